From an optimization exercise on the open Yosys and OpenROAD flow, aimed at small area; shortcuts taken in it are not production practice. RTL that was checked went through simulation tests only; none was proved equivalent to the original. Order is by start time. A run may have started before the one above it ended, and the first run may already hold edits. The series may have gaps, and a smaller design here may also do less where the tests do not look. For run 15, only the layout was checked, not whether the RTL still works.

File: design/flow/config.mk
export PLATFORM = sky130hd
export DESIGN_NAME = top_module
export DESIGN_NICKNAME = top_module
export VERILOG_FILES = /design/flow/design.v
export SDC_FILE = /design/flow/constraint.sdc
export NUM_CORES = 4
export LEC_CHECK = 0
export CAP_MARGIN = 20
export CORE_MARGIN = 2
export CORE_UTILIZATION = 40
export SLEW_MARGIN = 20
File: design/flow/constraint.sdc
create_clock -name core_clock -period 44.0 [get_ports {CLOCK}]
set_input_delay 8.8000 -clock core_clock [delete_from_list [all_inputs] [get_ports {CLOCK}]]
set_output_delay 8.8000 -clock core_clock [all_outputs]
set_load 0.01 [all_outputs]
File: design/flow/design.v
`timescale 1ns / 1ps
module half_clock(
    input CLOCK,
    input reset,
    output reg HALF_CLOCK,
    output HALF_RISE
    );
    reg [2:0] COUNT;
    always @ (posedge CLOCK) begin
        if (reset) begin
            COUNT <= 3'b000;
            HALF_CLOCK <= 1'b0;
        end else begin
            COUNT <= COUNT + 1;
            HALF_CLOCK <= (COUNT == 3'b000) ? ~HALF_CLOCK : HALF_CLOCK;
        end
    end
    assign HALF_RISE = (COUNT == 3'b000) & ~HALF_CLOCK;
endmodule
`timescale 1ns / 1ps
module DAC_clock(
    input CLOCK,
    input reset,
    output reg DAC_CLOCK
    );
    reg [31:0] COUNT;
    reg [31:0] MAX_COUNT;
    always @ (posedge CLOCK) begin
        if (reset) begin
            COUNT <= 0;
            MAX_COUNT <= 0;
            DAC_CLOCK <= 1'b0;
        end else begin
            MAX_COUNT <= 1000;
            DAC_CLOCK <= (COUNT == MAX_COUNT/2) ? ~DAC_CLOCK : DAC_CLOCK;
            COUNT <= (COUNT == MAX_COUNT/2) ? 0 : (COUNT + 1);
        end
    end
endmodule
`timescale 1ns / 1ps
module clock_2s(
    input CLOCK,
    input reset,
    output reg show_freq
    );
    reg [31:0] COUNT;
    reg [31:0] MAX_COUNT;
    always @ (posedge CLOCK) begin
        if (reset) begin
            COUNT <= 0;
            MAX_COUNT <= 0;
            show_freq <= 1'b0;
        end else begin
            MAX_COUNT <= 200000;
            show_freq <= (COUNT == MAX_COUNT/2) ? ~show_freq : show_freq;
            COUNT <= (COUNT == MAX_COUNT/2) ? 0 : (COUNT + 1);
        end
    end
endmodule
`timescale 1ns / 1ps
module start_clock(
    input CLOCK,reset,
    input [11:0] Freq_Req,
    input [7:0] step,
    output reg START_CLOCK,
    output START_RISE
    );
    reg [31:0] COUNT;
    reg [31:0] MAX_COUNT;
    wire [11:0] Freq_Div = (Freq_Req == 12'd0) ? 12'd1 : Freq_Req;
    wire wrap = (COUNT >= MAX_COUNT/2);
    always@(posedge CLOCK) begin
        if(reset) begin
            START_CLOCK <= 0;
            MAX_COUNT <= 0;
            COUNT <= 0;
        end else begin
            MAX_COUNT <= (100000000*step) / (Freq_Div *8192);
            START_CLOCK <= wrap ? ~START_CLOCK : START_CLOCK;
            COUNT <= wrap ? 0 : (COUNT + 1);
        end
    end
    assign START_RISE = wrap & ~START_CLOCK;
endmodule
`timescale 1ns / 1ps
module DA2RefComp(
    input CLOCK,
    input CLK_EN,
    input RST,
    output D1,
    output D2,
    output CLK_OUT,
    output reg nSYNC,
    input [11:0] DATA1,
    input [11:0] DATA2,
    input START,
    output reg DONE
    );
    localparam [3:0] control = 4'b0000;
    localparam [1:0] Idle = 2'd0, ShiftOut = 2'd1, SyncData = 2'd2;
    reg [1:0] current_state;
    reg [1:0] next_state;
    reg [15:0] temp1;
    reg [15:0] temp2;
    reg [27:0] clk_counter;
    reg [3:0] shiftCounter;
    reg enShiftCounter;
    reg enParalelLoad;
    wire clk_div = clk_counter[0];
    wire div_rise = CLK_EN & ~clk_counter[0];
    always @(posedge CLOCK) begin
        if (RST)
            clk_counter <= 28'd0;
        else if (CLK_EN)
            clk_counter <= clk_counter + 1'b1;
    end
    assign CLK_OUT = clk_counter[0];
    always @(posedge CLOCK) begin
        if (RST) begin
            shiftCounter <= 4'd0;
            temp1 <= 16'd0;
            temp2 <= 16'd0;
        end else if (div_rise) begin
            if (enParalelLoad) begin
                shiftCounter <= 4'd0;
                temp1 <= {control, DATA1};
                temp2 <= {control, DATA2};
            end else if (enShiftCounter) begin
                temp1 <= {temp1[14:0], temp1[15]};
                temp2 <= {temp2[14:0], temp2[15]};
                shiftCounter <= shiftCounter + 1'b1;
            end
        end
    end
    assign D1 = temp1[15];
    assign D2 = temp2[15];
    always @(posedge CLOCK) begin
        if (RST)
            current_state <= Idle;
        else if (div_rise)
            current_state <= next_state;
    end
    always @(*) begin
        if (current_state == Idle) begin
            enShiftCounter = 1'b0;
            DONE = 1'b1;
            nSYNC = 1'b1;
            enParalelLoad = 1'b1;
        end else if (current_state == ShiftOut) begin
            enShiftCounter = 1'b1;
            DONE = 1'b0;
            nSYNC = 1'b0;
            enParalelLoad = 1'b0;
        end else begin
            enShiftCounter = 1'b0;
            DONE = 1'b0;
            nSYNC = 1'b1;
            enParalelLoad = 1'b0;
        end
    end
    always @(*) begin
        next_state = current_state;
        case (current_state)
            Idle:     if (START == 1'b1) next_state = ShiftOut;
            ShiftOut: if (shiftCounter == 4'hF) next_state = SyncData;
            SyncData: if (START == 1'b0) next_state = Idle;
            default:  next_state = Idle;
        endcase
    end
endmodule
`timescale 1ns / 1ps
module my_DAC(
    input CLOCK,
    input RESET,
    input [11:0] Freq,Amp,
    input set_sqr,set_tri,set_sine,
    output [3:0] JA,
    output LED
    );
    reg [11:0] DATA_A;
    reg [10:0] COUNT;
    localparam [7:0] step = 32;
    reg [31:0] new_data_a;
    wire START_CLOCK, START_RISE;
    wire HALF_CLOCK, HALF_RISE;
    wire DAC_CLOCK;
    reg [11:0] SINE_LUT [0:255];
    initial $readmemh("sine.hex",SINE_LUT);
    half_clock c2(CLOCK, RESET, HALF_CLOCK, HALF_RISE);
    DAC_clock c3(CLOCK, RESET, DAC_CLOCK);
    start_clock c4(CLOCK,RESET,Freq,step,START_CLOCK,START_RISE);
    always @ (posedge CLOCK) begin
        if (RESET)
            new_data_a <= 0;
        else if (HALF_RISE)
            new_data_a <= (DATA_A * Amp) / 3300;
    end
    always @ (posedge CLOCK) begin
        if (RESET) begin
            DATA_A <= 12'b0;
            COUNT <= 11'b0;
        end else if (START_RISE) begin
            if(set_tri == 1) begin   
                if (COUNT == 1'b0)
                begin
                    if (DATA_A >= (12'hFFF-step))
                    begin
                        COUNT <= 1'b1;
                        DATA_A <= DATA_A - step;
                    end
                    else
                        DATA_A <= DATA_A + step;
                end
                else
                begin
                    if(DATA_A < step)  
                    begin
                        COUNT <= 1'b0;
                        DATA_A <= DATA_A + step;
                    end
                    else
                        DATA_A <= DATA_A - step;
                end
            end else if(set_sqr == 1) begin   
                DATA_A <= (COUNT <= (4096/step)) ? 0: 12'hFFF;
                COUNT <= (COUNT == (8192/step)) ? 0 : (COUNT + 1);
            end else if(set_sine == 1) begin   
                DATA_A <= SINE_LUT[COUNT[7:0]];
                COUNT <= (COUNT >= ((8192/step)-1)) ? 0 : (COUNT + 1);
            end
        end
    end
    DA2RefComp MY_BASIC_DAC(
        .CLOCK(CLOCK),
        .CLK_EN(HALF_RISE),
        .RST(RESET),
        .D1(JA[1]),
        .D2(JA[2]),
        .CLK_OUT(JA[3]),
        .nSYNC(JA[0]),
        .DATA1(new_data_a[11:0]),
        .DATA2(12'b0),
        .START(DAC_CLOCK),
        .DONE(LED)
        );
endmodule
`timescale 1ns / 1ps
module sevenseg(
 input clock, reset,
 input [3:0] in0, in1, in2, in3,   
 output reg [6:0] sseg_temp,  
 output [3:0] an    
 );
localparam N = 18;
reg [N-1:0]count;  
always @ (posedge clock)
 begin
  if (reset)
   count <= 0;
  else
   count <= count + 1;
 end
reg [3:0]sseg;  
reg [3:0]an_temp;  
always @ (*)
 begin
  case(count[N-1:N-2])  
   2'b00 :   
    begin
     sseg = in0;
     an_temp = 4'b1110;
    end
   2'b01:   
    begin
     sseg = in1;
     an_temp = 4'b1101;
    end
   2'b10:   
    begin
     sseg = in2;
     an_temp = 4'b1011;
    end
   2'b11:   
    begin
     sseg = in3;
     an_temp = 4'b0111;
    end
  endcase
 end
assign an = an_temp;
always @ (*)
 begin
  case(sseg)
   4'd0 : sseg_temp = 7'b1000000;  
   4'd1 : sseg_temp = 7'b1111001;  
   4'd2 : sseg_temp = 7'b0100100;  
   4'd3 : sseg_temp = 7'b0110000;  
   4'd4 : sseg_temp = 7'b0011001;  
   4'd5 : sseg_temp = 7'b0010010;  
   4'd6 : sseg_temp = 7'b0000010;  
   4'd7 : sseg_temp = 7'b1111000;  
   4'd8 : sseg_temp = 7'b0000000;  
   4'd9 : sseg_temp = 7'b0010000;  
   default : sseg_temp = 7'b0111111;  
  endcase
 end
endmodule
`timescale 1ns / 1ps
module mouse(
	input wire CLOCK,
	input wire reset,
	input wire clk,  
	input wire data,  
	output reg [1:0] d
);
reg [7:0] data_curr;
reg [3:0] b;
reg [1:0] c1;
reg flag;
reg clk_s1, clk_s2, data_s1;
wire clk_fall = clk_s2 & ~clk_s1;
wire flag_rise = clk_fall & (b == 4'd10) & ~flag;
always @(posedge CLOCK)
begin
	if (reset) begin
		clk_s1 <= 1'b1;
		clk_s2 <= 1'b1;
		data_s1 <= 1'b1;
	end else begin
		clk_s1 <= clk;
		clk_s2 <= clk_s1;
		data_s1 <= data;
	end
end
always @(posedge CLOCK)  
begin
if (reset) begin
	b <= 4'd0;
	flag <= 1'b0;
	data_curr <= 8'hf0;
end else if (clk_fall) begin
case(b)
	1:;  
	2:data_curr[0]<=data_s1;
	3:data_curr[1]<=data_s1;
	4:data_curr[2]<=data_s1;
	5:data_curr[3]<=data_s1;
	6:data_curr[4]<=data_s1;
	7:data_curr[5]<=data_s1;
	8:data_curr[6]<=data_s1;
	9:data_curr[7]<=data_s1;
	10:flag<=1'b1;  
	11:flag<=1'b0;  
	default:;
endcase
 if(b<=10)
	b <= b+1;
 else if(b==11)
	b <= 1;
end
end
always @(posedge CLOCK)  
begin
if (reset) begin
	c1 <= 2'd0;
	d <= 2'd0;
end else if (flag_rise) begin
	if(c1 == 2)
		c1 <= 0;
	else
		c1 <= c1+1;
	if(c1 == 0)
		if(data_curr[1] == 1)
			if(d == 2)
				d <= 0;
			else
				d <= d+1;
end
end
endmodule
`timescale 1ns / 1ps
module top_module(
	input CLOCK,
	input reset,
	input PS2Clk,  
	input PS2Data,  
	input [15:1] SW,
	input PB1,PB2,
	output [6:0] seg,  
	output [3:0] an,    
	output [3:0] JA,
	output LED
    );
	reg [11:0] Freq,Amp;
	reg [11:0] Freq1,Amp1;
	reg [3:0] d0,d1,d2,d3;
	wire show_freq;
	wire slow_clock, slow_rise;
	wire [1:0] sel;
	reg set_sqr,set_tri,set_sine;
sevenseg seg7(CLOCK,reset,d0,d1,d2,d3,seg,an);
clock_2s clock_2second(CLOCK,reset,show_freq);
my_DAC dac(CLOCK,reset,Freq,Amp,set_sqr,set_tri,set_sine,JA,LED);
half_clock hc(CLOCK,reset,slow_clock,slow_rise);
mouse mouse1(CLOCK,reset,PS2Clk,PS2Data,sel);
	always@(sel,SW[15:13])
	begin
		set_sqr = 0;
		set_tri = 0;
		set_sine = 0;
		if(SW[15] == 1) begin
			if(sel == 0) begin
				set_sqr = 1;
				set_tri = 0;
				set_sine = 0;
			end else if(sel == 1) begin
				set_sqr = 0;
				set_tri = 1;
				set_sine = 0;
			end else if(sel == 2) begin
				set_sqr = 0;
				set_tri = 0;
				set_sine = 1;
			end
		end else begin
			if(SW[14:13] == 0) begin
				set_sqr = 1;
				set_tri = 0;
				set_sine = 0;
			end else if(SW[14:13] == 1) begin
				set_sqr = 1;
				set_tri = 0;
				set_sine = 0;
			end else if(SW[14:13] == 2) begin
				set_sqr = 0;
				set_tri = 1;
				set_sine = 0;
			end else if(SW[14:13] == 3) begin
				set_sqr = 0;
				set_tri = 0;
				set_sine = 1;
			end
		end
	end
	always@(posedge CLOCK)
        begin
            if(reset) begin
                Freq <= 1;
                Amp <= 1;
            end else begin
                if(PB1 == 1) begin
                    Freq <= SW[12:1];
                end else if(PB2 == 1) begin
                    Amp <= SW[12:1];
                end
            end
        end
	always@(posedge CLOCK)
	begin
		if (reset) begin
			d0 = 4'd0;
			d1 = 4'd0;
			d2 = 4'd0;
			d3 = 4'd0;
		end else if (slow_rise) begin
			Freq1 = Freq;
			Amp1 = Amp;
			if(show_freq == 1) begin
				d3 = Freq1 / 1000;
				Freq1 = Freq1 - d3*1000;
				d2 = Freq1 / 100;
				Freq1 = Freq1 - d2*100;
				d1 = Freq1 / 10;
				Freq1 = Freq1 - d1*10;
				d0 = Freq1;
			end else begin
				d3 = Amp1 / 1000;
				Amp1 = Amp1 - d3*1000;
				d2 = Amp1 / 100;
				Amp1 = Amp1 - d2*100;
				d1 = Amp1 / 10;
				Amp1 = Amp1 - d1*10;
				d0 = Amp1;
			end
		end
	end
endmodule
File: design/flow/sine.hex
800
832
864
896
8c8
8fa
92c
95e
98f
9c0
9f1
a22
a52
a82
ab1
ae0
b0f
b3d
b6b
b98
bc5
bf1
c1c
c47
c71
c9a
cc3
ceb
d12
d39
d5f
d83
da7
dca
ded
e0e
e2e
e4e
e6c
e8a
ea6
ec1
edc
ef5
f0d
f24
f3a
f4f
f63
f76
f87
f98
fa7
fb5
fc2
fcd
fd8
fe1
fe9
ff0
ff5
ff9
ffd
ffe
fff
ffe
ffd
ff9
ff5
ff0
fe9
fe1
fd8
fcd
fc2
fb5
fa7
f98
f87
f76
f63
f4f
f3a
f24
f0d
ef5
edc
ec1
ea6
e8a
e6c
e4e
e2e
e0e
ded
dca
da7
d83
d5f
d39
d12
ceb
cc3
c9a
c71
c47
c1c
bf1
bc5
b98
b6b
b3d
b0f
ae0
ab1
a82
a52
a22
9f1
9c0
98f
95e
92c
8fa
8c8
896
864
832
800
7cd
79b
769
737
705
6d3
6a1
670
63f
60e
5dd
5ad
57d
54e
51f
4f0
4c2
494
467
43a
40e
3e3
3b8
38e
365
33c
314
2ed
2c6
2a0
27c
258
235
212
1f1
1d1
1b1
193
175
159
13e
123
10a
f2
db
c5
b0
9c
89
78
67
58
4a
3d
32
27
1e
16
f
a
6
2
1
0
1
2
6
a
f
16
1e
27
32
3d
4a
58
67
78
89
9c
b0
c5
db
f2
10a
123
13e
159
175
193
1b1
1d1
1f1
212
235
258
27c
2a0
2c6
2ed
314
33c
365
38e
3b8
3e3
40e
43a
467
494
4c2
4f0
51f
54e
57d
5ad
5dd
60e
63f
670
6a1
6d3
705
737
769
79b
7cd
File: design/flow/run.sh
#!/bin/bash
# synth_recipe.tcl (not shown) runs the flow's synth.tcl, then flattens the netlist and writes it again
# the make line also repeats each setting of config.mk as NAME=value (left out here)
make -C /OpenROAD-flow-scripts/flow DESIGN_CONFIG=/design/flow/config.mk WORK_HOME=/design/flow/orfs CLKGATE_MAP_FILE= SYNTH_SCRIPT=/design/flow/synth_recipe.tcl finish
==> reports/results.txt, run 1 <==
yosys synthesis warning count = 9
Syn Inst Count = 4,974
Placement Cell Area = 37,500 sq um
critical path class = reg2reg
vias in the first global route = 32,800
Worst Setup SP = Freq[11]
TNS Setup = 0 ps
GR Util All Layers = 0.204
CTS sink cnt = 283
Worst Hold Launch = seg7.count[0]
first-pass GRT wire length = 165 mm
share of layout cells above drive strength 1 = 0.0452
final worst-path cycle share = 0.904
slowest stage delay, CP = 570 ps
Synth top area share = 0.156
Max-cap violations = 0
clk buf depth = 3
R2R Setup Slk = 4240 ps
Final Hold Vio Count = 0
largest net degree at the start of global routing = 69
CTS Hold Bufs = 0
fin area = 38,500 sq um
Worst EP required = 44,450 ps
Clock Latency Late Sink = 580 ps
H-tree depth = 1
area leader, netlist = dfxtp_1
Top cell by count, worst path = a21o_1
RSZ-0062 raised after global routing = false
TritonRoute pass-1 iters = 6
Slew HR = 0.277
die height = 305 um
Initial DRC Count = 2,949
top cells by count, synth = nand2_1 (605), nor2_1 (493), a21oi_1 (370)
Area Growth Syn to Fin = 6.18%
library cells used by synthesis = 116
endpoints failing setup = 0
Most used DFF post-synth = dfxtp_1
crit path max-delay cell type = nor4_2
final WL = 97.9 mm
Worst Hold Class = reg2reg
hold_ws = 442 ps
# fillers = 9,318
Async SR Flop Fraction = 0
Core Rows = 110
total die area = 93,100 sq um
vias post-DR = 34,900
r2r worst-path depth = 210
gr ovfl total = 0
Worst setup EP type = flip-flop
I/O Buffers = 36
Initial Utilization = 0.404
status = complete, no violations
Post-synth EDFFs = 0
Routed Antenna Nets = 0
CP Capture Point = dac.c4.MAX_COUNT[1]
Final GP Congestion = 0.950
Pins Over Slew Limit = 0
Remaining DRCs = 0
Worst Setup Start Kind = flip-flop
Area contributors post-synth = dfxtp_1 (16%), ha_1 (12%), nand2_1 (6.3%)
skew final = 12.3 ps
WL per Instance = 16.2 um
cts bufs inserted = 30
crit path time final = 39,760 ps
post-synthesis sequential area ratio = 0.156
Clock Tree Root = clkbuf_16
Mean Syn Cell Area = 7.29 sq um
f_max = 25.2 MHz
R2R Path Start = Freq[11]
Die X = 305 um
Critical Path Fanout Max = 25
post-synth net total = 5,451
routed vias/inst = 5.77
worst path arrival time = 40,210 ps
io pins = 37
area of the core = 89,900 sq um
top-count cell post-synth = nand2_1
DP HPWL = 71.9 mm
CTS clk-pin slew, worst paths = 70 ps
CTS tree = yes
Syn Std Cell Area = 36,300 sq um
initial antenna violation count = 2
R2R Path End = dac.c4.MAX_COUNT[1]
layout net count = 5,323
final cell utilization of the core = 0.429
Worst Max-Slew Pin Slew = 1080 ps
synthesized flop and latch total = 283
[worst min path at each step]
| stage | to | slack (ps) | depth (start not counted) |
|---|---|---|---|
| 6_report | seg7.count[0] | 440 | 1 |
| 5_1_grt | seg7.count[0] | 460 | 1 |
| 4_1_cts | seg7.count[0] | 440 | 1 |
| 3_5_place_dp | seg7.count[0] | 430 | 1 |
| 3_3_place_gp | seg7.count[0] | 430 | 1 |
| 2_1_floorplan | seg7.count[0] | 410 | 1 |
[cell type report]
class / instances / area, sq um / share of cell area
diodes: 2 / 5.00 / 0.000130
clock buffers: 42 / 856 / 0.0222
clock inverters: 12 / 151 / 0.00393
inverters: 300 / 1130 / 0.0293
multi-input cells: 4163 / 28600 / 0.743
flip-flops and latches: 283 / 5670 / 0.147
well taps: 1176 / 1470 / 0.0382
repair buffers: 68 / 602 / 0.0156
[kinds of logic after synthesis]
kind of cell,count (synthesis),synth area share
and+or+nand+nor,1845,0.238
DFF,283,0.156
buffers and inverters,528,0.0559
adders and majority gates,481,0.187
AOI/OAI and AO/OA,1420,0.257
muxes,86,0.0257
xor gates and xnor gates,330,0.0799
other,1,0.000103
[per-stage QoR]
stage / cells / setup WS [ps]
after floorplan: 4974 / 5490
after global placement: 5990 / 2950
after detailed placement: 5990 / 2340
after CTS: 6044 / 2200
after global routing: 6046 / 179
final: 6046 / 4240
[worst max-delay path: cells and delay by family, from the launching register on]
family / cells / cell delay [ps]
xor gates and xnor gates: 1 / 220
adders and majority gates: 18 / 5530
muxes: 4 / 1430
and+or+nand+nor: 75 / 11410
buffers and inverters: 6 / 1350
DFF: 1 / 460
AOI/OAI and AO/OA: 106 / 19210
[what timing repair did]
action | in CTS | in global routing
resized for setup | 0 | 12
setup endpoints to repair | 0 | 2
setup buffers | 0 | 0
[registers in the layout, summed over array words and instances, names as in the netlist, 16 cells and up, named ones only]
| name | flops |
|---|---|
| dac.MY_BASIC_DAC.temp2 | 16 |
| dac.c4.MAX_COUNT | 19 |
| dac.MY_BASIC_DAC.temp1 | 16 |
| clock_2second.COUNT | 32 |
| dac.c4.COUNT | 32 |
| seg7.count | 18 |
| dac.c3.COUNT | 32 |
[cells in the final DEF (no fill, tap or decap), types with 17 or more instances in the layout]
cell | synthesis | layout
nor2b_1 | 56 | 56
o21ai_0 | 304 | 304
ha_1 | 346 | 346
a21o_1 | 118 | 118
and2_1 | 87 | 87
nor3_1 | 118 | 117
or2_2 | 27 | 27
xnor2_1 | 181 | 181
a21oi_1 | 370 | 369
clkdlybuf4s50_1 | 0 | 35
buf_4 | 7 | 32
xor2_1 | 148 | 148
and3_1 | 52 | 50
nand2b_1 | 75 | 74
inv_1 | 296 | 295
fa_1 | 110 | 110
o211ai_1 | 42 | 42
nor4_1 | 35 | 33
mux2_2 | 27 | 27
o22ai_1 | 38 | 38
nand3_1 | 134 | 134
nand2_1 | 605 | 605
clkbuf_16 | 0 | 30
nor2_1 | 493 | 489
or3_1 | 47 | 46
dfxtp_1 | 283 | 283
a211oi_1 | 56 | 56
a31oi_1 | 59 | 59
o31ai_1 | 61 | 61
mux2i_1 | 55 | 55
nand4_1 | 46 | 46
o21a_1 | 80 | 80
a311oi_1 | 19 | 19
a211o_1 | 17 | 17
maj3_1 | 24 | 24
[layer usage]
| layer | track usage | routed length [um] | vias to the layer above |
|---|---|---|---|
| met5 | 0 | 0 | - |
| met2 | 0.337 | 43600 | 921 |
| met1 | 0.286 | 46600 | 16300 |
| met4 | 0.0479 | 2390 | 0 |
| met3 | 0.0226 | 5250 | 196 |
| li1 | - | - | 17500 |
Power of run 1 is not shown: default switching activity piles up to over one toggle a cycle in this logic, so the estimate is an artifact.
==> run 2: changes to the inputs <==
==> design/flow/design.v (replaced) <==
`timescale 1ns / 1ps
module top_module(
	input CLOCK,
	input reset,
	input PS2Clk,
	input PS2Data,
	input [15:1] SW,
	input PB1,PB2,
	output [6:0] seg,
	output [3:0] an,
	output [3:0] JA,
	output LED
    );
    reg [17:0] cnt;
    always @(posedge CLOCK)
        if (reset) cnt <= 18'd0;
        else       cnt <= cnt + 1'b1;
    wire hr       = (cnt[3:0] == 4'd0);    
    wire div_rise = hr & ~cnt[4];           
    wire cap      = hr &  cnt[4];           
    assign JA[3]  = ~(cnt[4] ^ hr);         
    reg [11:0] Freq, Amp;
    always @(posedge CLOCK)
        if (reset) begin
            Freq <= 12'd1;
            Amp  <= 12'd1;
        end else if (PB1)
            Freq <= SW[12:1];
        else if (PB2)
            Amp <= SW[12:1];
    reg [16:0] c2;
    reg show_freq;
    always @(posedge CLOCK)
        if (reset) begin
            c2 <= 17'd100000;
            show_freq <= 1'b0;
        end else if (c2 == 17'd100000) begin
            c2 <= 17'd0;
            show_freq <= ~show_freq;
        end else
            c2 <= c2 + 1'b1;
    reg [8:0] c3;
    reg dac_start;
    always @(posedge CLOCK)
        if (reset) begin
            c3 <= 9'd500;
            dac_start <= 1'b0;
        end else if (c3 == 9'd500) begin
            c3 <= 9'd0;
            dac_start <= ~dac_start;
        end else
            c3 <= c3 + 1'b1;
    reg [17:0] sc_cnt;
    reg sc_w, sc_clk;
    wire [11:0] Fd = (Freq == 12'd0) ? 12'd1 : Freq;
    wire [17:0] T = 18'd195312 / Fd;
    wire [17:0] sc_next = sc_w ? 18'd0 : sc_cnt + 1'b1;
    always @(posedge CLOCK) begin
        sc_cnt <= sc_next;
        if (reset) begin
            sc_w <= 1'b1;
            sc_clk <= 1'b0;
        end else begin
            sc_w <= (sc_next >= T);
            if (sc_w) sc_clk <= ~sc_clk;
        end
    end
    wire start_rise = sc_w & ~sc_clk;
    wire [1:0] msel;
    reg set_sqr, set_tri, set_sine;
    always @(*) begin
        set_sqr = 1'b0; set_tri = 1'b0; set_sine = 1'b0;
        if (SW[15]) begin
            set_sqr  = (msel == 2'd0);
            set_tri  = (msel == 2'd1);
            set_sine = (msel == 2'd2);
        end else begin
            set_sqr  = ~SW[14];
            set_tri  = SW[14] & ~SW[13];
            set_sine = SW[14] &  SW[13];
        end
    end
    reg [8:0] wc;
    reg [11:0] data_a;
    wire [6:0] sj = wc[6:0];
    wire [6:0] sidx = sj[6] ? (7'd0 - sj) : sj;
    reg [10:0] qv;
    always @(*) begin
        case (sidx)
            7'd0: qv = 11'h000;
            7'd1: qv = 11'h032;
            7'd2: qv = 11'h064;
            7'd3: qv = 11'h096;
            7'd4: qv = 11'h0c8;
            7'd5: qv = 11'h0fa;
            7'd6: qv = 11'h12c;
            7'd7: qv = 11'h15e;
            7'd8: qv = 11'h18f;
            7'd9: qv = 11'h1c0;
            7'd10: qv = 11'h1f1;
            7'd11: qv = 11'h222;
            7'd12: qv = 11'h252;
            7'd13: qv = 11'h282;
            7'd14: qv = 11'h2b1;
            7'd15: qv = 11'h2e0;
            7'd16: qv = 11'h30f;
            7'd17: qv = 11'h33d;
            7'd18: qv = 11'h36b;
            7'd19: qv = 11'h398;
            7'd20: qv = 11'h3c5;
            7'd21: qv = 11'h3f1;
            7'd22: qv = 11'h41c;
            7'd23: qv = 11'h447;
            7'd24: qv = 11'h471;
            7'd25: qv = 11'h49a;
            7'd26: qv = 11'h4c3;
            7'd27: qv = 11'h4eb;
            7'd28: qv = 11'h512;
            7'd29: qv = 11'h539;
            7'd30: qv = 11'h55f;
            7'd31: qv = 11'h583;
            7'd32: qv = 11'h5a7;
            7'd33: qv = 11'h5ca;
            7'd34: qv = 11'h5ed;
            7'd35: qv = 11'h60e;
            7'd36: qv = 11'h62e;
            7'd37: qv = 11'h64e;
            7'd38: qv = 11'h66c;
            7'd39: qv = 11'h68a;
            7'd40: qv = 11'h6a6;
            7'd41: qv = 11'h6c1;
            7'd42: qv = 11'h6dc;
            7'd43: qv = 11'h6f5;
            7'd44: qv = 11'h70d;
            7'd45: qv = 11'h724;
            7'd46: qv = 11'h73a;
            7'd47: qv = 11'h74f;
            7'd48: qv = 11'h763;
            7'd49: qv = 11'h776;
            7'd50: qv = 11'h787;
            7'd51: qv = 11'h798;
            7'd52: qv = 11'h7a7;
            7'd53: qv = 11'h7b5;
            7'd54: qv = 11'h7c2;
            7'd55: qv = 11'h7cd;
            7'd56: qv = 11'h7d8;
            7'd57: qv = 11'h7e1;
            7'd58: qv = 11'h7e9;
            7'd59: qv = 11'h7f0;
            7'd60: qv = 11'h7f5;
            7'd61: qv = 11'h7f9;
            7'd62: qv = 11'h7fd;
            7'd63: qv = 11'h7fe;
            7'd64: qv = 11'h7ff;
            default: qv = 11'h7ff;
        endcase
    end
    wire [11:0] sine_val = ~wc[7] ? {1'b1, qv} :
                           (sj == 7'd0) ? 12'h800 : {1'b0, ~qv};
    always @(posedge CLOCK)
        if (reset) begin
            data_a <= 12'd0;
            wc <= 9'd0;
        end else if (start_rise) begin
            if (set_tri) begin
                if (wc == 9'd0) begin
                    if (data_a >= 12'd4063) begin
                        wc <= 9'd1;
                        data_a[11:5] <= data_a[11:5] - 1'b1;
                    end else
                        data_a[11:5] <= data_a[11:5] + 1'b1;
                end else begin
                    if (data_a < 12'd32) begin
                        wc <= 9'd0;
                        data_a[11:5] <= data_a[11:5] + 1'b1;
                    end else
                        data_a[11:5] <= data_a[11:5] - 1'b1;
                end
            end else if (set_sqr) begin
                data_a <= (wc <= 9'd128) ? 12'h000 : 12'hFFF;
                wc <= (wc == 9'd256) ? 9'd0 : wc + 1'b1;
            end else if (set_sine) begin
                data_a <= sine_val;
                wc <= (wc >= 9'd255) ? 9'd0 : wc + 1'b1;
            end
        end
    reg busy, shifting;       
    reg [3:0] k;              
    reg [11:0] Dm;
    reg [11:0] H;
    reg [12:0] L;
    wire mul_step = ~busy & cnt[4] & (cnt[3:0] != 4'd0) & (cnt[3:0] <= 4'd13);
    wire div_step = shifting & div_rise & (k >= 4'd2) & (k != 4'd15);
    wire [12:0] msum = {1'b0, H} + (L[0] ? {1'b0, Dm} : 13'd0);
    wire [12:0] dx = {H, L[12]};
    wire dq = (dx >= 13'd3300);
    wire [12:0] dr = dq ? dx - 13'd3300 : dx;
    always @(posedge CLOCK) begin
        if (cap & ~busy) begin
            Dm <= data_a;
            H <= 12'd0;
            L <= {1'b0, Amp};
        end else if (mul_step) begin
            H <= msum[12:1];
            L <= {msum[0], L[12:1]};
        end else if (div_step) begin
            H <= dr[11:0];
            L <= {L[11:0], dq};
        end
    end
    always @(posedge CLOCK)
        if (reset) begin
            busy <= 1'b0;
            shifting <= 1'b0;
            k <= 4'd0;
        end else if (div_rise) begin
            if (~busy) begin
                if (dac_start) begin
                    busy <= 1'b1;
                    shifting <= 1'b1;
                end
            end else if (shifting) begin
                k <= k + 1'b1;
                if (k == 4'd15) shifting <= 1'b0;
            end else if (~dac_start)
                busy <= 1'b0;
        end
    assign JA[0] = ~shifting;
    assign JA[1] = shifting & (k[3] | k[2]) & L[0];
    assign JA[2] = 1'b0;
    assign LED = ~busy;
    reg ps_c1, ps_c2, ps_d;
    reg [3:0] b;
    reg dbit;
    reg [1:0] c1, ms;
    wire clk_fall = ps_c2 & ~ps_c1;
    always @(posedge CLOCK) begin
        ps_d <= PS2Data;
        if (reset) begin
            ps_c1 <= 1'b1;
            ps_c2 <= 1'b1;
        end else begin
            ps_c1 <= PS2Clk;
            ps_c2 <= ps_c1;
        end
    end
    always @(posedge CLOCK)
        if (reset) begin
            b <= 4'd0;
            dbit <= 1'b0;
        end else if (clk_fall) begin
            if (b == 4'd3) dbit <= ps_d;
            if (b <= 4'd10) b <= b + 1'b1;
            else if (b == 4'd11) b <= 4'd1;
        end
    wire flag_rise = clk_fall & (b == 4'd10);
    always @(posedge CLOCK)
        if (reset) begin
            c1 <= 2'd0;
            ms <= 2'd0;
        end else if (flag_rise) begin
            c1 <= (c1 == 2'd2) ? 2'd0 : c1 + 1'b1;
            if (c1 == 2'd0 && dbit)
                ms <= (ms == 2'd2) ? 2'd0 : ms + 1'b1;
        end
    assign msel = ms;
    reg [11:0] X;
    always @(posedge CLOCK)
        if (reset) X <= 12'd0;
        else if (hr) X <= show_freq ? Freq : Amp;
    reg [15:0] bcd;
    integer i;
    always @(*) begin
        bcd = 16'd0;
        for (i = 11; i >= 0; i = i - 1) begin
            if (bcd[3:0]   >= 4'd5) bcd[3:0]   = bcd[3:0]   + 4'd3;
            if (bcd[7:4]   >= 4'd5) bcd[7:4]   = bcd[7:4]   + 4'd3;
            if (bcd[11:8]  >= 4'd5) bcd[11:8]  = bcd[11:8]  + 4'd3;
            bcd = {bcd[14:0], X[i]};
        end
    end
    reg [3:0] dig;
    reg [3:0] an_r;
    always @(*) begin
        case (cnt[17:16])
            2'd0: begin dig = bcd[3:0];   an_r = 4'b1110; end
            2'd1: begin dig = bcd[7:4];   an_r = 4'b1101; end
            2'd2: begin dig = bcd[11:8];  an_r = 4'b1011; end
            default: begin dig = bcd[15:12]; an_r = 4'b0111; end
        endcase
    end
    assign an = an_r;
    reg [6:0] seg_r;
    always @(*) begin
        case (dig)
            4'd0 : seg_r = 7'b1000000;
            4'd1 : seg_r = 7'b1111001;
            4'd2 : seg_r = 7'b0100100;
            4'd3 : seg_r = 7'b0110000;
            4'd4 : seg_r = 7'b0011001;
            4'd5 : seg_r = 7'b0010010;
            4'd6 : seg_r = 7'b0000010;
            4'd7 : seg_r = 7'b1111000;
            4'd8 : seg_r = 7'b0000000;
            4'd9 : seg_r = 7'b0010000;
            default : seg_r = 7'b0111111;
        endcase
    end
    assign seg = seg_r;
endmodule
removed: design/flow/sine.hex
==> run 2 against run 1 <==
Compared with the run above:
- clock skew about the same
- design area down 42%
- global-route usage up 1.0 points
- sequential share of layout area up 2.3 points
- synthesized cell count down 45%
- area after synthesis down 43%
- worst hold slack better by 9.1 ps
- worst setup slack better by 2700 ps
- register-to-register slack better by 2700 ps
==> reports/results.txt, run 2 <==
Area Growth Syn to Fin = 7.44%
worst slack, placed = 7650 ps (+5300 ps)
Slew HR = 0.261 (-0.0157)
met2 WL post-DR = 26.9 mm (-38%)
Clock Tree Root = clkbuf_16
GR Util All Layers = 0.215 (+0.0104)
Initial Utilization = 0.405 (+0.00185)
hold_ws = 451 ps (+9.08 ps)
layout net count = 2,963 (-44%)
TritonRoute pass-1 iters = 6 (unchanged)
# fillers = 5,153 (-45%)
share of layout cells above drive strength 1 = 0.0676 (+0.0225)
WL per Instance = 17.3 um (+7.0%)
total die area = 53,900 sq um (-42%)
io pins = 37 (unchanged)
Top cell by count, worst path = ha_1
clk buf depth = 2 (-1)
worst path arrival time = 37,420 ps (-2790 ps)
CTS Hold Bufs = 0 (unchanged)
yosys synthesis warning count = 1 (-8)
final worst-path cycle share = 0.843 (-0.0606)
top sig layer = met4
f_max = 27.0 MHz (+7.2%)
status = complete, no violations
CTS tree = yes
placed cells = 3,367 (-44%)
critical path class = reg2reg
post-cts resize count = 0 (unchanged)
Async SR Flop Fraction = 0 (unchanged)
met1 wire length = 28.1 mm (-40%)
Largest regs = cnt: 18 flops, sc_cnt: 18 flops, c2: 17 flops
Pins Over Slew Limit = 0 (unchanged)
CTS clk-pin slew, worst paths = 70 ps (about the same)
Finished Layout Cells = 3,400 (-44%)
routed vias/inst = 5.85 (+1.3%)
endpoints failing setup = 0 (unchanged)
Setup Fix Bufs, Post-CTS = 0 (unchanged)
Most used DFF post-synth = dfxtp_1
n_diodes = 0 (-2)
Final GP Congestion = 0.937 (-1.4%)
largest net degree at the start of global routing = 51 (-26%)
I/O Buffers = 35 (-2.8%)
area of the core = 51,400 sq um (-43%)
RSZ-0062 raised after global routing = false
area leader, netlist = dfxtp_1
post-synth net total = 2,990 (-45%)
Worst Setup Start Kind = flip-flop
die height = 232 um (-24%)
slowest stage delay, CP = 740 ps (+170 ps)
vias in the first global route = 18,800 (-43%)
Die X = 232 um (-24%)
Remaining DRCs = 0 (unchanged)
cts bufs inserted = 17 (-43%)
Syn Std Cell Area = 20,800 sq um (-43%)
initial antenna violation count = 0 (-2)
CTS sink cnt = 178 (-37%)
final WL = 58.9 mm (-40%)
library cells used by synthesis = 103 (-11%)
Area contributors post-synth = dfxtp_1 (15%), ha_1 (14%), nor2_1 (5.3%)
metal3 WL = 2.76 mm (-48%)
gr ovfl total = 0 (unchanged)
skew final = 12.6 ps (+0.220 ps)
Worst Hold Class = reg2reg
Worst EP required = 44,330 ps (-120 ps)
Final WS setup = 6910 ps (+2670 ps)
Max-cap violations = 0 (unchanged)
Critical Path Fanout Max = 20 (-20%)
Core Rows = 83 (-25%)
Post-synth EDFFs = 24 (+24)
post-synthesis sequential area ratio = 0.182 (+0.0263)
top cells by count, synth = nor2_1 (297), nand2_1 (236), ha_1 (234)
top-count cell post-synth = nor2_1
Worst setup EP type = flip-flop
vias post-DR = 19,900 (-43%)
Synth top area share = 0.148 (-0.00827)
Clock Latency Late Sink = 430 ps (-150 ps)
Initial DRC Count = 1,526 (-48%)
synthesized flop and latch total = 178 (-37%)
Syn Inst Count = 2,734 (-45%)
H-tree depth = 4 (+3)
crit path max-delay cell type = dfxtp_1
most common cell after layout, fill and taps aside = nor2_1
first-pass GRT wire length = 96.0 mm (-42%)
DP HPWL = 44.6 mm (-38%)
Final Hold Vio Count = 0 (unchanged)
Mean Syn Cell Area = 7.62 sq um (+4.5%)
most frequent cells in the layout = nor2_1 (297), nand2_1 (236), ha_1 (234), a21oi_1 (177), dfxtp_1 (154)
Worst Max-Slew Pin Slew = 1100 ps (+19.4 ps)
crit path time final = 37,090 ps (-2670 ps)
Routed Antenna Nets = 0 (unchanged)
TNS Setup = 0 ps (unchanged)
==> run 2: cell count changes after synthesis, sizes merged, moves of 56 or more <==
cell	before	now
nand2	606	237
nor2	497	299
a21oi	376	179
inv	296	132
o21ai	324	165
dfxtp	283	154
clkbuf	193	77
ha	346	234
fa	110	1
xnor2	182	95
nor3	122	59
xor2	148	86
a21o	118	57
and2	88	32
==> run 2: path summary, 6_finish.rpt <==
check | from | slack [ps] | end | cells past startpoint
min | data_a[1] | 450 | Dm[1] | 0
max reg2reg | Freq[1] | 6910 | sc_w | 146
min reg2reg | data_a[1] | 450 | Dm[1] | 0
max | Freq[1] | 6910 | sc_w | 146
==> run 2: area by class of cell <==
cell class / instances / area (sq um) / share of cell area
multi-input combinational: 2313 / 16100 / 0.719
sequential: 178 / 3800 / 0.170
tap: 680 / 851 / 0.0380
timing repair buffer: 62 / 568 / 0.0254
inverter: 135 / 507 / 0.0226
clock buffer: 19 / 433 / 0.0193
clock inverter: 13 / 130 / 0.00581
==> run 2: cells by family after synthesis <==
logic type,Yosys count,synth area share
simple gates,987,0.232
compound gates,758,0.243
buf+inv,243,0.0462
fa+ha+maj,235,0.141
xor+xnor,181,0.0761
flops,178,0.182
mux,151,0.0786
other cells,1,0.000180
==> run 2: per-stage QoR <==
step / instance area (sq um) / utilization
detailed placement: 21800 / 0.424
finish: 22400 / 0.436
global placement: 21800 / 0.424
floorplan: 20800 / -
global route: 22400 / 0.436
CTS: 22400 / 0.435
==> run 2: layer usage <==
layer,GRT usage,up-vias
met4,0.0497,0
met2,0.359,548
li1,-,9922
met3,0.0232,77
met5,0,-
met1,0.295,9344
==> run 2: critical path, delay by kind of cell (launching register included) <==
family                     cells  cell delay, ps
muxes                         12            4160
DFF                            1             740
AOI/OAI and AO/OA             75           16830
buffers and inverters         11            2930
and+or+nand+nor               30            6030
adders and majority gates     18            6210
Power of run 2 is left out for the same reason.
==> run 3: changes to the inputs <==
==> design/flow/flow/run.sh (new file) <==
#!/bin/bash
# Own layout flow: the standard synthesis (registers and their names
# unchanged), then the combinational logic between the registers
# re-optimised for area by ABC, then the standard layout from floorplan
# to finish.  Each tool writes its full output to a log of its own here.
set -euo pipefail
W=$(pwd)
F=$W/flow
R=$W/orfs/results/${FLOW_PLATFORM:-sky130hd}/top_module/base
export REOPT_LIB=$FLOW_HOME/platforms/sky130hd/lib/sky130_fd_sc_hd__tt_025C_1v80.lib
export REOPT_DIR=$W/reopt
mkdir -p "$REOPT_DIR"

# 1. standard synthesis only
bash standard.sh "$R/1_2_yosys.v" > "$W/flow_synth.log" 2>&1
cp "$R/1_2_yosys.v" "$REOPT_DIR/std.v"

# 2. combinational re-optimisation
grep -o -- "-dont_use [A-Za-z0-9_]*" "$W/orfs/logs/${FLOW_PLATFORM:-sky130hd}/top_module/base/1_2_yosys.log" \
    | sort -u | tr '\n' ' ' > "$REOPT_DIR/dont_use.txt" || true
yosys -q -p "read_liberty -ignore_miss_func $REOPT_LIB; write_verilog -noattr $REOPT_DIR/cells_all.v" \
    > "$W/flow_cells.log" 2>&1
python3 "$F/comb_cells.py" "$REOPT_DIR/cells_all.v" "$REOPT_DIR/cells_comb.v" > "$W/flow_comb_cells.log" 2>&1
export REOPT_IN=$REOPT_DIR/std.v
export REOPT_OUT=$REOPT_DIR/reopt.v
export REOPT_SCRIPT=$F/area.abc
yosys -c "$F/reopt.tcl" > "$W/flow_reopt.log" 2>&1
cp "$REOPT_OUT" "$R/1_2_yosys.v"

# 3. standard layout from the re-optimised netlist
bash standard.sh > "$W/flow_layout.log" 2>&1
==> design/flow/flow/area.abc (new file) <==
strash
&get -n
&fraig -x
&put
dc2
dc2
strash
&get -n
&deepsyn -T 60
&put
strash
&get -n
&dch -f
&nf -R 1000
&put
==> design/flow/flow/comb_cells.py (new file) <==
#!/usr/bin/env python3
# Keeps the combinational cells of the liberty dump (argv[1]) as a techmap
# file (argv[2]): every module without a register, minus tie/fill/tap/etc.
import re, sys
src = open(sys.argv[1]).read()
mods = re.split(r'(?=^module )', src, flags=re.M)
skip = re.compile(r'module sky130_fd_sc_hd__(df|edf|sdf|dl|sdl|lpflow|probe|tap|fill|decap|diode|conb|macro)')
keep = [m for m in mods if m.startswith('module') and not skip.match(m) and 'reg ' not in m]
open(sys.argv[2], 'w').write(''.join(keep))
print(len(keep), 'combinational cells')
==> design/flow/flow/reopt.tcl (new file) <==
# Re-optimise the combinational logic of the standard netlist for area.
# Registers (and every other non-combinational cell) stay as they are.
yosys -import
set lib $::env(REOPT_LIB)
set du [string trim [read [open $::env(REOPT_DIR)/dont_use.txt]]]
read_liberty -lib $lib
read_verilog $::env(REOPT_IN)
hierarchy -check -top top_module
tee -o $::env(REOPT_DIR)/stat_before.txt stat -liberty $lib
techmap -map $::env(REOPT_DIR)/cells_comb.v
techmap
opt -purge
eval abc -script $::env(REOPT_SCRIPT) -liberty $lib $du
opt_clean -purge
hilomap -singleton -hicell sky130_fd_sc_hd__conb_1 HI -locell sky130_fd_sc_hd__conb_1 LO
insbuf -buf sky130_fd_sc_hd__buf_4 A X
splitnets
opt_clean -purge
check -assert
tee -o $::env(REOPT_DIR)/stat_after.txt stat -liberty $lib
write_verilog -noattr -nohex -nodec $::env(REOPT_OUT)
==> design/flow/standard.sh (new file) <==
#!/bin/bash
# synth_recipe.tcl (not shown) runs the flow's synth.tcl, then flattens the netlist and writes it again
# the make line also repeats each setting of config.mk as NAME=value (left out here)
make -C /OpenROAD-flow-scripts/flow DESIGN_CONFIG=/design/flow/config.mk WORK_HOME=/design/flow/orfs CLKGATE_MAP_FILE= SYNTH_SCRIPT=/design/flow/synth_recipe.tcl "${@:-finish}"
removed: design/flow/run.sh
==> run 3 against run 2 <==
Compared with the run above:
- routed wire length fell by 43%
- final cell count shrank 32%
- maximum frequency is essentially flat
- non-clock buffer count did not move
- worst setup slack better by 15 ps
- critical path type unchanged
==> reports/results.txt, run 3 <==
Routed Antenna Nets = 0 (unchanged)
Critical Path Fanout Max = 17 (-15%)
Worst path top cell family by delay = simple AND/OR/NAND/NOR gates
vias post-DR = 13,000 (-35%)
Clock Latency Late Sink = 440 ps (about the same)
most common cell after layout, fill and taps aside = nor2_1
vias in the first global route = 11,700 (-37%)
first-pass GRT wire length = 57.2 mm (-40%)
Worst Hold Class = reg2reg
Mean Syn Cell Area = 7.08 sq um (-7.1%)
share of layout cells above drive strength 1 = 0.0311 (-0.0366)
post-cts resize count = 0 (unchanged)
endpoints failing setup = 0 (unchanged)
Largest regs = cnt: 18 flops, sc_cnt: 18 flops, c2: 17 flops
yosys synthesis warning count = 1 (unchanged)
cts bufs inserted = 17 (unchanged)
Worst setup EP type = flip-flop
most frequent cells in the layout = nor2_1 (255), nand2_1 (219), a21oi_1 (209), dfxtp_1 (154), o21ai_0 (139)
Worst EP required = 44,330 ps (about the same)
Remaining DRCs = 0 (unchanged)
post-synth net total = 1,843 (-38%)
Buf+Inv Stages, Crit Path = 18 (+7)
Core Rows = 65 (-22%)
clk buf depth = 2 (unchanged)
TNS Setup = 0 ps (unchanged)
Initial Utilization = 0.408 (+0.00234)
Worst Max-Slew Pin Slew = 1060 ps (-41.4 ps)
total die area = 33,700 sq um (-38%)
GR Util All Layers = 0.204 (-0.0110)
I/O Buffers = 35 (unchanged)
f_max = 27.0 MHz (about the same)
n_diodes = 0 (unchanged)
die height = 184 um (-21%)
Final Hold Vio Count = 0 (unchanged)
DP HPWL = 24.7 mm (-45%)
Syn Std Cell Area = 12,900 sq um (-38%)
critical path class = reg2reg
initial antenna violation count = 0 (unchanged)
routed vias/inst = 5.63 (-3.7%)
CTS Hold Bufs = 0 (unchanged)
final worst-path cycle share = 0.843 (about the same)
Final GP Congestion = 0.871 (-7.0%)
RSZ-0062 raised after global routing = false
TritonRoute pass-1 iters = 8 (+2)
Max-cap violations = 0 (unchanged)
Slew HR = 0.286 (+0.0252)
crit path max-delay cell type = dfxtp_1
sequential cell area = 3800 sq um (unchanged)
Worst Setup Start Kind = flip-flop
area of the core = 31,600 sq um (-38%)
status = complete, no violations
largest net degree at the start of global routing = 43 (-16%)
skew final = 11.3 ps (-1.24 ps)
layout net count = 1,909 (-36%)
WL per Instance = 14.7 um (-15%)
Area Growth Syn to Fin = 12.0%
# fillers = 3,135 (-39%)
Die X = 184 um (-21%)
Initial DRC Count = 1,024 (-33%)
Setup Fix Bufs, Post-CTS = 0 (unchanged)
gr ovfl total = 0 (unchanged)
Top cell by count, worst path = nor2_1
worst path arrival time = 37,400 ps (-20 ps)
area of the multi-input gates = 8700 sq um (-46%)
final WL = 33.8 mm (-43%)
Syn Inst Count = 1,822 (-33%)
CTS clk-pin slew, worst paths = 70 ps (about the same)
H-tree depth = 4 (unchanged)
crit path time final = 37,070 ps (-15.2 ps)
Pins Over Slew Limit = 0 (unchanged)
CTS sink cnt = 178 (unchanged)
CTS tree = yes
io pins = 37 (unchanged)
Clock Tree Root = clkbuf_16
slowest stage delay, CP = 780 ps (+40 ps)
==> run 3: final cells by class <==
cell class	count	area share
Sequential cell	178	0.263
Tap cell	402	0.0348
Multi-Input combinational cell	1551	0.602
Timing Repair Buffer	62	0.0393
Clock buffer	20	0.0324
Clock inverter	11	0.00788
Inverter	78	0.0203
==> run 3: per-stage QoR <==
stage,std cells,hold slack (ps),utilization,setup WS [ps],area (sq um)
3_5_place_dp,2270,441,0.437,7540,13800
2_1_floorplan,1822,417,-,10980,12900
6_report,2302,453,0.457,6930,14400
5_1_grt,2302,457,0.457,1640,14400
3_3_place_gp,2270,435,0.437,8560,13800
4_1_cts,2301,456,0.456,7370,14400
==> run 3: path summary, 6_finish.rpt <==
path	start	end	slack, ps	cells past startpoint
setup reg to reg	Freq[9]	sc_w	6930	227
hold / removal	ps_c1	ps_c2	450	1
hold reg to reg	ps_c1	ps_c2	450	1
setup / recovery	Freq[9]	sc_w	6930	227
==> run 3: layer usage <==
layer | vias up | GRT usage | routed length (um)
met5 | - | 0 | 0
met4 | 0 | 0.0474 | 350
met3 | 36 | 0.0275 | 1540
met2 | 310 | 0.336 | 15100
met1 | 5944 | 0.283 | 16800
li1 | 6678 | - | -
==> run 3: worst reg2reg max path: cells and delay by family (launching register included) <==
family / cells / cell delay, ps
buffers and inverters: 18 / 3160
adders and majority gates: 5 / 1540
muxes: 1 / 390
AOI/OAI and AO/OA: 74 / 13260
xor gates and xnor gates: 6 / 1130
DFF: 1 / 780
and+or+nand+nor: 123 / 16760
Power of run 3 is not shown: the default activity estimate is doubtful for this run.
==> run 4: changes to the inputs <==
--- a/design/flow/design.v
+++ b/design/flow/design.v
@@ -34,9 +34,9 @@
         if (reset) begin
-            c2 <= 17'd100000;
+            c2 <= 17'h15728;
             show_freq <= 1'b0;
-        end else if (c2 == 17'd100000) begin
-            c2 <= 17'd0;
+        end else if (c2 == 17'h15728) begin
+            c2 <= 17'h1ffff;
             show_freq <= ~show_freq;
         end else
-            c2 <= c2 + 1'b1;
+            c2 <= {c2[15:0], c2[16] ^ c2[13]};
     reg [8:0] c3;
@@ -45,9 +45,9 @@
         if (reset) begin
-            c3 <= 9'd500;
+            c3 <= 9'h1bc;
             dac_start <= 1'b0;
-        end else if (c3 == 9'd500) begin
-            c3 <= 9'd0;
+        end else if (c3 == 9'h1bc) begin
+            c3 <= 9'h1ff;
             dac_start <= ~dac_start;
         end else
-            c3 <= c3 + 1'b1;
+            c3 <= {c3[7:0], c3[8] ^ c3[4]};
     reg [17:0] sc_cnt;
@@ -159,2 +159,14 @@
                            (sj == 7'd0) ? 12'h800 : {1'b0, ~qv};
+    wire inwin = cnt[4] & (cnt[3:0] <= 4'd12);
+    wire [1:0] mode_now = set_tri ? 2'd1 : set_sqr ? 2'd2 : set_sine ? 2'd3 : 2'd0;
+    reg pend;
+    reg [1:0] pmode;
+    always @(posedge CLOCK) begin
+        if (start_rise & inwin) pmode <= mode_now;
+        if (reset) pend <= 1'b0;
+        else if (start_rise & inwin) pend <= 1'b1;
+        else if (~inwin) pend <= 1'b0;
+    end
+    wire upd = (start_rise | pend) & ~inwin;
+    wire [1:0] mode = pend ? pmode : mode_now;
     always @(posedge CLOCK)
@@ -163,4 +175,4 @@
             wc <= 9'd0;
-        end else if (start_rise) begin
-            if (set_tri) begin
+        end else if (upd) begin
+            if (mode == 2'd1) begin
                 if (wc == 9'd0) begin
@@ -178,6 +190,6 @@
                 end
-            end else if (set_sqr) begin
+            end else if (mode == 2'd2) begin
                 data_a <= (wc <= 9'd128) ? 12'h000 : 12'hFFF;
                 wc <= (wc == 9'd256) ? 9'd0 : wc + 1'b1;
-            end else if (set_sine) begin
+            end else if (mode == 2'd3) begin
                 data_a <= sine_val;
@@ -188,3 +200,2 @@
     reg [3:0] k;              
-    reg [11:0] Dm;
     reg [11:0] H;
@@ -193,3 +204,3 @@
     wire div_step = shifting & div_rise & (k >= 4'd2) & (k != 4'd15);
-    wire [12:0] msum = {1'b0, H} + (L[0] ? {1'b0, Dm} : 13'd0);
+    wire [12:0] msum = {1'b0, H} + (L[0] ? {1'b0, data_a} : 13'd0);
     wire [12:0] dx = {H, L[12]};
@@ -199,3 +210,2 @@
         if (cap & ~busy) begin
-            Dm <= data_a;
             H <= 12'd0;
==> run 4 against run 3 <==
Compared with the run above:
- area after synthesis shrank 2.6%
- first-iteration DRC count shrank 16%
- clock-buffer cell count shrank 2
- register-to-register slack lost 1700 ps
- routed wire length shrank 2.3%
- die area shrank 2.5%
- non-clock buffer count is the same
- maximum frequency shrank 4.5%
- worst setup slack lost 1700 ps
- final cell count shrank 3.4%
- critical path type unchanged
- highest routed layer unchanged
==> reports/results.txt, run 4 <==
critical path class = reg2reg
CTS tree = yes
total die area = 32,800 sq um (-2.5%)
Setup Fix Bufs, Post-CTS = 0 (unchanged)
Worst Setup Start Kind = flip-flop
WL per Instance = 14.8 um (+1.1%)
Die X = 181 um (-1.3%)
Area Growth Syn to Fin = 12.6%
Worst Hold Depth = 1 (unchanged)
Routed Antenna Nets = 0 (unchanged)
Top cell by count, worst path = nor2_1
Syn Std Cell Area = 12,600 sq um (-2.6%)
Remaining DRCs = 0 (unchanged)
vias in the first global route = 11,400 (-2.8%)
crit path time final = 38,810 ps (+1740 ps)
R2R Path End = sc_w
n_diodes = 0 (unchanged)
hold_ws = 435 ps (-17.8 ps)
share of layout cells above drive strength 1 = 0.0372 (+0.00615)
Mean Syn Cell Area = 7.18 sq um (+1.5%)
DP HPWL = 24.1 mm (-2.5%)
worst path arrival time = 39,120 ps (+1720 ps)
Worst Hold Launch = c2[2]
final WL = 33.0 mm (-2.3%)
most frequent cells in the layout = nor2_1 (237), nand2_1 (201), dfxtp_1 (155), a21oi_1 (151), o21ai_0 (106)
RSZ-0062 raised after global routing = false
worst slack, placed = 3790 ps (-3750 ps)
Slew HR = 0.410 (+0.124)
Critical Path Fanout Max = 15 (-2)
CTS sink cnt = 169 (-5.1%)
Clock Latency Late Sink = 430 ps (about the same)
first-pass GRT wire length = 55.7 mm (-2.7%)
crit path max-delay cell type = nor4_1
endpoints failing setup = 0 (unchanged)
layout net count = 1,836 (-3.8%)
Core Rows = 64 (-1.5%)
TritonRoute pass-1 iters = 5 (-3)
Syn Inst Count = 1,749 (-4.0%)
status = complete, no violations
CTS Hold Bufs = 0 (unchanged)
Worst Hold Path EP = c2[3]
GR Util All Layers = 0.201 (-0.00267)
post-synth net total = 1,770 (-4.0%)
Clock Tree Root = clkbuf_16
Final GP Congestion = 0.906 (+4.0%)
R2R Path Start = Freq[10]
f_max = 25.8 MHz (-4.5%)
Max-cap violations = 0 (unchanged)
yosys synthesis warning count = 1 (unchanged)
skew final = 17.0 ps (+5.67 ps)
Initial DRC Count = 857 (-16%)
Final WS setup = 5190 ps (-1740 ps)
clk buf depth = 2 (unchanged)
I/O Buffers = 35 (unchanged)
Largest regs = cnt: 18 flops, sc_cnt: 18 flops, c2: 17 flops
Initial Utilization = 0.409 (+0.000860)
vias post-DR = 12,400 (-4.2%)
io pins = 37 (unchanged)
R2R Setup Slk = 5190 ps (-1740 ps)
routed vias/inst = 5.59 (-0.82%)
Worst Max-Slew Pin Slew = 885 ps (-178 ps)
area of the core = 30,700 sq um (-2.8%)
gr ovfl total = 0 (unchanged)
post-cts resize count = 0 (unchanged)
largest net degree at the start of global routing = 93 (+120%)
final worst-path cycle share = 0.882 (+0.0395)
Final Hold Vio Count = 0 (unchanged)
CTS clk-pin slew, worst paths = 70 ps (about the same)
Worst Hold Class = reg2reg
Worst EP required = 44,310 ps (-20 ps)
most common cell after layout, fill and taps aside = nor2_1
die height = 181 um (-1.3%)
TNS Setup = 0 ps (unchanged)
cts bufs inserted = 17 (unchanged)
Pins Over Slew Limit = 0 (unchanged)
r2r worst-path depth = 212 (-6.6%)
H-tree depth = 4 (unchanged)
Worst setup EP type = flip-flop
initial antenna violation count = 0 (unchanged)
slowest stage delay, CP = 550 ps (-230 ps)
run 4: worst max path at each step:
stage / from / to / slack (ps) / cells after the start
6_report: Freq[10] / sc_w / 5190 / 212
3_5_place_dp: Freq[10] / sc_w / 3790 / 213
4_1_cts: Freq[10] / sc_w / 3630 / 213
5_1_grt: Freq[11] / sc_w / 40 / 214
3_3_place_gp: Freq[10] / sc_w / 4650 / 211
2_1_floorplan: Freq[10] / sc_w / 8470 / 208
run 4: per-layer routing:
metal / vias up / part of all wire / track usage
met5: - / 0 / 0
met4: 0 / 0.011 / 0.0429
met3: 26 / 0.043 / 0.0288
met2: 266 / 0.45 / 0.338
met1: 5698 / 0.49 / 0.274
li1: 6436 / - / -
run 4: final cells by class:
class                           count  area (sq um)
Sequential cell                   169          3520
Multi-Input combinational cell   1497          8710
Clock buffer                       18           429
Clock inverter                     14           184
Inverter                           68           255
Fill cell                        3183         16600
Tap cell                          396           495
Timing Repair Buffer               62           551
run 4: stage by stage:
stage,cell area [sq um],utilization,instances
finish,14100,0.460,2224
global route,14100,0.460,2224
CTS,14100,0.459,2224
detailed placement,13500,0.439,2192
global placement,13500,0.439,2192
floorplan,12600,-,1749
run 4: critical path, delay by kind of cell, from the launching register on:
kind	cells	cell delay, ps
AOI/OAI and AO/OA	83	16050
and+or+nand+nor	103	15790
adders and majority gates	12	4100
xor gates and xnor gates	6	1180
buffers and inverters	7	1050
DFF	1	300
muxes	1	150
Power of run 4 is left out: the tool's default activity adds up to more than one toggle a clock period on the data nets, which glitch-free logic cannot reach.
==> run 5: changes to the inputs <==
--- a/design/flow/flow/run.sh
+++ b/design/flow/flow/run.sh
@@ -29,3 +29,6 @@
 
-# 3. standard layout from the re-optimised netlist
+# 3. standard layout from the re-optimised netlist, with small port
+#    buffers and a clock tree of small buffers
+export BUFFER_PORTS_ARGS="-buffer_cell sky130_fd_sc_hd__buf_1"
+export CTS_ARGS="-sink_clustering_enable -repair_clock_nets -buf_list sky130_fd_sc_hd__clkbuf_8 -root_buf sky130_fd_sc_hd__clkbuf_16 -dont_use_dummy_load"
 bash standard.sh > "$W/flow_layout.log" 2>&1
==> run 5 against run 4 <==
Compared with the run above:
- still clean
- clock skew rose by 22 ps
- routed wire length is 0.49% higher
- synthesized cell count is the same
- worst setup slack worse by 83 ps
- core utilization down 1.9 points
- register-to-register slack lost 80 ps
- sequential share of layout area up 1.1 points
- final cell count fell by 0.72%
- maximum frequency is 0.21% lower
- critical path type unchanged
- highest routed layer unchanged
==> reports/results.txt, run 5 <==
Final WS setup = 5100 ps (-83.0 ps)
die height = 181 um (unchanged)
worst path arrival time = 39,140 ps (+20 ps)
io pins = 37 (unchanged)
Worst setup EP type = flip-flop
CTS tree = yes
Worst Hold Depth = 1 (unchanged)
Max-cap violations = 0 (unchanged)
WL per Instance = 15.0 um (+1.2%)
CTS sink cnt = 169 (unchanged)
Area Growth Syn to Fin = 7.94%
Worst Setup Start Kind = flip-flop
CTS clk-pin slew, worst paths = 100 ps (+30 ps)
Final GP Congestion = 0.909 (+0.42%)
cts bufs inserted = 17 (unchanged)
R2R Setup Slk = 5100 ps (-80 ps)
GR Util All Layers = 0.200 (-0.00150)
Critical Path Fanout Max = 16 (+1)
Routed Antenna Nets = 0 (unchanged)
Worst Max-Slew Pin Slew = 956 ps (+70.8 ps)
Largest regs = cnt: 18 flops, sc_cnt: 18 flops, c2: 17 flops
R2R Path End = sc_w
gr ovfl total = 0 (unchanged)
R2R Path Start = Freq[11]
share of layout cells above drive strength 1 = 0.0287 (-0.00850)
status = complete, no violations
Top cell by count, worst path = o21ai_0
Remaining DRCs = 0 (unchanged)
H-tree depth = 4 (unchanged)
Slew HR = 0.363 (-0.0472)
TritonRoute pass-1 iters = 9 (+4)
Worst EP required = 44,240 ps (-70 ps)
Worst Hold Path EP = c2[5]
Die X = 181 um (unchanged)
CTS Hold Bufs = 0 (unchanged)
clk buf depth = 2 (unchanged)
yosys synthesis warning count = 1 (unchanged)
Clock Latency Late Sink = 390 ps (-40 ps)
endpoints failing setup = 0 (unchanged)
final WL = 33.2 mm (+0.49%)
worst slack, placed = 4130 ps (+341 ps)
largest net degree at the start of global routing = 99 (+6.5%)
final worst-path cycle share = 0.884 (+0.00189)
area of the core = 30,700 sq um (unchanged)
Finished Layout Cells = 2,208 (-0.72%)
Initial DRC Count = 1,036 (+21%)
critical path class = reg2reg
I/O Buffers = 35 (unchanged)
first-pass GRT wire length = 55.2 mm (-0.83%)
Placement Cell Area = 13,300 sq um (-1.6%)
routed vias/inst = 5.62 (+0.53%)
vias in the first global route = 11,100 (-2.5%)
Worst Hold Class = reg2reg
vias post-DR = 12,400 (-0.19%)
most frequent cells in the layout = nor2_1 (237), nand2_1 (202), dfxtp_1 (155), a21oi_1 (152), o21ai_0 (107)
hold_ws = 435 ps (-0.602 ps)
total die area = 32,800 sq um (unchanged)
layout net count = 1,835 (-0.054%)
slowest stage delay, CP = 500 ps (-50 ps)
fin area = 13,600 sq um (-4.1%)
f_max = 25.7 MHz (-0.21%)
Syn Std Cell Area = 12,600 sq um (unchanged)
post-synth net total = 1,770 (unchanged)
crit path max-delay cell type = or4_1
Core Rows = 64 (unchanged)
Initial Utilization = 0.409 (unchanged)
Pins Over Slew Limit = 0 (unchanged)
n_diodes = 0 (unchanged)
placed cells = 2,191 (-0.046%)
most common cell after layout, fill and taps aside = nor2_1
crit path time final = 38,900 ps (+83.0 ps)
DP HPWL = 23.9 mm (-0.84%)
r2r worst-path depth = 211 (-0.47%)
Final Hold Vio Count = 0 (unchanged)
Worst Hold Launch = c2[4]
Clock Tree Root = clkbuf_16
skew final = 39.0 ps (+22.0 ps)
Mean Syn Cell Area = 7.18 sq um (unchanged)
initial antenna violation count = 0 (unchanged)
Syn Inst Count = 1,749 (unchanged)
run 5: worst max-delay path: cells and delay by family (launching register included):
kind                       cells  cell delay (ps)
AOI/OAI and AO/OA             83            16260
DFF                            1              310
muxes                          1              160
buffers and inverters          8             1060
and+or+nand+nor              101            15540
xor gates and xnor gates       6             1320
adders and majority gates     12             4080
run 5: layout make-up:
class	count	area (sq um)
tap	396	495
multi-input combinational	1497	8710
sequential	169	3520
fill	3189	17200
inverter	68	255
clock buffer	17	245
timing repair buffer	61	330
run 5: what timing repair did:
action | in CTS | in global routing
endpoints found under the setup margin | 0 | 1
buffers inserted | 0 | 0
resized for setup | 0 | 8
run 5: worst max path at each step:
| stage | to | slack (ps) | cells after the start | start |
|---|---|---|---|---|
| 6_report | sc_w | 5100 | 211 | Freq[11] |
| 3_3_place_gp | sc_w | 5370 | 212 | Freq[11] |
| 3_5_place_dp | sc_w | 4130 | 211 | Freq[11] |
| 5_1_grt | sc_w | -40 | 215 | Freq[11] |
| 2_1_floorplan | sc_w | 8470 | 208 | Freq[10] |
| 4_1_cts | sc_w | 3920 | 211 | Freq[11] |
run 5: through the flow:
| stage | utilization | TNS, ps |
|---|---|---|
| after floorplan | - | 0 |
| after global placement | 0.432 | 0 |
| after detailed placement | 0.432 | 0 |
| after CTS | 0.440 | 0 |
| after global routing | 0.441 | -43.7 |
| final | 0.441 | 0 |
run 5: metal layers:
| layer | vias to the layer above | routed length [um] | GRT usage |
|---|---|---|---|
| met4 | 0 | 216 | 0.0335 |
| met1 | 5699 | 16500 | 0.279 |
| met5 | - | 0 | 0 |
| met3 | 21 | 1570 | 0.0286 |
| met2 | 283 | 14900 | 0.331 |
| li1 | 6399 | - | - |
Power of run 5 is left out for the same reason.
==> run 6: changes to the inputs <==
--- a/design/flow/design.v
+++ b/design/flow/design.v
@@ -13,6 +13,19 @@
     );
-    reg [17:0] cnt;
+    reg [4:0] cnt;
+    reg [10:0] cmid;
+    reg [1:0] csel;
+    wire c_lo_end = (cnt == 5'd31);
+    wire cmid_z10 = (cmid[9:0] == 10'd0);
     always @(posedge CLOCK)
-        if (reset) cnt <= 18'd0;
-        else       cnt <= cnt + 1'b1;
+        if (reset) begin
+            cnt <= 5'd0;
+            cmid <= 11'h001;
+            csel <= 2'd0;
+        end else begin
+            cnt <= cnt + 1'b1;
+            if (c_lo_end) begin
+                cmid <= {cmid[9:0], cmid[10] ^ cmid[8] ^ cmid_z10};
+                if (cmid_z10 & ~cmid[10]) csel <= csel + 1'b1;
+            end
+        end
     wire hr       = (cnt[3:0] == 4'd0);    
@@ -294,3 +307,3 @@
     always @(*) begin
-        case (cnt[17:16])
+        case (csel)
             2'd0: begin dig = bcd[3:0];   an_r = 4'b1110; end
--- a/design/flow/flow/run.sh
+++ b/design/flow/flow/run.sh
@@ -32,3 +32,3 @@
 export BUFFER_PORTS_ARGS="-buffer_cell sky130_fd_sc_hd__buf_1"
-export CTS_ARGS="-sink_clustering_enable -repair_clock_nets -buf_list sky130_fd_sc_hd__clkbuf_8 -root_buf sky130_fd_sc_hd__clkbuf_16 -dont_use_dummy_load"
+export CTS_ARGS="-sink_clustering_enable -repair_clock_nets -buf_list sky130_fd_sc_hd__clkbuf_8 -root_buf sky130_fd_sc_hd__clkbuf_16 -sink_clustering_size 16 -dont_use_dummy_load"
 bash standard.sh > "$W/flow_layout.log" 2>&1
--- a/design/flow/flow/reopt.tcl
+++ b/design/flow/flow/reopt.tcl
@@ -12,2 +12,5 @@
 opt -purge
+# hide the names techmap gave the cells' internal nets, so that ports keep
+# their own nets and need no extra buffers
+yosys rename -hide w:*.*
 eval abc -script $::env(REOPT_SCRIPT) -liberty $lib $du
--- a/design/flow/config.mk
+++ b/design/flow/config.mk
@@ -10,2 +10,3 @@
 export CORE_UTILIZATION = 40
+export GPL_TIMING_DRIVEN = 0
 export SLEW_MARGIN = 20
==> run 6 against run 5 <==
Compared with the run above:
- flip-flop and latch count unchanged
- clock-buffer cell count did not move
- worst setup slack worse by 710 ps
- sequential share of layout area rose by 0.20 points
- non-clock buffer count down 13
- worst hold slack worse by 26 ps
- first-iteration DRC count fell by 11%
- die area shrank 0.99%
- design area is 0.52% lower
- critical endpoint unchanged
- highest routed layer unchanged
==> reports/results.txt, run 6 <==
crit path max-delay cell type = or4_1
Pins Over Slew Limit = 0 (unchanged)
yosys synthesis warning count = 1 (unchanged)
Slew HR = 0.263 (-0.100)
Max-cap violations = 0 (unchanged)
vias in the first global route = 11,300 (+2.0%)
Worst setup EP type = flip-flop
vias post-DR = 12,300 (-0.88%)
critical path class = reg2reg
CTS tree = yes
Worst Hold Class = reg2reg
I/O Buffers = 35 (unchanged)
Final Hold Vio Count = 0 (unchanged)
routed vias/inst = 5.56 (-1.0%)
TritonRoute pass-1 iters = 5 (-4)
placed cells = 2,192 (+0.046%)
Clock Latency Late Sink = 400 ps (about the same)
DP HPWL = 23.0 mm (-3.6%)
Routed Antenna Nets = 0 (unchanged)
Die X = 180 um (-0.49%)
GR Util All Layers = 0.190 (-0.00950)
f_max = 25.3 MHz (-1.8%)
Mean Syn Cell Area = 7.10 sq um (-1.2%)
final worst-path cycle share = 0.900 (+0.0160)
slowest stage delay, CP = 620 ps (+120 ps)
gr ovfl total = 0 (unchanged)
final WL = 31.3 mm (-5.5%)
H-tree depth = 4 (unchanged)
Largest regs = sc_cnt: 18 flops, c2: 17 flops, L: 13 flops
WL per Instance = 14.2 um (-5.7%)
first-pass GRT wire length = 53.2 mm (-3.7%)
Core Rows = 64 (unchanged)
max reg flops = 18
most common cell after layout, fill and taps aside = nand2_1
most frequent cells in the layout = nand2_1 (246), nor2_1 (235), a21oi_1 (170), dfxtp_1 (148), o21ai_0 (148)
worst path arrival time = 39,850 ps (+710 ps)
CTS sink cnt = 169 (unchanged)
endpoints failing setup = 0 (unchanged)
Clock Tree Root = clkbuf_16
crit path time final = 39,600 ps (+706 ps)
die height = 180 um (-0.49%)
Syn Std Cell Area = 12,400 sq um (-1.0%)
Finished Layout Cells = 2,211 (+0.14%)
RSZ-0062 raised after global routing = false
Worst path top cell family by delay = simple AND/OR/NAND/NOR gates
Top cell by count, worst path = nor2_1
clk buf depth = 2 (unchanged)
Initial DRC Count = 921 (-11%)
Final GP Congestion = 0.917 (+0.88%)
status = complete, no violations
io pins = 37 (unchanged)
Top reg by flops = sc_cnt
TNS Setup = 0 ps (unchanged)
cts bufs inserted = 17 (unchanged)
Buf+Inv Stages, Crit Path = 6 (-2)
post-synth net total = 1,773 (+0.17%)
CTS clk-pin slew, worst paths = 120 ps (+20 ps)
skew final = 48.0 ps (+9.02 ps)
largest net degree at the start of global routing = 39 (-61%)
layout net count = 1,838 (+0.16%)
Syn Inst Count = 1,752 (+0.17%)
CTS Hold Bufs = 0 (unchanged)
share of layout cells above drive strength 1 = 0.0292 (+0.000504)
Worst Max-Slew Pin Slew = 1100 ps (+142 ps)
initial antenna violation count = 0 (unchanged)
Area Growth Syn to Fin = 8.47%
Initial Utilization = 0.407 (-0.00199)
total die area = 32,500 sq um (-0.99%)
Worst EP required = 44,250 ps (about the same)
area of the core = 30,600 sq um (-0.52%)
Critical Path Fanout Max = 24 (+8)
Remaining DRCs = 0 (unchanged)
Worst Setup Start Kind = flip-flop
n_diodes = 0 (unchanged)
[run 6: layout make-up]
cell class / instances / area (sq um)
inverter: 66 / 251
buffer: 2 / 15.0
timing repair buffer: 46 / 236
sequential: 169 / 3530
multi-input combinational: 1515 / 8720
tap: 396 / 495
fill: 3131 / 17100
clock buffer: 17 / 245
[run 6: timing repair]
action / 4_1_cts / 5_1_grt
endpoints found under the hold margin: 0 / 0
setup buffers: 0 / 2
endpoints found under the setup margin: 0 / 1
resized for setup: 0 / 16
[run 6: final timing paths]
path,from,end,slack [ps],cells after the start
setup / recovery,Freq[9],sc_w,4400,213
hold / removal,c2[15],c2[16],410,1
setup reg to reg,Freq[9],sc_w,4400,213
hold reg to reg,c2[15],c2[16],410,1
[run 6: per-layer routing]
metal / share of wire / vias to the layer above / GRT usage
met1: 0.47 / 5674 / 0.244
met4: 0.020 / 0 / 0.0555
met2: 0.48 / 208 / 0.335
met5: 0 / - / 0
li1: - / 6366 / -
met3: 0.031 / 45 / 0.0224
[run 6: worst register-to-register path: cells and delay by family (launching register included)]
family | cells | cell delay [ps]
AO/OA/AOI/OAI | 67 | 12300
XOR/XNOR | 10 | 2020
adder cells (fa/ha/maj) | 17 | 6120
buffers and inverters | 6 | 1260
flip-flops | 1 | 470
AND/OR/NAND/NOR | 113 | 17290
[run 6: stage by stage]
stage | hold slack (ps) | setup WS, ps | instance area, sq um | util
after floorplan | 405 | 7110 | 12400 | -
after global placement | 416 | 172 | 13100 | 0.427
after detailed placement | 422 | 2080 | 13200 | 0.431
after CTS | 405 | 1920 | 13400 | 0.439
after global routing | 424 | 111 | 13500 | 0.441
final | 409 | 4400 | 13500 | 0.441
Power of run 6 is left out for the same reason.
==> run 7: changes to the inputs <==
--- a/design/flow/flow/run.sh
+++ b/design/flow/flow/run.sh
@@ -32,3 +32,3 @@
 export BUFFER_PORTS_ARGS="-buffer_cell sky130_fd_sc_hd__buf_1"
-export CTS_ARGS="-sink_clustering_enable -repair_clock_nets -buf_list sky130_fd_sc_hd__clkbuf_8 -root_buf sky130_fd_sc_hd__clkbuf_16 -sink_clustering_size 16 -dont_use_dummy_load"
+export CTS_ARGS="-sink_clustering_enable -repair_clock_nets -buf_list sky130_fd_sc_hd__clkbuf_8 -root_buf sky130_fd_sc_hd__clkbuf_16 -sink_clustering_size 8 -sink_clustering_max_diameter 30 -dont_use_dummy_load"
 bash standard.sh > "$W/flow_layout.log" 2>&1
==> run 7 against run 6 <==
Compared with the run above:
- still clean on timing, DRC and antenna
- sequential share of layout area stayed put
- core utilization stayed put
- clock skew unchanged
- first-iteration DRC count unchanged
- global-route usage stayed put
- clock-buffer cell count did not move
- register-to-register slack about the same
- maximum frequency unchanged
- critical path depth unchanged
- area after synthesis stayed put
- via count did not move
- critical path type unchanged
==> reports/results.txt, run 7 <==
I/O Buffers = 35 (unchanged)
Worst EP required = 44,250 ps (about the same)
H-tree depth = 4 (unchanged)
most frequent cells in the layout = nand2_1 (246), nor2_1 (235), a21oi_1 (170), dfxtp_1 (148), o21ai_0 (148)
Pins Over Slew Limit = 0 (unchanged)
Routed Antenna Nets = 0 (unchanged)
CTS Hold Bufs = 0 (unchanged)
Initial Utilization = 0.407 (unchanged)
area of the core = 30,600 sq um (unchanged)
TritonRoute pass-1 iters = 5 (unchanged)
final worst-path cycle share = 0.900 (unchanged)
skew final = 48.0 ps (unchanged)
Clock Latency Late Sink = 400 ps (about the same)
status = complete, no violations
Syn Inst Count = 1,752 (unchanged)
Largest regs = sc_cnt: 18 flops, c2: 17 flops, L: 13 flops
Area Growth Syn to Fin = 8.47% (unchanged)
Final Hold Vio Count = 0 (unchanged)
gr ovfl total = 0 (unchanged)
TNS Setup = 0 ps (unchanged)
routed vias/inst = 5.56 (unchanged)
WL per Instance = 14.2 um (unchanged)
n_diodes = 0 (unchanged)
largest net degree at the start of global routing = 39 (unchanged)
Critical Path Fanout Max = 24 (unchanged)
max reg flops = 18 (unchanged)
Mean Syn Cell Area = 7.10 sq um (unchanged)
crit path max-delay cell type = or4_1
CTS tree = yes
vias in the first global route = 11,300 (unchanged)
CTS sink cnt = 169 (unchanged)
Worst Setup Start Kind = flip-flop
cts bufs inserted = 17 (unchanged)
vias post-DR = 12,300 (unchanged)
Syn Std Cell Area = 12,400 sq um (unchanged)
GR Util All Layers = 0.190 (unchanged)
most common cell after layout, fill and taps aside = nand2_1
first-pass GRT wire length = 53.2 mm (unchanged)
Max-cap violations = 0 (unchanged)
total die area = 32,500 sq um (unchanged)
f_max = 25.3 MHz (unchanged)
# fillers = 3,131 (unchanged)
Final GP Congestion = 0.917 (unchanged)
post-synth net total = 1,773 (unchanged)
slowest stage delay, CP = 620 ps (about the same)
final WL = 31.3 mm (unchanged)
Top cell by count, worst path = nor2_1
Worst Hold Class = reg2reg
DP HPWL = 23.0 mm (unchanged)
worst path arrival time = 39,850 ps (about the same)
endpoints failing setup = 0 (unchanged)
share of layout cells above drive strength 1 = 0.0292 (unchanged)
Slew HR = 0.263 (unchanged)
Core Rows = 64 (unchanged)
Initial DRC Count = 921 (unchanged)
die height = 180 um (unchanged)
clk buf depth = 2 (unchanged)
Clock Tree Root = clkbuf_16
Worst setup EP type = flip-flop
Die X = 180 um (unchanged)
initial antenna violation count = 0 (unchanged)
RSZ-0062 raised after global routing = false
Worst Max-Slew Pin Slew = 1100 ps (unchanged)
crit path time final = 39,600 ps (unchanged)
Remaining DRCs = 0 (unchanged)
CTS clk-pin slew, worst paths = 120 ps (about the same)
io pins = 37 (unchanged)
layout net count = 1,838 (unchanged)
Top reg by flops = sc_cnt
critical path class = reg2reg
yosys synthesis warning count = 1 (unchanged)
## run 7: worst paths after layout
| check | to | depth (start not counted) | start | slack [ps] |
|---|---|---|---|---|
| worst max register to register | sc_w | 213 | Freq[9] | 4400 |
| worst min register to register | c2[16] | 1 | c2[15] | 410 |
| worst max-delay path | sc_w | 213 | Freq[9] | 4400 |
| worst min-delay path | c2[16] | 1 | c2[15] | 410 |
## run 7: metal layers
metal  vias up  share of wire  GRT usage
met2       208           0.48      0.335
li1       6366              -          -
met3        45          0.031     0.0224
met5         -              0          0
met1      5674           0.47      0.244
met4         0          0.020     0.0555
## run 7: critical path: cells and delay by family, from the launching register on
kind / cells / cell delay, ps
adder cells (fa/ha/maj): 17 / 6120
XOR/XNOR: 10 / 2020
AO/OA/AOI/OAI: 67 / 12300
buffers and inverters: 6 / 1260
flip-flops: 1 / 470
AND/OR/NAND/NOR: 113 / 17230
## run 7: metrics by stage
stage | hold slack (ps) | setup slack, ps | util | std cells | instance area (sq um)
after CTS | 405 | 1920 | 0.439 | 2209 | 13400
after floorplan | 405 | 7110 | - | 1752 | 12400
final | 409 | 4400 | 0.441 | 2211 | 13500
after global routing | 424 | 111 | 0.441 | 2211 | 13500
after detailed placement | 422 | 2080 | 0.431 | 2192 | 13200
after global placement | 416 | 172 | 0.427 | 2183 | 13100
## run 7: final cells by class
type | count | area, sq um | area share
tap | 396 | 495 | 0.0367
buffer | 2 | 15.0 | 0.00111
multi-input combinational | 1515 | 8720 | 0.646
clock buffer | 17 | 245 | 0.0182
timing repair buffer | 46 | 236 | 0.0175
sequential | 169 | 3530 | 0.262
inverter | 66 | 251 | 0.0186
## run 7: what timing repair did
item | CTS | global route
setup endpoints to repair | 0 | 1
hold endpoints to repair | 0 | 0
resized for setup | 0 | 16
setup buffers | 0 | 2
Power of run 7 is left out for the same reason.
==> run 8: changes to the inputs <==
--- a/design/flow/flow/run.sh
+++ b/design/flow/flow/run.sh
@@ -24,6 +24,15 @@
 export REOPT_IN=$REOPT_DIR/std.v
-export REOPT_OUT=$REOPT_DIR/reopt.v
-export REOPT_SCRIPT=$F/area.abc
-yosys -c "$F/reopt.tcl" > "$W/flow_reopt.log" 2>&1
-cp "$REOPT_OUT" "$R/1_2_yosys.v"
+# four ABC runs with different seeds side by side; the smallest is kept
+for seed in 1 2 3 4; do
+    sed "s/&deepsyn -T 60/\&deepsyn -T 150 -S $seed/" "$F/area.abc" > "$REOPT_DIR/area_$seed.abc"
+    REOPT_SCRIPT=$REOPT_DIR/area_$seed.abc REOPT_OUT=$REOPT_DIR/reopt_$seed.v REOPT_TAG=_$seed \
+        yosys -c "$F/reopt.tcl" > "$W/flow_reopt_$seed.log" 2>&1 &
+done
+wait
+best=$(for seed in 1 2 3 4; do
+    a=$(sed -n "s/.*Chip area for module .*: //p" "$REOPT_DIR/stat_after_$seed.txt" 2>/dev/null)
+    [ -n "$a" ] && [ -s "$REOPT_DIR/reopt_$seed.v" ] && echo "$a $seed"
+done | sort -g | head -n 1 | cut -d' ' -f2)
+echo "kept ABC run $best" > "$W/flow_reopt_pick.log"
+cp "$REOPT_DIR/reopt_$best.v" "$R/1_2_yosys.v"
 
@@ -32,3 +41,3 @@
 export BUFFER_PORTS_ARGS="-buffer_cell sky130_fd_sc_hd__buf_1"
-export CTS_ARGS="-sink_clustering_enable -repair_clock_nets -buf_list sky130_fd_sc_hd__clkbuf_8 -root_buf sky130_fd_sc_hd__clkbuf_16 -sink_clustering_size 8 -sink_clustering_max_diameter 30 -dont_use_dummy_load"
+export CTS_ARGS="-sink_clustering_enable -repair_clock_nets -buf_list sky130_fd_sc_hd__clkbuf_8 -root_buf sky130_fd_sc_hd__clkbuf_16 -sink_clustering_size 16 -dont_use_dummy_load"
 bash standard.sh > "$W/flow_layout.log" 2>&1
--- a/design/flow/flow/reopt.tcl
+++ b/design/flow/flow/reopt.tcl
@@ -8,3 +8,3 @@
 hierarchy -check -top top_module
-tee -o $::env(REOPT_DIR)/stat_before.txt stat -liberty $lib
+tee -o $::env(REOPT_DIR)/stat_before$::env(REOPT_TAG).txt stat -liberty $lib
 techmap -map $::env(REOPT_DIR)/cells_comb.v
@@ -22,3 +22,3 @@
 check -assert
-tee -o $::env(REOPT_DIR)/stat_after.txt stat -liberty $lib
+tee -o $::env(REOPT_DIR)/stat_after$::env(REOPT_TAG).txt stat -liberty $lib
 write_verilog -noattr -nohex -nodec $::env(REOPT_OUT)
--- a/design/flow/config.mk
+++ b/design/flow/config.mk
@@ -9,3 +9,3 @@
 export CORE_MARGIN = 2
-export CORE_UTILIZATION = 40
+export CORE_UTILIZATION = 55
 export GPL_TIMING_DRIVEN = 0
==> run 8 against run 7 <==
Compared with the run above:
- still clean on timing, DRC and antenna
- die area decreased by 28%
- design area shrank 2.4%
- first-iteration DRC count shrank 13%
- core utilization grew 16 points
- sequential share of layout area up 0.59 points
- routed wire length is 4.6% lower
- global-route usage increased by 6.0 points
- critical endpoint unchanged
==> reports/results.txt, run 8 <==
status = complete, no violations
skew final = 36.9 ps (-11.1 ps)
area of the core = 21,900 sq um (-28%)
CTS sink cnt = 169 (unchanged)
RSZ-0062 raised after global routing = false
most common cell after layout, fill and taps aside = nor2_1
Area Growth Syn to Fin = 7.27%
yosys synthesis warning count = 1 (unchanged)
endpoints failing setup = 0 (unchanged)
DP HPWL = 22.2 mm (-3.7%)
gr ovfl total = 0 (unchanged)
f_max = 25.2 MHz (-0.24%)
CTS tree = yes
Clock Tree Root = clkbuf_16
Top Usage Layer GRT = met2
WL per Instance = 14.7 um (+4.0%)
io pins = 37 (unchanged)
Worst Setup Start Kind = flip-flop
vias post-DR = 12,100 (-1.8%)
Remaining DRCs = 0 (unchanged)
Critical Path Fanout Max = 20 (-17%)
Top cell by count, worst path = nor2_1
Max-cap violations = 0 (unchanged)
Top reg by flops = sc_cnt
Syn Std Cell Area = 12,300 sq um (-1.3%)
initial antenna violation count = 0 (unchanged)
routed vias/inst = 5.95 (+7.1%)
die height = 153 um (-15%)
critical path class = reg2reg
Mean Syn Cell Area = 7.26 sq um (+2.3%)
fin area = 13,200 sq um (-2.4%)
TNS Setup = 0 ps (unchanged)
Initial Utilization = 0.561 (+0.154)
slowest stage delay, CP = 550 ps (-70 ps)
# fillers = 2,039 (-35%)
Worst path top cell family by delay = compound AO/OA/AOI/OAI gates
Largest regs = sc_cnt: 18 flops, c2: 17 flops, L: 13 flops
Initial DRC Count = 798 (-13%)
Final GP Congestion = 0.907 (-1.1%)
CTS clk-pin slew, worst paths = 80 ps (-40 ps)
most frequent cells in the layout = nor2_1 (264), nand2_1 (174), dfxtp_1 (154), a21oi_1 (151), xnor2_1 (116)
Syn Inst Count = 1,690 (-3.5%)
GR Util met2 = 0.400 (+0.0648)
H-tree depth = 4 (unchanged)
Worst EP required = 44,240 ps (about the same)
total die area = 23,500 sq um (-28%)
Pins Over Slew Limit = 0 (unchanged)
Clock Latency Late Sink = 390 ps (about the same)
max reg flops = 18 (unchanged)
final WL = 29.9 mm (-4.6%)
Worst Hold Class = reg2reg
post-synth net total = 1,711 (-3.5%)
met1 usage = 0.350 (+0.107)
first-pass GRT wire length = 50.3 mm (-5.4%)
Die X = 153 um (-15%)
Slew HR = 0.267 (+0.00396)
Buf+Inv Stages, Crit Path = 7 (+1)
Worst Max-Slew Pin Slew = 1100 ps (+0.445 ps)
Core Rows = 54 (-16%)
vias in the first global route = 10,600 (-7.0%)
Worst setup EP type = flip-flop
final worst-path cycle share = 0.902 (+0.00215)
TritonRoute pass-1 iters = 6 (+1)
share of layout cells above drive strength 1 = 0.0223 (-0.00689)
n_diodes = 0 (unchanged)
met3 Use GR = 0.0369 (+0.0144)
GR Util All Layers = 0.250 (+0.0598)
CTS Hold Bufs = 0 (unchanged)
cts bufs inserted = 17 (unchanged)
worst path arrival time = 39,930 ps (+80 ps)
Placement Cell Area = 12,800 sq um (-2.7%)
I/O Buffers = 35 (unchanged)
crit path time final = 39,700 ps (+94.4 ps)
Final Hold Vio Count = 0 (unchanged)
Routed Antenna Nets = 0 (unchanged)
layout net count = 1,771 (-3.6%)
clk buf depth = 2 (unchanged)
crit path max-delay cell type = dfxtp_1
largest net degree at the start of global routing = 35 (-10%)
run 8: final cells by class:
| type | instances | area [sq um] | area share |
|---|---|---|---|
| well taps | 280 | 350 | 0.0266 |
| inverters | 66 | 248 | 0.0188 |
| repair buffers | 41 | 220 | 0.0167 |
| clock buffers | 17 | 245 | 0.0186 |
| flip-flops and latches | 169 | 3520 | 0.268 |
| multi-input cells | 1453 | 8560 | 0.650 |
| plain buffers | 2 | 15.0 | 0.00114 |
run 8: worst reg2reg max path: cells and delay by family (launching register included):
kind	cells	cell delay (ps)
AO/OA/AOI/OAI	73	14640
XOR/XNOR	10	2050
adder cells (fa/ha/maj)	19	6750
buffers and inverters	7	990
flip-flops	1	550
multiplexers	1	320
AND/OR/NAND/NOR	94	14290
run 8: worst paths after layout:
| check | depth (start not counted) | slack, ps | start | to |
|---|---|---|---|---|
| max | 204 | 4300 | Freq[9] | sc_w |
| min reg2reg | 1 | 440 | c2[2] | c2[3] |
| max reg2reg | 204 | 4300 | Freq[9] | sc_w |
| min | 1 | 440 | c2[2] | c2[3] |
run 8: what timing repair did:
item / 4_1_cts / 5_1_grt
setup buffers: 0 / 2
gates resized for setup: 0 / 12
setup endpoints to repair: 0 / 1
run 8: metal layers:
metal / up-vias / routed length (um)
li1: 6203 / -
met3: 29 / 1230
met4: 0 / 478
met2: 265 / 13500
met5: - / 0
met1: 5574 / 14700
run 8: per-stage QoR:
step                std cells  worst slack [ps]  utilization  hold WS (ps)
floorplan                1690              7600            -           405
global placement         2005              1570        0.583           420
detailed placement       2009              2860        0.586           417
CTS                      2026              2640        0.598           441
global route             2028              88.6        0.601           461
finish                   2028              4300        0.601           440
Power of run 8 is not shown: the default activity estimate is doubtful for this run.
==> run 9: changes to the inputs <==
--- a/design/flow/flow/run.sh
+++ b/design/flow/flow/run.sh
@@ -24,10 +24,12 @@
 export REOPT_IN=$REOPT_DIR/std.v
-# four ABC runs with different seeds side by side; the smallest is kept
-for seed in 1 2 3 4; do
-    sed "s/&deepsyn -T 60/\&deepsyn -T 150 -S $seed/" "$F/area.abc" > "$REOPT_DIR/area_$seed.abc"
-    REOPT_SCRIPT=$REOPT_DIR/area_$seed.abc REOPT_OUT=$REOPT_DIR/reopt_$seed.v REOPT_TAG=_$seed \
-        yosys -c "$F/reopt.tcl" > "$W/flow_reopt_$seed.log" 2>&1 &
+# eight ABC runs with different seeds, four at a time; the smallest is kept
+for batch in "1 2 3 4" "5 6 7 8"; do
+    for seed in $batch; do
+        sed "s/&deepsyn -T 60/\&deepsyn -T 150 -S $seed/" "$F/area.abc" > "$REOPT_DIR/area_$seed.abc"
+        REOPT_SCRIPT=$REOPT_DIR/area_$seed.abc REOPT_OUT=$REOPT_DIR/reopt_$seed.v REOPT_TAG=_$seed \
+            yosys -c "$F/reopt.tcl" > "$W/flow_reopt_$seed.log" 2>&1 &
+    done
+    wait
 done
-wait
-best=$(for seed in 1 2 3 4; do
+best=$(for seed in 1 2 3 4 5 6 7 8; do
     a=$(sed -n "s/.*Chip area for module .*: //p" "$REOPT_DIR/stat_after_$seed.txt" 2>/dev/null)
@@ -35,4 +37,8 @@
 done | sort -g | head -n 1 | cut -d' ' -f2)
-echo "kept ABC run $best" > "$W/flow_reopt_pick.log"
-cp "$REOPT_DIR/reopt_$best.v" "$R/1_2_yosys.v"
+if [ -n "$best" ]; then
+    echo "kept ABC run $best" > "$W/flow_reopt_pick.log"
+    cp "$REOPT_DIR/reopt_$best.v" "$R/1_2_yosys.v"
+else
+    echo "no ABC run finished; standard netlist kept" > "$W/flow_reopt_pick.log"
+fi
 
==> run 9 against run 8 <==
Compared with the run above:
- area after synthesis unchanged
- final cell count unchanged
- first-iteration DRC count unchanged
- global-route usage unchanged
==> reports/results.txt, run 9 <==
status = complete, no violations
crit path max-delay cell type = dfxtp_1
initial antenna violation count = 0 (unchanged)
Syn Inst Count = 1,690 (unchanged)
DP HPWL = 22.2 mm (unchanged)
fin area = 13,200 sq um (unchanged)
Max-cap violations = 0 (unchanged)
GR Util met2 = 0.400 (unchanged)
TNS Setup = 0 ps (unchanged)
vias in the first global route = 10,600 (unchanged)
gr ovfl total = 0 (unchanged)
Top Usage Layer GRT = met2
Top reg by flops = sc_cnt
io pins = 37 (unchanged)
Top cell by count, worst path = nor2_1
vias post-DR = 12,100 (unchanged)
crit path time final = 39,700 ps (unchanged)
# fillers = 2,039 (unchanged)
slowest stage delay, CP = 550 ps (about the same)
Worst path top cell family by delay = compound AO/OA/AOI/OAI gates
sequential cell area = 3520 sq um (unchanged)
Final Hold Vio Count = 0 (unchanged)
most frequent cells in the layout = nor2_1 (264), nand2_1 (174), dfxtp_1 (154), a21oi_1 (151), xnor2_1 (116)
Initial DRC Count = 798 (unchanged)
cts bufs inserted = 17 (unchanged)
routed vias/inst = 5.95 (unchanged)
max reg flops = 18 (unchanged)
Pins Over Slew Limit = 0 (unchanged)
Critical Path Fanout Max = 20 (unchanged)
clk buf depth = 2 (unchanged)
Placement Cell Area = 12,800 sq um (unchanged)
Worst setup EP type = flip-flop
Buf+Inv Stages, Crit Path = 7 (unchanged)
CTS sink cnt = 169 (unchanged)
Clock Tree Root = clkbuf_16
met1 usage = 0.350 (unchanged)
R2R Path Start = Freq[9]
final cell utilization of the core = 0.601 (unchanged)
Slew HR = 0.267 (unchanged)
Worst Hold Launch = c2[2]
Die X = 153 um (unchanged)
post-synth net total = 1,711 (unchanged)
area of the multi-input gates = 8560 sq um (unchanged)
Worst Setup Start Kind = flip-flop
f_max = 25.2 MHz (unchanged)
Worst Hold Class = reg2reg
share of layout cells above drive strength 1 = 0.0223 (unchanged)
worst path arrival time = 39,930 ps (about the same)
TritonRoute pass-1 iters = 6 (unchanged)
critical path class = reg2reg
final WL = 29.9 mm (unchanged)
yosys synthesis warning count = 1 (unchanged)
Area Growth Syn to Fin = 7.27% (unchanged)
final worst-path cycle share = 0.902 (unchanged)
Routed Antenna Nets = 0 (unchanged)
most common cell after layout, fill and taps aside = nor2_1
CTS tree = yes
Clock Latency Late Sink = 390 ps (about the same)
Worst EP required = 44,240 ps (about the same)
endpoints failing setup = 0 (unchanged)
RSZ-0062 raised after global routing = false
largest net degree at the start of global routing = 35 (unchanged)
Core Rows = 54 (unchanged)
Mean Syn Cell Area = 7.26 sq um (unchanged)
r2r worst-path depth = 204 (unchanged)
I/O Buffers = 35 (unchanged)
H-tree depth = 4 (unchanged)
Remaining DRCs = 0 (unchanged)
Syn Std Cell Area = 12,300 sq um (unchanged)
WL per Instance = 14.7 um (unchanged)
area of the core = 21,900 sq um (unchanged)
R2R Path End = sc_w
layout net count = 1,771 (unchanged)
die height = 153 um (unchanged)
met3 Use GR = 0.0369 (unchanged)
CTS clk-pin slew, worst paths = 80 ps (about the same)
Final GP Congestion = 0.907 (unchanged)
skew final = 36.9 ps (unchanged)
n_diodes = 0 (unchanged)
GR Util All Layers = 0.250 (unchanged)
Largest regs = sc_cnt: 18 flops, c2: 17 flops, L: 13 flops
Worst Hold Path EP = c2[3]
Worst Hold Depth = 1 (unchanged)
Initial Utilization = 0.561 (unchanged)
Worst Max-Slew Pin Slew = 1100 ps (unchanged)
R2R Setup Slk = 4300 ps (about the same)
first-pass GRT wire length = 50.3 mm (unchanged)
total die area = 23,500 sq um (unchanged)
-- run 9: stage by stage --
stage / setup slack [ps] / hold WS [ps] / std cells
floorplan: 7600 / 405 / 1690
global placement: 1570 / 420 / 2005
detailed placement: 2860 / 417 / 2009
CTS: 2640 / 441 / 2026
global route: 88.6 / 461 / 2028
finish: 4300 / 440 / 2028
-- run 9: worst max path at each step --
stage	endpoint	slack, ps	startpoint	depth (start not counted)
after floorplan	sc_w	7600	Freq[10]	197
final	sc_w	4300	Freq[9]	204
after global placement	sc_w	1570	Freq[7]	196
after detailed placement	sc_w	2860	Freq[9]	200
after CTS	sc_w	2640	Freq[9]	199
after global routing	sc_w	90	Freq[10]	209
-- run 9: per-layer routing --
layer,up-vias,part of all wire
met5,-,0
met4,0,0.016
met3,29,0.041
met2,265,0.45
met1,5574,0.49
li1,6203,-
-- run 9: repair_timing --
item	4_1_cts	5_1_grt
hold endpoints to repair	0	0
hold buffers	0	0
resized for setup	0	12
buffers inserted	0	2
endpoints found under the setup margin	0	1
-- run 9: final cells by class --
| type | instances | area share |
|---|---|---|
| multi-input combinational | 1453 | 0.650 |
| sequential | 169 | 0.268 |
| tap | 280 | 0.0266 |
| inverter | 66 | 0.0188 |
| clock buffer | 17 | 0.0186 |
| timing repair buffer | 41 | 0.0167 |
| buffer | 2 | 0.00114 |
Power of run 9 is not shown: the default activity estimate is doubtful for this run.
==> run 10: changes to the inputs <==
--- a/design/flow/flow/run.sh
+++ b/design/flow/flow/run.sh
@@ -24,12 +24,10 @@
 export REOPT_IN=$REOPT_DIR/std.v
-# eight ABC runs with different seeds, four at a time; the smallest is kept
-for batch in "1 2 3 4" "5 6 7 8"; do
-    for seed in $batch; do
-        sed "s/&deepsyn -T 60/\&deepsyn -T 150 -S $seed/" "$F/area.abc" > "$REOPT_DIR/area_$seed.abc"
-        REOPT_SCRIPT=$REOPT_DIR/area_$seed.abc REOPT_OUT=$REOPT_DIR/reopt_$seed.v REOPT_TAG=_$seed \
-            yosys -c "$F/reopt.tcl" > "$W/flow_reopt_$seed.log" 2>&1 &
-    done
-    wait
+# four ABC runs with different seeds side by side; the smallest is kept
+for seed in 1 2 3 4; do
+    sed "s/&deepsyn -T 60/\&deepsyn -T 150 -S $seed/" "$F/area.abc" > "$REOPT_DIR/area_$seed.abc"
+    REOPT_SCRIPT=$REOPT_DIR/area_$seed.abc REOPT_OUT=$REOPT_DIR/reopt_$seed.v REOPT_TAG=_$seed \
+        yosys -c "$F/reopt.tcl" > "$W/flow_reopt_$seed.log" 2>&1 &
 done
-best=$(for seed in 1 2 3 4 5 6 7 8; do
+wait
+best=$(for seed in 1 2 3 4; do
     a=$(sed -n "s/.*Chip area for module .*: //p" "$REOPT_DIR/stat_after_$seed.txt" 2>/dev/null)
@@ -37,8 +35,4 @@
 done | sort -g | head -n 1 | cut -d' ' -f2)
-if [ -n "$best" ]; then
-    echo "kept ABC run $best" > "$W/flow_reopt_pick.log"
-    cp "$REOPT_DIR/reopt_$best.v" "$R/1_2_yosys.v"
-else
-    echo "no ABC run finished; standard netlist kept" > "$W/flow_reopt_pick.log"
-fi
+echo "kept ABC run $best" > "$W/flow_reopt_pick.log"
+cp "$REOPT_DIR/reopt_$best.v" "$R/1_2_yosys.v"
 
--- a/design/flow/config.mk
+++ b/design/flow/config.mk
@@ -7,3 +7,3 @@
 export LEC_CHECK = 0
-export CAP_MARGIN = 20
+export CAP_MARGIN = 5
 export CORE_MARGIN = 2
@@ -11,2 +11,3 @@
 export GPL_TIMING_DRIVEN = 0
-export SLEW_MARGIN = 20
+export SETUP_SLACK_MARGIN = -2
+export SLEW_MARGIN = 5
==> run 10 against run 9 <==
Compared with the run above:
- register-to-register slack lost 1800 ps
- flip-flop and latch count did not move
- still clean on timing, DRC and antenna
- area after synthesis unchanged
- clock skew increased by 12 ps
- critical endpoint unchanged
- die area stayed put
- largest cell class unchanged
==> reports/results.txt, run 10 <==
R2R Path Start = Freq[9]
largest net degree at the start of global routing = 47 (+34%)
Final GP Congestion = 0.907 (unchanged)
die height = 153 um (unchanged)
most frequent cells in the layout = nor2_1 (267), nand2_1 (174), dfxtp_1 (155), a21oi_1 (151), xnor2_1 (116)
io pins = 37 (unchanged)
H-tree depth = 4 (unchanged)
Mean Syn Cell Area = 7.26 sq um (unchanged)
most common cell after layout, fill and taps aside = nor2_1
DP HPWL = 22.1 mm (-0.19%)
layout net count = 1,767 (-0.23%)
Setup Fix Bufs, Post-CTS = 0 (unchanged)
Remaining DRCs = 0 (unchanged)
Initial DRC Count = 803 (+0.63%)
Worst Setup SP = Freq[9]
area of the core = 21,900 sq um (unchanged)
Clock Tree Root = clkbuf_16
yosys synthesis warning count = 1 (unchanged)
Slew HR = 0.248 (-0.0185)
R2R Setup Slk = 2550 ps (-1750 ps)
R2R Path End = sc_w
max reg flops = 18 (unchanged)
Die X = 153 um (unchanged)
final worst-path cycle share = 0.942 (+0.0398)
final WL = 29.9 mm (about the same)
GR Util All Layers = 0.250 (about the same)
total die area = 23,500 sq um (unchanged)
CTS tree = yes
WL per Instance = 14.8 um (+0.14%)
Worst Setup Start Kind = flip-flop
Area Growth Syn to Fin = 6.46%
Worst Max-Slew Pin Slew = 1120 ps (+25.4 ps)
share of layout cells above drive strength 1 = 0.0155 (-0.00683)
clk buf depth = 2 (unchanged)
Worst Hold Class = reg2reg
Largest regs = sc_cnt: 18 flops, c2: 17 flops, L: 13 flops
Final Hold Vio Count = 0 (unchanged)
I/O Buffers = 35 (unchanged)
critical path class = reg2reg
Clock Latency Late Sink = 400 ps (about the same)
cts bufs inserted = 17 (unchanged)
Initial Utilization = 0.561 (unchanged)
Core Rows = 54 (unchanged)
Routed Antenna Nets = 0 (unchanged)
Syn Std Cell Area = 12,300 sq um (unchanged)
TritonRoute pass-1 iters = 6 (unchanged)
crit path time final = 41,450 ps (+1750 ps)
crit path max-delay cell type = o21ai_1
endpoints failing setup = 0 (unchanged)
Syn Inst Count = 1,690 (unchanged)
vias post-DR = 11,900 (-1.1%)
Worst setup EP type = flip-flop
skew final = 48.4 ps (+11.5 ps)
slowest stage delay, CP = 700 ps (+150 ps)
CP Capture Point = sc_w
Max-cap violations = 0 (unchanged)
worst path arrival time = 41,680 ps (+1750 ps)
CTS sink cnt = 169 (unchanged)
initial antenna violation count = 0 (unchanged)
final cell utilization of the core = 0.597 (-0.00452)
Worst EP required = 44,230 ps (about the same)
gr ovfl total = 0 (unchanged)
status = complete, no violations
Worst Hold Depth = 1 (unchanged)
post-synth net total = 1,711 (unchanged)
CTS clk-pin slew, worst paths = 110 ps (+30 ps)
Pins Over Slew Limit = 0 (unchanged)
first-pass GRT wire length = 50.5 mm (+0.33%)
n_diodes = 0 (unchanged)
routed vias/inst = 5.90 (-0.91%)
Critical Path Fanout Max = 20 (unchanged)
vias in the first global route = 10,500 (-0.59%)
r2r worst-path depth = 197 (-3.4%)
Top reg by flops = sc_cnt
f_max = 24.1 MHz (-4.2%)
==> run 10: critical path, delay by kind of cell (launching register included) <==
family                     cells  cell delay [ps]
DFF                            1              550
and+or+nand+nor               95            15870
buffers and inverters          1              100
AOI/OAI and AO/OA             71            15440
muxes                          1              310
adders and majority gates     19             6750
xor gates and xnor gates      10             2160
==> run 10: how the worst min path moves through the flow <==
stage	slack [ps]	start	endpoint
2_1_floorplan	400	c2[2]	c2[3]
4_1_cts	430	c2[2]	c2[3]
3_5_place_dp	420	c2[15]	c2[16]
3_3_place_gp	420	c2[2]	c2[3]
6_report	420	c2[2]	c2[3]
5_1_grt	460	c2[2]	c2[3]
==> run 10: area by class of cell <==
class / instances / area, sq um
Sequential cell: 169 / 3520
Timing Repair Buffer: 37 / 164
Buffer: 2 / 15.0
Clock buffer: 17 / 245
Multi-Input combinational cell: 1453 / 8520
Tap cell: 280 / 350
Inverter: 66 / 248
Fill cell: 2083 / 8820
==> run 10: repair_timing <==
action / in CTS / in global routing
hold buffers: 0 / 0
resized for setup: 0 / 3
hold endpoints to repair: 0 / 0
setup endpoints to repair: 0 / 1
==> run 10: metal layers <==
metal	part of all wire	vias up	routed length, um	GRT usage
li1	-	6202	-	-
met1	0.49	5454	14700	0.355
met2	0.46	260	13700	0.406
met3	0.039	22	1180	0.0337
met4	0.010	0	303	0.0550
met5	0	-	0	0
==> run 10: metrics by stage <==
| step | worst slack (ps) | cell area [sq um] | hold slack (ps) | setup TNS [ps] | cells |
|---|---|---|---|---|---|
| 2_1_floorplan | 7600 | 12300 | 405 | 0 | 1690 |
| 3_3_place_gp | 1570 | 12800 | 420 | 0 | 2005 |
| 3_5_place_dp | 1360 | 12800 | 417 | 0 | 2006 |
| 4_1_cts | 1120 | 13000 | 431 | 0 | 2023 |
| 5_1_grt | -1930 | 13100 | 464 | -1930 | 2024 |
| 6_report | 2550 | 13100 | 420 | 0 | 2024 |
Power of run 10 is not shown: the default activity estimate is doubtful for this run.
==> run 11: changes to the inputs <==
--- a/design/flow/flow/run.sh
+++ b/design/flow/flow/run.sh
@@ -25,3 +25,3 @@
 # four ABC runs with different seeds side by side; the smallest is kept
-for seed in 1 2 3 4; do
+for seed in 4; do
     sed "s/&deepsyn -T 60/\&deepsyn -T 150 -S $seed/" "$F/area.abc" > "$REOPT_DIR/area_$seed.abc"
@@ -31,3 +31,3 @@
 wait
-best=$(for seed in 1 2 3 4; do
+best=$(for seed in 4; do
     a=$(sed -n "s/.*Chip area for module .*: //p" "$REOPT_DIR/stat_after_$seed.txt" 2>/dev/null)
--- a/design/flow/config.mk
+++ b/design/flow/config.mk
@@ -9,3 +9,3 @@
 export CORE_MARGIN = 2
-export CORE_UTILIZATION = 55
+export CORE_UTILIZATION = 65
 export GPL_TIMING_DRIVEN = 0
==> run 11 against run 10 <==
Compared with the run above:
- area after synthesis is the same
- highest routed layer unchanged
- critical path depth shrank 1
- still clean
- critical endpoint unchanged
- die area down 15%
- clock-buffer cell count stayed put
- non-clock buffer count decreased by 1
==> reports/results.txt, run 11 <==
crit path time final = 41,790 ps (+338 ps)
met1 wire length = 14.0 mm (-5.2%)
Clock Latency Late Sink = 390 ps (about the same)
skew final = 41.1 ps (-7.30 ps)
H-tree depth = 4 (unchanged)
Initial DRC Count = 847 (+5.5%)
Worst setup EP type = flip-flop
largest net degree at the start of global routing = 43 (-8.5%)
status = complete, no violations
initial antenna violation count = 0 (unchanged)
io pins = 37 (unchanged)
worst path arrival time = 42,030 ps (+350 ps)
vias post-DR = 12,300 (+2.6%)
WL per Instance = 15.0 um (+1.5%)
max reg flops = 18 (unchanged)
Worst Max-Slew Pin Slew = 1260 ps (+132 ps)
I/O Buffers = 35 (unchanged)
vias in the first global route = 10,800 (+2.6%)
area of the core = 18,600 sq um (-15%)
routed vias/inst = 6.20 (+5.1%)
clk buf depth = 2 (unchanged)
Die X = 141 um (-7.8%)
Syn Inst Count = 1,690 (unchanged)
Placement Cell Area = 12,700 sq um (-0.45%)
TritonRoute pass-1 iters = 6 (unchanged)
Setup Fix Bufs, Post-CTS = 0 (unchanged)
final worst-path cycle share = 0.950 (+0.00769)
CTS clk-pin slew, worst paths = 90 ps (-20 ps)
CTS tree = yes
Final GP Congestion = 0.980 (+8.0%)
CTS Hold Bufs = 0 (unchanged)
Finished Layout Cells = 1,977 (-2.3%)
layout net count = 1,766 (-0.057%)
most frequent cells in the layout = nor2_1 (267), nand2_1 (174), dfxtp_1 (155), a21oi_1 (151), xnor2_1 (116)
final WL = 29.6 mm (-0.82%)
critical path class = reg2reg
placed cells = 1,960 (-2.3%)
top sig layer = met4
Worst Hold Class = reg2reg
final cell utilization of the core = 0.697 (+0.100)
hold_ws = 433 ps (+12.9 ps)
total die area = 20,000 sq um (-15%)
DP HPWL = 21.9 mm (-1.1%)
metal3 WL = 1.35 mm (+15%)
Mean Syn Cell Area = 7.26 sq um (unchanged)
crit path max-delay cell type = nor3_2
CTS sink cnt = 169 (unchanged)
Initial Utilization = 0.658 (+0.0977)
Area Growth Syn to Fin = 5.85%
Routed Antenna Nets = 0 (unchanged)
met2 WL post-DR = 13.8 mm (+1.1%)
Slew HR = 0.159 (-0.0886)
Worst EP required = 44,240 ps (about the same)
n_diodes = 0 (unchanged)
post-synth net total = 1,711 (unchanged)
most common cell after layout, fill and taps aside = nor2_1
fin area = 13,000 sq um (-0.57%)
Top reg by flops = sc_cnt
Core Rows = 50 (-7.4%)
endpoints failing setup = 0 (unchanged)
slowest stage delay, CP = 710 ps (about the same)
GR Util All Layers = 0.293 (+0.0426)
first-pass GRT wire length = 49.7 mm (-1.5%)
Max-cap violations = 0 (unchanged)
share of layout cells above drive strength 1 = 0.0149 (-0.000565)
f_max = 23.9 MHz (-0.81%)
yosys synthesis warning count = 1 (unchanged)
Pins Over Slew Limit = 0 (unchanged)
Remaining DRCs = 0 (unchanged)
Clock Tree Root = clkbuf_16
Worst Setup Start Kind = flip-flop
gr ovfl total = 0 (unchanged)
Syn Std Cell Area = 12,300 sq um (unchanged)
cts bufs inserted = 17 (unchanged)
Largest regs = sc_cnt: 18 flops, c2: 17 flops, L: 13 flops
Critical Path Fanout Max = 19 (-5.0%)
die height = 141 um (-7.8%)
Final Hold Vio Count = 0 (unchanged)
[run 11: stage by stage]
stage / setup slack (ps) / setup TNS [ps]
6_report: 2210 / 0
5_1_grt: -1850 / -1850
4_1_cts: 1320 / 0
3_5_place_dp: 1570 / 0
3_3_place_gp: 2070 / 0
2_1_floorplan: 7600 / 0
[run 11: final timing paths]
path / end / depth (start not counted) / slack, ps / from
max: sc_w / 196 / 2210 / Freq[10]
min: ps_c2 / 1 / 430 / ps_c1
max reg2reg: sc_w / 196 / 2210 / Freq[10]
min reg2reg: ps_c2 / 1 / 430 / ps_c1
[run 11: area by class of cell]
class	count	area [sq um]
Sequential cell	169	3520
Tap cell	234	293
Fill cell	1599	5650
Inverter	66	248
Buffer	2	15.0
Multi-Input combinational cell	1453	8510
Timing Repair Buffer	36	153
Clock buffer	17	245
[run 11: worst max-delay path, delay by kind of cell, from the launching register on]
family | cells | cell delay [ps]
buffers and inverters | 1 | 120
muxes | 1 | 310
AOI/OAI and AO/OA | 71 | 15480
xor gates and xnor gates | 10 | 2200
adders and majority gates | 19 | 6790
DFF | 1 | 560
and+or+nand+nor | 94 | 16080
[run 11: what timing repair did]
item,in CTS,in global routing
endpoints found under the setup margin,0,1
endpoints found under the hold margin,0,0
resized for setup,0,2
[run 11: per-layer routing]
layer | up-vias | GRT usage
li1 | 6192 | -
met1 | 5720 | 0.401
met2 | 294 | 0.482
met3 | 44 | 0.0418
met4 | 0 | 0.0874
met5 | - | 0
Power of run 11 is not shown: the default activity estimate is doubtful for this run.
==> run 12: changes to the inputs <==
--- a/design/flow/flow/run.sh
+++ b/design/flow/flow/run.sh
@@ -25,3 +25,3 @@
 # four ABC runs with different seeds side by side; the smallest is kept
-for seed in 4; do
+for seed in 1 2 3 4; do
     sed "s/&deepsyn -T 60/\&deepsyn -T 150 -S $seed/" "$F/area.abc" > "$REOPT_DIR/area_$seed.abc"
@@ -31,3 +31,3 @@
 wait
-best=$(for seed in 4; do
+best=$(for seed in 1 2 3 4; do
     a=$(sed -n "s/.*Chip area for module .*: //p" "$REOPT_DIR/stat_after_$seed.txt" 2>/dev/null)
==> run 12 against run 11 <==
Compared with the run above:
- worst hold slack stayed put
- global-route usage stayed put
- sequential share of layout area stayed put
==> reports/results.txt, run 12 <==
most frequent cells in the layout = nor2_1 (267), nand2_1 (174), dfxtp_1 (155), a21oi_1 (151), xnor2_1 (116)
H-tree depth = 4 (unchanged)
R2R Setup Slk = 2210 ps (about the same)
Worst EP required = 44,240 ps (about the same)
cts bufs inserted = 17 (unchanged)
f_max = 23.9 MHz (unchanged)
DP HPWL = 21.9 mm (unchanged)
# fillers = 1,599 (unchanged)
skew final = 41.1 ps (unchanged)
critical path class = reg2reg
first-pass GRT wire length = 49.7 mm (unchanged)
vias post-DR = 12,300 (unchanged)
most common cell after layout, fill and taps aside = nor2_1
Worst path top cell family by delay = simple AND/OR/NAND/NOR gates
Core Rows = 50 (unchanged)
Final GP Congestion = 0.980 (unchanged)
Finished Layout Cells = 1,977 (unchanged)
Pins Over Slew Limit = 0 (unchanged)
share of layout cells above drive strength 1 = 0.0149 (unchanged)
I/O Buffers = 35 (unchanged)
Worst Hold Path EP = ps_c2
clk buf depth = 2 (unchanged)
Clock Latency Late Sink = 390 ps (about the same)
Mean Syn Cell Area = 7.26 sq um (unchanged)
Syn Inst Count = 1,690 (unchanged)
final cell utilization of the core = 0.697 (unchanged)
final WL = 29.6 mm (unchanged)
crit path max-delay cell type = nor3_2
CTS clk-pin slew, worst paths = 90 ps (about the same)
fin area = 13,000 sq um (unchanged)
CTS sink cnt = 169 (unchanged)
gr ovfl total = 0 (unchanged)
R2R Path End = sc_w
CTS Hold Bufs = 0 (unchanged)
Worst Max-Slew Pin Slew = 1260 ps (unchanged)
final worst-path cycle share = 0.950 (unchanged)
status = complete, no violations
CTS tree = yes
largest net degree at the start of global routing = 43 (unchanged)
area of the multi-input gates = 8510 sq um (unchanged)
initial antenna violation count = 0 (unchanged)
area of the core = 18,600 sq um (unchanged)
R2R Path Start = Freq[10]
Clock Tree Root = clkbuf_16
yosys synthesis warning count = 1 (unchanged)
Max-cap violations = 0 (unchanged)
Slew HR = 0.159 (unchanged)
Die X = 141 um (unchanged)
endpoints failing setup = 0 (unchanged)
hold_ws = 433 ps (unchanged)
Routed Antenna Nets = 0 (unchanged)
Critical Path Fanout Max = 19 (unchanged)
Initial DRC Count = 847 (unchanged)
Syn Std Cell Area = 12,300 sq um (unchanged)
Top reg by flops = sc_cnt
TritonRoute pass-1 iters = 6 (unchanged)
vias in the first global route = 10,800 (unchanged)
die height = 141 um (unchanged)
Final Hold Vio Count = 0 (unchanged)
worst path arrival time = 42,030 ps (about the same)
routed vias/inst = 6.20 (unchanged)
Placement Cell Area = 12,700 sq um (unchanged)
Largest regs = sc_cnt: 18 flops, c2: 17 flops, L: 13 flops
layout net count = 1,766 (unchanged)
Worst Hold Class = reg2reg
max reg flops = 18 (unchanged)
GR Util All Layers = 0.293 (unchanged)
Worst setup EP type = flip-flop
WL per Instance = 15.0 um (unchanged)
io pins = 37 (unchanged)
n_diodes = 0 (unchanged)
total die area = 20,000 sq um (unchanged)
Worst Hold Depth = 1 (unchanged)
Worst Setup Start Kind = flip-flop
Area Growth Syn to Fin = 5.85% (unchanged)
sequential cell area = 3520 sq um (unchanged)
r2r worst-path depth = 196 (unchanged)
Buf+Inv Stages, Crit Path = 1 (unchanged)
Worst Hold Launch = ps_c1
slowest stage delay, CP = 710 ps (about the same)
Remaining DRCs = 0 (unchanged)
placed cells = 1,960 (unchanged)
crit path time final = 41,790 ps (unchanged)
Initial Utilization = 0.658 (unchanged)
post-synth net total = 1,711 (unchanged)
-- run 12: routing by layer --
metal  vias up  GRT usage  part of all wire
li1       6192          -                 -
met1      5720      0.401              0.47
met2       294      0.482              0.47
met3        44     0.0418             0.046
met4         0     0.0874             0.017
met5         -          0                 0
-- run 12: worst max path at each step --
stage / start / cells after the start / end
CTS: Freq[10] / 197 / sc_w
floorplan: Freq[10] / 197 / sc_w
global route: Freq[9] / 197 / sc_w
finish: Freq[10] / 196 / sc_w
detailed placement: Freq[10] / 197 / sc_w
global placement: Freq[10] / 197 / sc_w
-- run 12: stage by stage --
stage / setup slack (ps) / TNS (ps)
after floorplan: 7600 / 0
after global placement: 2070 / 0
after detailed placement: 1570 / 0
after CTS: 1320 / 0
after global routing: -1850 / -1850
final: 2210 / 0
-- run 12: area by class of cell --
class | instances | share of cell area
multi-input cells | 1453 | 0.655
flip-flops and latches | 169 | 0.271
well taps | 234 | 0.0225
inverters | 66 | 0.0191
clock buffers | 17 | 0.0189
repair buffers | 36 | 0.0117
plain buffers | 2 | 0.00116
-- run 12: timing repair --
item                                   4_1_cts  5_1_grt
setup endpoints to repair                    0        1
endpoints found under the hold margin        0        0
buffers inserted                             0        0
gates resized for setup                      0        2
Power of run 12 is not shown: the default activity estimate is doubtful for this run.
==> run 13: changes to the inputs <==
--- a/design/flow/flow/run.sh
+++ b/design/flow/flow/run.sh
@@ -25,3 +25,3 @@
 # four ABC runs with different seeds side by side; the smallest is kept
-for seed in 1 2 3 4; do
+for seed in 4; do
     sed "s/&deepsyn -T 60/\&deepsyn -T 150 -S $seed/" "$F/area.abc" > "$REOPT_DIR/area_$seed.abc"
@@ -31,3 +31,3 @@
 wait
-best=$(for seed in 1 2 3 4; do
+best=$(for seed in 4; do
     a=$(sed -n "s/.*Chip area for module .*: //p" "$REOPT_DIR/stat_after_$seed.txt" 2>/dev/null)
@@ -41,3 +41,3 @@
 export BUFFER_PORTS_ARGS="-buffer_cell sky130_fd_sc_hd__buf_1"
-export CTS_ARGS="-sink_clustering_enable -repair_clock_nets -buf_list sky130_fd_sc_hd__clkbuf_8 -root_buf sky130_fd_sc_hd__clkbuf_16 -sink_clustering_size 16 -dont_use_dummy_load"
+export CTS_ARGS="-sink_clustering_enable -repair_clock_nets -buf_list sky130_fd_sc_hd__clkbuf_8 -root_buf sky130_fd_sc_hd__clkbuf_8 -sink_clustering_size 16 -dont_use_dummy_load"
 bash standard.sh > "$W/flow_layout.log" 2>&1
--- a/design/flow/config.mk
+++ b/design/flow/config.mk
@@ -9,3 +9,3 @@
 export CORE_MARGIN = 2
-export CORE_UTILIZATION = 65
+export CORE_UTILIZATION = 70
 export GPL_TIMING_DRIVEN = 0
==> run 13 against run 12 <==
Compared with the run above:
- still clean
- synthesized cell count did not move
- die area fell by 6.9%
- area after synthesis did not move
- global-route usage rose by 2.1 points
- clock-buffer cell count did not move
- worst hold slack improved by 15 ps
- core utilization rose by 5.5 points
- flip-flop and latch count did not move
- first-iteration DRC count rose by 11%
- clock skew rose by 8.7 ps
- non-clock buffer count did not move
- critical endpoint unchanged
==> reports/results.txt, run 13 <==
CTS Hold Bufs = 0 (unchanged)
final cell utilization of the core = 0.752 (+0.0553)
area of the core = 17,200 sq um (-7.5%)
crit path max-delay cell type = a21oi_1
Worst setup EP type = flip-flop
largest net degree at the start of global routing = 45 (+4.7%)
die height = 136 um (-3.5%)
critical path class = reg2reg
vias post-DR = 12,500 (+1.7%)
Worst Max-Slew Pin Slew = 1290 ps (+34.1 ps)
Remaining DRCs = 0 (unchanged)
Pins Over Slew Limit = 0 (unchanged)
CP Capture Point = sc_w
Final GP Congestion = 0.936 (-4.5%)
R2R Setup Slk = 1900 ps (-310 ps)
TritonRoute pass-1 iters = 6 (unchanged)
I/O Buffers = 35 (unchanged)
f_max = 23.8 MHz (-0.74%)
Initial DRC Count = 937 (+11%)
most frequent cells in the layout = nor2_1 (267), nand2_1 (174), dfxtp_1 (155), a21oi_1 (152), xnor2_1 (116)
status = complete, no violations
post-synth net total = 1,711 (unchanged)
Worst Hold Class = reg2reg
final worst-path cycle share = 0.957 (+0.00704)
H-tree depth = 4 (unchanged)
clk buf depth = 2 (unchanged)
initial antenna violation count = 0 (unchanged)
CTS clk-pin slew, worst paths = 90 ps (about the same)
Routed Antenna Nets = 0 (unchanged)
worst path arrival time = 42,420 ps (+390 ps)
most common cell after layout, fill and taps aside = nor2_1
max reg flops = 18 (unchanged)
Syn Std Cell Area = 12,300 sq um (unchanged)
Worst EP required = 44,320 ps (+80 ps)
R2R Path Start = Freq[10]
Mean Syn Cell Area = 7.26 sq um (unchanged)
placed cells = 1,951 (-0.46%)
total die area = 18,600 sq um (-6.9%)
Finished Layout Cells = 1,968 (-0.46%)
Top reg by flops = sc_cnt
vias in the first global route = 10,900 (+1.0%)
Clock Tree Root = clkbuf_8
CTS sink cnt = 169 (unchanged)
Area Growth Syn to Fin = 5.64%
hold_ws = 447 ps (+14.7 ps)
io pins = 37 (unchanged)
yosys synthesis warning count = 1 (unchanged)
first-pass GRT wire length = 48.8 mm (-1.9%)
endpoints failing setup = 0 (unchanged)
layout net count = 1,766 (unchanged)
Core Rows = 48 (-4.0%)
CTS tree = yes
R2R Path End = sc_w
final WL = 30.1 mm (+1.4%)
gr ovfl total = 0 (unchanged)
Worst Setup SP = Freq[10]
slowest stage delay, CP = 780 ps (+70 ps)
Initial Utilization = 0.712 (+0.0537)
Clock Latency Late Sink = 480 ps (+90 ps)
n_diodes = 0 (unchanged)
Final Hold Vio Count = 0 (unchanged)
skew final = 49.8 ps (+8.68 ps)
crit path time final = 42,100 ps (+310 ps)
cts bufs inserted = 17 (unchanged)
DP HPWL = 22.1 mm (+0.98%)
share of layout cells above drive strength 1 = 0.0143 (-0.000574)
Max-cap violations = 0 (unchanged)
r2r worst-path depth = 198 (+1.0%)
GR Util All Layers = 0.314 (+0.0213)
Critical Path Fanout Max = 19 (unchanged)
Slew HR = 0.137 (-0.0228)
Syn Inst Count = 1,690 (unchanged)
Largest regs = sc_cnt: 18 flops, c2: 17 flops, L: 13 flops
routed vias/inst = 6.33 (+2.2%)
Worst Setup Start Kind = flip-flop
WL per Instance = 15.3 um (+1.9%)
Die X = 136 um (-3.5%)
run 13: per-layer routing:
layer,track usage,vias to the layer above,wire length [um]
met1,0.408,5809,13600
met2,0.540,384,14400
met3,0.0403,64,1480
met5,0,-,0
li1,-,6206,-
met4,0.101,0,616
run 13: per-stage QoR:
stage          TNS (ps)  setup slack, ps  cell area (sq um)
2_1_floorplan         0             7600              12300
3_3_place_gp          0             2420              12700
3_5_place_dp          0             1620              12700
4_1_cts               0             1410              12900
5_1_grt           -1940            -1940              13000
6_report              0             1900              13000
run 13: critical path: cells and delay by family (launching register included):
kind            cells  cell delay, ps
flops               1             550
xor+xnor           10            2200
simple gates       95           15920
fa+ha+maj          19            6810
mux                 1             310
buf+inv             1             100
compound gates     72           16040
run 13: worst min path at each step:
| stage | slack (ps) | cells after the start | start | endpoint |
|---|---|---|---|---|
| finish | 450 | 1 | c3[2] | c3[3] |
| floorplan | 400 | 1 | c2[2] | c2[3] |
| global route | 460 | 1 | c2[3] | c2[4] |
| global placement | 420 | 1 | c2[2] | c2[3] |
| detailed placement | 420 | 1 | c2[11] | c2[12] |
| CTS | 450 | 1 | c2[9] | c2[10] |
run 13: final cells by class:
cell class                      instances  area [sq um]
Multi-Input combinational cell       1453          8510
Fill cell                            1385          4270
Sequential cell                       169          3520
Timing Repair Buffer                   36           153
Clock buffer                           17           234
Buffer                                  2          15.0
Inverter                               66           248
Tap cell                              225           282
run 13: timing repair:
item / CTS / global route
endpoints found under the setup margin: 0 / 1
setup buffers: 0 / 0
resized for setup: 0 / 1
Power of run 13 is not shown: the default activity estimate is doubtful for this run.
==> run 14: changes to the inputs <==
--- a/design/flow/flow/run.sh
+++ b/design/flow/flow/run.sh
@@ -41,3 +41,3 @@
 export BUFFER_PORTS_ARGS="-buffer_cell sky130_fd_sc_hd__buf_1"
-export CTS_ARGS="-sink_clustering_enable -repair_clock_nets -buf_list sky130_fd_sc_hd__clkbuf_8 -root_buf sky130_fd_sc_hd__clkbuf_8 -sink_clustering_size 16 -dont_use_dummy_load"
+export CTS_ARGS="-sink_clustering_enable -repair_clock_nets -buf_list sky130_fd_sc_hd__clkbuf_8 -root_buf sky130_fd_sc_hd__clkbuf_16 -sink_clustering_size 16 -dont_use_dummy_load"
 bash standard.sh > "$W/flow_layout.log" 2>&1
--- a/design/flow/config.mk
+++ b/design/flow/config.mk
@@ -7,7 +7,7 @@
 export LEC_CHECK = 0
-export CAP_MARGIN = 5
+export CAP_MARGIN = 0
 export CORE_MARGIN = 2
-export CORE_UTILIZATION = 70
+export CORE_UTILIZATION = 65
 export GPL_TIMING_DRIVEN = 0
 export SETUP_SLACK_MARGIN = -2
-export SLEW_MARGIN = 5
+export SLEW_MARGIN = 0
==> run 14 against run 13 <==
Compared with the run above:
- still clean
- worst setup slack better by 200 ps
- first-iteration DRC count decreased by 19%
- non-clock buffer count is 1 higher
- worst hold slack got worse by 14 ps
- area after synthesis is the same
- maximum frequency rose by 0.47%
==> reports/results.txt, run 14 <==
status = complete, no violations
f_max = 23.9 MHz (+0.47%)
n_diodes = 0 (unchanged)
Area Growth Syn to Fin = 5.86%
CTS clk-pin slew, worst paths = 90 ps (about the same)
vias post-DR = 12,300 (-1.5%)
I/O Buffers = 35 (unchanged)
WL per Instance = 14.9 um (-2.4%)
largest net degree at the start of global routing = 43 (-4.4%)
most frequent cells in the layout = nor2_1 (267), nand2_1 (174), dfxtp_1 (155), a21oi_1 (152), xnor2_1 (116)
share of layout cells above drive strength 1 = 0.0149 (+0.000565)
io pins = 37 (unchanged)
gr ovfl total = 0 (unchanged)
crit path time final = 41,900 ps (-196 ps)
endpoints failing setup = 0 (unchanged)
Pins Over Slew Limit = 0 (unchanged)
Placement Cell Area = 12,700 sq um (about the same)
Worst Setup Start Kind = flip-flop
initial antenna violation count = 0 (unchanged)
DP HPWL = 21.8 mm (-1.1%)
Worst Hold Class = reg2reg
TritonRoute pass-1 iters = 6 (unchanged)
post-synth net total = 1,711 (unchanged)
clk buf depth = 2 (unchanged)
Clock Tree Root = clkbuf_16
Max-cap violations = 0 (unchanged)
skew final = 37.7 ps (-12.1 ps)
Worst setup EP type = flip-flop
Core Rows = 50 (+4.2%)
area of the core = 18,600 sq um (+8.2%)
placed cells = 1,960 (+0.46%)
Initial Utilization = 0.658 (-0.0537)
slowest stage delay, CP = 770 ps (about the same)
Syn Std Cell Area = 12,300 sq um (unchanged)
Syn Inst Count = 1,690 (unchanged)
Final Hold Vio Count = 0 (unchanged)
yosys synthesis warning count = 1 (unchanged)
Initial DRC Count = 760 (-19%)
most common cell after layout, fill and taps aside = nor2_1
Routed Antenna Nets = 0 (unchanged)
Largest regs = sc_cnt: 18 flops, c2: 17 flops, L: 13 flops
Critical Path Fanout Max = 19 (unchanged)
worst path arrival time = 42,140 ps (-280 ps)
CTS sink cnt = 169 (unchanged)
hold_ws = 434 ps (-13.5 ps)
H-tree depth = 4 (unchanged)
final worst-path cycle share = 0.952 (-0.00445)
Mean Syn Cell Area = 7.26 sq um (unchanged)
GR Util All Layers = 0.292 (-0.0223)
Top reg by flops = sc_cnt
layout net count = 1,767 (+0.057%)
fin area = 13,000 sq um (+0.21%)
routed vias/inst = 6.20 (-2.0%)
post-cts resize count = 0 (unchanged)
Clock Latency Late Sink = 380 ps (-100 ps)
CTS tree = yes
first-pass GRT wire length = 49.6 mm (+1.8%)
Worst EP required = 44,240 ps (-80 ps)
cts bufs inserted = 17 (unchanged)
Remaining DRCs = 0 (unchanged)
crit path max-delay cell type = a21oi_1
critical path class = reg2reg
CTS Hold Bufs = 0 (unchanged)
max reg flops = 18 (unchanged)
vias in the first global route = 10,800 (-0.62%)
Final GP Congestion = 0.980 (+4.7%)
Die X = 141 um (+3.7%)
Worst Max-Slew Pin Slew = 1250 ps (-42.0 ps)
final WL = 29.5 mm (-1.9%)
Setup Fix Bufs, Post-CTS = 0 (unchanged)
total die area = 20,000 sq um (+7.5%)
die height = 141 um (+3.7%)
Finished Layout Cells = 1,978 (+0.51%)
Slew HR = 0.165 (+0.0281)
[run 14: changes by cell type in the layout (fill, tap and decap cells not counted)]
cell       delta
buf_2         +1
o21ai_0       +1
o21ai_1       -1
clkbuf_16     +1
clkbuf_8      -1
[run 14: through the flow]
| step | utilization | setup slack, ps | TNS (ps) |
|---|---|---|---|
| after global routing | 0.697 | -1970 | -1970 |
| after floorplan | - | 7600 | 0 |
| after CTS | 0.695 | 915 | 0 |
| final | 0.697 | 2100 | 0 |
| after detailed placement | 0.682 | 1130 | 0 |
| after global placement | 0.681 | 2070 | 0 |
[run 14: final timing paths]
path         startpoint     to  slack [ps]  cells past startpoint
max            Freq[10]   sc_w        2100                    197
min               ps_c1  ps_c2         430                      1
max reg2reg    Freq[10]   sc_w        2100                    197
min reg2reg       ps_c1  ps_c2         430                      1
[run 14: critical path: cells and delay by family, from the launching register on]
kind | cells | cell delay (ps)
compound gates | 71 | 15480
xor+xnor | 10 | 2200
fa+ha+maj | 19 | 6770
buf+inv | 2 | 410
flops | 1 | 560
mux | 1 | 300
simple gates | 94 | 15980
[run 14: area by class of cell]
type	count	area, sq um
flip-flops and latches	169	3520
inverters	66	248
fillers	1604	5650
repair buffers	37	158
plain buffers	2	15.0
well taps	234	293
multi-input cells	1453	8510
clock buffers	17	245
[run 14: metal layers]
metal | vias to the layer above | track usage | wire length (um)
li1 | 6186 | - | -
met1 | 5739 | 0.394 | 13900
met2 | 308 | 0.490 | 13800
met3 | 39 | 0.0442 | 1350
met4 | 0 | 0.0758 | 450
met5 | - | 0 | 0
Power of run 14 is not shown: the default activity estimate is doubtful for this run.
==> run 15: changes to the inputs <==
--- a/design/flow/design.v
+++ b/design/flow/design.v
@@ -68,3 +68,75 @@
     wire [11:0] Fd = (Freq == 12'd0) ? 12'd1 : Freq;
-    wire [17:0] T = 18'd195312 / Fd;
+    wire [17:0] T;
+    wire [0:0] dP17 = 1'b1;
+    assign T[17] = (Fd[11:1] == 0) && (dP17 >= Fd[0:0]);
+    wire [0:0] dD17 = dP17 - Fd[0:0];
+    wire [0:0] dR17 = T[17] ? dD17[0:0] : dP17[0:0];
+    wire [1:0] dP16 = {dR17, 1'b0};
+    assign T[16] = (Fd[11:2] == 0) && (dP16 >= Fd[1:0]);
+    wire [1:0] dD16 = dP16 - Fd[1:0];
+    wire [1:0] dR16 = T[16] ? dD16[1:0] : dP16[1:0];
+    wire [2:0] dP15 = {dR16, 1'b1};
+    assign T[15] = (Fd[11:3] == 0) && (dP15 >= Fd[2:0]);
+    wire [2:0] dD15 = dP15 - Fd[2:0];
+    wire [2:0] dR15 = T[15] ? dD15[2:0] : dP15[2:0];
+    wire [3:0] dP14 = {dR15, 1'b1};
+    assign T[14] = (Fd[11:4] == 0) && (dP14 >= Fd[3:0]);
+    wire [3:0] dD14 = dP14 - Fd[3:0];
+    wire [3:0] dR14 = T[14] ? dD14[3:0] : dP14[3:0];
+    wire [4:0] dP13 = {dR14, 1'b1};
+    assign T[13] = (Fd[11:5] == 0) && (dP13 >= Fd[4:0]);
+    wire [4:0] dD13 = dP13 - Fd[4:0];
+    wire [4:0] dR13 = T[13] ? dD13[4:0] : dP13[4:0];
+    wire [5:0] dP12 = {dR13, 1'b1};
+    assign T[12] = (Fd[11:6] == 0) && (dP12 >= Fd[5:0]);
+    wire [5:0] dD12 = dP12 - Fd[5:0];
+    wire [5:0] dR12 = T[12] ? dD12[5:0] : dP12[5:0];
+    wire [6:0] dP11 = {dR12, 1'b1};
+    assign T[11] = (Fd[11:7] == 0) && (dP11 >= Fd[6:0]);
+    wire [6:0] dD11 = dP11 - Fd[6:0];
+    wire [6:0] dR11 = T[11] ? dD11[6:0] : dP11[6:0];
+    wire [7:0] dP10 = {dR11, 1'b0};
+    assign T[10] = (Fd[11:8] == 0) && (dP10 >= Fd[7:0]);
+    wire [7:0] dD10 = dP10 - Fd[7:0];
+    wire [7:0] dR10 = T[10] ? dD10[7:0] : dP10[7:0];
+    wire [8:0] dP9 = {dR10, 1'b1};
+    assign T[9] = (Fd[11:9] == 0) && (dP9 >= Fd[8:0]);
+    wire [8:0] dD9 = dP9 - Fd[8:0];
+    wire [8:0] dR9 = T[9] ? dD9[8:0] : dP9[8:0];
+    wire [9:0] dP8 = {dR9, 1'b0};
+    assign T[8] = (Fd[11:10] == 0) && (dP8 >= Fd[9:0]);
+    wire [9:0] dD8 = dP8 - Fd[9:0];
+    wire [9:0] dR8 = T[8] ? dD8[9:0] : dP8[9:0];
+    wire [10:0] dP7 = {dR8, 1'b1};
+    assign T[7] = (Fd[11:11] == 0) && (dP7 >= Fd[10:0]);
+    wire [10:0] dD7 = dP7 - Fd[10:0];
+    wire [10:0] dR7 = T[7] ? dD7[10:0] : dP7[10:0];
+    wire [11:0] dP6 = {dR7, 1'b1};
+    assign T[6] = (dP6 >= Fd);
+    wire [11:0] dD6 = dP6 - Fd;
+    wire [11:0] dR6 = T[6] ? dD6[11:0] : dP6[11:0];
+    wire [12:0] dP5 = {dR6, 1'b1};
+    assign T[5] = (dP5 >= {1'b0, Fd});
+    wire [12:0] dD5 = dP5 - {1'b0, Fd};
+    wire [11:0] dR5 = T[5] ? dD5[11:0] : dP5[11:0];
+    wire [12:0] dP4 = {dR5, 1'b1};
+    assign T[4] = (dP4 >= {1'b0, Fd});
+    wire [12:0] dD4 = dP4 - {1'b0, Fd};
+    wire [11:0] dR4 = T[4] ? dD4[11:0] : dP4[11:0];
+    wire [12:0] dP3 = {dR4, 1'b0};
+    assign T[3] = (dP3 >= {1'b0, Fd});
+    wire [12:0] dD3 = dP3 - {1'b0, Fd};
+    wire [11:0] dR3 = T[3] ? dD3[11:0] : dP3[11:0];
+    wire [12:0] dP2 = {dR3, 1'b0};
+    assign T[2] = (dP2 >= {1'b0, Fd});
+    wire [12:0] dD2 = dP2 - {1'b0, Fd};
+    wire [11:0] dR2 = T[2] ? dD2[11:0] : dP2[11:0];
+    wire [12:0] dP1 = {dR2, 1'b0};
+    assign T[1] = (dP1 >= {1'b0, Fd});
+    wire [12:0] dD1 = dP1 - {1'b0, Fd};
+    wire [11:0] dR1 = T[1] ? dD1[11:0] : dP1[11:0];
+    wire [12:0] dP0 = {dR1, 1'b0};
+    assign T[0] = (dP0 >= {1'b0, Fd});
+    wire [12:0] dD0 = dP0 - {1'b0, Fd};
+    wire [11:0] dR0 = T[0] ? dD0[11:0] : dP0[11:0];
     wire [17:0] sc_next = sc_w ? 18'd0 : sc_cnt + 1'b1;
--- a/design/flow/flow/run.sh
+++ b/design/flow/flow/run.sh
@@ -25,3 +25,3 @@
 # four ABC runs with different seeds side by side; the smallest is kept
-for seed in 4; do
+for seed in 1 2 3 4; do
     sed "s/&deepsyn -T 60/\&deepsyn -T 150 -S $seed/" "$F/area.abc" > "$REOPT_DIR/area_$seed.abc"
@@ -31,3 +31,3 @@
 wait
-best=$(for seed in 4; do
+best=$(for seed in 1 2 3 4; do
     a=$(sed -n "s/.*Chip area for module .*: //p" "$REOPT_DIR/stat_after_$seed.txt" 2>/dev/null)
--- a/design/flow/config.mk
+++ b/design/flow/config.mk
@@ -7,3 +7,3 @@
 export LEC_CHECK = 0
-export CAP_MARGIN = 0
+export CAP_MARGIN = 5
 export CORE_MARGIN = 2
@@ -12,2 +12,2 @@
 export SETUP_SLACK_MARGIN = -2
-export SLEW_MARGIN = 0
+export SLEW_MARGIN = 5
==> run 15 against run 14 <==
Compared with the run above:
- worst hold slack improved by 12 ps
- area after synthesis increased by 0.71%
- via count increased by 1.5%
- final cell count increased by 1.4%
- register-to-register slack got worse by 200 ps
- routed wire length increased by 2.9%
- clock-buffer cell count unchanged
- core utilization increased by 0.54 points
- sequential share of layout area decreased by 0.27 points
- non-clock buffer count decreased by 1
- design area increased by 1.1%
- maximum frequency decreased by 0.47%
- critical path type unchanged
- largest cell class unchanged
==> reports/results.txt, run 15 <==
Worst Hold Class = reg2reg
hold_ws = 446 ps (+12.0 ps)
CP Capture Point = sc_w
CTS tree = yes
fin area = 13,100 sq um (+1.1%)
status = complete, no violations
f_max = 23.8 MHz (-0.47%)
GR Util met2 = 0.522 (+0.0322)
crit path time final = 42,100 ps (+199 ps)
Clock Tree Root = clkbuf_16
Placement Cell Area = 12,800 sq um (+0.74%)
Syn Inst Count = 1,717 (+1.6%)
Final GP Congestion = 0.956 (-2.4%)
met1 usage = 0.376 (-0.0177)
I/O Buffers = 35 (unchanged)
skew final = 38.7 ps (+0.962 ps)
most common cell after layout, fill and taps aside = nor2_1
WL per Instance = 15.1 um (+1.5%)
critical path depth in cells = 212 (+7.6%)
routed vias/inst = 6.21 (+0.16%)
GR Util All Layers = 0.295 (+0.00381)
Worst EP required = 44,250 ps (about the same)
io pins = 37 (unchanged)
R2R Setup Slk = 1900 ps (-200 ps)
yosys synthesis warning count = 1 (unchanged)
area of the core = 18,700 sq um (+0.34%)
max reg flops = 18 (unchanged)
Core Rows = 50 (unchanged)
worst path arrival time = 42,350 ps (+210 ps)
Top reg by flops = sc_cnt
Worst setup EP type = flip-flop
area of the multi-input gates = 8630 sq um (+1.4%)
first-pass GRT wire length = 50.0 mm (+0.75%)
gr ovfl total = 0 (unchanged)
met3 Use GR = 0.0435 (-0.000675)
Worst Setup Start Kind = flip-flop
Largest regs = sc_cnt: 18 flops, c2: 17 flops, L: 13 flops
Max-cap violations = 0 (unchanged)
Final Hold Vio Count = 0 (unchanged)
layout net count = 1,793 (+1.5%)
# fillers = 1,595 (-0.56%)
initial antenna violation count = 0 (unchanged)
Initial DRC Count = 918 (+21%)
CTS sink cnt = 169 (unchanged)
Worst path top cell family by delay = simple AND/OR/NAND/NOR gates
Clock Latency Late Sink = 380 ps (about the same)
Mean Syn Cell Area = 7.20 sq um (-0.87%)
Top Usage Layer GRT = met2
Syn Std Cell Area = 12,400 sq um (+0.71%)
Final WS setup = 1900 ps (-199 ps)
R2R Path Start = Freq[10]
CTS clk-pin slew, worst paths = 90 ps (about the same)
total die area = 20,100 sq um (+0.69%)
vias post-DR = 12,500 (+1.5%)
final WL = 30.3 mm (+2.9%)
vias in the first global route = 11,100 (+2.8%)
slowest stage delay, CP = 650 ps (-120 ps)
critical path class = reg2reg
TritonRoute pass-1 iters = 8 (+2)
worst slack, placed = -1580 ps (-2700 ps)
Pins Over Slew Limit = 0 (unchanged)
Worst Setup SP = Freq[10]
Top cell by count, worst path = nor2_1
Routed Antenna Nets = 0 (unchanged)
Die X = 142 um (+0.35%)
sequential cell area = 3530 sq um (+0.11%)
post-synth net total = 1,738 (+1.6%)
most frequent cells in the layout = nor2_1 (242), nand2_1 (212), dfxtp_1 (152), a21oi_1 (138), o21ai_0 (132)
R2R Path End = sc_w
Buf+Inv Stages, Crit Path = 4 (+2)
Critical Path Fanout Max = 21 (+2)
Remaining DRCs = 0 (unchanged)
Area Growth Syn to Fin = 6.29%
r2r worst-path depth = 212 (+7.6%)
crit path max-delay cell type = dfxtp_1
largest net degree at the start of global routing = 43 (unchanged)
H-tree depth = 4 (unchanged)
endpoints failing setup = 0 (unchanged)
Setup Fix Bufs, Post-CTS = 0 (unchanged)
die height = 142 um (+0.35%)
clk buf depth = 2 (unchanged)
final worst-path cycle share = 0.957 (+0.00453)
Initial Utilization = 0.661 (+0.00248)
Finished Layout Cells = 2,005 (+1.4%)
share of layout cells above drive strength 1 = 0.0192 (+0.00430)
Worst Max-Slew Pin Slew = 1250 ps (+5.49 ps)
Slew HR = 0.158 (-0.00702)
DP HPWL = 22.3 mm (+2.2%)
cts bufs inserted = 17 (unchanged)
placed cells = 1,987 (+1.4%)
## run 15: stage by stage
stage	setup TNS, ps	util
floorplan	0	-
global placement	-957	0.683
detailed placement	-1580	0.685
CTS	-1860	0.698
global route	-2030	0.702
finish	0	0.702
## run 15: layout make-up
cell class                      instances  area share
Multi-Input combinational cell       1474       0.657
Sequential cell                       169       0.268
Tap cell                              234      0.0223
Inverter                               72      0.0206
Clock buffer                           17      0.0187
Timing Repair Buffer                   36      0.0116
Buffer                                  2     0.00114
Antenna cell                            1    0.000190
## run 15: repair_timing
action,in CTS,in global routing
hold endpoints to repair,0,0
resized for setup,0,21
hold buffers,0,0
endpoints found under the setup margin,0,1
## run 15: metal layers
metal  share of wire  wire (um)
met1            0.46      13800
met4           0.017        528
met5               0          0
met2            0.48      14600
met3           0.046       1380
## run 15: worst min path at each step
stage / startpoint / end / slack, ps / cells after the start
after floorplan: c2[8] / c2[9] / 410 / 1
after global placement: c2[2] / c2[3] / 420 / 1
after detailed placement: c3[6] / c3[7] / 430 / 1
after CTS: c2[8] / c2[9] / 450 / 1
after global routing: c2[10] / c2[11] / 480 / 1
final: c2[9] / c2[10] / 450 / 1
Power of run 15 is not shown: default switching activity piles up to over one toggle a cycle in this logic, so the estimate is an artifact.

[separate check: timing with driven ports]
In the flow no input, the clock included, has a driving cell. The finished layouts below were timed again as built, in two steps.
Step 1 (the two cells are an assumption about what drives the block):
set clk [get_ports {CLOCK}]
set_driving_cell -lib_cell sky130_fd_sc_hd__clkbuf_16 $clk
set_driving_cell -lib_cell sky130_fd_sc_hd__buf_2 [delete_from_list [all_inputs] $clk]
Step 2 times the ports against the registers' clock, not the clock port: input delays grow and output delays shrink by t, the midpoint of the rising clock arrivals with the driver on.
a / b / c = ideal ports / drivers / drivers and shift; a / b = the first two.
run | t, ns | setup slack, ns | worst setup path after step 2
run 1 | 0.638 | 4.243 / 4.243 / 4.243 | register to register
run 2 | 0.475 | 6.910 / 6.910 / 6.910 | register to register
run 3 | 0.477 | 6.926 / 6.926 / 6.926 | register to register
run 4 | 0.468 | 5.187 / 5.187 / 5.187 | register to register
run 5 | 0.414 | 5.104 / 5.104 / 5.104 | register to register
run 6 | 0.423 | 4.398 / 4.398 / 4.398 | register to register
run 7 | 0.423 | 4.398 / 4.398 / 4.398 | register to register
run 8 | 0.417 | 4.304 / 4.304 / 4.304 | register to register
run 9 | 0.417 | 4.304 / 4.304 / 4.304 | register to register
run 10 | 0.418 | 2.551 / 2.551 / 2.551 | register to register
run 11 | 0.420 | 2.212 / 2.212 / 2.212 | register to register
run 12 | 0.420 | 2.212 / 2.212 / 2.212 | register to register
run 13 | 0.495 | 1.903 / 1.903 / 1.903 | register to register
run 14 | 0.412 | 2.098 / 2.098 / 2.098 | register to register
run 15 | 0.414 | 1.899 / 1.899 / 1.899 | register to register
After both steps setup and hold are still met in every run listed.
